Context: an optimization exercise on an open-source flow, tuned for small area. The choices shown serve that exercise and are no tape-out recipe. At most, simulation tests tie the RTL to the original design; equivalence was not proved. Order is by start time. A run may have started before the one above it ended, and the first run may already hold edits. Some runs may be left out. An edit can pass the tests and still lose a function that they never use. For runs 1 and 3, only the layout was checked, not whether the RTL still works. The clock port is modelled as an ideal driver; clocking choices that lean on that would not hold on a real chip.

==> flow/design.v <==
module spi_slave_gpio_regmap (
  input  logic       clk,
  input  logic       rst_n,
  input  logic       cs,        
  input  logic       sclk,
  input  logic       mosi,
  output logic       miso,
  input  logic [7:0] gpio_in,
  output logic [7:0] gpio_out
);
  localparam byte ADDR_ID        = 8'h00;
  localparam byte ADDR_GPIO_IN   = 8'h01;
  localparam byte ADDR_GPIO_OUT  = 8'h02;
  localparam byte ID_VALUE       = 8'hA5;
  logic [7:0] regfile [0:255];
  assign gpio_out = regfile[ADDR_GPIO_OUT];
  logic sclk_d1, sclk_d2;
  logic cs_d1,   cs_d2;
  logic mosi_d1, mosi_d2;
  always_ff @(posedge clk or negedge rst_n) begin
    if (!rst_n) begin
      sclk_d1 <= 0; sclk_d2 <= 0;
      cs_d1   <= 1; cs_d2   <= 1;
      mosi_d1 <= 0; mosi_d2 <= 0;
    end else begin
      sclk_d1 <= sclk;
      sclk_d2 <= sclk_d1;
      cs_d1   <= cs;
      cs_d2   <= cs_d1;
      mosi_d1 <= mosi;
      mosi_d2 <= mosi_d1;
    end
  end
  wire sclk_rise =  sclk_d1 & ~sclk_d2;
  wire sclk_fall = ~sclk_d1 &  sclk_d2;
  wire cs_active = ~cs_d2;
  logic [2:0] bit_cnt;
  logic [1:0] byte_cnt;
  logic [7:0] shift_in;
  logic [7:0] shift_out;
  logic       rw;
  logic [7:0] addr;
  function automatic logic [7:0] read_reg(input logic [7:0] a);
    case (a)
      ADDR_ID       : read_reg = ID_VALUE;
      ADDR_GPIO_IN  : read_reg = gpio_in;
      default       : read_reg = regfile[a];
    endcase
  endfunction
  always_ff @(posedge clk or negedge rst_n) begin
    if (!rst_n) begin
      bit_cnt   <= 0;
      byte_cnt  <= 0;
      shift_in  <= 0;
      shift_out <= 0;
      rw        <= 0;
      addr      <= 0;
      miso      <= 0;
      for (int i = 0; i < 256; i++) begin
        regfile[i] <= 8'h00;
      end
    end
    else begin
      if (!cs_active) begin
        bit_cnt  <= 0;
        byte_cnt <= 0;
      end
      if (cs_active && sclk_rise) begin
        shift_in <= {shift_in[6:0], mosi_d2};
        if (bit_cnt == 3'd7) begin
          logic [7:0] full_byte;
          full_byte = {shift_in[6:0], mosi_d2};
          case (byte_cnt)
            2'd0: begin
              rw <= full_byte[0];
            end
            2'd1: begin
              addr <= full_byte;
              if (!rw)
                shift_out <= read_reg(full_byte);
            end
            2'd2: begin
              if (rw) begin
                if (addr != ADDR_ID && addr != ADDR_GPIO_IN)
                  regfile[addr] <= full_byte;
              end
            end
          endcase
          byte_cnt <= byte_cnt + 1;
          bit_cnt  <= 0;
        end
        else begin
          bit_cnt <= bit_cnt + 1;
        end
      end
      if (cs_active && sclk_fall) begin
        miso      <= shift_out[7];
        shift_out <= {shift_out[6:0], 1'b0};
      end
    end
  end
endmodule
==> flow/run.sh <==
#!/bin/bash
# synth_recipe.tcl (not shown) runs the flow's synth.tcl, then flattens the netlist and writes it again
# the make line also repeats each setting of config.mk as NAME=value (left out here)
make -C /OpenROAD-flow-scripts/flow DESIGN_CONFIG=/design/flow/config.mk WORK_HOME=/design/flow/orfs CLKGATE_MAP_FILE= SYNTH_SCRIPT=/design/flow/synth_recipe.tcl finish
==> flow/config.mk <==
export PLATFORM = sky130hd
export DESIGN_NAME = spi_slave_gpio_regmap
export DESIGN_NICKNAME = spi_slave_gpio_regmap
export VERILOG_FILES = /design/flow/design.v
export SDC_FILE = /design/flow/constraint.sdc
export NUM_CORES = 4
export LEC_CHECK = 0
export CAP_MARGIN = 40
export CORE_MARGIN = 2
export CORE_UTILIZATION = 45
export PLACE_DENSITY = 0.6
export SLEW_MARGIN = 40
==> flow/constraint.sdc <==
create_clock -name core_clock -period 10.0 [get_ports {clk}]
set_input_delay 2.0000 -clock core_clock [delete_from_list [all_inputs] [get_ports {clk}]]
set_output_delay 2.0000 -clock core_clock [all_outputs]
set_load 0.01 [all_outputs]
==> qor.txt, run 1 <==
CTS tree - built
Busiest layer in global routing - met2
Top cells by count, synth - dfrtp_1, mux2_2, a22oi_1
TritonCTS buffer count - 225
Cell Chain, Critical Path - buf_4, buf_12, and4b_4, buf_4, buf_4, a22oi_1, o22ai_1, nor4_1, nand4_1, nor4_1, o22ai_1
Antenna violations before repair - 98
Synth area leaders - dfrtp_1, mux2_2, a22oi_1
Worst clock skew - 0.03458 ns
Detailed Routing Iterations Pass 1 - 10
Seq cells post-synth - 2068
Crit end category - register
Top FF cell, synth - dfrtp_1
Most flops, register - regfile
Core area - 202300 um^2
Met3 Use GR - 29.31%
Register area share after synthesis - 56.46%
Status - timing/DRC/antenna clean
Post_cts resized - 0
Clock latency (worst-skew pair) - 0.91 ns
Sink Count - 2068
Crit path max-delay cell type - nor4_1
Clock buffer depth - 3
Initial DRC count - 14457
Vias in the first global route - 71030
Post-Syn Instances - 6828
Post-synthesis async set-or-reset flop share - 100.0%
Initial Util - 45.30%
Total GRT Usage - 54.58%
Clock slew at reported path FFs - 0.06 ns
Ys Warns - 2
Slew of the pin with the lowest slew margin - 1.096 ns
# setup viols final - 0
Share of cells above drive strength 1 - 45.02%
RD Place Congestion - 1.120
Number of setup buffers added after CTS - 0
H-tree depth - 4
Worst hold-check path type - reg2reg
CP peak stage delay - 0.89 ns
Global routing usage on met1 - 64.90%
Die height - 455.3 um
Row cnt - 165
Final hold vios - 0
Most used cell, CP - buf_4
Num ports - 22
Most frequent cell after synthesis - dfrtp_1
Via count - 76765
# nets final - 7015
GR Util met2 - 71.85%
Post-Route WL - 571.3 mm
Mapped Area - 91660 um^2
Syn-to-layout area delta - 16.84%
Top Registers - regfile (2032), addr (8), shift_out (8)
Number of port buffers - 21
Worst setup SP type - register
Worst path arrival time - 7.10 ns
Hold-fix buffers, CTS - 0
Setup TNS - 0 ns
Tcrit/Tclk final - 63.38%
Cell variety after synth - 62
Synth top area share - 56.40%
Max Fclk - 157.8 MHz
Pin count of the biggest net entering global routing - 142
Die Wd - 455.3 um
Clk Tree Root Cell - clkbuf_16
Filler cells - 17255
Gr ovfl total - 0
Syn Area/Cell - 13.42 um^2
Post-route antenna net violation count - 0
Number of flip-flops under the largest register name - 2032
Slew Viols, Final - 0
WL/cell - 57.65 um
DIE AREA - 207300 um^2
Minimum clock period - 6.338 ns
Via/cell ratio - 7.746
RSZ-0062 raised after global routing - false
First-pass GRT wire length - 734.1 mm
Critical-path maximum fanout - 107
Max-cap violation count - 0
Syn Nets - 6846
Cell accounting for the most synthesized area - dfrtp_1
Max_slew headroom - 26.96%
Post-DP HPWL - 393.8 mm
Post-synth EDFFs - 0
Kind of critical path - reg2reg
DRC viols - 0
Req. time, crit path - 10.76 ns
worst max-delay path, delay by kind of cell (launching register included):
kind | cells | cell delay [ns]
simple gates | 4 | 3.11
flops | 1 | 0.66
compound gates | 3 | 0.74
buf+inv | 4 | 1.31
final cells by class:
| cell class | count | area [um^2] | area share (%) |
|---|---|---|---|
| Clock inverter | 59 | 725.7 | 0.6776 |
| Sequential cell | 2068 | 51780 | 48.35 |
| Antenna cell | 56 | 140.1 | 0.1308 |
| Inverter | 3 | 11.26 | 0.01051 |
| Timing Repair Buffer | 492 | 5004 | 4.672 |
| Clock buffer | 353 | 6734 | 6.288 |
| Tap cell | 2672 | 3343 | 3.122 |
| Multi-Input combinational cell | 4207 | 39360 | 36.75 |
layout by cell type, fill, tap and decap left out, drive strengths merged, types with 23 or more instances in the layout:
master,n
a21oi,42
a221oi,76
a222oi,87
a22o,96
a22oi,520
a32oi,145
buf,459
clkbuf,366
clkinv,40
dfrtp,2066
diode,56
mux2,2048
nand2,146
nand3,79
nand4,78
nor2,358
nor3,36
nor4,70
o21ai,23
o22ai,204
layer usage:
metal  routed length [um]  vias to the layer above
met5                  804                        -
met4                61650                       59
met3                86200                     2413
met2               220200                     7459
met1               202400                    40372
li1                     -                    26462
worst paths after layout:
kind                                         to  slack, ns   startpoint  cells after the start
min in group asynchronous       regfile[181][2]       1.05        rst_n                      1
worst max register to register     shift_out[1]       3.66  shift_in[0]                     11
worst max-delay path               shift_out[1]       3.66  shift_in[0]                     11
worst min-delay path                      cs_d2       0.36        cs_d1                      0
worst min register to register            cs_d2       0.36        cs_d1                      0
max in group asynchronous       regfile[144][5]       6.55        rst_n                      5
per-stage QoR:
step,hold slack [ns],utilization [%],std cells,setup slack (ns),instance area [um^2]
2_1_floorplan,0.3312,-,6828,7.141,91660
3_3_place_gp,0.3474,47.96,9342,2.986,97040
3_5_place_dp,0.3534,48.86,9413,4.025,98850
4_1_cts,0.3605,52.55,9825,4.003,106300
5_1_grt,0.3654,52.87,9857,4.146,107000
6_report,0.3588,52.94,9910,3.662,107100
kinds of logic after synthesis:
| group | after synthesis | share of synthesized area (%) |
|---|---|---|
| AOI/OAI and AO/OA | 1250 | 10.51 |
| xor gates and xnor gates | 1 | 0.009557 |
| adders and majority gates | 5 | 0.06825 |
| buffers and inverters | 553 | 2.415 |
| DFF | 2068 | 56.46 |
| muxes | 2050 | 25.18 |
| and+or+nand+nor | 901 | 5.354 |
Power of run 1 is not shown: the default activity estimate is doubtful for this run.
==> inputs of run 2 (changes only) <==
==> flow/design.v (replaced) <==
module spi_slave_gpio_regmap (
  input  logic       clk,
  input  logic       rst_n,
  input  logic       cs,        
  input  logic       sclk,
  input  logic       mosi,
  output logic       miso,
  input  logic [7:0] gpio_in,
  output logic [7:0] gpio_out
);
  localparam logic [7:0] ID_VALUE = 8'hA5;
  logic sclk_d1, sclk_d2;
  logic cs_d1,   cs_d2;
  logic mosi_d1, mosi_d2;
  always_ff @(posedge clk or negedge rst_n) begin
    if (!rst_n) begin
      sclk_d1 <= 0; sclk_d2 <= 0;
      cs_d1   <= 1; cs_d2   <= 1;
      mosi_d1 <= 0; mosi_d2 <= 0;
    end else begin
      sclk_d1 <= sclk;
      sclk_d2 <= sclk_d1;
      cs_d1   <= cs;
      cs_d2   <= cs_d1;
      mosi_d1 <= mosi;
      mosi_d2 <= mosi_d1;
    end
  end
  wire sclk_rise =  sclk_d1 & ~sclk_d2;
  wire sclk_fall = ~sclk_d1 &  sclk_d2;
  wire cs_active = ~cs_d2;
  logic [2:0] bit_cnt;
  logic [1:0] byte_cnt;
  logic [7:0] shift_in;
  logic       rw;
  logic [7:0] addr;
  logic [7:0] gpio_reg;
  logic [7:0] wbuf;
  logic       wpend;
  logic [4:0] phase;
  logic       sweep;
  logic [7:0] rbuf;       
  logic [7:0] rpend;      
  logic [3:0] nout;       
  wire rise_act  = cs_active & sclk_rise;
  wire fall_act  = cs_active & sclk_fall;
  wire byte_done = rise_act & (bit_cnt == 3'd7);
  wire [7:0] full_byte = {shift_in[6:0], mosi_d2};
  wire ld_addr = byte_done & (byte_cnt == 2'd1);
  wire rd_load = ld_addr & ~rw;
  wire wr_evt  = byte_done & (byte_cnt == 2'd2) & rw;
  wire [7:0] addr_nx = ld_addr ? full_byte : addr;
  wire [7:0] wbuf_nx = wr_evt  ? full_byte : wbuf;
  wire       wact  = wr_evt | wpend;
  wire       wslot = (addr[4:0] == phase);
  logic [255:0] ring [0:7];
  logic [7:0]   ins;
  genvar gr;
  generate
    for (gr = 0; gr < 8; gr++) begin : g_ring
      assign ins[gr] = sweep | (wact & wslot & (addr[7:5] == gr));
      always_ff @(posedge clk)
        ring[gr] <= {ins[gr] ? wbuf_nx : ring[gr][7:0], ring[gr][255:8]};
    end
  endgenerate
  wire [4:0] rpos = addr_nx[4:0] - phase;    
  wire [2:0] rsel = addr_nx[7:5];
  function automatic logic is_tap(input int j, input int p);
    case (j)
      7: is_tap = (p % 2) == 0;
      6: is_tap = (p % 4) == 0;
      5: is_tap = (p == 0) || (p == 6) || (p == 12) || (p == 18) || (p == 24) || (p == 28);
      4: is_tap = (p % 8) == 0;
      3: is_tap = (p % 8) == 0;
      2: is_tap = (p == 0) || (p == 11) || (p == 22);
      1: is_tap = (p == 0) || (p == 11) || (p == 22);
      default: is_tap = (p % 16) == 0;
    endcase
  endfunction
  logic [7:0] aligned;
  logic [7:0] tapv;
  always_comb begin
    for (int j = 0; j < 8; j++) begin
      aligned[j] = 1'b0;
      tapv[j]    = 1'b0;
      for (int p = 0; p < 32; p++) begin
        if (is_tap(j, p) && rpos == p) begin
          aligned[j] = 1'b1;
          for (int r = 0; r < 8; r++)
            if (rsel == r) tapv[j] = ring[r][8*p + j];
        end
      end
    end
  end
  wire       special = (addr_nx[7:1] == 7'd0);
  wire [7:0] spec_val = addr_nx[0] ? gpio_in : ID_VALUE;
  wire [7:0] cap = aligned & (rd_load ? {8{~special}} : rpend);
  logic [7:0] rbuf_nx;
  always_comb
    for (int j = 0; j < 8; j++)
      rbuf_nx[j] = cap[j] ? tapv[j] : (rd_load ? spec_val[j] : rbuf[j]);
  always_ff @(posedge clk or negedge rst_n) begin
    if (!rst_n) begin
      bit_cnt  <= 0;
      byte_cnt <= 0;
      shift_in <= 0;
      rw       <= 0;
      addr     <= 0;
      gpio_reg <= 0;
      wbuf     <= 0;
      wpend    <= 0;
      phase    <= 0;
      sweep    <= 1;
      rbuf     <= 0;
      rpend    <= 0;
      nout     <= 4'd8;
      miso     <= 0;
    end else begin
      phase <= phase + 5'd1;
      if (phase == 5'd31) sweep <= 1'b0;
      addr  <= addr_nx;
      wbuf  <= wbuf_nx;
      wpend <= wact & ~wslot;
      rbuf  <= rbuf_nx;
      rpend <= (rd_load ? {8{~special}} : rpend) & ~aligned;
      if (!cs_active) begin
        bit_cnt  <= 0;
        byte_cnt <= 0;
      end
      if (rise_act) begin
        shift_in <= full_byte;
        if (bit_cnt == 3'd7) begin
          if (byte_cnt == 2'd0) rw <= full_byte[0];
          byte_cnt <= byte_cnt + 1;
          bit_cnt  <= 0;
        end else begin
          bit_cnt <= bit_cnt + 1;
        end
      end
      if (wr_evt && addr == 8'h02)
        gpio_reg <= full_byte;
      if (rd_load)
        nout <= 4'd0;
      if (fall_act) begin
        if (nout[3]) begin
          miso <= 1'b0;
        end else begin
          miso <= rbuf_nx[~nout[2:0]];
          nout <= nout + 4'd1;
        end
      end
    end
  end
  assign gpio_out = gpio_reg;
endmodule
==> qor.txt, run 2 <==
Status - timing/DRC/antenna clean
Most flops, register - ring
DIE AREA - 112900 um^2
WHS Path Cells - 0
Seq cells post-synth - 2119
Detailed Routing Iterations Pass 1 - 6
Die Wd - 336.0 um
Setup TNS - 0 ns
First-pass GRT wire length - 153.5 mm
Req. time, crit path - 10.73 ns
Synth top area share - 82.64%
Gr ovfl total - 0
Clock buffer depth - 3
Clk Tree Root Cell - clkbuf_16
Kind of critical path - reg2reg
RD Place Congestion - 0.9148
WHS Endpoint - ring[3][241]
Clock latency (worst-skew pair) - 0.79 ns
R2r setup slk - 3.46 ns
Worst setup SP type - register
Xor/xnor share of the synthesized area - 0.2118%
Post_cts resized - 0
Post-DP HPWL - 70.14 mm
TritonCTS buffer count - 186
# setup viols final - 0
Tcrit/Tclk final - 65.39%
Final hold vios - 0
Initial DRC count - 1917
Hold Slack - 0.2981 ns
RSZ-0062 raised after global routing - false
Multiplexer share of the synthesized area - 2.355%
Slew Viols, Final - 0
Crit path max-delay cell type - a211oi_1
Hold-fix buffers, CTS - 0
Worst R2R Path Depth - 22
Worst path arrival time - 7.27 ns
Post-route antenna net violation count - 0
Synth area leaders - dfxtp_1, dfrtp_1, mux2_2
Via/cell ratio - 4.779
Minimum clock period - 6.539 ns
Cell Chain, Critical Path - ha_1, ha_1, nand2_2, nor2_2, nand2_1, nand2_1, inv_1, ha_1, inv_1, fa_1, nand2b_1, nor2_1, o21ai_1, a2111oi_0, o221ai_1, o211ai_1, o2111ai_1, a211oi_1, o311a_1, nor4b_2, a2111oi_0, or4_1
Post-Synth Adder-Cell Area - 0.3430%
Core Util, Final - 53.16%
CP peak stage delay - 0.68 ns
Worst clock skew - 0.03975 ns
Post-synthesis async set-or-reset flop share - 3.351%
Max_slew headroom - 45.64%
Die height - 336.0 um
Crit end category - register
Number of setup buffers added after CTS - 0
Clock slew at reported path FFs - 0.06 ns
Worst hold-check path type - reg2reg
Most frequent cell after synthesis - dfxtp_1
Register area share after synthesis - 86.23%
WL/cell - 21.40 um
Ys Warns - 2
CTS tree - built
Number of flip-flops under the largest register name - 2048
Syn-to-layout area delta - 16.96%
Cell accounting for the most synthesized area - dfxtp_1
Sink Count - 2119
Largest family of logic cells by synthesized area - compound AO/OA/AOI/OAI gates
Post-Syn Instances - 3179
Initial Util - 45.45%
R2R Path Start - bit_cnt[0]
Post-synth EDFFs - 0
Top cells by count, synth - dfxtp_1, nand2_1, a21oi_1
Cell variety after synth - 93
# nets final - 3369
Most used cell, CP - ha_1
Slew of the pin with the lowest slew margin - 0.8084 ns
Mapped Area - 49610 um^2
Syn Nets - 3205
Cell Area, Placed - 51690 um^2
Num ports - 22
Synth Area in Compound Gates - 6.224%
Max-cap violation count - 0
Most frequent cells in the layout - dfxtp_1, clkbuf_16, nand2_1
Max Fclk - 152.9 MHz
Total GRT Usage - 18.93%
Buf/Inv on CP - 2
Post-Route WL - 106.3 mm
Final std cell area, no fill - 58030 um^2
Syn Area/Cell - 15.61 um^2
Row cnt - 121
Reg2reg end - miso
Hold_sp - ring[3][249]
Core area - 109200 um^2
Critical-path maximum fanout - 18
Top FF cell, synth - dfxtp_1
Antenna violations before repair - 11
Share of cells above drive strength 1 - 13.76%
Most common library cell in the layout ignoring fill and taps - dfxtp_1
Via count - 23738
Vias in the first global route - 23054
H-tree depth - 4
DRC viols - 0
Number of port buffers - 21
CP delay by family, top - compound AO/OA/AOI/OAI gates
Post-Synth Simple-Gate Area - 3.609%
Pin count of the biggest net entering global routing - 65
## run 2: worst reg2reg max path, delay by kind of cell (launching register included)
kind                       cells  cell delay [ns]
adders and majority gates      4             1.15
buffers and inverters          2             0.22
and+or+nand+nor                8             2.10
DFF                            1             0.37
AOI/OAI and AO/OA              8             2.65
## run 2: kinds of logic (layout without fill, tap and decap cells)
family                     Yosys count  after routing
AOI/OAI and AO/OA                  450            450
xor gates and xnor gates            12             12
adders and majority gates           13             13
buffers and inverters              116            426
DFF                               2119           2119
muxes                              106            106
other                                0              2
and+or+nand+nor                    363            363
## run 2: worst max path at each step
stage	start	endpoint	slack (ns)	depth (start not counted)
2_1_floorplan	bit_cnt[0]	miso	4.62	25
3_3_place_gp	bit_cnt[0]	miso	3.47	22
3_5_place_dp	bit_cnt[0]	miso	3.50	22
4_1_cts	bit_cnt[0]	miso	3.53	22
5_1_grt	bit_cnt[0]	miso	3.02	22
6_report	bit_cnt[0]	miso	3.46	22
## run 2: per-layer routing
metal  vias up  part of all wire, %  routed length, um  track usage, %
met3       248                  6.2               6600           3.979
met1     11603                   46              48810           26.08
met2       828                   43              46170           28.48
met4         2                  4.4               4691           9.226
li1      11057                    -                  -               -
met5         -                0.017                 18               0
## run 2: cell type report
type,instances,area (um^2)
Timing Repair Buffer,64,543.0
Inverter,28,107.6
Antenna cell,2,5.005
Fill cell,8849,51130
Clock buffer,271,5458
Clock inverter,63,874.6
Multi-Input combinational cell,944,6412
Sequential cell,2119,42780
Tap cell,1476,1847
## run 2: metrics by stage
| stage | instances | worst slack [ns] |
|---|---|---|
| final | 4967 | 3.461 |
| after global routing | 4965 | 3.015 |
| after CTS | 4965 | 3.532 |
| after detailed placement | 4631 | 3.504 |
| after global placement | 4628 | 3.468 |
| after floorplan | 3179 | 4.615 |
Power of run 2 is not shown: the default activity estimate is doubtful for this run.
==> inputs of run 3 (changes only) <==
--- a/flow/design.v
+++ b/flow/design.v
@@ -14,17 +14,17 @@
   logic mosi_d1, mosi_d2;
   always_ff @(posedge clk or negedge rst_n) begin
     if (!rst_n) begin
-      sclk_d1 <= 0; sclk_d2 <= 0;
-      cs_d1   <= 1; cs_d2   <= 1;
-      mosi_d1 <= 0; mosi_d2 <= 0;
+      cs_d1 <= 1; cs_d2 <= 1;
     end else begin
-      sclk_d1 <= sclk;
-      sclk_d2 <= sclk_d1;
-      cs_d1   <= cs;
-      cs_d2   <= cs_d1;
-      mosi_d1 <= mosi;
-      mosi_d2 <= mosi_d1;
+      cs_d1 <= cs;
+      cs_d2 <= cs_d1;
     end
+  end
+  always_ff @(posedge clk) begin
+    sclk_d1 <= sclk;
+    sclk_d2 <= sclk_d1;
+    mosi_d1 <= mosi;
+    mosi_d2 <= mosi_d1;
   end
   wire sclk_rise =  sclk_d1 & ~sclk_d2;
   wire sclk_fall = ~sclk_d1 &  sclk_d2;
@@ -40,7 +40,6 @@
   logic [4:0] phase;
   logic       sweep;
   logic [7:0] rbuf;       
-  logic [7:0] rpend;      
   logic [3:0] nout;       
   wire rise_act  = cs_active & sclk_rise;
   wire fall_act  = cs_active & sclk_fall;
@@ -94,49 +93,25 @@
   end
   wire       special = (addr_nx[7:1] == 7'd0);
   wire [7:0] spec_val = addr_nx[0] ? gpio_in : ID_VALUE;
-  wire [7:0] cap = aligned & (rd_load ? {8{~special}} : rpend);
+  wire [7:0] cap = aligned & {8{~special}};
   logic [7:0] rbuf_nx;
   always_comb
     for (int j = 0; j < 8; j++)
       rbuf_nx[j] = cap[j] ? tapv[j] : (rd_load ? spec_val[j] : rbuf[j]);
   always_ff @(posedge clk or negedge rst_n) begin
     if (!rst_n) begin
-      bit_cnt  <= 0;
-      byte_cnt <= 0;
-      shift_in <= 0;
-      rw       <= 0;
-      addr     <= 0;
       gpio_reg <= 0;
       wbuf     <= 0;
       wpend    <= 0;
       phase    <= 0;
       sweep    <= 1;
-      rbuf     <= 0;
-      rpend    <= 0;
       nout     <= 4'd8;
       miso     <= 0;
     end else begin
       phase <= phase + 5'd1;
       if (phase == 5'd31) sweep <= 1'b0;
-      addr  <= addr_nx;
       wbuf  <= wbuf_nx;
       wpend <= wact & ~wslot;
-      rbuf  <= rbuf_nx;
-      rpend <= (rd_load ? {8{~special}} : rpend) & ~aligned;
-      if (!cs_active) begin
-        bit_cnt  <= 0;
-        byte_cnt <= 0;
-      end
-      if (rise_act) begin
-        shift_in <= full_byte;
-        if (bit_cnt == 3'd7) begin
-          if (byte_cnt == 2'd0) rw <= full_byte[0];
-          byte_cnt <= byte_cnt + 1;
-          bit_cnt  <= 0;
-        end else begin
-          bit_cnt <= bit_cnt + 1;
-        end
-      end
       if (wr_evt && addr == 8'h02)
         gpio_reg <= full_byte;
       if (rd_load)
@@ -151,5 +126,23 @@
       end
     end
   end
+  always_ff @(posedge clk) begin
+    addr <= addr_nx;
+    rbuf <= rbuf_nx;
+    if (!cs_active) begin
+      bit_cnt  <= 0;
+      byte_cnt <= 0;
+    end
+    if (rise_act) begin
+      shift_in <= full_byte;
+      if (bit_cnt == 3'd7) begin
+        if (byte_cnt == 2'd0) rw <= full_byte[0];
+        byte_cnt <= byte_cnt + 1;
+        bit_cnt  <= 0;
+      end else begin
+        bit_cnt <= bit_cnt + 1;
+      end
+    end
+  end
   assign gpio_out = gpio_reg;
 endmodule
--- a/flow/config.mk
+++ b/flow/config.mk
@@ -8,5 +8,6 @@
 export CAP_MARGIN = 40
 export CORE_MARGIN = 2
 export CORE_UTILIZATION = 45
+export CTS_BUF_LIST = sky130_fd_sc_hd__clkbuf_2 sky130_fd_sc_hd__clkbuf_4
 export PLACE_DENSITY = 0.6
 export SLEW_MARGIN = 40
==> qor.txt, run 3 <==
Crit path max-delay cell type - nor3_2
H-tree depth - 5
DIE AREA - 111600 um^2
Cell Area, Placed - 51030 um^2
Antenna violations before repair - 4
CP delay by family, top - simple AND/OR/NAND/NOR gates
First-pass GRT wire length - 154.0 mm
Post_cts resized - 0
Slew Viols, Final - 0
Post-synthesis async set-or-reset flop share - 1.421%
R2r setup slk - 4.11 ns
R2R Path Start - bit_cnt[0]
Worst Setup SP - bit_cnt[0]
Clock latency (worst-skew pair) - 1.20 ns
Crit end category - register
WL/cell - 19.60 um
Req. time, crit path - 11.02 ns
Clk Tree Root Cell - clkbuf_4
Top FF cell, synth - dfxtp_1
RSZ-0062 raised after global routing - false
CP peak stage delay - 0.60 ns
Post-DP HPWL - 67.78 mm
Vias in the first global route - 24811
Status - timing/DRC/antenna clean
Pre-CTS WS - 4.179 ns
Top cells by count, synth - dfxtp_1, nand2_1, a21oi_1
Share of cells above drive strength 1 - 24.02%
Number of setup buffers added after CTS - 0
Gr ovfl total - 0
Most common library cell in the layout ignoring fill and taps - dfxtp_1
Die Wd - 334.1 um
Worst hold-check path type - reg2reg
Number of port buffers - 21
Post-route antenna net violation count - 0
Max_slew headroom - 42.80%
Via count - 24615
Via/cell ratio - 4.581
TritonCTS buffer count - 483
Most used cell, CP - ha_1
Worst setup SP type - register
Seq cells post-synth - 2111
Filler cells - 9091
Cell accounting for the most synthesized area - dfxtp_1
Post-route setup slack - 4.110 ns
Setup TNS - 0 ns
# nets final - 3615
DRC viols - 0
Total GRT Usage - 19.09%
Max Fclk - 169.8 MHz
Syn Area/Cell - 15.69 um^2
Cell variety after synth - 87
Cell Chain, Critical Path - ha_1, ha_1, nor4bb_4, buf_4, nand2_4, nand2_1, nand2_1, inv_1, ha_1, inv_1, fa_1, a211oi_1, nor3_1, o211a_1, or2_1, nor3_2, o31ai_2, nor2_1, a32oi_1, a32o_1, a311oi_1, o31ai_1
Synth top area share - 84.52%
Clock buffer depth - 4
Detailed Routing Iterations Pass 1 - 5
Hold_sp - ring[6][186]
Final hold vios - 0
Max-cap violation count - 0
Pin count of the biggest net entering global routing - 58
Sink Count - 2111
Kind of critical path - reg2reg
Most flops, register - ring
Mapped Area - 49030 um^2
Final std cell area, no fill - 57200 um^2
# setup viols final - 0
Number of flip-flops under the largest register name - 2048
Ys Warns - 2
Most frequent cell after synthesis - dfxtp_1
RD Place Congestion - 0.8881
Buf/Inv on CP - 3
Post-synth EDFFs - 11
Num ports - 22
Hold-fix buffers, CTS - 0
Worst path arrival time - 6.91 ns
Row cnt - 121
Syn-to-layout area delta - 16.66%
Core area - 108400 um^2
Post-Route WL - 105.3 mm
Die height - 334.1 um
Slew of the pin with the lowest slew margin - 0.8580 ns
Initial Util - 45.23%
Critical-path maximum fanout - 25
Register area share after synthesis - 86.74%
Minimum clock period - 5.890 ns
Synth area leaders - dfxtp_1, mux2_2, dfrtp_1
Worst clock skew - 0.1165 ns
Post-Syn Instances - 3124
Most frequent cells in the layout - dfxtp_1, clkbuf_4, nand2_1
CTS tree - built
Clock slew at reported path FFs - 0.08 ns
Tcrit/Tclk final - 58.90%
Syn Nets - 3150
Initial DRC count - 1698
-- run 3: changes by cell type in the layout (fill, tap and decap cells not counted), moves of 12 or more --
| cell | change |
|---|---|
| clkbuf_1 | -40 |
| clkinv_1 | +78 |
| o21ai_0 | -15 |
| clkbuf_16 | -189 |
| clkbuf_8 | -42 |
| dfrtp_1 | -41 |
| clkinv_2 | -12 |
| dfxtp_1 | +22 |
| clkbuf_4 | +743 |
-- run 3: worst register-to-register path: cells and delay by family, from the launching register on --
family	cells	cell delay [ns]
AO/OA/AOI/OAI	7	1.71
adder cells (fa/ha/maj)	4	1.03
buffers and inverters	3	0.62
flip-flops	1	0.35
AND/OR/NAND/NOR	8	2.03
-- run 3: worst paths after layout --
kind                                 to  cells after the start
max                                miso                     22
min                        ring[6][178]                      0
max reg2reg                        miso                     22
min reg2reg                ring[6][178]                      0
max in group asynchronous       wbuf[7]                      1
min in group asynchronous       nout[0]                      1
-- run 3: cell type report --
cell class / instances / area (um^2) / area share [%]
clock buffers: 743 / 5578 / 9.752
well taps: 1414 / 1769 / 3.093
multi-input cells: 904 / 6088 / 10.64
repair buffers: 64 / 558.0 / 0.9757
inverters: 25 / 93.84 / 0.1641
flip-flops and latches: 2111 / 42530 / 74.35
diodes: 4 / 10.01 / 0.01750
clock inverters: 108 / 573.1 / 1.002
-- run 3: kinds of logic after synthesis --
group	Yosys count	synth area share, %
flip-flops	2111	86.74
AO/OA/AOI/OAI	391	5.408
AND/OR/NAND/NOR	379	3.828
buffers and inverters	109	1.005
multiplexers	109	2.463
adder cells (fa/ha/maj)	13	0.3471
XOR/XNOR	12	0.2144
-- run 3: layer usage --
layer  global-route usage [%]  wire (um)
met2                    28.54      46720
met5                        0          0
met1                    25.95      49920
met4                    8.204       2740
met3                    5.398       5923
-- run 3: metrics by stage --
stage | instances | utilization [%] | hold slack [ns]
detailed placement | 4518 | 47.08 | 0.3121
floorplan | 3124 | - | 0.3096
global route | 5371 | 52.76 | 0.1888
CTS | 5369 | 52.75 | 0.2081
global placement | 4516 | 47.01 | 0.3095
finish | 5373 | 52.76 | 0.2269
Power of run 3 is not shown: the default activity estimate is doubtful for this run.
==> inputs of run 4 (changes only) <==
--- a/flow/design.v
+++ b/flow/design.v
@@ -83,10 +83,9 @@
       aligned[j] = 1'b0;
       tapv[j]    = 1'b0;
       for (int p = 0; p < 32; p++) begin
-        if (is_tap(j, p) && rpos == p) begin
-          aligned[j] = 1'b1;
-          for (int r = 0; r < 8; r++)
-            if (rsel == r) tapv[j] = ring[r][8*p + j];
+        if (is_tap(j, p)) begin
+          aligned[j] = aligned[j] | (rpos == p);
+          tapv[j] = tapv[j] | ((rpos == p) & ring[rsel][8*p + j]);
         end
       end
     end
==> flow/config.mk (replaced) <==
export PLATFORM = sky130hd
export DESIGN_NAME = spi_slave_gpio_regmap
export DESIGN_NICKNAME = spi_slave_gpio_regmap
export VERILOG_FILES = /design/flow/design.v
export SDC_FILE = /design/flow/constraint.sdc
export NUM_CORES = 4
export LEC_CHECK = 0
export CAP_MARGIN = 20
export CORE_MARGIN = 2
export CORE_UTILIZATION = 65
export CTS_BUF_LIST = sky130_fd_sc_hd__clkbuf_8
export CTS_CLUSTER_DIAMETER = 40
export CTS_CLUSTER_SIZE = 16
export PLACE_DENSITY = 0.75
export SLEW_MARGIN = 20
==> qor.txt, run 4 <==
Number of port buffers - 21
Die Wd - 278.0 um
Die height - 278.0 um
DIE AREA - 77270 um^2
Total GRT Usage - 28.10%
Number of flip-flops under the largest register name - 2048
Max Fclk - 159.4 MHz
Most common library cell in the layout ignoring fill and taps - dfxtp_1
Setup TNS - 0 ns
Post_cts resized - 0
Syn-to-layout area delta - 9.117%
Most frequent cells in the layout - dfxtp_1, clkbuf_8, mux2_2
Sink Count - 2111
Worst setup SP type - register
Post-synth EDFFs - 11
Slew Viols, Final - 0
Cell accounting for the most synthesized area - dfxtp_1
Max-cap violation count - 0
Slew of the pin with the lowest slew margin - 1.152 ns
Hold-fix buffers, CTS - 0
Mapped Area - 48790 um^2
Synth area leaders - dfxtp_1, mux2_2, dfrtp_1
Clock latency (worst-skew pair) - 0.84 ns
Seq cells post-synth - 2111
Filler cells - 4480
First-pass GRT wire length - 155.2 mm
Syn Area/Cell - 16.19 um^2
RSZ-0062 raised after global routing - false
Worst path arrival time - 6.97 ns
Crit end category - register
Critical-path maximum fanout - 36
RD Place Congestion - 0.9367
Post-synthesis async set-or-reset flop share - 1.421%
Top cells by count, synth - dfxtp_1, mux2_2, o21ai_0
CTS tree - built
Row cnt - 100
Pin count of the biggest net entering global routing - 40
Gr ovfl total - 0
Status - failed layout checks
Initial Util - 65.65%
Post-route antenna net violation count - 1
TritonCTS buffer count - 164
Ys Warns - 2
Initial DRC count - 1946
# setup viols final - 0
Detailed Routing Iterations Pass 1 - 6
Top FF cell, synth - dfxtp_1
Syn Nets - 3040
Register area share after synthesis - 87.16%
Post-Syn Instances - 3014
Via count - 22545
Worst clock skew - 0.03929 ns
Final hold vios - 0
Kind of critical path - reg2reg
DRC viols - 0
# nets final - 3183
Via/cell ratio - 5.368
Post-DP HPWL - 70.69 mm
Clock buffer depth - 3
Number of setup buffers added after CTS - 0
Post-Route WL - 107.9 mm
Clk Tree Root Cell - clkbuf_8
Synth top area share - 84.94%
Antenna violations before repair - 8
Share of cells above drive strength 1 - 12.16%
Vias in the first global route - 23051
Core area - 74320 um^2
Clock slew at reported path FFs - 0.09 ns
Most frequent cell after synthesis - dfxtp_1
Minimum clock period - 6.274 ns
Tcrit/Tclk final - 62.74%
Num ports - 22
Req. time, crit path - 10.70 ns
Max_slew headroom - 22.72%
Worst hold-check path type - reg2reg
Cell variety after synth - 100
WL/cell - 25.69 um
Most flops, register - ring
H-tree depth - 4
Layout check faults - antenna violations
[run 4: cell types whose count changed after synthesis, moves of 12 or more]
cell and change:
nand2_1 -69, buf_2 -12, a221oi_1 -13, a22o_1 +14, a21oi_1 -28, nor2_1 -16
o22ai_1 -17, o21a_1 +16
[run 4: final cells by class]
cell class                      count  area (um^2)  area share (%)
Clock buffer                      176         2422           4.550
Antenna cell                        7        17.52         0.03290
Timing Repair Buffer               51        430.4          0.8085
Tap cell                          969         1212           2.277
Multi-Input combinational cell    801         5884           11.05
Inverter                           28        105.1          0.1974
Sequential cell                  2111        42530           79.88
Clock inverter                     57        639.4           1.201
[run 4: cell families (layout without fill, tap and decap cells)]
group	Yosys count	count (layout)	synth area share [%]
other cells	0	7	0
simple gates	283	283	3.165
fa+ha+maj	13	13	0.3488
compound gates	384	384	5.714
mux	109	109	2.488
buf+inv	102	312	0.9078
flops	2111	2111	87.16
xor+xnor	12	12	0.2154
[run 4: metrics by stage]
stage          cells  utilization, %  cell area [um^2]  setup WS, ns  hold WS (ns)
2_1_floorplan   3014               -             48790         5.228        0.3096
3_3_place_gp    3960           67.47             50140         3.908        0.3096
3_5_place_dp    3960           67.49             50160         3.828        0.3121
4_1_cts         4193           71.61             53220         3.833        0.2865
5_1_grt         4194           71.61             53220         3.353        0.3153
6_report        4200           71.63             53240         3.726        0.3066
[run 4: worst paths after layout]
kind                          endpoint  cells after the start        start  slack, ns
max                               miso                     20  byte_cnt[1]       3.73
min                        ring[0][25]                      0  ring[0][33]       0.31
max reg2reg                       miso                     20  byte_cnt[1]       3.73
min reg2reg                ring[0][25]                      0  ring[0][33]       0.31
max in group asynchronous  gpio_reg[4]                      1        rst_n       8.17
min in group asynchronous  gpio_reg[3]                      1        rst_n       1.28
[run 4: critical path: stages, from the launching register on]
cell	delay [ns]
dfxtp_1	0.33
inv_1	0.11
ha_1	0.15
buf_4	0.39
inv_1	0.47
nor2_4	0.57
nand2_1	0.11
nand2_1	0.11
inv_1	0.06
ha_1	0.18
inv_1	0.07
fa_1	0.49
nor2b_1	0.70
o21ai_0	0.37
nor3_4	0.53
nor2_1	0.10
a21bo_2	0.27
or4_1	0.57
a32oi_1	0.20
o31ai_1	0.08
a211o_1	0.27
[run 4: metal layers]
layer | vias up | global-route usage, % | part of all wire, %
met5 | - | 0 | 0.012
met1 | 11256 | 40.58 | 47
met4 | 2 | 9.716 | 3.0
met2 | 735 | 43.05 | 45
li1 | 10365 | - | -
met3 | 187 | 5.280 | 5.6
Power of run 4 is not shown: the default activity estimate is doubtful for this run.
==> inputs of run 5 (changes only) <==
--- a/flow/config.mk
+++ b/flow/config.mk
@@ -8,8 +8,8 @@
 export CAP_MARGIN = 20
 export CORE_MARGIN = 2
 export CORE_UTILIZATION = 65
-export CTS_BUF_LIST = sky130_fd_sc_hd__clkbuf_8
-export CTS_CLUSTER_DIAMETER = 40
-export CTS_CLUSTER_SIZE = 16
+export CTS_BUF_LIST = sky130_fd_sc_hd__clkbuf_16
+export CTS_CLUSTER_DIAMETER = 50
+export CTS_CLUSTER_SIZE = 32
 export PLACE_DENSITY = 0.75
 export SLEW_MARGIN = 20
==> qor.txt, run 5 <==
Max_slew headroom - 22.17%
Setup TNS - 0 ns
RSZ-0062 raised after global routing - false
# setup viols final - 0
Synth top area share - 84.94%
Gr ovfl total - 0
Crit end category - register
Detailed Routing Iterations Pass 1 - 5
Critical-path maximum fanout - 36
Post_cts resized - 0
Most frequent cells in the layout - dfxtp_1, clkbuf_16, mux2_2
Post-Syn Instances - 3014
Via/cell ratio - 5.427
GR Util met2 - 46.72%
Clk Tree Root Cell - clkbuf_16
Initial Util - 65.65%
Top cells by count, synth - dfxtp_1, mux2_2, o21ai_0
Met3 Use GR - 4.886%
Worst hold-check path type - reg2reg
Footprint of the multi-input gates - 5884 um^2
DIE AREA - 77270 um^2
Hold-fix buffers, CTS - 0
# nets final - 3137
Filler cells - 4202
Reg area - 42530 um^2
Clock latency (worst-skew pair) - 0.72 ns
Global routing usage on met1 - 41.53%
Register area share after synthesis - 87.16%
Syn Area/Cell - 16.19 um^2
Cell accounting for the most synthesized area - dfxtp_1
Post-DP HPWL - 70.69 mm
Synth area leaders - dfxtp_1, mux2_2, dfrtp_1
TritonCTS buffer count - 118
Kind of critical path - reg2reg
Status - timing/DRC/antenna clean
CTS tree - built
Clock buffer depth - 3
Initial DRC count - 2073
Worst path arrival time - 6.86 ns
Minimum clock period - 6.257 ns
Max Fclk - 159.8 MHz
Req. time, crit path - 10.61 ns
Post-Route WL - 113.4 mm
Top FF cell, synth - dfxtp_1
Slew Viols, Final - 0
Max-cap violation count - 0
Syn-to-layout area delta - 11.61%
Seq cells post-synth - 2111
Final hold vios - 0
Core area - 74320 um^2
Cell variety after synth - 100
Syn Nets - 3040
Die Wd - 278.0 um
First-pass GRT wire length - 162.6 mm
WL/cell - 27.10 um
Antenna violations before repair - 4
Most flops, register - ring
Vias in the first global route - 23402
Number of setup buffers added after CTS - 0
Num ports - 22
Sink Count - 2111
Tcrit/Tclk final - 62.57%
Slew of the pin with the lowest slew margin - 1.160 ns
Ys Warns - 2
Post-synth EDFFs - 11
Post-route antenna net violation count - 0
Total GRT Usage - 29.38%
Share of cells above drive strength 1 - 11.95%
Most common library cell in the layout ignoring fill and taps - dfxtp_1
Row cnt - 100
DRC viols - 0
RD Place Congestion - 0.9367
Post-synthesis async set-or-reset flop share - 1.421%
H-tree depth - 3
Via count - 22714
Pin count of the biggest net entering global routing - 40
Most frequent cell after synthesis - dfxtp_1
Mapped Area - 48790 um^2
Core Util, Final - 73.27%
Clock slew at reported path FFs - 0.10 ns
Busiest layer in global routing - met2
Worst clock skew - 0.06937 ns
Number of flip-flops under the largest register name - 2048
Worst setup SP type - register
Die height - 278.0 um
Number of port buffers - 21
-- run 5: cell types whose count changed in the layout (fill, tap and decap cells not counted), sizes merged --
cell      delta
bufinv       +4
clkinv      +29
clkbuf      -57
inv         +11
diode        -5
clkinvlp     +3
-- run 5: worst max-delay path, stage by stage, from the launching register on --
cell	delay (ns)
dfxtp_1	0.33
inv_1	0.12
ha_1	0.15
buf_4	0.39
inv_1	0.48
nor2_4	0.56
nand2_1	0.11
nand2_1	0.11
inv_1	0.06
ha_1	0.18
inv_1	0.07
fa_1	0.49
nor2b_1	0.71
o21ai_0	0.37
nor3_4	0.54
nor2_1	0.10
a21bo_2	0.27
or4_1	0.57
a32oi_1	0.21
o31ai_1	0.09
a211o_1	0.27
-- run 5: per-layer routing --
layer  vias to the layer above  part of all wire (%)
li1                      10309                     -
met1                     11376                    45
met2                       812                    46
met3                       215                   6.0
met4                         2                   3.3
met5                         -                 0.011
-- run 5: logic make-up after synthesis --
| kind of cell | synth area share, % |
|---|---|
| flip-flops | 87.16 |
| XOR/XNOR | 0.2154 |
| multiplexers | 2.488 |
| AND/OR/NAND/NOR | 3.165 |
| buffers and inverters | 0.9078 |
| adder cells (fa/ha/maj) | 0.3488 |
| AO/OA/AOI/OAI | 5.714 |
-- run 5: final cells by class --
| type | count | share of cell area [%] |
|---|---|---|
| Sequential cell | 2111 | 78.09 |
| Clock buffer | 119 | 5.469 |
| Antenna cell | 2 | 0.009191 |
| Tap cell | 969 | 2.226 |
| Inverter | 28 | 0.1930 |
| Multi-Input combinational cell | 801 | 10.81 |
| Clock inverter | 104 | 2.413 |
| Timing Repair Buffer | 51 | 0.7904 |
-- run 5: per-stage QoR --
stage	area (um^2)	std cells	hold WS (ns)	setup WS (ns)
after floorplan	48790	3014	0.3096	5.228
after global placement	50140	3960	0.3096	3.908
after detailed placement	50160	3960	0.3121	3.828
after CTS	54450	4183	0.2851	3.862
after global routing	54450	4183	0.2823	3.393
final	54450	4185	0.2873	3.743
-- run 5: final timing paths --
kind / from / end / slack, ns / cells after the start
setup / recovery: byte_cnt[1] / miso / 3.74 / 20
hold / removal: ring[3][85] / ring[3][77] / 0.29 / 0
setup reg to reg: byte_cnt[1] / miso / 3.74 / 20
hold reg to reg: ring[3][85] / ring[3][77] / 0.29 / 0
max in group asynchronous: rst_n / gpio_reg[4] / 8.01 / 1
min in group asynchronous: rst_n / nout[1] / 1.40 / 1
Power of run 5 is not shown: the default activity estimate is doubtful for this run.
==> inputs of run 6 (changes only) <==
==> flow/flow/run.sh (new file) <==
#!/bin/bash
# Standard layout, with clock tree synthesis told not to add dummy loads.
set -euo pipefail
export CTS_ARGS="-sink_clustering_enable -repair_clock_nets -buf_list sky130_fd_sc_hd__clkbuf_16 -sink_clustering_size 32 -sink_clustering_max_diameter 50 -dont_use_dummy_load"
bash standard.sh > standard_flow.log 2>&1
==> flow/standard.sh (new file) <==
#!/bin/bash
# synth_recipe.tcl (not shown) runs the flow's synth.tcl, then flattens the netlist and writes it again
# the make line also repeats each setting of config.mk as NAME=value (left out here)
make -C /OpenROAD-flow-scripts/flow DESIGN_CONFIG=/design/flow/config.mk WORK_HOME=/design/flow/orfs CLKGATE_MAP_FILE= SYNTH_SCRIPT=/design/flow/synth_recipe.tcl "${@:-finish}"
--- a/flow/config.mk
+++ b/flow/config.mk
@@ -8,8 +8,5 @@
 export CAP_MARGIN = 20
 export CORE_MARGIN = 2
 export CORE_UTILIZATION = 65
-export CTS_BUF_LIST = sky130_fd_sc_hd__clkbuf_16
-export CTS_CLUSTER_DIAMETER = 50
-export CTS_CLUSTER_SIZE = 32
 export PLACE_DENSITY = 0.75
 export SLEW_MARGIN = 20
removed: flow/run.sh
==> qor.txt, run 6 <==
Kind of critical path - reg2reg
Worst path arrival time - 6.86 ns
# setup viols final - 0
R2R Path Start - byte_cnt[1]
Most used cell, CP - inv_1
Cell variety after synth - 100
CP peak stage delay - 0.71 ns
Seq cells post-synth - 2111
Worst hold-check path type - reg2reg
WHS Path Cells - 0
RSZ-0062 raised after global routing - false
Synth area leaders - dfxtp_1, mux2_2, dfrtp_1
Die Wd - 278.0 um
Syn Area/Cell - 16.19 um^2
Total GRT Usage - 28.72%
Via/cell ratio - 5.503
Max-cap violation count - 0
Crit end category - register
Syn-to-layout area delta - 8.868%
Clock latency (worst-skew pair) - 0.70 ns
Number of setup buffers added after CTS - 0
WHS Endpoint - ring[3][77]
Cell Chain, Critical Path - inv_1, ha_1, buf_4, inv_1, nor2_4, nand2_1, nand2_1, inv_1, ha_1, inv_1, fa_1, nor2b_1, o21ai_0, nor3_4, nor2_1, a21bo_2, or4_1, a32oi_1, o31ai_1, a211o_1
Cell accounting for the most synthesized area - dfxtp_1
DIE AREA - 77270 um^2
Critical-path maximum fanout - 36
CP delay by family, top - simple AND/OR/NAND/NOR gates
Syn Nets - 3040
Via count - 22453
Worst clock skew - 0.1302 ns
Post_cts resized - 0
Initial Util - 65.65%
Worst setup SP type - register
Sink Count - 2111
Num ports - 22
Most frequent cell after synthesis - dfxtp_1
H-tree depth - 3
Initial DRC count - 2030
RD Place Congestion - 0.9367
Met3 Use GR - 4.592%
Clock slew at reported path FFs - 0.08 ns
Slew of the pin with the lowest slew margin - 1.103 ns
Reg2reg end - miso
Req. time, crit path - 10.55 ns
Hold Slack - 0.2408 ns
Tcrit/Tclk final - 63.07%
Gr ovfl total - 0
Share of cells above drive strength 1 - 9.360%
Hold_sp - ring[3][85]
Placed cells - 3960
Number of port buffers - 21
Die height - 278.0 um
Most common library cell in the layout ignoring fill and taps - dfxtp_1
CTS tree - built
Core area - 74320 um^2
TritonCTS buffer count - 118
Number of flip-flops under the largest register name - 2048
First-pass GRT wire length - 159.2 mm
Worst R2R Path Depth - 20
Crit path max-delay cell type - nor2b_1
Mapped Area - 48790 um^2
Synth top area share - 84.94%
Post-DP HPWL - 70.69 mm
Most frequent cells in the layout - dfxtp_1, clkbuf_16, mux2_2
Max Fclk - 158.5 MHz
Ys Warns - 2
GR Util met2 - 45.90%
Buf/Inv on CP - 5
Post-synthesis async set-or-reset flop share - 1.421%
Minimum clock period - 6.307 ns
Post-synth EDFFs - 11
Antenna violations before repair - 6
WL/cell - 27.11 um
Max_slew headroom - 26.05%
Register area share after synthesis - 87.16%
Clock buffer depth - 3
Busiest layer in global routing - met2
Global routing usage on met1 - 40.72%
Clk Tree Root Cell - clkbuf_16
Status - timing/DRC/antenna clean
# nets final - 3137
Top cells by count, synth - dfxtp_1, mux2_2, o21ai_0
Setup TNS - 0 ns
R2r setup slk - 3.69 ns
Pin count of the biggest net entering global routing - 40
Post-Syn Instances - 3014
Most flops, register - ring
Hold-fix buffers, CTS - 0
Top FF cell, synth - dfxtp_1
Final hold vios - 0
Final cell count without fillers - 4080
DRC viols - 0
Post-route antenna net violation count - 0
Vias in the first global route - 23192
Row cnt - 100
Post-Route WL - 110.6 mm
Slew Viols, Final - 0
Detailed Routing Iterations Pass 1 - 6
run 6: how the worst max path moves through the flow:
stage / startpoint / end / slack, ns / cells past startpoint
floorplan: bit_cnt[0] / miso / 5.23 / 21
global placement: byte_cnt[1] / miso / 3.91 / 20
detailed placement: byte_cnt[1] / miso / 3.83 / 20
CTS: byte_cnt[1] / miso / 3.84 / 20
global route: byte_cnt[1] / miso / 3.37 / 20
finish: byte_cnt[1] / miso / 3.69 / 20
run 6: stage by stage:
stage	setup slack, ns	area [um^2]	utilization (%)
after global placement	3.908	50140	67.47
after global routing	3.369	53110	71.46
after floorplan	5.228	48790	-
final	3.693	53120	71.47
after detailed placement	3.828	50160	67.49
after CTS	3.841	53110	71.46
run 6: cell families after synthesis:
group           count (synthesis)  synth area share, %
flops                        2111                87.16
compound gates                384                5.714
simple gates                  283                3.165
mux                           109                2.488
buf+inv                       102               0.9078
fa+ha+maj                      13               0.3488
xor+xnor                       12               0.2154
run 6: layer usage:
| layer | routed length, um | share of wire, % |
|---|---|---|
| met5 | 30 | 0.027 |
| met4 | 3279 | 3.0 |
| met3 | 6291 | 5.7 |
| met2 | 51190 | 46 |
| met1 | 49820 | 45 |
run 6: worst reg2reg max path: cells and delay by family (launching register included):
family | cells | cell delay (ns)
AND/OR/NAND/NOR | 7 | 2.71
AO/OA/AOI/OAI | 5 | 1.27
buffers and inverters | 5 | 1.13
adder cells (fa/ha/maj) | 3 | 0.83
flip-flops | 1 | 0.33
run 6: cell type report:
cell class | instances | area, um^2
Antenna cell | 2 | 5.005
Sequential cell | 2111 | 42530
Timing Repair Buffer | 51 | 430.4
Multi-Input combinational cell | 801 | 5884
Tap cell | 969 | 1212
Inverter | 28 | 105.1
Fill cell | 4412 | 21210
Clock buffer | 118 | 2953
Power of run 6 is not shown: the default activity estimate is doubtful for this run.
==> inputs of run 7 (changes only) <==
==> flow/flow/run.sh (replaced) <==
#!/bin/bash
# Standard layout, with clock tree synthesis told not to add dummy loads.
set -euo pipefail
export CTS_ARGS="-sink_clustering_enable -repair_clock_nets -buf_list sky130_fd_sc_hd__clkbuf_8 -sink_clustering_size 16 -sink_clustering_max_diameter 40 -dont_use_dummy_load"
bash standard.sh > standard_flow.log 2>&1
==> qor.txt, run 7 <==
Via/cell ratio - 5.427
Top cells by count, synth - dfxtp_1, mux2_2, o21ai_0
Initial DRC count - 1908
First-pass GRT wire length - 154.2 mm
Gr ovfl total - 0
Most flops, register - ring
Filler cells - 4550
RSZ-0062 raised after global routing - false
Tcrit/Tclk final - 63.18%
Slew of the pin with the lowest slew margin - 1.110 ns
Cell variety after synth - 100
Ys Warns - 2
Syn Nets - 3040
Core area - 74320 um^2
Die height - 278.0 um
Worst path arrival time - 6.95 ns
Top FF cell, synth - dfxtp_1
DIE AREA - 77270 um^2
Most common library cell in the layout ignoring fill and taps - dfxtp_1
Post-DP HPWL - 70.69 mm
Kind of critical path - reg2reg
TritonCTS buffer count - 164
Synth area leaders - dfxtp_1, mux2_2, dfrtp_1
Number of port buffers - 21
Footprint of the multi-input gates - 5884 um^2
Syn Area/Cell - 16.19 um^2
Critical-path maximum fanout - 36
Worst setup SP type - register
Number of setup buffers added after CTS - 0
Most frequent cells in the layout - dfxtp_1, clkbuf_8, mux2_2
Setup TNS - 0 ns
WL/cell - 26.03 um
Req. time, crit path - 10.63 ns
Sink Count - 2111
Total GRT Usage - 27.92%
Reg area - 42530 um^2
CTS tree - built
Mapped Area - 48790 um^2
Status - timing/DRC/antenna clean
Post-synth EDFFs - 11
Via count - 22399
Post-route setup slack - 3.682 ns
Worst hold-check path type - reg2reg
Clock latency (worst-skew pair) - 0.84 ns
# setup viols final - 0
Initial Util - 65.65%
Vias in the first global route - 22831
Synth top area share - 84.94%
Max-cap violation count - 0
Most frequent cell after synthesis - dfxtp_1
# nets final - 3183
Post-Route WL - 107.4 mm
Die Wd - 278.0 um
Max_slew headroom - 25.56%
Post-route antenna net violation count - 0
Post_cts resized - 0
Post-Syn Instances - 3014
Slew Viols, Final - 0
Hold-fix buffers, CTS - 0
DRC viols - 0
Minimum clock period - 6.318 ns
H-tree depth - 4
Clk Tree Root Cell - clkbuf_8
Crit end category - register
Pre-CTS WS - 3.828 ns
Detailed Routing Iterations Pass 1 - 8
Register area share after synthesis - 87.16%
Antenna violations before repair - 7
RD Place Congestion - 0.9367
Row cnt - 100
Clock buffer depth - 3
Post-synthesis async set-or-reset flop share - 1.421%
Pin count of the biggest net entering global routing - 40
Max Fclk - 158.3 MHz
Num ports - 22
Cell accounting for the most synthesized area - dfxtp_1
Final hold vios - 0
Seq cells post-synth - 2111
Number of flip-flops under the largest register name - 2048
Syn-to-layout area delta - 7.447%
Share of cells above drive strength 1 - 10.68%
Worst clock skew - 0.1214 ns
Clock slew at reported path FFs - 0.09 ns
## run 7: layout make-up
class	count	share of cell area, %
Sequential cell	2111	81.12
Multi-Input combinational cell	801	11.22
Clock buffer	164	4.306
Tap cell	969	2.313
Timing Repair Buffer	51	0.8210
Inverter	28	0.2005
Antenna cell	3	0.01432
## run 7: worst paths after layout
kind / depth (start not counted) / slack, ns / startpoint / end
max: 20 / 3.68 / byte_cnt[1] / miso
min: 0 / 0.24 / ring[0][33] / ring[0][25]
max reg2reg: 20 / 3.68 / byte_cnt[1] / miso
min reg2reg: 0 / 0.24 / ring[0][33] / ring[0][25]
max in group asynchronous: 1 / 8.08 / rst_n / wbuf[2]
min in group asynchronous: 1 / 1.33 / rst_n / wbuf[6]
## run 7: logic make-up after synthesis
family | after synthesis | synth area share, %
flops | 2111 | 87.16
compound gates | 384 | 5.714
simple gates | 283 | 3.165
mux | 109 | 2.488
buf+inv | 102 | 0.9078
fa+ha+maj | 13 | 0.3488
xor+xnor | 12 | 0.2154
## run 7: layer usage
layer | wire length, um | share of wire, % | GRT usage (%) | up-vias
met2 | 47720 | 44 | 42.65 | 798
met4 | 3239 | 3.0 | 9.328 | 2
li1 | - | - | - | 10282
met1 | 49240 | 46 | 40.20 | 11118
met5 | 16 | 0.015 | 0 | -
met3 | 7197 | 6.7 | 5.776 | 199
## run 7: worst max-delay path, cell delays in order, from the launching register on
cell	delay, ns
dfxtp_1	0.32
inv_1	0.12
ha_1	0.16
buf_4	0.40
inv_1	0.48
nor2_4	0.57
nand2_1	0.11
nand2_1	0.11
inv_1	0.06
ha_1	0.18
inv_1	0.07
fa_1	0.49
nor2b_1	0.71
o21ai_0	0.37
nor3_4	0.55
nor2_1	0.10
a21bo_2	0.27
or4_1	0.57
a32oi_1	0.20
o31ai_1	0.08
a211o_1	0.27
## run 7: through the flow
| step | utilization (%) | instance area (um^2) | hold slack [ns] | instances |
|---|---|---|---|---|
| after floorplan | - | 48790 | 0.3096 | 3014 |
| after global placement | 67.47 | 50140 | 0.3096 | 3960 |
| after detailed placement | 67.49 | 50160 | 0.3121 | 3960 |
| after CTS | 70.53 | 52420 | 0.2392 | 4124 |
| after global routing | 70.53 | 52420 | 0.2517 | 4125 |
| final | 70.54 | 52420 | 0.2397 | 4127 |
Power of run 7 is not shown: the default activity estimate is doubtful for this run.
==> inputs of run 8 (changes only) <==
--- a/flow/design.v
+++ b/flow/design.v
@@ -71,25 +71,581 @@
       5: is_tap = (p == 0) || (p == 6) || (p == 12) || (p == 18) || (p == 24) || (p == 28);
       4: is_tap = (p % 8) == 0;
       3: is_tap = (p % 8) == 0;
-      2: is_tap = (p == 0) || (p == 11) || (p == 22);
-      1: is_tap = (p == 0) || (p == 11) || (p == 22);
+      2: is_tap = (p == 0) || (p == 10) || (p == 20);
+      1: is_tap = (p == 0) || (p == 10) || (p == 20);
       default: is_tap = (p % 16) == 0;
     endcase
   endfunction
-  logic [7:0] aligned;
-  logic [7:0] tapv;
+  logic [7:0]  r_oh, r_oh_n;
+  logic [15:0] p_oh;
+  logic [7:0]  aligned;
+  logic [7:0]  tapv;
   always_comb begin
+    for (int r = 0; r < 8; r++) begin
+      r_oh[r]   = (rsel == r);
+      r_oh_n[r] = ~r_oh[r];
+    end
+    for (int k = 0; k < 16; k++) p_oh[k] = (rpos == 2*k);
     for (int j = 0; j < 8; j++) begin
       aligned[j] = 1'b0;
-      tapv[j]    = 1'b0;
-      for (int p = 0; p < 32; p++) begin
-        if (is_tap(j, p)) begin
-          aligned[j] = aligned[j] | (rpos == p);
-          tapv[j] = tapv[j] | ((rpos == p) & ring[rsel][8*p + j]);
-        end
-      end
+      for (int k = 0; k < 16; k++)
+        if (is_tap(j, 2*k)) aligned[j] = aligned[j] | p_oh[k];
     end
   end
+  wire tl1;
+  sgr_aoi32 utl1 (.a({p_oh[0], p_oh[1], p_oh[2]}), .b({ring[0][7], ring[0][23], ring[0][39]}), .y(tl1));
+  wire tl2;
+  sgr_aoi32 utl2 (.a({p_oh[3], p_oh[4], p_oh[5]}), .b({ring[0][55], ring[0][71], ring[0][87]}), .y(tl2));
+  wire tl3;
+  sgr_aoi32 utl3 (.a({p_oh[6], p_oh[7], p_oh[8]}), .b({ring[0][103], ring[0][119], ring[0][135]}), .y(tl3));
+  wire tl4;
+  sgr_aoi32 utl4 (.a({p_oh[9], p_oh[10], p_oh[11]}), .b({ring[0][151], ring[0][167], ring[0][183]}), .y(tl4));
+  wire tl5;
+  sgr_aoi32 utl5 (.a({p_oh[12], p_oh[13], p_oh[14]}), .b({ring[0][199], ring[0][215], ring[0][231]}), .y(tl5));
+  wire tl6;
+  sgr_nand2 utl6 (.a({p_oh[15], ring[0][247]}), .y(tl6));
+  wire tg7;
+  sgr_nand3 utg7 (.a({tl1, tl2, tl3}), .y(tg7));
+  wire tg8;
+  sgr_nand3 utg8 (.a({tl4, tl5, tl6}), .y(tg8));
+  wire tl9;
+  sgr_aoi32 utl9 (.a({p_oh[0], p_oh[1], p_oh[2]}), .b({ring[1][7], ring[1][23], ring[1][39]}), .y(tl9));
+  wire tl10;
+  sgr_aoi32 utl10 (.a({p_oh[3], p_oh[4], p_oh[5]}), .b({ring[1][55], ring[1][71], ring[1][87]}), .y(tl10));
+  wire tl11;
+  sgr_aoi32 utl11 (.a({p_oh[6], p_oh[7], p_oh[8]}), .b({ring[1][103], ring[1][119], ring[1][135]}), .y(tl11));
+  wire tl12;
+  sgr_aoi32 utl12 (.a({p_oh[9], p_oh[10], p_oh[11]}), .b({ring[1][151], ring[1][167], ring[1][183]}), .y(tl12));
+  wire tl13;
+  sgr_aoi32 utl13 (.a({p_oh[12], p_oh[13], p_oh[14]}), .b({ring[1][199], ring[1][215], ring[1][231]}), .y(tl13));
+  wire tl14;
+  sgr_nand2 utl14 (.a({p_oh[15], ring[1][247]}), .y(tl14));
+  wire tg15;
+  sgr_nand3 utg15 (.a({tl9, tl10, tl11}), .y(tg15));
+  wire tg16;
+  sgr_nand3 utg16 (.a({tl12, tl13, tl14}), .y(tg16));
+  wire tl17;
+  sgr_aoi32 utl17 (.a({p_oh[0], p_oh[1], p_oh[2]}), .b({ring[2][7], ring[2][23], ring[2][39]}), .y(tl17));
+  wire tl18;
+  sgr_aoi32 utl18 (.a({p_oh[3], p_oh[4], p_oh[5]}), .b({ring[2][55], ring[2][71], ring[2][87]}), .y(tl18));
+  wire tl19;
+  sgr_aoi32 utl19 (.a({p_oh[6], p_oh[7], p_oh[8]}), .b({ring[2][103], ring[2][119], ring[2][135]}), .y(tl19));
+  wire tl20;
+  sgr_aoi32 utl20 (.a({p_oh[9], p_oh[10], p_oh[11]}), .b({ring[2][151], ring[2][167], ring[2][183]}), .y(tl20));
+  wire tl21;
+  sgr_aoi32 utl21 (.a({p_oh[12], p_oh[13], p_oh[14]}), .b({ring[2][199], ring[2][215], ring[2][231]}), .y(tl21));
+  wire tl22;
+  sgr_nand2 utl22 (.a({p_oh[15], ring[2][247]}), .y(tl22));
+  wire tg23;
+  sgr_nand3 utg23 (.a({tl17, tl18, tl19}), .y(tg23));
+  wire tg24;
+  sgr_nand3 utg24 (.a({tl20, tl21, tl22}), .y(tg24));
+  wire tl25;
+  sgr_aoi32 utl25 (.a({p_oh[0], p_oh[1], p_oh[2]}), .b({ring[3][7], ring[3][23], ring[3][39]}), .y(tl25));
+  wire tl26;
+  sgr_aoi32 utl26 (.a({p_oh[3], p_oh[4], p_oh[5]}), .b({ring[3][55], ring[3][71], ring[3][87]}), .y(tl26));
+  wire tl27;
+  sgr_aoi32 utl27 (.a({p_oh[6], p_oh[7], p_oh[8]}), .b({ring[3][103], ring[3][119], ring[3][135]}), .y(tl27));
+  wire tl28;
+  sgr_aoi32 utl28 (.a({p_oh[9], p_oh[10], p_oh[11]}), .b({ring[3][151], ring[3][167], ring[3][183]}), .y(tl28));
+  wire tl29;
+  sgr_aoi32 utl29 (.a({p_oh[12], p_oh[13], p_oh[14]}), .b({ring[3][199], ring[3][215], ring[3][231]}), .y(tl29));
+  wire tl30;
+  sgr_nand2 utl30 (.a({p_oh[15], ring[3][247]}), .y(tl30));
+  wire tg31;
+  sgr_nand3 utg31 (.a({tl25, tl26, tl27}), .y(tg31));
+  wire tg32;
+  sgr_nand3 utg32 (.a({tl28, tl29, tl30}), .y(tg32));
+  wire tl33;
+  sgr_aoi32 utl33 (.a({p_oh[0], p_oh[1], p_oh[2]}), .b({ring[4][7], ring[4][23], ring[4][39]}), .y(tl33));
+  wire tl34;
+  sgr_aoi32 utl34 (.a({p_oh[3], p_oh[4], p_oh[5]}), .b({ring[4][55], ring[4][71], ring[4][87]}), .y(tl34));
+  wire tl35;
+  sgr_aoi32 utl35 (.a({p_oh[6], p_oh[7], p_oh[8]}), .b({ring[4][103], ring[4][119], ring[4][135]}), .y(tl35));
+  wire tl36;
+  sgr_aoi32 utl36 (.a({p_oh[9], p_oh[10], p_oh[11]}), .b({ring[4][151], ring[4][167], ring[4][183]}), .y(tl36));
+  wire tl37;
+  sgr_aoi32 utl37 (.a({p_oh[12], p_oh[13], p_oh[14]}), .b({ring[4][199], ring[4][215], ring[4][231]}), .y(tl37));
+  wire tl38;
+  sgr_nand2 utl38 (.a({p_oh[15], ring[4][247]}), .y(tl38));
+  wire tg39;
+  sgr_nand3 utg39 (.a({tl33, tl34, tl35}), .y(tg39));
+  wire tg40;
+  sgr_nand3 utg40 (.a({tl36, tl37, tl38}), .y(tg40));
+  wire tl41;
+  sgr_aoi32 utl41 (.a({p_oh[0], p_oh[1], p_oh[2]}), .b({ring[5][7], ring[5][23], ring[5][39]}), .y(tl41));
+  wire tl42;
+  sgr_aoi32 utl42 (.a({p_oh[3], p_oh[4], p_oh[5]}), .b({ring[5][55], ring[5][71], ring[5][87]}), .y(tl42));
+  wire tl43;
+  sgr_aoi32 utl43 (.a({p_oh[6], p_oh[7], p_oh[8]}), .b({ring[5][103], ring[5][119], ring[5][135]}), .y(tl43));
+  wire tl44;
+  sgr_aoi32 utl44 (.a({p_oh[9], p_oh[10], p_oh[11]}), .b({ring[5][151], ring[5][167], ring[5][183]}), .y(tl44));
+  wire tl45;
+  sgr_aoi32 utl45 (.a({p_oh[12], p_oh[13], p_oh[14]}), .b({ring[5][199], ring[5][215], ring[5][231]}), .y(tl45));
+  wire tl46;
+  sgr_nand2 utl46 (.a({p_oh[15], ring[5][247]}), .y(tl46));
+  wire tg47;
+  sgr_nand3 utg47 (.a({tl41, tl42, tl43}), .y(tg47));
+  wire tg48;
+  sgr_nand3 utg48 (.a({tl44, tl45, tl46}), .y(tg48));
+  wire tl49;
+  sgr_aoi32 utl49 (.a({p_oh[0], p_oh[1], p_oh[2]}), .b({ring[6][7], ring[6][23], ring[6][39]}), .y(tl49));
+  wire tl50;
+  sgr_aoi32 utl50 (.a({p_oh[3], p_oh[4], p_oh[5]}), .b({ring[6][55], ring[6][71], ring[6][87]}), .y(tl50));
+  wire tl51;
+  sgr_aoi32 utl51 (.a({p_oh[6], p_oh[7], p_oh[8]}), .b({ring[6][103], ring[6][119], ring[6][135]}), .y(tl51));
+  wire tl52;
+  sgr_aoi32 utl52 (.a({p_oh[9], p_oh[10], p_oh[11]}), .b({ring[6][151], ring[6][167], ring[6][183]}), .y(tl52));
+  wire tl53;
+  sgr_aoi32 utl53 (.a({p_oh[12], p_oh[13], p_oh[14]}), .b({ring[6][199], ring[6][215], ring[6][231]}), .y(tl53));
+  wire tl54;
+  sgr_nand2 utl54 (.a({p_oh[15], ring[6][247]}), .y(tl54));
+  wire tg55;
+  sgr_nand3 utg55 (.a({tl49, tl50, tl51}), .y(tg55));
+  wire tg56;
+  sgr_nand3 utg56 (.a({tl52, tl53, tl54}), .y(tg56));
+  wire tl57;
+  sgr_aoi32 utl57 (.a({p_oh[0], p_oh[1], p_oh[2]}), .b({ring[7][7], ring[7][23], ring[7][39]}), .y(tl57));
+  wire tl58;
+  sgr_aoi32 utl58 (.a({p_oh[3], p_oh[4], p_oh[5]}), .b({ring[7][55], ring[7][71], ring[7][87]}), .y(tl58));
+  wire tl59;
+  sgr_aoi32 utl59 (.a({p_oh[6], p_oh[7], p_oh[8]}), .b({ring[7][103], ring[7][119], ring[7][135]}), .y(tl59));
+  wire tl60;
+  sgr_aoi32 utl60 (.a({p_oh[9], p_oh[10], p_oh[11]}), .b({ring[7][151], ring[7][167], ring[7][183]}), .y(tl60));
+  wire tl61;
+  sgr_aoi32 utl61 (.a({p_oh[12], p_oh[13], p_oh[14]}), .b({ring[7][199], ring[7][215], ring[7][231]}), .y(tl61));
+  wire tl62;
+  sgr_nand2 utl62 (.a({p_oh[15], ring[7][247]}), .y(tl62));
+  wire tg63;
+  sgr_nand3 utg63 (.a({tl57, tl58, tl59}), .y(tg63));
+  wire tg64;
+  sgr_nand3 utg64 (.a({tl60, tl61, tl62}), .y(tg64));
+  wire tl65;
+  sgr_aoi32 utl65 (.a({r_oh[0], r_oh[0], r_oh[1]}), .b({tg7, tg8, tg15}), .y(tl65));
+  wire tl66;
+  sgr_aoi32 utl66 (.a({r_oh[1], r_oh[2], r_oh[2]}), .b({tg16, tg23, tg24}), .y(tl66));
+  wire tl67;
+  sgr_aoi32 utl67 (.a({r_oh[3], r_oh[3], r_oh[4]}), .b({tg31, tg32, tg39}), .y(tl67));
+  wire tl68;
+  sgr_aoi32 utl68 (.a({r_oh[4], r_oh[5], r_oh[5]}), .b({tg40, tg47, tg48}), .y(tl68));
+  wire tl69;
+  sgr_aoi32 utl69 (.a({r_oh[6], r_oh[6], r_oh[7]}), .b({tg55, tg56, tg63}), .y(tl69));
+  wire tl70;
+  sgr_nand2 utl70 (.a({r_oh[7], tg64}), .y(tl70));
+  wire tg71;
+  sgr_nand3 utg71 (.a({tl65, tl66, tl67}), .y(tg71));
+  wire tg72;
+  sgr_nand3 utg72 (.a({tl68, tl69, tl70}), .y(tg72));
+  wire tg73;
+  sgr_nor2 utg73 (.a({tg71, tg72}), .y(tg73));
+  wire tg74;
+  sgr_inv utg74 (.a(tg73), .y(tg74));
+  assign tapv[7] = tg74;
+  wire tl75;
+  sgr_aoi32 utl75 (.a({p_oh[0], p_oh[2], p_oh[4]}), .b({ring[0][6], ring[0][38], ring[0][70]}), .y(tl75));
+  wire tl76;
+  sgr_aoi32 utl76 (.a({p_oh[6], p_oh[8], p_oh[10]}), .b({ring[0][102], ring[0][134], ring[0][166]}), .y(tl76));
+  wire tl77;
+  sgr_nand2 utl77 (.a({p_oh[12], ring[0][198]}), .y(tl77));
+  wire tl78;
+  sgr_nand2 utl78 (.a({p_oh[14], ring[0][230]}), .y(tl78));
+  wire tg79;
+  sgr_nand4 utg79 (.a({tl75, tl76, tl77, tl78}), .y(tg79));
+  wire tl80;
+  sgr_aoi32 utl80 (.a({p_oh[0], p_oh[2], p_oh[4]}), .b({ring[1][6], ring[1][38], ring[1][70]}), .y(tl80));
+  wire tl81;
+  sgr_aoi32 utl81 (.a({p_oh[6], p_oh[8], p_oh[10]}), .b({ring[1][102], ring[1][134], ring[1][166]}), .y(tl81));
+  wire tl82;
+  sgr_nand2 utl82 (.a({p_oh[12], ring[1][198]}), .y(tl82));
+  wire tl83;
+  sgr_nand2 utl83 (.a({p_oh[14], ring[1][230]}), .y(tl83));
+  wire tg84;
+  sgr_nand4 utg84 (.a({tl80, tl81, tl82, tl83}), .y(tg84));
+  wire tl85;
+  sgr_aoi32 utl85 (.a({p_oh[0], p_oh[2], p_oh[4]}), .b({ring[2][6], ring[2][38], ring[2][70]}), .y(tl85));
+  wire tl86;
+  sgr_aoi32 utl86 (.a({p_oh[6], p_oh[8], p_oh[10]}), .b({ring[2][102], ring[2][134], ring[2][166]}), .y(tl86));
+  wire tl87;
+  sgr_nand2 utl87 (.a({p_oh[12], ring[2][198]}), .y(tl87));
+  wire tl88;
+  sgr_nand2 utl88 (.a({p_oh[14], ring[2][230]}), .y(tl88));
+  wire tg89;
+  sgr_nand4 utg89 (.a({tl85, tl86, tl87, tl88}), .y(tg89));
+  wire tl90;
+  sgr_aoi32 utl90 (.a({p_oh[0], p_oh[2], p_oh[4]}), .b({ring[3][6], ring[3][38], ring[3][70]}), .y(tl90));
+  wire tl91;
+  sgr_aoi32 utl91 (.a({p_oh[6], p_oh[8], p_oh[10]}), .b({ring[3][102], ring[3][134], ring[3][166]}), .y(tl91));
+  wire tl92;
+  sgr_nand2 utl92 (.a({p_oh[12], ring[3][198]}), .y(tl92));
+  wire tl93;
+  sgr_nand2 utl93 (.a({p_oh[14], ring[3][230]}), .y(tl93));
+  wire tg94;
+  sgr_nand4 utg94 (.a({tl90, tl91, tl92, tl93}), .y(tg94));
+  wire tl95;
+  sgr_aoi32 utl95 (.a({p_oh[0], p_oh[2], p_oh[4]}), .b({ring[4][6], ring[4][38], ring[4][70]}), .y(tl95));
+  wire tl96;
+  sgr_aoi32 utl96 (.a({p_oh[6], p_oh[8], p_oh[10]}), .b({ring[4][102], ring[4][134], ring[4][166]}), .y(tl96));
+  wire tl97;
+  sgr_nand2 utl97 (.a({p_oh[12], ring[4][198]}), .y(tl97));
+  wire tl98;
+  sgr_nand2 utl98 (.a({p_oh[14], ring[4][230]}), .y(tl98));
+  wire tg99;
+  sgr_nand4 utg99 (.a({tl95, tl96, tl97, tl98}), .y(tg99));
+  wire tl100;
+  sgr_aoi32 utl100 (.a({p_oh[0], p_oh[2], p_oh[4]}), .b({ring[5][6], ring[5][38], ring[5][70]}), .y(tl100));
+  wire tl101;
+  sgr_aoi32 utl101 (.a({p_oh[6], p_oh[8], p_oh[10]}), .b({ring[5][102], ring[5][134], ring[5][166]}), .y(tl101));
+  wire tl102;
+  sgr_nand2 utl102 (.a({p_oh[12], ring[5][198]}), .y(tl102));
+  wire tl103;
+  sgr_nand2 utl103 (.a({p_oh[14], ring[5][230]}), .y(tl103));
+  wire tg104;
+  sgr_nand4 utg104 (.a({tl100, tl101, tl102, tl103}), .y(tg104));
+  wire tl105;
+  sgr_aoi32 utl105 (.a({p_oh[0], p_oh[2], p_oh[4]}), .b({ring[6][6], ring[6][38], ring[6][70]}), .y(tl105));
+  wire tl106;
+  sgr_aoi32 utl106 (.a({p_oh[6], p_oh[8], p_oh[10]}), .b({ring[6][102], ring[6][134], ring[6][166]}), .y(tl106));
+  wire tl107;
+  sgr_nand2 utl107 (.a({p_oh[12], ring[6][198]}), .y(tl107));
+  wire tl108;
+  sgr_nand2 utl108 (.a({p_oh[14], ring[6][230]}), .y(tl108));
+  wire tg109;
+  sgr_nand4 utg109 (.a({tl105, tl106, tl107, tl108}), .y(tg109));
+  wire tl110;
+  sgr_aoi32 utl110 (.a({p_oh[0], p_oh[2], p_oh[4]}), .b({ring[7][6], ring[7][38], ring[7][70]}), .y(tl110));
+  wire tl111;
+  sgr_aoi32 utl111 (.a({p_oh[6], p_oh[8], p_oh[10]}), .b({ring[7][102], ring[7][134], ring[7][166]}), .y(tl111));
+  wire tl112;
+  sgr_nand2 utl112 (.a({p_oh[12], ring[7][198]}), .y(tl112));
+  wire tl113;
+  sgr_nand2 utl113 (.a({p_oh[14], ring[7][230]}), .y(tl113));
+  wire tg114;
+  sgr_nand4 utg114 (.a({tl110, tl111, tl112, tl113}), .y(tg114));
+  wire tl115;
+  sgr_aoi32 utl115 (.a({r_oh[0], r_oh[1], r_oh[2]}), .b({tg79, tg84, tg89}), .y(tl115));
+  wire tl116;
+  sgr_aoi32 utl116 (.a({r_oh[3], r_oh[4], r_oh[5]}), .b({tg94, tg99, tg104}), .y(tl116));
+  wire tl117;
+  sgr_nand2 utl117 (.a({r_oh[6], tg109}), .y(tl117));
+  wire tl118;
+  sgr_nand2 utl118 (.a({r_oh[7], tg114}), .y(tl118));
+  wire tg119;
+  sgr_nand4 utg119 (.a({tl115, tl116, tl117, tl118}), .y(tg119));
+  assign tapv[6] = tg119;
+  wire tl120;
+  sgr_aoi32 utl120 (.a({p_oh[0], p_oh[3], p_oh[6]}), .b({ring[0][5], ring[0][53], ring[0][101]}), .y(tl120));
+  wire tl121;
+  sgr_aoi32 utl121 (.a({p_oh[9], p_oh[12], p_oh[14]}), .b({ring[0][149], ring[0][197], ring[0][229]}), .y(tl121));
+  wire tg122;
+  sgr_nand2 utg122 (.a({tl120, tl121}), .y(tg122));
+  wire tl123;
+  sgr_aoi32 utl123 (.a({p_oh[0], p_oh[3], p_oh[6]}), .b({ring[1][5], ring[1][53], ring[1][101]}), .y(tl123));
+  wire tl124;
+  sgr_aoi32 utl124 (.a({p_oh[9], p_oh[12], p_oh[14]}), .b({ring[1][149], ring[1][197], ring[1][229]}), .y(tl124));
+  wire tg125;
+  sgr_nand2 utg125 (.a({tl123, tl124}), .y(tg125));
+  wire tl126;
+  sgr_aoi32 utl126 (.a({p_oh[0], p_oh[3], p_oh[6]}), .b({ring[2][5], ring[2][53], ring[2][101]}), .y(tl126));
+  wire tl127;
+  sgr_aoi32 utl127 (.a({p_oh[9], p_oh[12], p_oh[14]}), .b({ring[2][149], ring[2][197], ring[2][229]}), .y(tl127));
+  wire tg128;
+  sgr_nand2 utg128 (.a({tl126, tl127}), .y(tg128));
+  wire tl129;
+  sgr_aoi32 utl129 (.a({p_oh[0], p_oh[3], p_oh[6]}), .b({ring[3][5], ring[3][53], ring[3][101]}), .y(tl129));
+  wire tl130;
+  sgr_aoi32 utl130 (.a({p_oh[9], p_oh[12], p_oh[14]}), .b({ring[3][149], ring[3][197], ring[3][229]}), .y(tl130));
+  wire tg131;
+  sgr_nand2 utg131 (.a({tl129, tl130}), .y(tg131));
+  wire tl132;
+  sgr_aoi32 utl132 (.a({p_oh[0], p_oh[3], p_oh[6]}), .b({ring[4][5], ring[4][53], ring[4][101]}), .y(tl132));
+  wire tl133;
+  sgr_aoi32 utl133 (.a({p_oh[9], p_oh[12], p_oh[14]}), .b({ring[4][149], ring[4][197], ring[4][229]}), .y(tl133));
+  wire tg134;
+  sgr_nand2 utg134 (.a({tl132, tl133}), .y(tg134));
+  wire tl135;
+  sgr_aoi32 utl135 (.a({p_oh[0], p_oh[3], p_oh[6]}), .b({ring[5][5], ring[5][53], ring[5][101]}), .y(tl135));
+  wire tl136;
+  sgr_aoi32 utl136 (.a({p_oh[9], p_oh[12], p_oh[14]}), .b({ring[5][149], ring[5][197], ring[5][229]}), .y(tl136));
+  wire tg137;
+  sgr_nand2 utg137 (.a({tl135, tl136}), .y(tg137));
+  wire tl138;
+  sgr_aoi32 utl138 (.a({p_oh[0], p_oh[3], p_oh[6]}), .b({ring[6][5], ring[6][53], ring[6][101]}), .y(tl138));
+  wire tl139;
+  sgr_aoi32 utl139 (.a({p_oh[9], p_oh[12], p_oh[14]}), .b({ring[6][149], ring[6][197], ring[6][229]}), .y(tl139));
+  wire tg140;
+  sgr_nand2 utg140 (.a({tl138, tl139}), .y(tg140));
+  wire tl141;
+  sgr_aoi32 utl141 (.a({p_oh[0], p_oh[3], p_oh[6]}), .b({ring[7][5], ring[7][53], ring[7][101]}), .y(tl141));
+  wire tl142;
+  sgr_aoi32 utl142 (.a({p_oh[9], p_oh[12], p_oh[14]}), .b({ring[7][149], ring[7][197], ring[7][229]}), .y(tl142));
+  wire tg143;
+  sgr_nand2 utg143 (.a({tl141, tl142}), .y(tg143));
+  wire tl144;
+  sgr_aoi32 utl144 (.a({r_oh[0], r_oh[1], r_oh[2]}), .b({tg122, tg125, tg128}), .y(tl144));
+  wire tl145;
+  sgr_aoi32 utl145 (.a({r_oh[3], r_oh[4], r_oh[5]}), .b({tg131, tg134, tg137}), .y(tl145));
+  wire tl146;
+  sgr_nand2 utl146 (.a({r_oh[6], tg140}), .y(tl146));
+  wire tl147;
+  sgr_nand2 utl147 (.a({r_oh[7], tg143}), .y(tl147));
+  wire tg148;
+  sgr_nand4 utg148 (.a({tl144, tl145, tl146, tl147}), .y(tg148));
+  assign tapv[5] = tg148;
+  wire tl149;
+  sgr_aoi32 utl149 (.a({p_oh[0], p_oh[4], p_oh[8]}), .b({ring[0][4], ring[0][68], ring[0][132]}), .y(tl149));
+  wire tl150;
+  sgr_nand2 utl150 (.a({p_oh[12], ring[0][196]}), .y(tl150));
+  wire tg151;
+  sgr_nand2 utg151 (.a({tl149, tl150}), .y(tg151));
+  wire tl152;
+  sgr_aoi32 utl152 (.a({p_oh[0], p_oh[4], p_oh[8]}), .b({ring[1][4], ring[1][68], ring[1][132]}), .y(tl152));
+  wire tl153;
+  sgr_nand2 utl153 (.a({p_oh[12], ring[1][196]}), .y(tl153));
+  wire tg154;
+  sgr_nand2 utg154 (.a({tl152, tl153}), .y(tg154));
+  wire tl155;
+  sgr_aoi32 utl155 (.a({p_oh[0], p_oh[4], p_oh[8]}), .b({ring[2][4], ring[2][68], ring[2][132]}), .y(tl155));
+  wire tl156;
+  sgr_nand2 utl156 (.a({p_oh[12], ring[2][196]}), .y(tl156));
+  wire tg157;
+  sgr_nand2 utg157 (.a({tl155, tl156}), .y(tg157));
+  wire tl158;
+  sgr_aoi32 utl158 (.a({p_oh[0], p_oh[4], p_oh[8]}), .b({ring[3][4], ring[3][68], ring[3][132]}), .y(tl158));
+  wire tl159;
+  sgr_nand2 utl159 (.a({p_oh[12], ring[3][196]}), .y(tl159));
+  wire tg160;
+  sgr_nand2 utg160 (.a({tl158, tl159}), .y(tg160));
+  wire tl161;
+  sgr_aoi32 utl161 (.a({p_oh[0], p_oh[4], p_oh[8]}), .b({ring[4][4], ring[4][68], ring[4][132]}), .y(tl161));
+  wire tl162;
+  sgr_nand2 utl162 (.a({p_oh[12], ring[4][196]}), .y(tl162));
+  wire tg163;
+  sgr_nand2 utg163 (.a({tl161, tl162}), .y(tg163));
+  wire tl164;
+  sgr_aoi32 utl164 (.a({p_oh[0], p_oh[4], p_oh[8]}), .b({ring[5][4], ring[5][68], ring[5][132]}), .y(tl164));
+  wire tl165;
+  sgr_nand2 utl165 (.a({p_oh[12], ring[5][196]}), .y(tl165));
+  wire tg166;
+  sgr_nand2 utg166 (.a({tl164, tl165}), .y(tg166));
+  wire tl167;
+  sgr_aoi32 utl167 (.a({p_oh[0], p_oh[4], p_oh[8]}), .b({ring[6][4], ring[6][68], ring[6][132]}), .y(tl167));
+  wire tl168;
+  sgr_nand2 utl168 (.a({p_oh[12], ring[6][196]}), .y(tl168));
+  wire tg169;
+  sgr_nand2 utg169 (.a({tl167, tl168}), .y(tg169));
+  wire tl170;
+  sgr_aoi32 utl170 (.a({p_oh[0], p_oh[4], p_oh[8]}), .b({ring[7][4], ring[7][68], ring[7][132]}), .y(tl170));
+  wire tl171;
+  sgr_nand2 utl171 (.a({p_oh[12], ring[7][196]}), .y(tl171));
+  wire tg172;
+  sgr_nand2 utg172 (.a({tl170, tl171}), .y(tg172));
+  wire tl173;
+  sgr_aoi32 utl173 (.a({r_oh[0], r_oh[1], r_oh[2]}), .b({tg151, tg154, tg157}), .y(tl173));
+  wire tl174;
+  sgr_aoi32 utl174 (.a({r_oh[3], r_oh[4], r_oh[5]}), .b({tg160, tg163, tg166}), .y(tl174));
+  wire tl175;
+  sgr_nand2 utl175 (.a({r_oh[6], tg169}), .y(tl175));
+  wire tl176;
+  sgr_nand2 utl176 (.a({r_oh[7], tg172}), .y(tl176));
+  wire tg177;
+  sgr_nand4 utg177 (.a({tl173, tl174, tl175, tl176}), .y(tg177));
+  assign tapv[4] = tg177;
+  wire tl178;
+  sgr_aoi32 utl178 (.a({p_oh[0], p_oh[4], p_oh[8]}), .b({ring[0][3], ring[0][67], ring[0][131]}), .y(tl178));
+  wire tl179;
+  sgr_nand2 utl179 (.a({p_oh[12], ring[0][195]}), .y(tl179));
+  wire tg180;
+  sgr_nand2 utg180 (.a({tl178, tl179}), .y(tg180));
+  wire tl181;
+  sgr_aoi32 utl181 (.a({p_oh[0], p_oh[4], p_oh[8]}), .b({ring[1][3], ring[1][67], ring[1][131]}), .y(tl181));
+  wire tl182;
+  sgr_nand2 utl182 (.a({p_oh[12], ring[1][195]}), .y(tl182));
+  wire tg183;
+  sgr_nand2 utg183 (.a({tl181, tl182}), .y(tg183));
+  wire tl184;
+  sgr_aoi32 utl184 (.a({p_oh[0], p_oh[4], p_oh[8]}), .b({ring[2][3], ring[2][67], ring[2][131]}), .y(tl184));
+  wire tl185;
+  sgr_nand2 utl185 (.a({p_oh[12], ring[2][195]}), .y(tl185));
+  wire tg186;
+  sgr_nand2 utg186 (.a({tl184, tl185}), .y(tg186));
+  wire tl187;
+  sgr_aoi32 utl187 (.a({p_oh[0], p_oh[4], p_oh[8]}), .b({ring[3][3], ring[3][67], ring[3][131]}), .y(tl187));
+  wire tl188;
+  sgr_nand2 utl188 (.a({p_oh[12], ring[3][195]}), .y(tl188));
+  wire tg189;
+  sgr_nand2 utg189 (.a({tl187, tl188}), .y(tg189));
+  wire tl190;
+  sgr_aoi32 utl190 (.a({p_oh[0], p_oh[4], p_oh[8]}), .b({ring[4][3], ring[4][67], ring[4][131]}), .y(tl190));
+  wire tl191;
+  sgr_nand2 utl191 (.a({p_oh[12], ring[4][195]}), .y(tl191));
+  wire tg192;
+  sgr_nand2 utg192 (.a({tl190, tl191}), .y(tg192));
+  wire tl193;
+  sgr_aoi32 utl193 (.a({p_oh[0], p_oh[4], p_oh[8]}), .b({ring[5][3], ring[5][67], ring[5][131]}), .y(tl193));
+  wire tl194;
+  sgr_nand2 utl194 (.a({p_oh[12], ring[5][195]}), .y(tl194));
+  wire tg195;
+  sgr_nand2 utg195 (.a({tl193, tl194}), .y(tg195));
+  wire tl196;
+  sgr_aoi32 utl196 (.a({p_oh[0], p_oh[4], p_oh[8]}), .b({ring[6][3], ring[6][67], ring[6][131]}), .y(tl196));
+  wire tl197;
+  sgr_nand2 utl197 (.a({p_oh[12], ring[6][195]}), .y(tl197));
+  wire tg198;
+  sgr_nand2 utg198 (.a({tl196, tl197}), .y(tg198));
+  wire tl199;
+  sgr_aoi32 utl199 (.a({p_oh[0], p_oh[4], p_oh[8]}), .b({ring[7][3], ring[7][67], ring[7][131]}), .y(tl199));
+  wire tl200;
+  sgr_nand2 utl200 (.a({p_oh[12], ring[7][195]}), .y(tl200));
+  wire tg201;
+  sgr_nand2 utg201 (.a({tl199, tl200}), .y(tg201));
+  wire tl202;
+  sgr_aoi32 utl202 (.a({r_oh[0], r_oh[1], r_oh[2]}), .b({tg180, tg183, tg186}), .y(tl202));
+  wire tl203;
+  sgr_aoi32 utl203 (.a({r_oh[3], r_oh[4], r_oh[5]}), .b({tg189, tg192, tg195}), .y(tl203));
+  wire tl204;
+  sgr_nand2 utl204 (.a({r_oh[6], tg198}), .y(tl204));
+  wire tl205;
+  sgr_nand2 utl205 (.a({r_oh[7], tg201}), .y(tl205));
+  wire tg206;
+  sgr_nand4 utg206 (.a({tl202, tl203, tl204, tl205}), .y(tg206));
+  assign tapv[3] = tg206;
+  wire tl207;
+  sgr_aoi32 utl207 (.a({p_oh[0], p_oh[5], p_oh[10]}), .b({ring[0][2], ring[0][82], ring[0][162]}), .y(tl207));
+  wire tg208;
+  sgr_nor2 utg208 (.a({r_oh_n[0], tl207}), .y(tg208));
+  wire tl209;
+  sgr_aoi32 utl209 (.a({p_oh[0], p_oh[5], p_oh[10]}), .b({ring[1][2], ring[1][82], ring[1][162]}), .y(tl209));
+  wire tg210;
+  sgr_nor2 utg210 (.a({r_oh_n[1], tl209}), .y(tg210));
+  wire tl211;
+  sgr_aoi32 utl211 (.a({p_oh[0], p_oh[5], p_oh[10]}), .b({ring[2][2], ring[2][82], ring[2][162]}), .y(tl211));
+  wire tg212;
+  sgr_nor2 utg212 (.a({r_oh_n[2], tl211}), .y(tg212));
+  wire tl213;
+  sgr_aoi32 utl213 (.a({p_oh[0], p_oh[5], p_oh[10]}), .b({ring[3][2], ring[3][82], ring[3][162]}), .y(tl213));
+  wire tg214;
+  sgr_nor2 utg214 (.a({r_oh_n[3], tl213}), .y(tg214));
+  wire tl215;
+  sgr_aoi32 utl215 (.a({p_oh[0], p_oh[5], p_oh[10]}), .b({ring[4][2], ring[4][82], ring[4][162]}), .y(tl215));
+  wire tg216;
+  sgr_nor2 utg216 (.a({r_oh_n[4], tl215}), .y(tg216));
+  wire tl217;
+  sgr_aoi32 utl217 (.a({p_oh[0], p_oh[5], p_oh[10]}), .b({ring[5][2], ring[5][82], ring[5][162]}), .y(tl217));
+  wire tg218;
+  sgr_nor2 utg218 (.a({r_oh_n[5], tl217}), .y(tg218));
+  wire tl219;
+  sgr_aoi32 utl219 (.a({p_oh[0], p_oh[5], p_oh[10]}), .b({ring[6][2], ring[6][82], ring[6][162]}), .y(tl219));
+  wire tg220;
+  sgr_nor2 utg220 (.a({r_oh_n[6], tl219}), .y(tg220));
+  wire tl221;
+  sgr_aoi32 utl221 (.a({p_oh[0], p_oh[5], p_oh[10]}), .b({ring[7][2], ring[7][82], ring[7][162]}), .y(tl221));
+  wire tg222;
+  sgr_nor2 utg222 (.a({r_oh_n[7], tl221}), .y(tg222));
+  wire tg223;
+  sgr_nor4 utg223 (.a({tg208, tg210, tg212, tg214}), .y(tg223));
+  wire tg224;
+  sgr_nor4 utg224 (.a({tg216, tg218, tg220, tg222}), .y(tg224));
+  wire tg225;
+  sgr_nand2 utg225 (.a({tg223, tg224}), .y(tg225));
+  assign tapv[2] = tg225;
+  wire tl226;
+  sgr_aoi32 utl226 (.a({p_oh[0], p_oh[5], p_oh[10]}), .b({ring[0][1], ring[0][81], ring[0][161]}), .y(tl226));
+  wire tg227;
+  sgr_nor2 utg227 (.a({r_oh_n[0], tl226}), .y(tg227));
+  wire tl228;
+  sgr_aoi32 utl228 (.a({p_oh[0], p_oh[5], p_oh[10]}), .b({ring[1][1], ring[1][81], ring[1][161]}), .y(tl228));
+  wire tg229;
+  sgr_nor2 utg229 (.a({r_oh_n[1], tl228}), .y(tg229));
+  wire tl230;
+  sgr_aoi32 utl230 (.a({p_oh[0], p_oh[5], p_oh[10]}), .b({ring[2][1], ring[2][81], ring[2][161]}), .y(tl230));
+  wire tg231;
+  sgr_nor2 utg231 (.a({r_oh_n[2], tl230}), .y(tg231));
+  wire tl232;
+  sgr_aoi32 utl232 (.a({p_oh[0], p_oh[5], p_oh[10]}), .b({ring[3][1], ring[3][81], ring[3][161]}), .y(tl232));
+  wire tg233;
+  sgr_nor2 utg233 (.a({r_oh_n[3], tl232}), .y(tg233));
+  wire tl234;
+  sgr_aoi32 utl234 (.a({p_oh[0], p_oh[5], p_oh[10]}), .b({ring[4][1], ring[4][81], ring[4][161]}), .y(tl234));
+  wire tg235;
+  sgr_nor2 utg235 (.a({r_oh_n[4], tl234}), .y(tg235));
+  wire tl236;
+  sgr_aoi32 utl236 (.a({p_oh[0], p_oh[5], p_oh[10]}), .b({ring[5][1], ring[5][81], ring[5][161]}), .y(tl236));
+  wire tg237;
+  sgr_nor2 utg237 (.a({r_oh_n[5], tl236}), .y(tg237));
+  wire tl238;
+  sgr_aoi32 utl238 (.a({p_oh[0], p_oh[5], p_oh[10]}), .b({ring[6][1], ring[6][81], ring[6][161]}), .y(tl238));
+  wire tg239;
+  sgr_nor2 utg239 (.a({r_oh_n[6], tl238}), .y(tg239));
+  wire tl240;
+  sgr_aoi32 utl240 (.a({p_oh[0], p_oh[5], p_oh[10]}), .b({ring[7][1], ring[7][81], ring[7][161]}), .y(tl240));
+  wire tg241;
+  sgr_nor2 utg241 (.a({r_oh_n[7], tl240}), .y(tg241));
+  wire tg242;
+  sgr_nor4 utg242 (.a({tg227, tg229, tg231, tg233}), .y(tg242));
+  wire tg243;
+  sgr_nor4 utg243 (.a({tg235, tg237, tg239, tg241}), .y(tg243));
+  wire tg244;
+  sgr_nand2 utg244 (.a({tg242, tg243}), .y(tg244));
+  assign tapv[1] = tg244;
+  wire tl245;
+  sgr_nand2 utl245 (.a({p_oh[0], ring[0][0]}), .y(tl245));
+  wire tl246;
+  sgr_nand2 utl246 (.a({p_oh[8], ring[0][128]}), .y(tl246));
+  wire tg247;
+  sgr_nand2 utg247 (.a({tl245, tl246}), .y(tg247));
+  wire tl248;
+  sgr_nand2 utl248 (.a({p_oh[0], ring[1][0]}), .y(tl248));
+  wire tl249;
+  sgr_nand2 utl249 (.a({p_oh[8], ring[1][128]}), .y(tl249));
+  wire tg250;
+  sgr_nand2 utg250 (.a({tl248, tl249}), .y(tg250));
+  wire tl251;
+  sgr_nand2 utl251 (.a({p_oh[0], ring[2][0]}), .y(tl251));
+  wire tl252;
+  sgr_nand2 utl252 (.a({p_oh[8], ring[2][128]}), .y(tl252));
+  wire tg253;
+  sgr_nand2 utg253 (.a({tl251, tl252}), .y(tg253));
+  wire tl254;
+  sgr_nand2 utl254 (.a({p_oh[0], ring[3][0]}), .y(tl254));
+  wire tl255;
+  sgr_nand2 utl255 (.a({p_oh[8], ring[3][128]}), .y(tl255));
+  wire tg256;
+  sgr_nand2 utg256 (.a({tl254, tl255}), .y(tg256));
+  wire tl257;
+  sgr_nand2 utl257 (.a({p_oh[0], ring[4][0]}), .y(tl257));
+  wire tl258;
+  sgr_nand2 utl258 (.a({p_oh[8], ring[4][128]}), .y(tl258));
+  wire tg259;
+  sgr_nand2 utg259 (.a({tl257, tl258}), .y(tg259));
+  wire tl260;
+  sgr_nand2 utl260 (.a({p_oh[0], ring[5][0]}), .y(tl260));
+  wire tl261;
+  sgr_nand2 utl261 (.a({p_oh[8], ring[5][128]}), .y(tl261));
+  wire tg262;
+  sgr_nand2 utg262 (.a({tl260, tl261}), .y(tg262));
+  wire tl263;
+  sgr_nand2 utl263 (.a({p_oh[0], ring[6][0]}), .y(tl263));
+  wire tl264;
+  sgr_nand2 utl264 (.a({p_oh[8], ring[6][128]}), .y(tl264));
+  wire tg265;
+  sgr_nand2 utg265 (.a({tl263, tl264}), .y(tg265));
+  wire tl266;
+  sgr_nand2 utl266 (.a({p_oh[0], ring[7][0]}), .y(tl266));
+  wire tl267;
+  sgr_nand2 utl267 (.a({p_oh[8], ring[7][128]}), .y(tl267));
+  wire tg268;
+  sgr_nand2 utg268 (.a({tl266, tl267}), .y(tg268));
+  wire tl269;
+  sgr_aoi32 utl269 (.a({r_oh[0], r_oh[1], r_oh[2]}), .b({tg247, tg250, tg253}), .y(tl269));
+  wire tl270;
+  sgr_aoi32 utl270 (.a({r_oh[3], r_oh[4], r_oh[5]}), .b({tg256, tg259, tg262}), .y(tl270));
+  wire tl271;
+  sgr_nand2 utl271 (.a({r_oh[6], tg265}), .y(tl271));
+  wire tl272;
+  sgr_nand2 utl272 (.a({r_oh[7], tg268}), .y(tl272));
+  wire tg273;
+  sgr_nand4 utg273 (.a({tl269, tl270, tl271, tl272}), .y(tg273));
+  assign tapv[0] = tg273;
   wire       special = (addr_nx[7:1] == 7'd0);
   wire [7:0] spec_val = addr_nx[0] ? gpio_in : ID_VALUE;
   wire [7:0] cap = aligned & {8{~special}};
@@ -145,3 +701,30 @@
   end
   assign gpio_out = gpio_reg;
 endmodule
+module sgr_inv (input logic a, output logic y);
+  assign y = ~a;
+endmodule
+module sgr_nand2 (input logic [1:0] a, output logic y);
+  assign y = ~&a;
+endmodule
+module sgr_nand3 (input logic [2:0] a, output logic y);
+  assign y = ~&a;
+endmodule
+module sgr_nand4 (input logic [3:0] a, output logic y);
+  assign y = ~&a;
+endmodule
+module sgr_nor2 (input logic [1:0] a, output logic y);
+  assign y = ~|a;
+endmodule
+module sgr_nor3 (input logic [2:0] a, output logic y);
+  assign y = ~|a;
+endmodule
+module sgr_nor4 (input logic [3:0] a, output logic y);
+  assign y = ~|a;
+endmodule
+module sgr_aoi22 (input logic [1:0] a, input logic [1:0] b, output logic y);
+  assign y = ~|(a & b);
+endmodule
+module sgr_aoi32 (input logic [2:0] a, input logic [2:0] b, output logic y);
+  assign y = ~|(a & b);
+endmodule
--- a/flow/config.mk
+++ b/flow/config.mk
@@ -10,3 +10,4 @@
 export CORE_UTILIZATION = 65
 export PLACE_DENSITY = 0.75
 export SLEW_MARGIN = 20
+export SYNTH_HIERARCHICAL = 1
==> qor.txt, run 8 <==
RD Place Congestion - 0.8497
Buf/Inv on CP - 2
Final hold vios - 0
Syn Nets - 2734
CTS tree - built
Detailed Routing Iterations Pass 1 - 6
CP peak stage delay - 0.53 ns
Max_slew headroom - 23.91%
Most flops, register - ring
Max Fclk - 147.1 MHz
Via count - 19437
Reg area - 42530 um^2
Worst hold-check path type - reg2reg
# nets final - 2927
Seq cells post-synth - 2111
Row cnt - 98
Syn Area/Cell - 17.30 um^2
Register area share after synthesis - 90.78%
Req. time, crit path - 10.63 ns
Core area - 71360 um^2
Vias in the first global route - 20077
Syn-to-layout area delta - 8.154%
Filler cells - 4345
Hold Slack - 0.2663 ns
Worst path arrival time - 7.42 ns
Crit end category - register
Synth top area share - 88.46%
Hold-fix buffers, CTS - 0
Post-route antenna net violation count - 0
Top FF cell, synth - dfxtp_1
Worst setup SP type - register
Top cells by count, synth - dfxtp_1, nand2_1, a222oi_1
Critical-path maximum fanout - 25
Post_cts resized - 0
Post-Syn Instances - 2708
# setup viols final - 0
Clock latency (worst-skew pair) - 0.84 ns
Pin count of the biggest net entering global routing - 41
DIE AREA - 74230 um^2
Most used cell, CP - ha_1
Clock buffer depth - 3
First-pass GRT wire length - 113.7 mm
Slew of the pin with the lowest slew margin - 1.141 ns
Synth area leaders - dfxtp_1, a222oi_1, mux2_1
Number of flip-flops under the largest register name - 2048
Die height - 272.5 um
Cell Chain, Critical Path - ha_1, ha_1, nand4bb_2, nor2_2, mux2i_1, ha_1, fa_1, nand2b_1, a21oi_2, xor2_2, xnor2_1, nand2_1, nor2_4, buf_16, buf_4, a222oi_1, nand2_1, a222oi_1, nand4_1, mux2_2, o211a_1, a32oi_1, o211ai_1
Initial DRC count - 1669
Most common library cell in the layout ignoring fill and taps - dfxtp_1
Post-synthesis async set-or-reset flop share - 1.421%
Gr ovfl total - 0
Total GRT Usage - 20.40%
Post-DP HPWL - 45.51 mm
WL/cell - 19.25 um
Clk Tree Root Cell - clkbuf_8
Post-Route WL - 74.12 mm
H-tree depth - 4
Footprint of the multi-input gates - 4213 um^2
Number of port buffers - 21
Kind of critical path - reg2reg
Minimum clock period - 6.797 ns
Antenna violations before repair - 4
Core Util, Final - 71.00%
Via/cell ratio - 5.049
Most frequent cell after synthesis - dfxtp_1
Initial Util - 65.64%
Mapped Area - 46850 um^2
Max-cap violation count - 0
Num ports - 22
Clock slew at reported path FFs - 0.09 ns
Post-route setup slack - 3.203 ns
RSZ-0062 raised after global routing - false
Post-synth EDFFs - 11
Pre-CTS WS - 3.398 ns
Number of setup buffers added after CTS - 0
Status - timing/DRC/antenna clean
Most frequent cells in the layout - dfxtp_1, clkbuf_8, nand2_1
Setup TNS - 0 ns
Worst clock skew - 0.09058 ns
TritonCTS buffer count - 165
Cell variety after synth - 59
Ys Warns - 8
Crit path max-delay cell type - nor2_2
Cell accounting for the most synthesized area - dfxtp_1
Slew Viols, Final - 0
Sink Count - 2111
Share of cells above drive strength 1 - 8.520%
Die Wd - 272.5 um
CP delay by family, top - simple AND/OR/NAND/NOR gates
Tcrit/Tclk final - 67.97%
DRC viols - 0
==> run 8: cell types whose count changed after synthesis, moves of 15 or more <==
cell      delta
a222oi_1   +111
o21ai_0     -64
nand2_1     +62
mux2_2      -59
mux2_1      +58
a21oi_1     -56
clkbuf_1    -33
a22oi_1     -25
buf_2       -20
o21a_1      -19
a211oi_1    -18
a22o_1      -18
nand2b_1    -16
mux2i_1     -15
==> run 8: layer usage <==
metal	vias up	track usage, %	share of wire (%)
met2	617	30.68	44
li1	9291	-	-
met4	4	9.919	3.9
met1	9325	28.35	46
met5	-	0	0.036
met3	200	4.514	5.9
==> run 8: layout make-up <==
| cell class | count | share of cell area [%] |
|---|---|---|
| sequential | 2111 | 83.93 |
| multi-input combinational | 553 | 8.315 |
| clock buffer | 165 | 4.482 |
| tap | 950 | 2.346 |
| timing repair buffer | 36 | 0.6668 |
| inverter | 34 | 0.2519 |
| antenna | 1 | 0.004939 |
==> run 8: modules after synthesis, one instance, submodules excluded <==
module / flip-flops and latches / cells inside
spi_slave_gpio_regmap: 2111 / 2435
sgr_nor4: 0 / 1
sgr_aoi32: 0 / 1
sgr_nand4: 0 / 1
sgr_nand3: 0 / 1
sgr_inv: 0 / 1
sgr_nand2: 0 / 1
sgr_nor2: 0 / 1
==> run 8: path summary, 6_finish.rpt <==
check | startpoint | endpoint | slack (ns) | depth (start not counted)
min | ring[6][165] | ring[6][157] | 0.27 | 0
max | bit_cnt[0] | miso | 3.20 | 23
min in group asynchronous | rst_n | wbuf[2] | 1.26 | 1
max reg2reg | bit_cnt[0] | miso | 3.20 | 23
min reg2reg | ring[6][165] | ring[6][157] | 0.27 | 0
max in group asynchronous | rst_n | wbuf[3] | 8.18 | 1
==> run 8: cell families after synthesis <==
logic type               count (synthesis)  share of synthesized area [%]
buffers and inverters                   44                         0.3579
multiplexers                            93                          2.246
flip-flops                            2111                          90.78
adder cells (fa/ha/maj)                 13                         0.3632
XOR/XNOR                                17                         0.3633
AO/OA/AOI/OAI                          161                          3.218
AND/OR/NAND/NOR                        269                          2.674
==> run 8: per-stage QoR <==
step | cell area, um^2 | instances
3_3_place_gp | 48370 | 3683
2_1_floorplan | 46850 | 2708
6_report | 50670 | 3850
3_5_place_dp | 48370 | 3683
4_1_cts | 50640 | 3848
5_1_grt | 50670 | 3850
Power of run 8 is not shown: the default activity estimate is doubtful for this run.
==> inputs of run 9 (changes only) <==
==> flow/flow/run.sh (replaced) <==
#!/bin/bash
# Standard layout, with clock tree synthesis told not to add dummy loads and
# the port buffers made with the smallest buffer.
set -euo pipefail
export CTS_ARGS="-sink_clustering_enable -repair_clock_nets -buf_list sky130_fd_sc_hd__clkbuf_8 -sink_clustering_size 16 -sink_clustering_max_diameter 40 -dont_use_dummy_load"
export BUFFER_PORTS_ARGS="-buffer_cell sky130_fd_sc_hd__buf_1"
bash standard.sh > standard_flow.log 2>&1
==> flow/config.mk (replaced) <==
export PLATFORM = sky130hd
export DESIGN_NAME = spi_slave_gpio_regmap
export DESIGN_NICKNAME = spi_slave_gpio_regmap
export VERILOG_FILES = /design/flow/design.v
export SDC_FILE = /design/flow/constraint.sdc
export NUM_CORES = 4
export LEC_CHECK = 0
export CAP_MARGIN = 0
export CORE_MARGIN = 2
export CORE_UTILIZATION = 75
export PLACE_DENSITY = 0.85
export SLEW_MARGIN = 0
export SYNTH_HIERARCHICAL = 1
==> qor.txt, run 9 <==
Status - timing/DRC/antenna clean
R2r setup slk - 1.98 ns
Syn Nets - 2734
First-pass GRT wire length - 144.7 mm
Worst Setup SP - bit_cnt[0]
Cell Chain, Critical Path - ha_1, ha_1, nand4bb_2, nor2_2, mux2i_1, ha_1, fa_1, nand2b_1, a21oi_2, xor2_2, xnor2_1, nand2_1, nor2_4, buf_4, a222oi_1, nand3_1, a222oi_1, nand3_1, nor2_1, inv_1, mux2_2, or3_1, a32oi_1, o211ai_1
Initial DRC count - 2631
Hold-fix buffers, CTS - 0
Clock latency (worst-skew pair) - 0.83 ns
R2R Path Start - bit_cnt[0]
Sink Count - 2111
Crit path max-delay cell type - nor2_2
Via/cell ratio - 5.833
Syn-to-layout area delta - 7.401%
Die height - 253.9 um
Post-synth EDFFs - 11
Post-synthesis async set-or-reset flop share - 1.421%
Worst clock skew - 0.09484 ns
Post-route antenna net violation count - 0
Detailed Routing Iterations Pass 1 - 7
Post-Syn Instances - 2708
Final cell count without fillers - 3735
Tcrit/Tclk final - 80.16%
Initial Util - 75.91%
Cell variety after synth - 59
Post_cts resized - 0
# nets final - 2923
Crit end category - register
Top cells by count, synth - dfxtp_1, nand2_1, a222oi_1
Worst setup endpoint - miso
TritonCTS buffer count - 158
RSZ-0062 raised after global routing - false
Worst hold-check path type - reg2reg
Number of port buffers - 21
Synth area leaders - dfxtp_1, a222oi_1, mux2_1
Reg area - 42530 um^2
CP peak stage delay - 0.64 ns
Clock slew at reported path FFs - 0.11 ns
Slew Viols, Final - 0
RD Place Congestion - 0.8688
Top FF cell, synth - dfxtp_1
Gr ovfl total - 0
Post-DP HPWL - 54.87 mm
Pin count of the biggest net entering global routing - 58
# setup viols final - 0
Post-Route WL - 103.1 mm
Max_slew headroom - 5.391%
Final hold vios - 0
Clock buffer depth - 3
CTS tree - built
Cell accounting for the most synthesized area - dfxtp_1
Filler cells - 2483
Register area share after synthesis - 90.78%
Slew of the pin with the lowest slew margin - 1.413 ns
Share of cells above drive strength 1 - 8.394%
Core area - 61710 um^2
Req. time, crit path - 10.69 ns
Num ports - 22
Most frequent cells in the layout - dfxtp_1, clkbuf_8, nand2_1
H-tree depth - 4
Most used cell, CP - ha_1
Antenna violations before repair - 8
Setup TNS - 0 ns
Worst path arrival time - 8.71 ns
Mapped Area - 46850 um^2
Worst R2R Path Depth - 24
Max-cap violation count - 0
Most frequent cell after synthesis - dfxtp_1
Via count - 21787
Die Wd - 253.9 um
Number of flip-flops under the largest register name - 2048
Ys Warns - 8
Most common library cell in the layout ignoring fill and taps - dfxtp_1
Syn Area/Cell - 17.30 um^2
Synth top area share - 88.46%
Minimum clock period - 8.016 ns
DRC viols - 0
Vias in the first global route - 22949
Max Fclk - 124.7 MHz
Number of setup buffers added after CTS - 0
Clk Tree Root Cell - clkbuf_8
Total GRT Usage - 31.41%
Kind of critical path - reg2reg
Row cnt - 91
Footprint of the multi-input gates - 4215 um^2
Worst setup SP type - register
DIE AREA - 64480 um^2
Most flops, register - ring
WL/cell - 27.60 um
Seq cells post-synth - 2111
Placed cells - 3574
Reg2reg end - miso
Critical-path maximum fanout - 57
-- run 9: cell count changes in the layout (fill, tap and decap cells not counted) --
cell / delta
a31oi_1: -1
buf_16: -1
clkdlybuf4s50_1: -20
a21oi_1: +1
buf_2: -1
buf_4: +4
diode_2: +2
buf_1: +20
a21oi_2: -1
a31oi_2: +1
clkbuf_8: -7
clkbuf_2: +1
-- run 9: worst min path at each step --
stage,startpoint,end,cells after the start
floorplan,mosi_d1,mosi_d2,0
detailed placement,ring[1][204],ring[1][196],0
finish,ring[4][149],ring[4][141],0
global route,ring[4][149],ring[4][141],0
global placement,ring[1][97],ring[1][89],0
CTS,ring[4][149],ring[4][141],0
-- run 9: cell families (layout without fill, tap and decap cells) --
| kind of cell | after synthesis | after routing | synth area share, % |
|---|---|---|---|
| flip-flops | 2111 | 2111 | 90.78 |
| XOR/XNOR | 17 | 17 | 0.3633 |
| adder cells (fa/ha/maj) | 13 | 13 | 0.3632 |
| other | 0 | 3 | 0 |
| AND/OR/NAND/NOR | 269 | 269 | 2.674 |
| AO/OA/AOI/OAI | 161 | 161 | 3.218 |
| buffers and inverters | 44 | 231 | 0.3579 |
| multiplexers | 93 | 93 | 2.246 |
-- run 9: cell type report --
class                   instances  area share (%)
flip-flops and latches       2111           84.52
multi-input cells             553           8.378
clock buffers                 158           4.322
well taps                     837           2.081
repair buffers                 39          0.4277
inverters                      34          0.2537
diodes                          3         0.01492
-- run 9: critical path, delay by kind of cell (launching register included) --
family | cells | cell delay (ns)
AO/OA/AOI/OAI | 5 | 1.66
XOR/XNOR | 2 | 0.54
adder cells (fa/ha/maj) | 4 | 1.40
flip-flops | 1 | 0.45
multiplexers | 2 | 0.68
AND/OR/NAND/NOR | 9 | 2.57
buffers and inverters | 2 | 0.58
-- run 9: Yosys stat by module, one instance, submodules excluded, a selection --
module	cells inside	times used	area, um^2	flip-flops and latches
sgr_nand4	1	13	6.256	0
sgr_nor4	1	4	12.51	0
sgr_nor2	1	17	3.754	0
sgr_inv	1	1	3.754	0
sgr_nand3	1	18	5.005	0
spi_slave_gpio_regmap	2435	1	44990	2111
-- run 9: stage by stage --
| stage | hold WS, ns | utilization, % | worst slack (ns) | area, um^2 |
|---|---|---|---|---|
| final | 0.2693 | 81.53 | 1.984 | 50310 |
| after global routing | 0.2779 | 81.52 | 1.843 | 50310 |
| after CTS | 0.2761 | 81.51 | 2.418 | 50300 |
| after detailed placement | 0.3121 | 77.98 | 3.003 | 48120 |
| after global placement | 0.3096 | 77.98 | 3.820 | 48120 |
| after floorplan | 0.3096 | - | 3.771 | 46850 |
-- run 9: layer usage --
layer  track usage [%]  routed length [um]  up-vias
met4             20.35                7411        8
met2             49.80               48600     1416
li1                  -                   -     9262
met5                 0                  52        -
met1             38.23               37720    10576
met3             8.542                9311      525
Power of run 9 is not shown: the default activity estimate is doubtful for this run.
==> inputs of run 10 (changes only) <==
--- a/flow/design.v
+++ b/flow/design.v
@@ -57,9 +57,13 @@
   genvar gr;
   generate
     for (gr = 0; gr < 8; gr++) begin : g_ring
+      logic [7:0] slot_in;
       assign ins[gr] = sweep | (wact & wslot & (addr[7:5] == gr));
+      for (genvar j = 0; j < 8; j++) begin : g_bit
+        sgr_ao22 u_in (.a({ins[gr], ~ins[gr]}), .b({wbuf_nx[j], ring[gr][j]}), .y(slot_in[j]));
+      end
       always_ff @(posedge clk)
-        ring[gr] <= {ins[gr] ? wbuf_nx : ring[gr][7:0], ring[gr][255:8]};
+        ring[gr] <= {slot_in, ring[gr][255:8]};
     end
   endgenerate
   wire [4:0] rpos = addr_nx[4:0] - phase;    
@@ -728,3 +732,6 @@
 module sgr_aoi32 (input logic [2:0] a, input logic [2:0] b, output logic y);
   assign y = ~|(a & b);
 endmodule
+module sgr_ao22 (input logic [1:0] a, input logic [1:0] b, output logic y);
+  assign y = |(a & b);
+endmodule
==> flow/flow/run.sh (replaced) <==
#!/bin/bash
# Standard layout, with clock tree synthesis told not to add dummy loads and
# the port buffers made with the smallest buffer.
set -euo pipefail
export CTS_ARGS="-sink_clustering_enable -repair_clock_nets -buf_list sky130_fd_sc_hd__clkbuf_4 -sink_clustering_buffer sky130_fd_sc_hd__clkbuf_16 -sink_clustering_size 36 -sink_clustering_max_diameter 70 -dont_use_dummy_load"
export BUFFER_PORTS_ARGS="-buffer_cell sky130_fd_sc_hd__buf_1"
bash standard.sh > standard_flow.log 2>&1
==> flow/config.mk (replaced) <==
export PLATFORM = sky130hd
export DESIGN_NAME = spi_slave_gpio_regmap
export DESIGN_NICKNAME = spi_slave_gpio_regmap
export VERILOG_FILES = /design/flow/design.v
export SDC_FILE = /design/flow/constraint.sdc
export NUM_CORES = 4
export LEC_CHECK = 0
export CAP_MARGIN = 20
export CORE_MARGIN = 2
export CORE_UTILIZATION = 65
export PLACE_DENSITY = 0.75
export SLEW_MARGIN = 20
export SYNTH_HIERARCHICAL = 1
==> qor.txt, run 10 <==
Max_slew headroom - 24.52%
Minimum clock period - 6.585 ns
Number of setup buffers added after CTS - 0
Cell variety after synth - 59
Setup TNS - 0 ns
Hold-fix buffers, CTS - 0
RD Place Congestion - 0.8970
Initial DRC count - 2218
Mapped Area - 46670 um^2
Most used cell, CP - ha_1
Number of port buffers - 21
Post-route antenna net violation count - 0
Max-cap violation count - 0
# setup viols final - 0
Number of flip-flops under the largest register name - 2048
Register area share after synthesis - 91.13%
Num ports - 22
CTS tree - built
Post-synth EDFFs - 11
RSZ-0062 raised after global routing - false
Post-DP HPWL - 48.37 mm
Gr ovfl total - 0
Worst path arrival time - 7.46 ns
Via/cell ratio - 5.156
Req. time, crit path - 10.87 ns
Total GRT Usage - 21.62%
Synth top area share - 88.80%
Most frequent cell after synthesis - dfxtp_1
Detailed Routing Iterations Pass 1 - 10
Core area - 71240 um^2
Worst clock skew - 0.1271 ns
Clk Tree Root Cell - clkbuf_4
Synth area leaders - dfxtp_1, a222oi_1, dfrtp_1
H-tree depth - 3
Pin count of the biggest net entering global routing - 49
DIE AREA - 73950 um^2
Kind of critical path - reg2reg
Most flops, register - ring
WL/cell - 21.19 um
Post-Route WL - 79.59 mm
Status - timing/DRC/antenna clean
Post-Syn Instances - 2709
First-pass GRT wire length - 119.6 mm
Slew Viols, Final - 0
Worst setup SP type - register
Ys Warns - 8
Syn Nets - 2735
Most common library cell in the layout ignoring fill and taps - dfxtp_1
Antenna violations before repair - 3
Clock latency (worst-skew pair) - 1.04 ns
# nets final - 2831
Syn-to-layout area delta - 6.293%
CP peak stage delay - 0.65 ns
Tcrit/Tclk final - 65.85%
Post-synthesis async set-or-reset flop share - 1.421%
Initial Util - 65.51%
Most frequent cells in the layout - dfxtp_1, nand2_1, a222oi_1
Final hold vios - 0
Die Wd - 271.9 um
Row cnt - 98
DRC viols - 0
Clock buffer depth - 3
Cell Chain, Critical Path - ha_1, ha_1, nand3b_1, nor2_4, mux2_2, inv_1, ha_1, fa_1, nand2b_1, a21oi_1, xor2_1, xnor2_1, nand2_1, nor2_4, buf_4, a222oi_1, nand2_1, a222oi_1, nand4_1, mux2_2, o211a_1, a21boi_1, o211ai_1
Post_cts resized - 0
Crit path max-delay cell type - a222oi_1
Seq cells post-synth - 2111
Vias in the first global route - 19580
Sink Count - 2111
Clock slew at reported path FFs - 0.12 ns
Top FF cell, synth - dfxtp_1
TritonCTS buffer count - 69
Worst hold-check path type - reg2reg
Die height - 271.9 um
Crit end category - register
Share of cells above drive strength 1 - 4.816%
Via count - 19366
Slew of the pin with the lowest slew margin - 1.131 ns
Max Fclk - 151.9 MHz
Cell accounting for the most synthesized area - dfxtp_1
Syn Area/Cell - 17.23 um^2
Top cells by count, synth - dfxtp_1, nand2_1, a222oi_1
Critical-path maximum fanout - 48
==> run 10: changes by cell type after synthesis, sizes merged, moves of 3 or more <==
cell,change
a22o,+64
mux2,-62
a21o,+4
nand3,+4
nor2,+4
o21ai,-4
mux2i,-3
nand2,-3
o211ai,-3
or2,-3
==> run 10: cell families (layout without fill, tap and decap cells) <==
logic type,count (synthesis),in the layout,synth area share [%]
adder cells (fa/ha/maj),13,13,0.3646
other,0,3,0
buffers and inverters,45,139,0.3888
AO/OA/AOI/OAI,222,222,4.416
multiplexers,28,28,0.6756
XOR/XNOR,16,16,0.3298
flip-flops,2111,2111,91.13
AND/OR/NAND/NOR,274,274,2.700
==> run 10: through the flow <==
stage | cells | setup WS (ns) | instance area (um^2) | hold WS, ns | util [%]
after floorplan | 2709 | 3.544 | 46670 | 0.3096 | -
after global placement | 3684 | 3.874 | 48030 | 0.3096 | 67.42
after detailed placement | 3684 | 3.661 | 48030 | 0.3121 | 67.42
after CTS | 3753 | 3.555 | 49600 | 0.2351 | 69.62
after global routing | 3756 | 3.012 | 49600 | 0.2457 | 69.63
final | 3756 | 3.415 | 49600 | 0.2376 | 69.63
==> run 10: cell type report <==
type | instances | area, um^2
antenna | 3 | 7.507
inverter | 36 | 135.1
tap | 950 | 1189
timing repair buffer | 34 | 177.7
sequential | 2111 | 42530
clock buffer | 69 | 1569
multi-input combinational | 553 | 4000
fill | 4495 | 21640
==> run 10: final timing paths <==
check                             from           to  slack (ns)  cells past startpoint
setup / recovery            bit_cnt[0]         miso        3.41                     23
setup reg to reg            bit_cnt[0]         miso        3.41                     23
hold / removal             ring[4][99]  ring[4][91]        0.24                      0
min in group asynchronous        rst_n     phase[1]        1.05                      1
hold reg to reg            ring[4][99]  ring[4][91]        0.24                      0
max in group asynchronous        rst_n  gpio_reg[7]        8.34                      1
==> run 10: worst max-delay path, delay by kind of cell, from the launching register on <==
family / cells / cell delay [ns]
buf+inv: 2 / 0.45
flops: 1 / 0.38
fa+ha+maj: 4 / 1.07
compound gates: 6 / 1.69
mux: 2 / 0.65
simple gates: 7 / 1.65
xor+xnor: 2 / 0.51
==> run 10: per-module statistics from Yosys, one instance, submodules excluded <==
module | cell area [um^2] | cells inside
sgr_ao22 | 8.758 | 1
sgr_nor2 | 3.754 | 1
sgr_aoi32 | 10.01 | 1
sgr_inv | 3.754 | 1
sgr_nand4 | 6.256 | 1
spi_slave_gpio_regmap | 44250 | 2372
sgr_nand2 | 3.754 | 1
sgr_nor4 | 12.51 | 1
sgr_nand3 | 5.005 | 1
==> run 10: layer usage <==
layer | track usage [%] | routed length (um)
met5 | 0 | 0
met4 | 6.246 | 2234
met3 | 3.835 | 5018
met2 | 32.99 | 34940
met1 | 32.12 | 37390
Power of run 10 is not shown: the default activity estimate is doubtful for this run.
==> inputs of run 11 (changes only) <==
==> flow/flow/run.sh (replaced) <==
#!/bin/bash
# Standard layout, with clock tree synthesis told not to add dummy loads and
# the port buffers made with the smallest buffer.
set -euo pipefail
export CTS_ARGS="-sink_clustering_enable -repair_clock_nets -buf_list sky130_fd_sc_hd__clkbuf_8 -sink_clustering_size 18 -sink_clustering_max_diameter 60 -dont_use_dummy_load"
export BUFFER_PORTS_ARGS="-buffer_cell sky130_fd_sc_hd__buf_1"
bash standard.sh > standard_flow.log 2>&1
==> qor.txt, run 11 <==
Hold-fix buffers, CTS - 0
Slew Viols, Final - 0
Syn Area/Cell - 17.23 um^2
# setup viols final - 0
Setup TNS - 0 ns
Post-synth EDFFs - 11
First-pass GRT wire length - 118.8 mm
RSZ-0062 raised after global routing - false
Number of setup buffers added after CTS - 0
Max_slew headroom - 28.45%
Max Fclk - 155.9 MHz
Post-Syn Instances - 2709
Die Wd - 271.9 um
Status - timing/DRC/antenna clean
Total GRT Usage - 21.59%
Critical-path maximum fanout - 48
Post-synthesis async set-or-reset flop share - 1.421%
Req. time, crit path - 10.72 ns
Clk Tree Root Cell - clkbuf_8
Post-Route WL - 78.68 mm
Worst setup SP type - register
Cell accounting for the most synthesized area - dfxtp_1
Clock slew at reported path FFs - 0.11 ns
Share of cells above drive strength 1 - 7.006%
Post-route antenna net violation count - 0
DIE AREA - 73950 um^2
Gr ovfl total - 0
Num ports - 22
H-tree depth - 4
Initial DRC count - 2120
Sink Count - 2111
Pin count of the biggest net entering global routing - 49
# nets final - 2897
Hold_sp - ring[3][34]
Ys Warns - 8
Most common library cell in the layout ignoring fill and taps - dfxtp_1
Synth top area share - 88.80%
Synth area leaders - dfxtp_1, a222oi_1, dfrtp_1
Number of port buffers - 21
DRC viols - 0
Most frequent cells in the layout - dfxtp_1, clkbuf_8, nand2_1
Clock buffer depth - 3
Final std cell area, no fill - 49890 um^2
Most flops, register - ring
Max-cap violation count - 0
Worst path arrival time - 7.13 ns
Top cells by count, synth - dfxtp_1, nand2_1, a222oi_1
Cell Area, Placed - 48030 um^2
Clock latency (worst-skew pair) - 0.81 ns
Row cnt - 98
Hold Slack - 0.2866 ns
Detailed Routing Iterations Pass 1 - 9
CTS tree - built
Top FF cell, synth - dfxtp_1
Slew of the pin with the lowest slew margin - 1.072 ns
Tcrit/Tclk final - 64.14%
Die height - 271.9 um
Post_cts resized - 0
Cell variety after synth - 59
Register area share after synthesis - 91.13%
Crit end category - register
Final hold vios - 0
Number of flip-flops under the largest register name - 2048
Worst Setup SP - bit_cnt[0]
Minimum clock period - 6.414 ns
Seq cells post-synth - 2111
Via/cell ratio - 5.145
Mapped Area - 46670 um^2
Antenna violations before repair - 2
RD Place Congestion - 0.8970
Syn Nets - 2735
Most frequent cell after synthesis - dfxtp_1
Syn-to-layout area delta - 6.906%
R2R Path Start - bit_cnt[0]
WL/cell - 20.59 um
Worst hold-check path type - reg2reg
Via count - 19659
Core area - 71240 um^2
Vias in the first global route - 19997
Worst clock skew - 0.07139 ns
TritonCTS buffer count - 135
Initial Util - 65.51%
Post-DP HPWL - 48.37 mm
Kind of critical path - reg2reg
run 11: cell counts after synthesis:
Identical to the previous run, type by type.
run 11: path summary, 6_finish.rpt:
| path | endpoint | slack [ns] | depth (start not counted) |
|---|---|---|---|
| max in group asynchronous | wbuf[6] | 8.11 | 1 |
| max | miso | 3.59 | 23 |
| max reg2reg | miso | 3.59 | 23 |
| min in group asynchronous | miso | 1.29 | 1 |
| min | ring[3][26] | 0.29 | 0 |
| min reg2reg | ring[3][26] | 0.29 | 0 |
run 11: per-module statistics from Yosys, one instance, submodules excluded, a selection:
module / flops+latches / area [um^2] / cells
sgr_aoi32: 0 / 10.01 / 1
spi_slave_gpio_regmap: 2111 / 44250 / 2372
sgr_nand2: 0 / 3.754 / 1
sgr_nor4: 0 / 12.51 / 1
sgr_nor2: 0 / 3.754 / 1
sgr_ao22: 0 / 8.758 / 1
sgr_nand4: 0 / 6.256 / 1
run 11: metrics by stage:
stage          setup WS (ns)  std cells  util, %
2_1_floorplan          3.544       2709        -
3_3_place_gp           3.874       3684    67.42
3_5_place_dp           3.661       3684    67.42
4_1_cts                3.647       3819    70.02
5_1_grt                3.108       3820    70.03
6_report               3.586       3821    70.03
run 11: cell type report:
cell class	instances	area, um^2
inverter	36	135.1
tap	950	1189
multi-input combinational	553	4000
fill	4439	21350
clock buffer	135	1858
timing repair buffer	34	177.7
antenna	2	5.005
sequential	2111	42530
run 11: kinds of logic (layout without fill, tap and decap cells):
kind of cell / count (synthesis) / after routing / share of synthesized area (%)
other cells: 0 / 2 / 0
buf+inv: 45 / 205 / 0.3888
mux: 28 / 28 / 0.6756
simple gates: 274 / 274 / 2.700
xor+xnor: 16 / 16 / 0.3298
fa+ha+maj: 13 / 13 / 0.3646
compound gates: 222 / 222 / 4.416
flops: 2111 / 2111 / 91.13
run 11: worst max-delay path, cell delays in order, from the launching register on:
cell      delay (ns)
edfxtp_1        0.37
ha_1            0.16
ha_1            0.23
nand3b_1        0.23
nor2_4          0.41
mux2_2          0.28
inv_1           0.06
ha_1            0.20
fa_1            0.44
nand2b_1        0.17
a21oi_1         0.15
xor2_1          0.33
xnor2_1         0.25
nand2_1         0.23
nor2_4          0.47
buf_4           0.67
a222oi_1        0.19
nand2_1         0.10
a222oi_1        0.15
nand4_1         0.34
mux2_2          0.23
nor2_1          0.04
or4b_1          0.48
o211ai_1        0.12
run 11: layer usage:
metal  share of wire (%)  global-route usage (%)
met2                  43                   31.73
met5                   0                       0
met4                 3.4                   8.589
met1                  47                   31.00
met3                 7.2                   5.528
Power of run 11 is not shown: the default activity estimate is doubtful for this run.
==> inputs of run 12 (changes only) <==
==> flow/flow/run.sh (replaced) <==
#!/bin/bash
# Standard layout, with clock tree synthesis told not to add dummy loads and
# the port buffers made with the smallest buffer.
set -euo pipefail
export CTS_ARGS="-sink_clustering_enable -repair_clock_nets -buf_list sky130_fd_sc_hd__clkbuf_8 -sink_clustering_buffer sky130_fd_sc_hd__clkbuf_16 -sink_clustering_size 30 -sink_clustering_max_diameter 60 -dont_use_dummy_load"
export BUFFER_PORTS_ARGS="-buffer_cell sky130_fd_sc_hd__buf_1"
bash standard.sh > standard_flow.log 2>&1
==> qor.txt, run 12 <==
CP delay by family, top - compound AO/OA/AOI/OAI gates
Number of flip-flops under the largest register name - 2048
Initial DRC count - 2261
Post-synthesis async set-or-reset flop share - 1.421%
Worst path arrival time - 7.19 ns
Sink Count - 2111
Register area share after synthesis - 91.13%
WL/cell - 21.30 um
Top cells by count, synth - dfxtp_1, nand2_1, a222oi_1
Num ports - 22
RSZ-0062 raised after global routing - false
Worst setup SP type - register
# setup viols final - 0
Filler cells - 4390
First-pass GRT wire length - 120.7 mm
Worst Setup SP - bit_cnt[0]
Clock slew at reported path FFs - 0.11 ns
Most common library cell in the layout ignoring fill and taps - dfxtp_1
Mapped Area - 46670 um^2
Number of setup buffers added after CTS - 0
Seq cells post-synth - 2111
Hold_sp - ring[3][99]
Final hold vios - 0
Crit path depth - 23
Tcrit/Tclk final - 65.65%
Max_slew headroom - 28.06%
Syn Nets - 2735
Clock buffer depth - 3
Via count - 19550
Slew of the pin with the lowest slew margin - 1.078 ns
Die Wd - 271.9 um
DIE AREA - 73950 um^2
Worst hold-check path type - reg2reg
Top FF cell, synth - dfxtp_1
Most frequent cells in the layout - dfxtp_1, nand2_1, a222oi_1
Synth area leaders - dfxtp_1, a222oi_1, dfrtp_1
Minimum clock period - 6.565 ns
Setup TNS - 0 ns
Post_cts resized - 0
Initial Util - 65.51%
Row cnt - 98
Number of port buffers - 21
Status - timing/DRC/antenna clean
R2r setup slk - 3.43 ns
Cell variety after synth - 59
Critical-path maximum fanout - 48
Buf/Inv on CP - 2
Crit end category - register
Pin count of the biggest net entering global routing - 49
Worst clock skew - 0.09252 ns
Share of cells above drive strength 1 - 5.390%
Slew Viols, Final - 0
Kind of critical path - reg2reg
Worst setup endpoint - miso
Post-Syn Instances - 2709
Via/cell ratio - 5.183
RD Place Congestion - 0.8970
H-tree depth - 3
CTS tree - built
Syn-to-layout area delta - 7.319%
Max-cap violation count - 0
Max Fclk - 152.3 MHz
Hold-fix buffers, CTS - 0
Post-synth EDFFs - 11
Gr ovfl total - 0
Die height - 271.9 um
Detailed Routing Iterations Pass 1 - 9
Most flops, register - ring
Reg2reg end - miso
Syn Area/Cell - 17.23 um^2
R2R Path Start - bit_cnt[0]
Hold Slack - 0.2612 ns
# nets final - 2848
Worst R2R Path Depth - 23
Cell Chain, Critical Path - ha_1, ha_1, nand3b_1, nor2_4, mux2_2, inv_1, ha_1, fa_1, nand2b_1, a21oi_1, xor2_1, xnor2_1, nand2_1, nor2_4, buf_4, a222oi_1, nand2_1, a222oi_1, nand4_1, mux2_2, o211a_1, a21boi_1, o211ai_1
Antenna violations before repair - 2
Total GRT Usage - 21.83%
Ys Warns - 8
DRC viols - 0
Synth top area share - 88.80%
TritonCTS buffer count - 86
Most used cell, CP - ha_1
Post-route antenna net violation count - 0
CP peak stage delay - 0.63 ns
Most frequent cell after synthesis - dfxtp_1
Clock latency (worst-skew pair) - 0.80 ns
Req. time, crit path - 10.62 ns
Cell accounting for the most synthesized area - dfxtp_1
Crit path max-delay cell type - a222oi_1
Clk Tree Root Cell - clkbuf_8
Core area - 71240 um^2
Post-Route WL - 80.36 mm
Post-DP HPWL - 48.37 mm
Vias in the first global route - 19751
## run 12: per-module statistics from Yosys (local to each module, per instance)
module                 cells inside  flops+latches
sgr_aoi32                         1              0
sgr_nor4                          1              0
sgr_nand2                         1              0
sgr_nor2                          1              0
spi_slave_gpio_regmap          2372           2111
sgr_inv                           1              0
sgr_ao22                          1              0
sgr_nand4                         1              0
sgr_nand3                         1              0
## run 12: routing by layer
metal  up-vias  GRT usage, %  wire (um)
li1       9214             -          -
met1      9562         32.37      37810
met2       648         33.36      35510
met3       126         3.570       5089
met4         0         6.810       1951
met5         -             0          0
## run 12: logic make-up (layout without fill, tap and decap cells)
| kind of cell | Yosys count | in the layout | synth area share, % |
|---|---|---|---|
| DFF | 2111 | 2111 | 91.13 |
| and+or+nand+nor | 274 | 274 | 2.700 |
| AOI/OAI and AO/OA | 222 | 222 | 4.416 |
| buffers and inverters | 45 | 156 | 0.3888 |
| muxes | 28 | 28 | 0.6756 |
| xor gates and xnor gates | 16 | 16 | 0.3298 |
| adders and majority gates | 13 | 13 | 0.3646 |
| other | 0 | 2 | 0 |
## run 12: worst min path at each step
stage | endpoint | slack (ns) | cells past startpoint
floorplan | mosi_d2 | 0.31 | 0
global placement | ring[4][135] | 0.31 | 0
detailed placement | ring[0][82] | 0.31 | 0
CTS | ring[4][241] | 0.25 | 0
global route | ring[4][241] | 0.26 | 0
finish | ring[3][91] | 0.26 | 0
## run 12: cell type report
class	count	area (um^2)	share of cell area, %
Timing Repair Buffer	34	177.7	0.3548
Inverter	36	135.1	0.2698
Sequential cell	2111	42530	84.91
Multi-Input combinational cell	553	4000	7.987
Tap cell	950	1189	2.373
Antenna cell	2	5.005	0.009993
Clock buffer	86	2051	4.095
## run 12: metrics by stage
stage	instance area [um^2]	setup WS (ns)	utilization [%]	std cells
after floorplan	46670	3.544	-	2709
after global placement	48030	3.874	67.42	3684
after detailed placement	48030	3.661	67.42	3684
after CTS	50080	3.559	70.29	3770
after global routing	50080	3.006	70.30	3772
final	50080	3.435	70.30	3772
Power of run 12 is not shown: the default activity estimate is doubtful for this run.
==> inputs of run 13 (changes only) <==
==> flow/flow/run.sh (replaced) <==
#!/bin/bash
# Standard layout, with clock tree synthesis told not to add dummy loads and
# the port buffers made with the smallest buffer.
set -euo pipefail
export CTS_ARGS="-sink_clustering_enable -repair_clock_nets -buf_list sky130_fd_sc_hd__clkbuf_8 -sink_clustering_size 20 -sink_clustering_max_diameter 60 -dont_use_dummy_load"
export BUFFER_PORTS_ARGS="-buffer_cell sky130_fd_sc_hd__buf_1"
bash standard.sh > standard_flow.log 2>&1
==> qor.txt, run 13 <==
Vias in the first global route - 19787
CTS tree - built
Kind of critical path - reg2reg
TritonCTS buffer count - 117
Cell accounting for the most synthesized area - dfxtp_1
Mapped Area - 46670 um^2
R2r setup slk - 3.51 ns
Max-cap violation count - 0
Share of cells above drive strength 1 - 6.419%
Multiplexer share of the synthesized area - 0.6756%
Num ports - 22
First-pass GRT wire length - 118.6 mm
Xor/xnor share of the synthesized area - 0.3298%
Max_slew headroom - 28.37%
Minimum clock period - 6.487 ns
Syn Nets - 2735
Clk Tree Root Cell - clkbuf_8
Row cnt - 98
Post-Synth Adder-Cell Area - 0.3646%
Syn-to-layout area delta - 6.376%
Antenna violations before repair - 2
RD Place Congestion - 0.8970
Post-synthesis async set-or-reset flop share - 1.421%
Largest family of logic cells by synthesized area - compound AO/OA/AOI/OAI gates
Crit end category - register
Core area - 71240 um^2
Hold-fix buffers, CTS - 0
Final hold vios - 0
Initial Util - 65.51%
Post-Synth Simple-Gate Area - 2.700%
Synth Area in Compound Gates - 4.416%
Worst hold-check path type - reg2reg
Synth top area share - 88.80%
Sink Count - 2111
Worst setup SP type - register
Clock buffer depth - 3
Post-route antenna net violation count - 0
WL/cell - 20.77 um
Number of setup buffers added after CTS - 0
Post-DP HPWL - 48.37 mm
Clock latency (worst-skew pair) - 0.75 ns
Slew of the pin with the lowest slew margin - 1.073 ns
Most flops, register - ring
Via/cell ratio - 5.143
Most common library cell in the layout ignoring fill and taps - dfxtp_1
Seq cells post-synth - 2111
DRC viols - 0
Max Fclk - 154.2 MHz
Most frequent cells in the layout - dfxtp_1, nand2_1, a222oi_1
Top FF cell, synth - dfxtp_1
RSZ-0062 raised after global routing - false
Post-synth EDFFs - 11
Setup TNS - 0 ns
Die Wd - 271.9 um
Register area share after synthesis - 91.13%
Initial DRC count - 2005
Slew Viols, Final - 0
# setup viols final - 0
Ys Warns - 8
Syn Area/Cell - 17.23 um^2
Cell variety after synth - 59
Req. time, crit path - 10.67 ns
Via count - 19560
DIE AREA - 73950 um^2
Number of port buffers - 21
Tcrit/Tclk final - 64.87%
Pin count of the biggest net entering global routing - 49
Die height - 271.9 um
Total GRT Usage - 21.44%
Worst path arrival time - 7.16 ns
Status - timing/DRC/antenna clean
Gr ovfl total - 0
Number of flip-flops under the largest register name - 2048
Post-Syn Instances - 2709
Worst clock skew - 0.09179 ns
Post_cts resized - 0
Post-Route WL - 78.97 mm
Clock slew at reported path FFs - 0.11 ns
Detailed Routing Iterations Pass 1 - 7
Filler cells - 4478
Top cells by count, synth - dfxtp_1, nand2_1, a222oi_1
Most frequent cell after synthesis - dfxtp_1
H-tree depth - 3
Critical-path maximum fanout - 48
Synth area leaders - dfxtp_1, a222oi_1, dfrtp_1
# nets final - 2879
run 13: per-stage QoR:
step | setup slack (ns) | util (%) | hold WS (ns) | std cells | cell area, um^2
5_1_grt | 3.039 | 69.68 | 0.2624 | 3803 | 49640
3_5_place_dp | 3.661 | 67.42 | 0.3121 | 3684 | 48030
2_1_floorplan | 3.544 | - | 0.3096 | 2709 | 46670
6_report | 3.513 | 69.68 | 0.2645 | 3803 | 49640
3_3_place_gp | 3.874 | 67.42 | 0.3096 | 3684 | 48030
4_1_cts | 3.601 | 69.68 | 0.2684 | 3801 | 49640
run 13: worst paths after layout:
| kind | start | endpoint | cells past startpoint |
|---|---|---|---|
| min | ring[0][157] | ring[0][149] | 0 |
| max reg2reg | bit_cnt[0] | miso | 23 |
| max in group asynchronous | rst_n | wbuf[2] | 1 |
| min in group asynchronous | rst_n | gpio_reg[3] | 1 |
| max | bit_cnt[0] | miso | 23 |
| min reg2reg | ring[0][157] | ring[0][149] | 0 |
run 13: final cells by class:
type | instances | area (um^2) | area share [%]
clock buffer | 117 | 1610 | 3.244
antenna | 2 | 5.005 | 0.01008
tap | 950 | 1189 | 2.394
timing repair buffer | 34 | 177.7 | 0.3579
inverter | 36 | 135.1 | 0.2722
sequential | 2111 | 42530 | 85.66
multi-input combinational | 553 | 4000 | 8.058
run 13: logic make-up (layout without fill, tap and decap cells):
family / Yosys count / in the layout
compound gates: 222 / 222
xor+xnor: 16 / 16
flops: 2111 / 2111
buf+inv: 45 / 187
mux: 28 / 28
simple gates: 274 / 274
other cells: 0 / 2
fa+ha+maj: 13 / 13
run 13: modules after synthesis, one instance, submodules excluded, excerpt:
module,cells,area [um^2]
sgr_nand4,1,6.256
sgr_aoi32,1,10.01
sgr_nor2,1,3.754
sgr_nor4,1,12.51
spi_slave_gpio_regmap,2372,44250
sgr_nand3,1,5.005
sgr_ao22,1,8.758
sgr_inv,1,3.754
run 13: critical path: stages, from the launching register on:
cell	delay, ns
edfxtp_1	0.39
ha_1	0.18
ha_1	0.25
nand3b_1	0.23
nor2_4	0.41
mux2_2	0.28
inv_1	0.06
ha_1	0.20
fa_1	0.43
nand2b_1	0.17
a21oi_1	0.15
xor2_1	0.33
xnor2_1	0.25
nand2_1	0.23
nor2_4	0.47
buf_4	0.67
a222oi_1	0.19
nand2_1	0.10
a222oi_1	0.16
nand4_1	0.34
mux2_2	0.23
nor2_1	0.04
or4b_1	0.48
o211ai_1	0.11
run 13: routing by layer:
layer | track usage [%] | vias to the layer above | share of wire, % | routed length, um
met3 | 4.099 | 145 | 7.1 | 5594
met5 | 0 | - | 0 | 0
li1 | - | 9238 | - | -
met2 | 32.38 | 669 | 44 | 34450
met1 | 31.24 | 9508 | 46 | 36630
met4 | 7.880 | 0 | 2.9 | 2296
Power of run 13 is not shown: the default activity estimate is doubtful for this run.
==> inputs of run 14 (changes only) <==
--- a/flow/config.mk
+++ b/flow/config.mk
@@ -7,7 +7,7 @@
 export LEC_CHECK = 0
 export CAP_MARGIN = 20
 export CORE_MARGIN = 2
-export CORE_UTILIZATION = 65
-export PLACE_DENSITY = 0.75
+export CORE_UTILIZATION = 75
+export PLACE_DENSITY = 0.85
 export SLEW_MARGIN = 20
 export SYNTH_HIERARCHICAL = 1
==> qor.txt, run 14 <==
Status - timing/DRC/antenna clean
Synth area leaders - dfxtp_1, a222oi_1, dfrtp_1
Post-route antenna net violation count - 0
DRC viols - 0
# setup viols final - 0
Syn-to-layout area delta - 6.000%
Hold-fix buffers, CTS - 0
Minimum clock period - 6.942 ns
Die Wd - 253.4 um
Number of setup buffers added after CTS - 0
Most frequent cells in the layout - dfxtp_1, nand2_1, a222oi_1
Final std cell area, no fill - 49470 um^2
Pin count of the biggest net entering global routing - 58
Number of flip-flops under the largest register name - 2048
Slew of the pin with the lowest slew margin - 1.155 ns
Max_slew headroom - 22.89%
Post-Route WL - 90.91 mm
Clock buffer depth - 3
Antenna violations before repair - 2
Detailed Routing Iterations Pass 1 - 8
Post-synth EDFFs - 11
Post-DP HPWL - 56.27 mm
Synth top area share - 88.80%
Hold Slack - 0.2891 ns
TritonCTS buffer count - 116
Ys Warns - 8
DIE AREA - 64230 um^2
Worst clock skew - 0.1030 ns
RSZ-0062 raised after global routing - false
Initial DRC count - 2553
Syn Nets - 2735
Syn Area/Cell - 17.23 um^2
Cell variety after synth - 59
Max Fclk - 144.1 MHz
Die height - 253.4 um
WL/cell - 24.66 um
Register area share after synthesis - 91.13%
Filler cells - 2668
Vias in the first global route - 21547
RD Place Congestion - 0.9223
Final hold vios - 0
Core area - 61600 um^2
Req. time, crit path - 10.65 ns
Clk Tree Root Cell - clkbuf_8
Max-cap violation count - 0
Share of cells above drive strength 1 - 6.285%
Post-synthesis async set-or-reset flop share - 1.421%
CTS tree - built
Post_cts resized - 0
Worst path arrival time - 7.60 ns
Post-route setup slack - 3.058 ns
Top cells by count, synth - dfxtp_1, nand2_1, a222oi_1
Seq cells post-synth - 2111
Clock latency (worst-skew pair) - 0.78 ns
Number of port buffers - 21
Gr ovfl total - 0
Worst setup SP type - register
Total GRT Usage - 28.73%
Most common library cell in the layout ignoring fill and taps - dfxtp_1
Setup TNS - 0 ns
Critical-path maximum fanout - 57
# nets final - 2876
Via count - 20892
Cell accounting for the most synthesized area - dfxtp_1
Mapped Area - 46670 um^2
Crit end category - register
First-pass GRT wire length - 134.2 mm
Clock slew at reported path FFs - 0.12 ns
Via/cell ratio - 5.668
Most frequent cell after synthesis - dfxtp_1
Cell Area, Placed - 47870 um^2
Most flops, register - ring
Num ports - 22
Initial Util - 75.76%
Kind of critical path - reg2reg
Post-Syn Instances - 2709
Slew Viols, Final - 0
Sink Count - 2111
Tcrit/Tclk final - 69.42%
Worst hold-check path type - reg2reg
Top FF cell, synth - dfxtp_1
Pre-CTS WS - 3.367 ns
H-tree depth - 3
Row cnt - 91
## run 14: cell counts after synthesis
No cell type changed its count.
## run 14: critical path, stage by stage (launching register included)
cell and delay, ns:
edfxtp_1 0.41, ha_1 0.19, ha_1 0.29, nand3b_1 0.32, nor2_4 0.46, mux2_2 0.27, inv_1 0.07, ha_1 0.20
fa_1 0.43, nand2b_1 0.18, a21oi_1 0.26, xor2_1 0.35, xnor2_1 0.19, nand2_1 0.23, nor2_4 0.10, buf_4 0.39
a222oi_1 0.52, nand2_1 0.12, a222oi_1 0.60, nand4_1 0.27, mux2_2 0.35, o211a_1 0.26, a21boi_1 0.18, o211ai_1 0.14
## run 14: layout make-up
| cell class | instances | area [um^2] | area share, % |
|---|---|---|---|
| inverters | 36 | 135.1 | 0.2732 |
| flip-flops and latches | 2111 | 42530 | 85.97 |
| multi-input cells | 553 | 3998 | 8.081 |
| repair buffers | 32 | 162.7 | 0.3288 |
| clock buffers | 116 | 1597 | 3.227 |
| diodes | 1 | 2.502 | 0.005059 |
| well taps | 837 | 1047 | 2.117 |
## run 14: worst paths after layout
kind,slack (ns),startpoint,cells past startpoint,end
max,3.06,bit_cnt[0],23,miso
min,0.29,ring[5][8],0,ring[5][0]
max reg2reg,3.06,bit_cnt[0],23,miso
min reg2reg,0.29,ring[5][8],0,ring[5][0]
max in group asynchronous,8.07,rst_n,1,wbuf[0]
min in group asynchronous,1.33,rst_n,1,miso
## run 14: per-stage QoR
stage,util [%],cells
2_1_floorplan,-,2709
3_3_place_gp,77.71,3569
3_5_place_dp,77.71,3569
4_1_cts,80.30,3685
5_1_grt,80.31,3686
6_report,80.31,3686
## run 14: logic make-up (layout without fill, tap and decap cells)
family                     count (synthesis)  in the layout  synth area share [%]
AOI/OAI and AO/OA                        222            222                 4.416
xor gates and xnor gates                  16             16                0.3298
adders and majority gates                 13             13                0.3646
buffers and inverters                     45            184                0.3888
DFF                                     2111           2111                 91.13
muxes                                     28             28                0.6756
other                                      0              1                     0
and+or+nand+nor                          274            274                 2.700
## run 14: Yosys stat by module, one instance, submodules excluded, excerpt
module / cells inside / cell area, um^2 / flops+latches / times used
sgr_aoi32: 1 / 10.01 / 0 / 119
sgr_ao22: 1 / 8.758 / 0 / 64
sgr_inv: 1 / 3.754 / 0 / 1
sgr_nand2: 1 / 3.754 / 0 / 101
sgr_nand3: 1 / 5.005 / 0 / 18
sgr_nand4: 1 / 6.256 / 0 / 13
spi_slave_gpio_regmap: 2372 / 44250 / 2111 / 1
sgr_nor4: 1 / 12.51 / 0 / 4
## run 14: layer usage
metal	vias to the layer above	share of wire [%]	global-route usage, %
met3	357	8.2	5.345
met1	10106	40	38.21
met2	1191	46	45.45
met5	-	0	0
met4	0	5.8	15.33
li1	9238	-	-
Power of run 14 is not shown: the default activity estimate is doubtful for this run.
==> inputs of run 15 (changes only) <==
--- a/flow/config.mk
+++ b/flow/config.mk
@@ -7,7 +7,8 @@
 export LEC_CHECK = 0
 export CAP_MARGIN = 20
 export CORE_MARGIN = 2
-export CORE_UTILIZATION = 75
-export PLACE_DENSITY = 0.85
+export CORE_UTILIZATION = 65
+export GPL_TIMING_DRIVEN = 0
+export PLACE_DENSITY = 0.75
 export SLEW_MARGIN = 20
 export SYNTH_HIERARCHICAL = 1
==> qor.txt, run 15 <==
Worst Setup SP - bit_cnt[0]
Worst hold-check path type - reg2reg
Xor/xnor share of the synthesized area - 0.3298%
DRC viols - 0
Hold_sp - ring[2][27]
Number of flip-flops under the largest register name - 2048
Num ports - 22
Largest family of logic cells by synthesized area - compound AO/OA/AOI/OAI gates
Syn Nets - 2735
Most used cell, CP - ha_1
Most frequent cell after synthesis - dfxtp_1
Global routing usage on met1 - 31.16%
Initial DRC count - 1792
Via/cell ratio - 5.171
Syn-to-layout area delta - 7.022%
Max Fclk - 140.3 MHz
Detailed Routing Iterations Pass 1 - 6
Register area share after synthesis - 91.13%
Core area - 71240 um^2
Post-Route WL - 77.76 mm
Clk Tree Root Cell - clkbuf_8
Placed cells - 3694
CTS tree - built
Status - timing/DRC/antenna clean
Met3 Use GR - 3.500%
CP peak stage delay - 1.04 ns
Number of port buffers - 21
Synth area leaders - dfxtp_1, a222oi_1, dfrtp_1
Most frequent cells in the layout - dfxtp_1, nand2_1, a222oi_1
Post-Synth Adder-Cell Area - 0.3646%
Seq cells post-synth - 2111
Busiest layer in global routing - met2
Multiplexer share of the synthesized area - 0.6756%
Critical-path maximum fanout - 21
Hold-fix buffers, CTS - 0
Max_slew headroom - 14.30%
Synth Area in Compound Gates - 4.416%
Clock latency (worst-skew pair) - 0.76 ns
Minimum clock period - 7.125 ns
Row cnt - 98
Die height - 271.9 um
CP delay by family, top - compound AO/OA/AOI/OAI gates
Most flops, register - ring
TritonCTS buffer count - 116
Sink Count - 2111
Top FF cell, synth - dfxtp_1
Post-DP HPWL - 47.66 mm
Core Util, Final - 70.11%
Post-route setup slack - 2.875 ns
DIE AREA - 73950 um^2
Ys Warns - 8
Slew Viols, Final - 0
Cell variety after synth - 59
Tcrit/Tclk final - 71.25%
# nets final - 2888
Cell accounting for the most synthesized area - dfxtp_1
Crit end category - register
Post-synthesis async set-or-reset flop share - 1.421%
RD Place Congestion - 0.8135
Post-route antenna net violation count - 0
Worst clock skew - 0.08381 ns
Top cells by count, synth - dfxtp_1, nand2_1, a222oi_1
Synth top area share - 88.80%
H-tree depth - 3
Clock buffer depth - 3
Final cell count without fillers - 3811
Antenna violations before repair - 1
Slew of the pin with the lowest slew margin - 1.281 ns
Mapped Area - 46670 um^2
Pin count of the biggest net entering global routing - 31
Via count - 19706
Final hold vios - 0
Post_cts resized - 0
Pre-CTS WS - 2.879 ns
Max-cap violation count - 0
Kind of critical path - reg2reg
Syn Area/Cell - 17.23 um^2
Share of cells above drive strength 1 - 6.538%
Gr ovfl total - 0
Number of setup buffers added after CTS - 0
Clock slew at reported path FFs - 0.11 ns
Buf/Inv on CP - 4
Worst path arrival time - 7.71 ns
# setup viols final - 0
Post-Syn Instances - 2709
First-pass GRT wire length - 117.9 mm
RSZ-0062 raised after global routing - false
Die Wd - 271.9 um
GR Util met2 - 32.05%
Post-synth EDFFs - 11
Req. time, crit path - 10.58 ns
Initial Util - 65.51%
Most common library cell in the layout ignoring fill and taps - dfxtp_1
Total GRT Usage - 21.15%
Crit path max-delay cell type - a222oi_1
R2R Path Start - bit_cnt[0]
Vias in the first global route - 20034
Post-Synth Simple-Gate Area - 2.700%
Worst setup SP type - register
WL/cell - 20.41 um
[run 15: changes by cell type in the layout (fill, tap and decap cells not counted), sizes merged]
cell	before	now
buf	31	38
clkbuf	117	122
[run 15: path summary, 6_finish.rpt]
kind                       slack (ns)  cells past startpoint          end
max                              2.87                     25         miso
min in group asynchronous        1.28                      1      wbuf[0]
max in group asynchronous        8.23                      1      wbuf[3]
min                              0.25                      0  ring[2][19]
min reg2reg                      0.25                      0  ring[2][19]
max reg2reg                      2.87                     25         miso
[run 15: final cells by class]
cell class	instances	area (um^2)
Fill cell	4412	21300
Inverter	36	135.1
Antenna cell	1	2.502
Clock buffer	116	1597
Multi-Input combinational cell	553	4038
Sequential cell	2111	42530
Timing Repair Buffer	35	411.6
Buffer	9	46.29
Tap cell	950	1189
[run 15: cell families after synthesis]
kind of cell / count (synthesis)
buffers and inverters: 45
DFF: 2111
xor gates and xnor gates: 16
and+or+nand+nor: 274
AOI/OAI and AO/OA: 222
muxes: 28
adders and majority gates: 13
[run 15: stage by stage]
| stage | hold WS [ns] | cell area, um^2 | setup TNS, ns |
|---|---|---|---|
| after CTS | 0.2517 | 49940 | 0 |
| after global placement | 0.3096 | 47930 | -3.645 |
| after floorplan | 0.3096 | 46670 | 0 |
| final | 0.2506 | 49940 | 0 |
| after global routing | 0.2566 | 49940 | 0 |
| after detailed placement | 0.3121 | 48350 | 0 |
[run 15: Yosys stat by module (local to each module, per instance)]
module | flops+latches | cells | cell area [um^2] | times used
sgr_ao22 | 0 | 1 | 8.758 | 64
sgr_aoi32 | 0 | 1 | 10.01 | 119
sgr_inv | 0 | 1 | 3.754 | 1
sgr_nand2 | 0 | 1 | 3.754 | 101
sgr_nand3 | 0 | 1 | 5.005 | 18
sgr_nand4 | 0 | 1 | 6.256 | 13
sgr_nor2 | 0 | 1 | 3.754 | 17
sgr_nor4 | 0 | 1 | 12.51 | 4
spi_slave_gpio_regmap | 2111 | 2372 | 44250 | 1
[run 15: layer usage]
| layer | vias to the layer above | wire length (um) |
|---|---|---|
| met5 | - | 0 |
| met4 | 0 | 2277 |
| met3 | 151 | 4709 |
| met2 | 600 | 34170 |
| met1 | 9706 | 36610 |
| li1 | 9249 | - |
Power of run 15 is not shown: the default activity estimate is doubtful for this run.
==> inputs of run 16 (changes only) <==
==> flow/flow/run.sh (replaced) <==
#!/bin/bash
# Standard layout, with clock tree synthesis told not to add dummy loads and
# the port buffers made with the smallest buffer.
set -euo pipefail
export CTS_ARGS="-sink_clustering_enable -repair_clock_nets -buf_list sky130_fd_sc_hd__clkbuf_8 -sink_clustering_buffer sky130_fd_sc_hd__clkbuf_4 -sink_clustering_size 11 -sink_clustering_max_diameter 45 -dont_use_dummy_load"
export BUFFER_PORTS_ARGS="-buffer_cell sky130_fd_sc_hd__buf_1"
bash standard.sh > standard_flow.log 2>&1
--- a/flow/config.mk
+++ b/flow/config.mk
@@ -8,7 +8,6 @@
 export CAP_MARGIN = 20
 export CORE_MARGIN = 2
 export CORE_UTILIZATION = 65
-export GPL_TIMING_DRIVEN = 0
 export PLACE_DENSITY = 0.75
 export SLEW_MARGIN = 20
 export SYNTH_HIERARCHICAL = 1
==> qor.txt, run 16 <==
Setup TNS - 0 ns
DIE AREA - 73950 um^2
Cell accounting for the most synthesized area - dfxtp_1
First-pass GRT wire length - 120.1 mm
# nets final - 2973
Antenna violations before repair - 2
Synth area leaders - dfxtp_1, a222oi_1, dfrtp_1
Share of cells above drive strength 1 - 9.406%
Final hold vios - 0
RD Place Congestion - 0.8970
Most frequent cell after synthesis - dfxtp_1
Gr ovfl total - 0
Top cells by count, synth - dfxtp_1, nand2_1, a222oi_1
Xor/xnor share of the synthesized area - 0.3298%
Crit end category - register
Post-route antenna net violation count - 0
Initial Util - 65.51%
Most common library cell in the layout ignoring fill and taps - dfxtp_1
DRC viols - 0
CTS tree - built
Status - timing/DRC/antenna clean
Final cell count without fillers - 3897
Max Fclk - 155.9 MHz
Worst hold-check path type - reg2reg
Clk Tree Root Cell - clkbuf_8
Ys Warns - 8
Syn-to-layout area delta - 6.547%
RSZ-0062 raised after global routing - false
Crit path max-delay cell type - a222oi_1
Worst setup SP type - register
Row cnt - 98
Synth top area share - 88.80%
Detailed Routing Iterations Pass 1 - 9
Most flops, register - ring
Hold-fix buffers, CTS - 0
Worst clock skew - 0.09871 ns
# setup viols final - 0
WL/cell - 20.22 um
Minimum clock period - 6.416 ns
Syn Nets - 2735
Sink Count - 2111
TritonCTS buffer count - 211
Busiest layer in global routing - met2
Cell variety after synth - 59
Post-Route WL - 78.81 mm
Post-Syn Instances - 2709
Mapped Area - 46670 um^2
Top FF cell, synth - dfxtp_1
Critical-path maximum fanout - 48
Synth Area in Compound Gates - 4.416%
Vias in the first global route - 20608
Most used cell, CP - ha_1
Syn Area/Cell - 17.23 um^2
Clock latency (worst-skew pair) - 0.82 ns
Total GRT Usage - 21.76%
Die Wd - 271.9 um
H-tree depth - 4
Req. time, crit path - 10.67 ns
CP peak stage delay - 0.59 ns
R2r setup slk - 3.58 ns
Clock slew at reported path FFs - 0.10 ns
Number of port buffers - 21
Via/cell ratio - 5.174
Die height - 271.9 um
Worst path arrival time - 7.09 ns
Register area share after synthesis - 91.13%
Global routing usage on met1 - 31.34%
Seq cells post-synth - 2111
Post_cts resized - 0
Post-Synth Simple-Gate Area - 2.700%
Filler cells - 4520
Clock buffer depth - 3
Pin count of the biggest net entering global routing - 49
Initial DRC count - 1879
Post-synthesis async set-or-reset flop share - 1.421%
Core area - 71240 um^2
Tcrit/Tclk final - 64.16%
Slew of the pin with the lowest slew margin - 1.089 ns
Number of setup buffers added after CTS - 0
Post-Synth Adder-Cell Area - 0.3646%
Largest family of logic cells by synthesized area - compound AO/OA/AOI/OAI gates
Most frequent cells in the layout - dfxtp_1, clkbuf_4, nand2_1
Met3 Use GR - 5.404%
GR Util met2 - 31.88%
Num ports - 22
Kind of critical path - reg2reg
Placed cells - 3684
Slew Viols, Final - 0
Number of flip-flops under the largest register name - 2048
Cell Chain, Critical Path - ha_1, ha_1, nand3b_1, nor2_4, mux2_2, inv_1, ha_1, fa_1, nand2b_1, a21oi_1, xor2_1, xnor2_1, nand2_1, nor2_4, buf_4, a222oi_1, nand2_1, a222oi_1, nand4_1, mux2_2, o211a_1, a21boi_1, o211ai_1
Max_slew headroom - 27.35%
Post-DP HPWL - 48.37 mm
Max-cap violation count - 0
Post-synth EDFFs - 11
Via count - 20165
Multiplexer share of the synthesized area - 0.6756%
run 16: changes by cell type in the layout (fill, tap and decap cells not counted), moves of 7 or more:
cell	previous run	this run
nor2_4	11	4
buf_16	8	0
buf_4	1	13
clkbuf_8	116	17
clkbuf_4	0	194
run 16: cell families after synthesis:
group | count (synthesis)
AO/OA/AOI/OAI | 222
adder cells (fa/ha/maj) | 13
AND/OR/NAND/NOR | 274
flip-flops | 2111
XOR/XNOR | 16
multiplexers | 28
buffers and inverters | 45
run 16: worst paths after layout:
kind | end | cells after the start | from
setup / recovery | miso | 23 | bit_cnt[0]
hold / removal | ring[2][163] | 0 | ring[2][171]
setup reg to reg | miso | 23 | bit_cnt[0]
hold reg to reg | ring[2][163] | 0 | ring[2][171]
max in group asynchronous | wbuf[6] | 1 | rst_n
min in group asynchronous | gpio_reg[5] | 1 | rst_n
run 16: through the flow:
stage / setup slack, ns / hold WS [ns] / utilization, % / area, um^2
after global routing: 3.092 / 0.2774 / 69.79 / 49720
final: 3.584 / 0.2695 / 69.80 / 49720
after CTS: 3.632 / 0.2645 / 69.79 / 49720
after global placement: 3.874 / 0.3096 / 67.42 / 48030
after floorplan: 3.544 / 0.3096 / - / 46670
after detailed placement: 3.661 / 0.3121 / 67.42 / 48030
run 16: critical path: cells and delay by family, from the launching register on:
kind / cells / cell delay (ns)
flip-flops: 1 / 0.37
buffers and inverters: 2 / 0.46
AO/OA/AOI/OAI: 6 / 1.64
AND/OR/NAND/NOR: 7 / 1.60
XOR/XNOR: 2 / 0.52
multiplexers: 2 / 0.64
adder cells (fa/ha/maj): 4 / 1.03
run 16: modules after synthesis, one instance, submodules excluded:
module	flops+latches	area, um^2	cells
sgr_aoi32	0	10.01	1
sgr_nor2	0	3.754	1
spi_slave_gpio_regmap	2111	44250	2372
sgr_nand4	0	6.256	1
sgr_nand2	0	3.754	1
sgr_ao22	0	8.758	1
sgr_nand3	0	5.005	1
sgr_nor4	0	12.51	1
sgr_inv	0	3.754	1
run 16: per-layer routing:
layer / vias up / wire length [um] / share of wire (%)
li1: 9498 / - / -
met1: 9745 / 36780 / 47
met2: 756 / 33870 / 43
met3: 166 / 5726 / 7.3
met4: 0 / 2434 / 3.1
met5: - / 0 / 0
run 16: cell type report:
class	instances	area, um^2	share of cell area, %
Clock buffer	211	1690	3.400
Multi-Input combinational cell	553	4000	8.045
Tap cell	950	1189	2.391
Antenna cell	2	5.005	0.01007
Inverter	36	135.1	0.2718
Timing Repair Buffer	34	177.7	0.3573
Sequential cell	2111	42530	85.53
Power of run 16 is not shown: the default activity estimate is doubtful for this run.
==> inputs of run 17 (changes only) <==
==> flow/flow/run.sh (replaced) <==
#!/bin/bash
# Standard layout, with clock tree synthesis told not to add dummy loads and
# the port buffers made with the smallest buffer.
set -euo pipefail
export CTS_ARGS="-sink_clustering_enable -repair_clock_nets -buf_list sky130_fd_sc_hd__clkbuf_4 -sink_clustering_size 10 -sink_clustering_max_diameter 40 -dont_use_dummy_load"
export BUFFER_PORTS_ARGS="-buffer_cell sky130_fd_sc_hd__buf_1"
bash standard.sh > standard_flow.log 2>&1
==> qor.txt, run 17 <==
Minimum clock period - 6.434 ns
Syn Nets - 2735
Clk Tree Root Cell - clkbuf_4
Hold Slack - 0.2388 ns
Worst hold-check path type - reg2reg
Ys Warns - 8
Crit end category - register
Initial DRC count - 1922
Clock slew at reported path FFs - 0.10 ns
Most frequent cells in the layout - dfxtp_1, clkbuf_4, nand2_1
Reg2reg end - miso
Final std cell area, no fill - 49790 um^2
Via/cell ratio - 5.164
Number of flip-flops under the largest register name - 2048
Global routing usage on met1 - 31.04%
Worst path arrival time - 7.35 ns
Slew Viols, Final - 0
WHS Endpoint - ring[3][107]
Post-route antenna net violation count - 0
Worst R2R Path Depth - 23
Most common library cell in the layout ignoring fill and taps - dfxtp_1
Crit path max-delay cell type - a222oi_1
Top cells by count, synth - dfxtp_1, nand2_1, a222oi_1
Row cnt - 98
Setup TNS - 0 ns
Tcrit/Tclk final - 64.34%
Cell accounting for the most synthesized area - dfxtp_1
H-tree depth - 4
Met3 Use GR - 5.466%
Busiest layer in global routing - met2
Slew of the pin with the lowest slew margin - 1.074 ns
Kind of critical path - reg2reg
TritonCTS buffer count - 233
Seq cells post-synth - 2111
DIE AREA - 73950 um^2
Clock latency (worst-skew pair) - 1.08 ns
First-pass GRT wire length - 120.0 mm
Post_cts resized - 0
RSZ-0062 raised after global routing - false
Initial Util - 65.51%
Status - timing/DRC/antenna clean
Max Fclk - 155.4 MHz
Worst setup SP type - register
Syn Area/Cell - 17.23 um^2
GR Util met2 - 32.01%
RD Place Congestion - 0.8970
CP peak stage delay - 0.63 ns
Most frequent cell after synthesis - dfxtp_1
Post-DP HPWL - 48.37 mm
R2r setup slk - 3.57 ns
Share of cells above drive strength 1 - 10.08%
Pin count of the biggest net entering global routing - 49
Post-Route WL - 78.39 mm
Core area - 71240 um^2
Post-synth EDFFs - 11
# setup viols final - 0
Number of port buffers - 21
Top FF cell, synth - dfxtp_1
Mapped Area - 46670 um^2
Detailed Routing Iterations Pass 1 - 6
Clock buffer depth - 3
Synth area leaders - dfxtp_1, a222oi_1, dfrtp_1
Synth top area share - 88.80%
WHS Path Cells - 0
R2R Path Start - bit_cnt[0]
Hold_sp - ring[3][115]
Sink Count - 2111
Via count - 20258
Critical-path maximum fanout - 48
Register area share after synthesis - 91.13%
Gr ovfl total - 0
# nets final - 2995
Cell Area, Placed - 48030 um^2
Die Wd - 271.9 um
Hold-fix buffers, CTS - 0
Cell variety after synth - 59
Vias in the first global route - 20764
Max_slew headroom - 28.30%
Die height - 271.9 um
Most used cell, CP - ha_1
Final hold vios - 0
Req. time, crit path - 10.92 ns
Most flops, register - ring
Post-synthesis async set-or-reset flop share - 1.421%
Antenna violations before repair - 3
WL/cell - 19.98 um
Worst clock skew - 0.1149 ns
Syn-to-layout area delta - 6.695%
Num ports - 22
Total GRT Usage - 21.73%
DRC viols - 0
Number of setup buffers added after CTS - 0
Max-cap violation count - 0
Post-Syn Instances - 2709
CTS tree - built
Cell Chain, Critical Path - ha_1, ha_1, nand3b_1, nor2_4, mux2_2, inv_1, ha_1, fa_1, nand2b_1, a21oi_1, xor2_1, xnor2_1, nand2_1, nor2_4, buf_4, a222oi_1, nand2_1, a222oi_1, nand4_1, mux2_2, o211a_1, a21boi_1, o211ai_1
[run 17: cell types whose count changed in the layout (fill, tap and decap cells not counted), sizes merged]
cell / delta
clkbuf: +22
diode: +4
[run 17: per-stage QoR]
stage                     setup slack, ns  util (%)  std cells
after global routing                3.103     69.89       3923
after CTS                           3.648     69.87       3917
after global placement              3.874     67.42       3684
final                               3.566     69.89       3923
after floorplan                     3.544         -       2709
after detailed placement            3.661     67.42       3684
[run 17: worst max-delay path: cells and delay by family, from the launching register on]
family          cells  cell delay, ns
compound gates      6            1.67
xor+xnor            2            0.51
fa+ha+maj           4            1.03
buf+inv             2            0.46
flops               1            0.37
mux                 2            0.64
simple gates        7            1.60
[run 17: area by class of cell]
| class | instances | area (um^2) |
|---|---|---|
| sequential | 2111 | 42530 |
| fill | 4518 | 21450 |
| multi-input combinational | 553 | 4000 |
| clock buffer | 233 | 1749 |
| tap | 950 | 1189 |
| timing repair buffer | 34 | 177.7 |
| inverter | 36 | 135.1 |
| antenna | 6 | 15.01 |
[run 17: kinds of logic after synthesis]
logic type	share of synthesized area (%)
adder cells (fa/ha/maj)	0.3646
multiplexers	0.6756
flip-flops	91.13
AND/OR/NAND/NOR	2.700
XOR/XNOR	0.3298
buffers and inverters	0.3888
AO/OA/AOI/OAI	4.416
[run 17: how the worst max path moves through the flow]
stage / startpoint / end / slack [ns]
2_1_floorplan: bit_cnt[0] / miso / 3.54
3_3_place_gp: bit_cnt[0] / miso / 3.87
4_1_cts: bit_cnt[0] / miso / 3.65
6_report: bit_cnt[0] / miso / 3.57
3_5_place_dp: bit_cnt[0] / miso / 3.66
5_1_grt: bit_cnt[0] / miso / 3.10
[run 17: metal layers]
metal	wire (um)	part of all wire, %
met5	0	0
met4	2189	2.8
met3	5953	7.6
met2	34310	44
met1	35940	46
[run 17: per-module statistics from Yosys, one instance, submodules excluded]
module	area, um^2	cells inside	times used	flip-flops and latches
sgr_nand3	5.005	1	18	0
sgr_nand4	6.256	1	13	0
sgr_aoi32	10.01	1	119	0
sgr_nand2	3.754	1	101	0
sgr_nor4	12.51	1	4	0
sgr_inv	3.754	1	1	0
sgr_nor2	3.754	1	17	0
spi_slave_gpio_regmap	44250	2372	1	2111
sgr_ao22	8.758	1	64	0
Power of run 17 is not shown: the default activity estimate is doubtful for this run.
==> inputs of run 18 (changes only) <==
--- a/flow/design.v
+++ b/flow/design.v
@@ -35,11 +35,11 @@
   logic       rw;
   logic [7:0] addr;
   logic [7:0] gpio_reg;
-  logic [7:0] wbuf;
   logic       wpend;
   logic [4:0] phase;
   logic       sweep;
-  logic [7:0] rbuf;       
+  logic [7:0] dbuf;
+  logic [7:0] dbuf_nx;
   logic [3:0] nout;       
   wire rise_act  = cs_active & sclk_rise;
   wire fall_act  = cs_active & sclk_fall;
@@ -49,7 +49,6 @@
   wire rd_load = ld_addr & ~rw;
   wire wr_evt  = byte_done & (byte_cnt == 2'd2) & rw;
   wire [7:0] addr_nx = ld_addr ? full_byte : addr;
-  wire [7:0] wbuf_nx = wr_evt  ? full_byte : wbuf;
   wire       wact  = wr_evt | wpend;
   wire       wslot = (addr[4:0] == phase);
   logic [255:0] ring [0:7];
@@ -60,7 +59,7 @@
       logic [7:0] slot_in;
       assign ins[gr] = sweep | (wact & wslot & (addr[7:5] == gr));
       for (genvar j = 0; j < 8; j++) begin : g_bit
-        sgr_ao22 u_in (.a({ins[gr], ~ins[gr]}), .b({wbuf_nx[j], ring[gr][j]}), .y(slot_in[j]));
+        sgr_ao22 u_in (.a({ins[gr], ~ins[gr]}), .b({dbuf_nx[j], ring[gr][j]}), .y(slot_in[j]));
       end
       always_ff @(posedge clk)
         ring[gr] <= {slot_in, ring[gr][255:8]};
@@ -652,15 +651,16 @@
   assign tapv[0] = tg273;
   wire       special = (addr_nx[7:1] == 7'd0);
   wire [7:0] spec_val = addr_nx[0] ? gpio_in : ID_VALUE;
-  wire [7:0] cap = aligned & {8{~special}};
-  logic [7:0] rbuf_nx;
+  wire       reading = rd_load | ~nout[3];
+  wire [7:0] cap = aligned & {8{~special & reading}};
   always_comb
     for (int j = 0; j < 8; j++)
-      rbuf_nx[j] = cap[j] ? tapv[j] : (rd_load ? spec_val[j] : rbuf[j]);
+      dbuf_nx[j] = wr_evt ? full_byte[j] :
+                   cap[j] ? tapv[j] : (rd_load ? spec_val[j] : dbuf[j]);
   always_ff @(posedge clk or negedge rst_n) begin
     if (!rst_n) begin
       gpio_reg <= 0;
-      wbuf     <= 0;
+      dbuf     <= 0;
       wpend    <= 0;
       phase    <= 0;
       sweep    <= 1;
@@ -669,7 +669,7 @@
     end else begin
       phase <= phase + 5'd1;
       if (phase == 5'd31) sweep <= 1'b0;
-      wbuf  <= wbuf_nx;
+      dbuf  <= dbuf_nx;
       wpend <= wact & ~wslot;
       if (wr_evt && addr == 8'h02)
         gpio_reg <= full_byte;
@@ -679,7 +679,7 @@
         if (nout[3]) begin
           miso <= 1'b0;
         end else begin
-          miso <= rbuf_nx[~nout[2:0]];
+          miso <= dbuf_nx[~nout[2:0]];
           nout <= nout + 4'd1;
         end
       end
@@ -687,7 +687,6 @@
   end
   always_ff @(posedge clk) begin
     addr <= addr_nx;
-    rbuf <= rbuf_nx;
     if (!cs_active) begin
       bit_cnt  <= 0;
       byte_cnt <= 0;
==> flow/flow/run.sh (replaced) <==
#!/bin/bash
# Standard layout, with clock tree synthesis told not to add dummy loads and
# the port buffers made with the smallest buffer.
set -euo pipefail
export CTS_ARGS="-sink_clustering_enable -repair_clock_nets -buf_list sky130_fd_sc_hd__clkbuf_8 -sink_clustering_size 20 -sink_clustering_max_diameter 60 -dont_use_dummy_load"
export BUFFER_PORTS_ARGS="-buffer_cell sky130_fd_sc_hd__buf_1"
bash standard.sh > standard_flow.log 2>&1
==> qor.txt, run 18 <==
RD Place Congestion - 0.8481
Ys Warns - 8
Num ports - 22
Initial Util - 65.40%
Most flops, register - ring
Synth area leaders - dfxtp_1, a222oi_1, dfrtp_1
Worst Setup SP - bit_cnt[0]
WHS Path Cells - 0
CTS tree - built
TritonCTS buffer count - 116
Detailed Routing Iterations Pass 1 - 7
Pre-CTS WS - 3.006 ns
Total GRT Usage - 21.19%
Most frequent cell after synthesis - dfxtp_1
Number of port buffers - 21
Mapped Area - 46590 um^2
Post_cts resized - 0
Register area share after synthesis - 90.93%
Syn Nets - 2745
Max Fclk - 140.6 MHz
Cell Chain, Critical Path - ha_1, ha_1, nand3b_2, nor2_2, mux2i_1, ha_1, fa_1, nand2b_1, a21oi_1, xor2_1, xnor2_1, nand2_1, nor2_2, buf_4, a222oi_1, nand3_1, a222oi_1, nand3_1, nor2_1, inv_1, nand2_1, o211ai_1, a22o_1
# setup viols final - 0
Vias in the first global route - 20048
WHS Endpoint - ring[2][144]
Minimum clock period - 7.110 ns
Share of cells above drive strength 1 - 6.115%
First-pass GRT wire length - 117.7 mm
Initial DRC count - 1759
Pin count of the biggest net entering global routing - 33
Cell accounting for the most synthesized area - dfxtp_1
Req. time, crit path - 10.67 ns
Syn Area/Cell - 17.14 um^2
Max_slew headroom - 21.50%
Cell variety after synth - 58
Gr ovfl total - 0
WL/cell - 20.35 um
Via count - 19638
Clock latency (worst-skew pair) - 0.74 ns
H-tree depth - 3
Tcrit/Tclk final - 71.10%
Post-route antenna net violation count - 0
Number of setup buffers added after CTS - 0
Footprint of the multi-input gates - 4118 um^2
Most frequent cells in the layout - dfxtp_1, nand2_1, a222oi_1
Hold-fix buffers, CTS - 0
Most common library cell in the layout ignoring fill and taps - dfxtp_1
Status - timing/DRC/antenna clean
Final hold vios - 0
Critical-path maximum fanout - 17
Core Util, Final - 69.61%
Kind of critical path - reg2reg
Slew of the pin with the lowest slew margin - 1.173 ns
Synth top area share - 88.60%
Crit path max-delay cell type - o211ai_1
Reg2reg end - ring[2][255]
Worst path arrival time - 7.78 ns
Post-Route WL - 77.63 mm
Worst hold-check path type - reg2reg
R2R Path Start - bit_cnt[0]
Setup TNS - 0 ns
Reg area - 42370 um^2
Core area - 71240 um^2
Hold Slack - 0.2450 ns
Hold_sp - ring[2][152]
Filler cells - 4445
Die Wd - 271.7 um
R2r setup slk - 2.89 ns
Post-synth EDFFs - 11
Most used cell, CP - ha_1
Syn-to-layout area delta - 6.432%
Crit end category - register
Sink Count - 2103
Clk Tree Root Cell - clkbuf_8
Worst clock skew - 0.09909 ns
Top cells by count, synth - dfxtp_1, nand2_1, a222oi_1
CP peak stage delay - 0.84 ns
Clock buffer depth - 3
Antenna violations before repair - 5
Worst R2R Path Depth - 23
Max-cap violation count - 0
Post-DP HPWL - 48.07 mm
DRC viols - 0
Die height - 271.7 um
Row cnt - 98
Post-synthesis async set-or-reset flop share - 1.427%
Via/cell ratio - 5.149
DIE AREA - 73840 um^2
Seq cells post-synth - 2103
# nets final - 2890
Post-route setup slack - 2.890 ns
Clock slew at reported path FFs - 0.11 ns
Worst setup SP type - register
Number of flip-flops under the largest register name - 2048
Top FF cell, synth - dfxtp_1
RSZ-0062 raised after global routing - false
Post-Syn Instances - 2719
Slew Viols, Final - 0
## run 18: how the worst max path moves through the flow
| stage | endpoint | slack, ns | cells after the start |
|---|---|---|---|
| after floorplan | miso | 2.94 | 23 |
| after detailed placement | miso | 3.01 | 24 |
| after global routing | ring[1][255] | 2.33 | 23 |
| after global placement | ring[4][250] | 2.61 | 20 |
| final | ring[2][255] | 2.89 | 23 |
| after CTS | miso | 2.91 | 24 |
## run 18: per-stage QoR
step / std cells / cell area, um^2
floorplan: 2719 / 46590
global placement: 3695 / 47970
detailed placement: 3696 / 47990
CTS: 3812 / 49590
global route: 3814 / 49590
finish: 3814 / 49590
## run 18: Yosys stat by module (local to each module, per instance)
module / times used / cells inside
sgr_inv: 1 / 1
sgr_nand4: 13 / 1
sgr_nand3: 18 / 1
sgr_nor2: 17 / 1
spi_slave_gpio_regmap: 1 / 2382
sgr_nor4: 4 / 1
sgr_aoi32: 119 / 1
sgr_nand2: 101 / 1
sgr_ao22: 64 / 1
## run 18: cell type report
type	count	area share, %
Inverter	33	0.2498
Antenna cell	2	0.01009
Tap cell	950	2.397
Multi-Input combinational cell	574	8.303
Sequential cell	2103	85.43
Timing Repair Buffer	36	0.3886
Clock buffer	116	3.219
## run 18: logic make-up (layout without fill, tap and decap cells)
| kind of cell | count (synthesis) | count (layout) | share of synthesized area, % |
|---|---|---|---|
| xor gates and xnor gates | 17 | 17 | 0.3491 |
| buffers and inverters | 42 | 185 | 0.3384 |
| adders and majority gates | 13 | 13 | 0.3652 |
| and+or+nand+nor | 283 | 283 | 2.806 |
| AOI/OAI and AO/OA | 237 | 237 | 4.635 |
| DFF | 2103 | 2103 | 90.93 |
| other | 0 | 2 | 0 |
| muxes | 24 | 24 | 0.5800 |
## run 18: routing by layer
layer  vias to the layer above  wire length, um  track usage (%)
li1                       9282                -                -
met1                      9560            37260            31.34
met2                       622            32950            31.15
met3                       172             4567            3.804
met4                         2             2835            8.907
met5                         -               13                0
## run 18: critical path, delay by kind of cell (launching register included)
family	cells	cell delay [ns]
XOR/XNOR	2	0.58
AND/OR/NAND/NOR	9	2.64
AO/OA/AOI/OAI	5	1.49
adder cells (fa/ha/maj)	4	1.15
flip-flops	1	0.37
multiplexers	1	0.29
buffers and inverters	2	0.50
Power of run 18 is not shown: the default activity estimate is doubtful for this run.
==> inputs of run 19 (changes only) <==
==> flow/flow/run.sh (replaced) <==
#!/bin/bash
# Standard layout, with clock tree synthesis told not to add dummy loads and
# the port buffers made with the smallest buffer.
set -euo pipefail
export CTS_ARGS="-sink_clustering_enable -repair_clock_nets -buf_list sky130_fd_sc_hd__clkbuf_4 -sink_clustering_buffer sky130_fd_sc_hd__clkbuf_8 -sink_clustering_size 20 -sink_clustering_max_diameter 60 -dont_use_dummy_load"
export BUFFER_PORTS_ARGS="-buffer_cell sky130_fd_sc_hd__buf_1"
bash standard.sh > standard_flow.log 2>&1
==> qor.txt, run 19 <==
RD Place Congestion - 0.8481
Gr ovfl total - 0
Die height - 271.7 um
Num ports - 22
Detailed Routing Iterations Pass 1 - 9
Reg area - 42370 um^2
Vias in the first global route - 19985
Status - timing/DRC/antenna clean
Post-DP HPWL - 48.07 mm
Synth area leaders - dfxtp_1, a222oi_1, dfrtp_1
Worst setup SP type - register
RSZ-0062 raised after global routing - false
Filler cells - 4441
Register area share after synthesis - 90.93%
DRC viols - 0
Slew of the pin with the lowest slew margin - 1.196 ns
Setup TNS - 0 ns
Kind of critical path - reg2reg
Top FF cell, synth - dfxtp_1
Final cell count without fillers - 3814
Critical-path maximum fanout - 26
Syn Nets - 2745
Cell Area, Placed - 47990 um^2
Final std cell area, no fill - 49530 um^2
Ys Warns - 8
Crit path max-delay cell type - a222oi_1
Post-Route WL - 77.72 mm
First-pass GRT wire length - 117.9 mm
Most flops, register - ring
Footprint of the multi-input gates - 4118 um^2
Max-cap violation count - 0
Clock slew at reported path FFs - 0.11 ns
Post_cts resized - 0
Clock buffer depth - 3
Worst path arrival time - 7.94 ns
Clk Tree Root Cell - clkbuf_4
Final hold vios - 0
Worst hold-check path type - reg2reg
Sink Count - 2103
Multiplexer share of the synthesized area - 0.5800%
Pin count of the biggest net entering global routing - 33
Max Fclk - 140.4 MHz
Hold-fix buffers, CTS - 0
Via count - 19685
Syn-to-layout area delta - 6.311%
# nets final - 2890
WL/cell - 20.38 um
DIE AREA - 73840 um^2
Most frequent cell after synthesis - dfxtp_1
Max_slew headroom - 20.21%
Row cnt - 98
Via/cell ratio - 5.161
# setup viols final - 0
Slew Viols, Final - 0
Post-Synth Adder-Cell Area - 0.3652%
Largest family of logic cells by synthesized area - compound AO/OA/AOI/OAI gates
Post-synthesis async set-or-reset flop share - 1.427%
Most common library cell in the layout ignoring fill and taps - dfxtp_1
CTS tree - built
Crit end category - register
Post-synth EDFFs - 11
Core area - 71240 um^2
Buf/Inv on CP - 1
Tcrit/Tclk final - 71.24%
CP peak stage delay - 0.82 ns
Number of flip-flops under the largest register name - 2048
Req. time, crit path - 10.82 ns
Number of port buffers - 21
Total GRT Usage - 21.22%
Synth Area in Compound Gates - 4.635%
Initial DRC count - 1762
Most frequent cells in the layout - dfxtp_1, nand2_1, a222oi_1
Post-route antenna net violation count - 0
H-tree depth - 3
Seq cells post-synth - 2103
Number of setup buffers added after CTS - 0
Cell Chain, Critical Path - ha_1, ha_1, nand3b_2, nor2_2, mux2i_1, ha_1, fa_1, nand2b_1, a21oi_1, xor2_1, xor2_1, nand2_1, nor2_4, buf_4, a222oi_1, nand2_1, a222oi_1, nand4_1, nand2b_1, mux2i_1, o41ai_1, a31oi_1, o21ai_0, a221o_1
Minimum clock period - 7.124 ns
Most used cell, CP - ha_1
Share of cells above drive strength 1 - 6.115%
Die Wd - 271.7 um
Synth top area share - 88.60%
CP delay by family, top - simple AND/OR/NAND/NOR gates
Top cells by count, synth - dfxtp_1, nand2_1, a222oi_1
Initial Util - 65.40%
Worst clock skew - 0.1463 ns
Mapped Area - 46590 um^2
Post-Synth Simple-Gate Area - 2.806%
Cell variety after synth - 58
Antenna violations before repair - 5
Placed cells - 3696
Post-Syn Instances - 2719
Core Util, Final - 69.53%
Syn Area/Cell - 17.14 um^2
Clock latency (worst-skew pair) - 0.98 ns
Xor/xnor share of the synthesized area - 0.3491%
TritonCTS buffer count - 116
Cell accounting for the most synthesized area - dfxtp_1
## run 19: cell types whose count changed in the layout (fill, tap and decap cells not counted)
cell / change
clkbuf_4: +9
clkbuf_8: -9
## run 19: logic make-up (layout without fill, tap and decap cells)
family                   after synthesis  after routing
AO/OA/AOI/OAI                        237            237
multiplexers                          24             24
flip-flops                          2103           2103
AND/OR/NAND/NOR                      283            283
buffers and inverters                 42            185
XOR/XNOR                              17             17
other                                  0              2
adder cells (fa/ha/maj)               13             13
## run 19: metal layers
layer | global-route usage (%) | part of all wire [%]
met1 | 31.34 | 48
met3 | 3.927 | 6.3
met5 | 0 | 0.017
met4 | 8.329 | 3.3
met2 | 31.41 | 43
## run 19: worst reg2reg max path: stages (launching register included)
cell and delay (ns):
edfxtp_1 0.37, ha_1 0.15, ha_1 0.25, nand3b_2 0.24
nor2_2 0.72, mux2i_1 0.30, ha_1 0.30, fa_1 0.45
nand2b_1 0.17, a21oi_1 0.16, xor2_1 0.34, xor2_1 0.17
nand2_1 0.20, nor2_4 0.19, buf_4 0.31, a222oi_1 0.40
nand2_1 0.10, a222oi_1 0.82, nand4_1 0.29, nand2b_1 0.23
mux2i_1 0.21, o41ai_1 0.11, a31oi_1 0.15, o21ai_0 0.10
a221o_1 0.26
## run 19: worst paths after layout
kind,from,to,slack [ns],cells past startpoint
hold / removal,ring[2][152],ring[2][144],0.21,0
hold reg to reg,ring[2][152],ring[2][144],0.21,0
setup / recovery,bit_cnt[0],miso,2.88,24
min in group asynchronous,rst_n,gpio_reg[3],1.13,1
max in group asynchronous,rst_n,dbuf[2],8.31,1
setup reg to reg,bit_cnt[0],miso,2.88,24
## run 19: layout make-up
class / instances / share of cell area, %
Clock buffer: 116 / 3.109
Timing Repair Buffer: 36 / 0.3890
Antenna cell: 2 / 0.01010
Tap cell: 950 / 2.400
Multi-Input combinational cell: 574 / 8.313
Inverter: 33 / 0.2501
Sequential cell: 2103 / 85.53
## run 19: per-stage QoR
stage	setup WS (ns)	hold WS, ns
3_5_place_dp	3.006	0.3121
3_3_place_gp	2.611	0.3096
2_1_floorplan	2.938	0.3096
4_1_cts	2.907	0.2157
6_report	2.876	0.2082
5_1_grt	2.300	0.2194
## run 19: Yosys stat by module, one instance, submodules excluded
module | cells | times used
spi_slave_gpio_regmap | 2382 | 1
sgr_nand2 | 1 | 101
sgr_ao22 | 1 | 64
sgr_inv | 1 | 1
sgr_nor4 | 1 | 4
sgr_aoi32 | 1 | 119
sgr_nor2 | 1 | 17
sgr_nand4 | 1 | 13
sgr_nand3 | 1 | 18
Power of run 19 is not shown: the default activity estimate is doubtful for this run.
==> inputs of run 20 (changes only) <==
--- a/flow/design.v
+++ b/flow/design.v
@@ -50,14 +50,16 @@
   wire wr_evt  = byte_done & (byte_cnt == 2'd2) & rw;
   wire [7:0] addr_nx = ld_addr ? full_byte : addr;
   wire       wact  = wr_evt | wpend;
-  wire       wslot = (addr[4:0] == phase);
+  logic [7:0]  r_oh, r_oh_n;
+  logic [15:0] p_oh;
+  wire       wslot = p_oh[0];
   logic [255:0] ring [0:7];
   logic [7:0]   ins;
   genvar gr;
   generate
     for (gr = 0; gr < 8; gr++) begin : g_ring
       logic [7:0] slot_in;
-      assign ins[gr] = sweep | (wact & wslot & (addr[7:5] == gr));
+      assign ins[gr] = sweep | (wact & wslot & r_oh[gr]);
       for (genvar j = 0; j < 8; j++) begin : g_bit
         sgr_ao22 u_in (.a({ins[gr], ~ins[gr]}), .b({dbuf_nx[j], ring[gr][j]}), .y(slot_in[j]));
       end
@@ -79,8 +81,6 @@
       default: is_tap = (p % 16) == 0;
     endcase
   endfunction
-  logic [7:0]  r_oh, r_oh_n;
-  logic [15:0] p_oh;
   logic [7:0]  aligned;
   logic [7:0]  tapv;
   always_comb begin
==> qor.txt, run 20 <==
Post-Syn Instances - 2690
Initial Util - 65.90%
Syn Nets - 2716
TritonCTS buffer count - 118
Core area - 70390 um^2
Kind of critical path - reg2reg
Post-synth EDFFs - 11
Ys Warns - 8
Post_cts resized - 0
Mapped Area - 46390 um^2
Most frequent cell after synthesis - dfxtp_1
WL/cell - 20.69 um
Number of setup buffers added after CTS - 0
Global routing usage on met1 - 31.89%
Slew of the pin with the lowest slew margin - 1.134 ns
CP delay by family, top - simple AND/OR/NAND/NOR gates
Post-DP HPWL - 47.47 mm
Worst Setup SP - bit_cnt[0]
WHS Path Cells - 0
DRC viols - 0
# setup viols final - 0
Cell accounting for the most synthesized area - dfxtp_1
Antenna violations before repair - 4
Footprint of the multi-input gates - 3926 um^2
Vias in the first global route - 19798
Crit path depth - 25
Gr ovfl total - 0
Met3 Use GR - 3.600%
Clock slew at reported path FFs - 0.11 ns
Top cells by count, synth - dfxtp_1, nand2_1, a222oi_1
Buf/Inv on CP - 2
Minimum clock period - 7.231 ns
Synth top area share - 88.98%
Worst setup SP type - register
R2r setup slk - 2.77 ns
Via/cell ratio - 5.165
Cell variety after synth - 56
# nets final - 2871
Syn Area/Cell - 17.25 um^2
Max-cap violation count - 0
Worst hold-check path type - reg2reg
Most flops, register - ring
WHS Endpoint - ring[1][148]
Number of port buffers - 21
Initial DRC count - 1940
Setup TNS - 0 ns
Busiest layer in global routing - met1
Tcrit/Tclk final - 72.31%
Crit path max-delay cell type - a21oi_1
Hold_sp - ring[1][156]
Seq cells post-synth - 2103
Post-route antenna net violation count - 0
Total GRT Usage - 21.43%
H-tree depth - 3
Worst clock skew - 0.1811 ns
Final hold vios - 0
CP peak stage delay - 0.87 ns
Reg2reg end - miso
Register area share after synthesis - 91.32%
Synth area leaders - dfxtp_1, a222oi_1, dfrtp_1
Post-Route WL - 78.42 mm
Critical-path maximum fanout - 44
DIE AREA - 73520 um^2
Status - timing/DRC/antenna clean
R2R Path Start - bit_cnt[0]
GR Util met2 - 31.63%
Reg area - 42370 um^2
Max_slew headroom - 23.82%
Filler cells - 4415
Row cnt - 97
Number of flip-flops under the largest register name - 2048
Most frequent cells in the layout - dfxtp_1, nand2_1, a222oi_1
Die Wd - 271.2 um
Via count - 19576
RSZ-0062 raised after global routing - false
Post-synthesis async set-or-reset flop share - 1.427%
Top FF cell, synth - dfxtp_1
Pin count of the biggest net entering global routing - 45
Most common library cell in the layout ignoring fill and taps - dfxtp_1
Num ports - 22
Req. time, crit path - 10.91 ns
Worst R2R Path Depth - 25
Sink Count - 2103
Clk Tree Root Cell - clkbuf_4
RD Place Congestion - 0.9063
Hold-fix buffers, CTS - 0
Detailed Routing Iterations Pass 1 - 6
First-pass GRT wire length - 118.5 mm
Clock buffer depth - 3
Share of cells above drive strength 1 - 6.472%
Worst path arrival time - 8.14 ns
Clock latency (worst-skew pair) - 1.01 ns
Max Fclk - 138.3 MHz
Crit end category - register
Die height - 271.2 um
Syn-to-layout area delta - 6.519%
CTS tree - built
Slew Viols, Final - 0
## run 20: per-layer routing
layer,vias up,routed length (um)
met4,0,3234
li1,9217,-
met2,688,33240
met1,9486,37010
met3,185,4929
met5,-,0
## run 20: how the worst max path moves through the flow
stage,to,slack [ns]
after global routing,miso,2.22
after global placement,miso,3.16
final,miso,2.77
after floorplan,miso,2.98
after detailed placement,miso,2.94
after CTS,miso,2.91
## run 20: final cells by class
cell class | instances | share of cell area, %
timing repair buffer | 44 | 0.5115
multi-input combinational | 549 | 7.946
clock buffer | 118 | 3.173
antenna | 7 | 0.03545
sequential | 2103 | 85.73
tap | 940 | 2.380
inverter | 29 | 0.2203
## run 20: Yosys stat by module (local to each module, per instance)
module	copies in the design	flip-flops and latches
sgr_nand2	101	0
sgr_nand3	18	0
spi_slave_gpio_regmap	1	2103
sgr_inv	1	0
sgr_nor4	4	0
sgr_nand4	13	0
sgr_ao22	64	0
sgr_nor2	17	0
sgr_aoi32	119	0
## run 20: cell families after synthesis
family | Yosys count | synth area share (%)
flip-flops | 2103 | 91.32
AND/OR/NAND/NOR | 280 | 2.802
AO/OA/AOI/OAI | 223 | 4.383
buffers and inverters | 38 | 0.3290
multiplexers | 22 | 0.5421
adder cells (fa/ha/maj) | 13 | 0.3668
XOR/XNOR | 11 | 0.2535
## run 20: stage by stage
stage	setup slack, ns	std cells	util, %	area, um^2	hold slack, ns
2_1_floorplan	2.980	2690	-	46390	0.3096
6_report	2.769	3790	70.20	49410	0.1354
3_3_place_gp	3.158	3665	67.95	47830	0.3095
5_1_grt	2.220	3789	70.20	49410	0.1327
4_1_cts	2.909	3783	70.17	49400	0.1443
3_5_place_dp	2.943	3665	67.95	47830	0.3121
Power of run 20 is not shown: the default activity estimate is doubtful for this run.
==> inputs of run 21 (changes only) <==
--- a/flow/config.mk
+++ b/flow/config.mk
@@ -7,7 +7,7 @@
 export LEC_CHECK = 0
 export CAP_MARGIN = 20
 export CORE_MARGIN = 2
-export CORE_UTILIZATION = 65
-export PLACE_DENSITY = 0.75
+export CORE_UTILIZATION = 72
+export PLACE_DENSITY = 0.82
 export SLEW_MARGIN = 20
 export SYNTH_HIERARCHICAL = 1
==> qor.txt, run 21 <==
RSZ-0062 raised after global routing - false
Top FF cell, synth - dfxtp_1
Ys Warns - 8
# nets final - 2869
Detailed Routing Iterations Pass 1 - 9
Post_cts resized - 0
Final hold vios - 0
Syn Nets - 2716
Share of cells above drive strength 1 - 6.371%
Post-DP HPWL - 53.07 mm
Most frequent cells in the layout - dfxtp_1, nand2_1, a222oi_1
Register area share after synthesis - 91.32%
Worst setup SP type - register
Number of flip-flops under the largest register name - 2048
Worst clock skew - 0.1135 ns
Slew of the pin with the lowest slew margin - 1.149 ns
Critical-path maximum fanout - 16
Status - timing/DRC/antenna clean
WL/cell - 23.15 um
Clk Tree Root Cell - clkbuf_4
Clock slew at reported path FFs - 0.12 ns
Gr ovfl total - 0
Kind of critical path - reg2reg
CTS tree - built
H-tree depth - 3
Tcrit/Tclk final - 72.38%
First-pass GRT wire length - 127.5 mm
Post-Syn Instances - 2690
Most common library cell in the layout ignoring fill and taps - dfxtp_1
Most flops, register - ring
Vias in the first global route - 21194
Req. time, crit path - 10.92 ns
RD Place Congestion - 0.9370
Initial Util - 72.36%
Cell variety after synth - 56
Max_slew headroom - 23.10%
Total GRT Usage - 25.91%
Minimum clock period - 7.238 ns
Worst path arrival time - 8.16 ns
Crit end category - register
Synth area leaders - dfxtp_1, a222oi_1, dfrtp_1
GR Util met2 - 40.58%
Max-cap violation count - 0
Seq cells post-synth - 2103
Cell accounting for the most synthesized area - dfxtp_1
TritonCTS buffer count - 115
Setup TNS - 0 ns
Via count - 20392
Most frequent cell after synthesis - dfxtp_1
DIE AREA - 66480 um^2
Clock latency (worst-skew pair) - 1.02 ns
Post-Route WL - 85.60 mm
Top cells by count, synth - dfxtp_1, nand2_1, a222oi_1
Synth top area share - 88.98%
Max Fclk - 138.2 MHz
Die height - 257.8 um
Syn Area/Cell - 17.25 um^2
Pin count of the biggest net entering global routing - 35
Die Wd - 257.8 um
Met3 Use GR - 5.457%
Post-synth EDFFs - 11
DRC viols - 0
Mapped Area - 46390 um^2
Initial DRC count - 2252
Row cnt - 93
Slew Viols, Final - 0
Worst hold-check path type - reg2reg
Hold-fix buffers, CTS - 0
Post-synthesis async set-or-reset flop share - 1.427%
Syn-to-layout area delta - 6.182%
Core area - 64120 um^2
# setup viols final - 0
Global routing usage on met1 - 35.32%
Num ports - 22
Number of setup buffers added after CTS - 0
Clock buffer depth - 3
Sink Count - 2103
Number of port buffers - 21
Busiest layer in global routing - met2
Via/cell ratio - 5.514
Post-route antenna net violation count - 0
Antenna violations before repair - 5
## run 21: cell count changes in the layout (fill, tap and decap cells not counted)
cell,previous run,this run
buf_4,23,24
clkbuf_8,109,106
o21ai_2,1,0
diode_2,7,2
o21ai_1,2,3
## run 21: metrics by stage
| stage | utilization, % | setup slack [ns] | instances | hold WS (ns) | cell area [um^2] |
|---|---|---|---|---|---|
| 6_report | 76.83 | 2.762 | 3698 | 0.2414 | 49260 |
| 5_1_grt | 76.82 | 2.402 | 3697 | 0.2535 | 49260 |
| 4_1_cts | 76.81 | 2.847 | 3696 | 0.2325 | 49250 |
| 3_5_place_dp | 74.43 | 2.912 | 3581 | 0.3121 | 47720 |
| 3_3_place_gp | 74.43 | 3.439 | 3581 | 0.3096 | 47720 |
| 2_1_floorplan | - | 2.980 | 2690 | 0.3096 | 46390 |
## run 21: logic make-up after synthesis
logic type                 after synthesis  synth area share (%)
adders and majority gates               13                0.3668
muxes                                   22                0.5421
AOI/OAI and AO/OA                      223                 4.383
DFF                                   2103                 91.32
buffers and inverters                   38                0.3290
and+or+nand+nor                        280                 2.802
xor gates and xnor gates                11                0.2535
## run 21: per-layer routing
| metal | part of all wire (%) | wire, um | vias up |
|---|---|---|---|
| met4 | 4.5 | 3841 | 6 |
| met5 | 0.050 | 43 | - |
| met1 | 42 | 36060 | 9950 |
| li1 | - | - | 9205 |
| met2 | 45 | 38750 | 971 |
| met3 | 8.1 | 6904 | 260 |
## run 21: worst paths after layout
path,slack (ns),depth (start not counted),startpoint,end
min reg2reg,0.24,0,ring[5][228],ring[5][220]
max,2.76,24,bit_cnt[0],miso
max reg2reg,2.76,24,bit_cnt[0],miso
min,0.24,0,ring[5][228],ring[5][220]
max in group asynchronous,8.37,1,rst_n,dbuf[1]
min in group asynchronous,1.10,1,rst_n,wpend
## run 21: critical path, cell delays in order (launching register included)
cell and delay [ns]:
edfxtp_1 0.39, ha_1 0.16, ha_1 0.23, and4bb_1 0.51, and2_1 0.37, mux2i_1 0.21
ha_1 0.28, fa_1 0.44, nand2b_1 0.17, a21oi_1 0.15, xor2_1 0.32, xor2_2 0.18
nand2b_1 0.30, nor2_2 0.93, a222oi_1 0.35, nand3_1 0.18, a222oi_1 0.10, nand3_1 0.16
nor2_1 0.07, inv_1 0.07, a21oi_1 0.06, a21oi_1 0.86, nor2_1 0.10, a2111oi_0 0.41
nand4b_1 0.17
## run 21: final cells by class
type                            instances  area, um^2
Antenna cell                            2       5.005
Clock buffer                          115        1526
Fill cell                            3281       14860
Inverter                               29       108.9
Multi-Input combinational cell        549        3923
Sequential cell                      2103       42370
Tap cell                              855        1070
Timing Repair Buffer                   45       260.3
## run 21: per-module statistics from Yosys, one instance, submodules excluded
| module | flip-flops and latches | area (um^2) |
|---|---|---|
| sgr_nor2 | 0 | 3.754 |
| sgr_nand2 | 0 | 3.754 |
| sgr_aoi32 | 0 | 10.01 |
| sgr_inv | 0 | 3.754 |
| spi_slave_gpio_regmap | 2103 | 43970 |
| sgr_nor4 | 0 | 12.51 |
| sgr_nand4 | 0 | 6.256 |
| sgr_ao22 | 0 | 8.758 |
| sgr_nand3 | 0 | 5.005 |
Power of run 21 is not shown: the default activity estimate is doubtful for this run.
==> inputs of run 22 (changes only) <==
==> flow/config.mk (replaced) <==
export PLATFORM = sky130hd
export DESIGN_NAME = spi_slave_gpio_regmap
export DESIGN_NICKNAME = spi_slave_gpio_regmap
export VERILOG_FILES = /design/flow/design.v
export SDC_FILE = /design/flow/constraint.sdc
export NUM_CORES = 4
export LEC_CHECK = 0
export CAP_MARGIN = 0
export CORE_MARGIN = 2
export CORE_UTILIZATION = 65
export PLACE_DENSITY = 0.75
export SLEW_MARGIN = 0
export SYNTH_HIERARCHICAL = 1
==> qor.txt, run 22 <==
Top cells by count, synth - dfxtp_1, nand2_1, a222oi_1
Post-Syn Instances - 2690
Crit end category - register
Gr ovfl total - 0
CP peak stage delay - 0.87 ns
Post-synthesis async set-or-reset flop share - 1.427%
RSZ-0062 raised after global routing - false
Total GRT Usage - 21.43%
Via count - 19576
CTS tree - built
Hold-fix buffers, CTS - 0
Share of cells above drive strength 1 - 6.472%
Minimum clock period - 7.231 ns
TritonCTS buffer count - 118
Final cell count without fillers - 3790
Post-route antenna net violation count - 0
Top FF cell, synth - dfxtp_1
Number of setup buffers added after CTS - 0
Seq cells post-synth - 2103
Max Fclk - 138.3 MHz
Status - timing/DRC/antenna clean
Most flops, register - ring
Post-synth EDFFs - 11
Register area share after synthesis - 91.32%
Die height - 271.2 um
Clock latency (worst-skew pair) - 1.01 ns
Slew of the pin with the lowest slew margin - 1.134 ns
Row cnt - 97
Ys Warns - 8
Synth area leaders - dfxtp_1, a222oi_1, dfrtp_1
# nets final - 2871
Crit path max-delay cell type - a21oi_1
Syn Nets - 2716
DRC viols - 0
Initial DRC count - 1940
Cell accounting for the most synthesized area - dfxtp_1
Cell variety after synth - 56
Number of port buffers - 21
H-tree depth - 3
Detailed Routing Iterations Pass 1 - 6
Antenna violations before repair - 4
Pin count of the biggest net entering global routing - 45
Tcrit/Tclk final - 72.31%
Die Wd - 271.2 um
Number of flip-flops under the largest register name - 2048
Core area - 70390 um^2
Initial Util - 65.90%
Kind of critical path - reg2reg
# setup viols final - 0
Clock slew at reported path FFs - 0.11 ns
DIE AREA - 73520 um^2
Syn-to-layout area delta - 6.519%
Num ports - 22
Mapped Area - 46390 um^2
Worst path arrival time - 8.14 ns
Req. time, crit path - 10.91 ns
Most common library cell in the layout ignoring fill and taps - dfxtp_1
Worst setup SP type - register
Placed cells - 3665
Most frequent cells in the layout - dfxtp_1, nand2_1, a222oi_1
RD Place Congestion - 0.9063
Post_cts resized - 0
Core Util, Final - 70.20%
Via/cell ratio - 5.165
Final hold vios - 0
Critical-path maximum fanout - 44
Post-DP HPWL - 47.47 mm
Worst clock skew - 0.1811 ns
Max_slew headroom - 23.82%
Vias in the first global route - 19798
First-pass GRT wire length - 118.5 mm
Worst hold-check path type - reg2reg
Post-Route WL - 78.42 mm
Clk Tree Root Cell - clkbuf_4
Slew Viols, Final - 0
Most frequent cell after synthesis - dfxtp_1
Syn Area/Cell - 17.25 um^2
Clock buffer depth - 3
Synth top area share - 88.98%
Sink Count - 2103
WL/cell - 20.69 um
Max-cap violation count - 0
Setup TNS - 0 ns
run 22: worst paths after layout:
path	startpoint	end	cells after the start	slack (ns)
max in group asynchronous	rst_n	dbuf[3]	1	8.34
worst max register to register	bit_cnt[0]	miso	25	2.77
min in group asynchronous	rst_n	dbuf[0]	1	1.04
worst max-delay path	bit_cnt[0]	miso	25	2.77
worst min-delay path	ring[1][156]	ring[1][148]	0	0.14
worst min register to register	ring[1][156]	ring[1][148]	0	0.14
run 22: per-module statistics from Yosys, one instance, submodules excluded:
module,area (um^2),copies in the design
sgr_ao22,8.758,64
sgr_aoi32,10.01,119
sgr_inv,3.754,1
sgr_nand2,3.754,101
sgr_nand3,5.005,18
sgr_nand4,6.256,13
sgr_nor2,3.754,17
sgr_nor4,12.51,4
spi_slave_gpio_regmap,43970,1
run 22: layout make-up:
class	instances	area [um^2]
fill	4415	20980
timing repair buffer	44	252.7
clock buffer	118	1568
antenna	7	17.52
sequential	2103	42370
multi-input combinational	549	3926
tap	940	1176
inverter	29	108.9
run 22: kinds of logic (layout without fill, tap and decap cells):
group / count (synthesis) / in the layout / synth area share (%)
xor gates and xnor gates: 11 / 11 / 0.2535
and+or+nand+nor: 280 / 280 / 2.802
muxes: 22 / 22 / 0.5421
DFF: 2103 / 2103 / 91.32
buffers and inverters: 38 / 191 / 0.3290
AOI/OAI and AO/OA: 223 / 223 / 4.383
adders and majority gates: 13 / 13 / 0.3668
other: 0 / 7 / 0
run 22: critical path: cells and delay by family (launching register included):
family / cells / cell delay [ns]
DFF: 1 / 0.38
buffers and inverters: 2 / 0.73
xor gates and xnor gates: 2 / 0.48
AOI/OAI and AO/OA: 6 / 1.72
and+or+nand+nor: 10 / 2.51
adders and majority gates: 4 / 1.10
muxes: 1 / 0.21
run 22: stage by stage:
step	area [um^2]	hold slack [ns]	setup slack [ns]
2_1_floorplan	46390	0.3096	2.980
3_3_place_gp	47830	0.3095	3.158
3_5_place_dp	47830	0.3121	2.943
4_1_cts	49400	0.1443	2.909
5_1_grt	49410	0.1327	2.220
6_report	49410	0.1354	2.769
run 22: layer usage:
layer	global-route usage, %	vias to the layer above	routed length, um
met3	3.600	185	4929
met5	0	-	0
met1	31.89	9486	37010
li1	-	9217	-
met4	8.820	0	3234
met2	31.63	688	33240
Power of run 22 is not shown: the default activity estimate is doubtful for this run.

## re-timing with driven ports
In the flow no input, the clock included, has a driving cell. The finished layouts below were timed again as built, in two steps.
Step 1 sets driving cells, clkbuf_16 on the clock port and buf_2 on the other inputs (assumed; they add their load-dependent delay and slew).
Step 2 adds t to the input delays and takes it off the output delays; t is the mean of the earliest and latest rising clock arrival at the registers after step 1. Input paths then give back, and output paths get back, about the clock's delay inside the block.
a / b / c = no drivers / after step 1 / after step 2; a / b = the first two.
| run | shift t [ns] | slack for setup (ns) | latest minus earliest clock arrival (ns) | worst register clock-pin slew, ns |
|---|---|---|---|---|
| run 1 | 0.991 | 3.662 / 3.662 / 3.662 | 0.039 / 0.038 | 0.07 / 0.07 |
| run 2 | 0.844 | 3.461 / 3.461 / 3.461 | 0.045 / 0.046 | 0.07 / 0.07 |
| run 3 | 1.212 | 4.110 / 4.110 / 4.110 | 0.146 / 0.146 | 0.08 / 0.08 |
| run 4 | 0.889 | 3.726 / 3.726 / 3.726 | 0.044 / 0.045 | 0.11 / 0.11 |
| run 5 | 0.758 | 3.743 / 3.743 / 3.743 | 0.086 / 0.086 | 0.12 / 0.12 |
| run 6 | 0.708 | 3.693 / 3.693 / 3.693 | 0.140 / 0.140 | 0.11 / 0.11 |
| run 7 | 0.848 | 3.682 / 3.682 / 3.682 | 0.128 / 0.127 | 0.10 / 0.10 |
| run 8 | 0.848 | 3.203 / 3.203 / 3.203 | 0.110 / 0.110 | 0.10 / 0.10 |
| run 9 | 0.851 | 1.984 / 1.984 / 1.984 | 0.106 / 0.106 | 0.12 / 0.12 |
| run 10 | 1.029 | 3.415 / 3.415 / 3.415 | 0.150 / 0.150 | 0.13 / 0.13 |
| run 11 | 0.831 | 3.586 / 3.586 / 3.586 | 0.078 / 0.077 | 0.11 / 0.11 |
| run 12 | 0.799 | 3.435 / 3.435 / 3.435 | 0.126 / 0.127 | 0.11 / 0.11 |
| run 13 | 0.784 | 3.513 / 3.513 / 3.513 | 0.126 / 0.126 | 0.12 / 0.12 |
| run 14 | 0.789 | 3.058 / 3.058 / 3.058 | 0.111 / 0.111 | 0.12 / 0.12 |
| run 15 | 0.764 | 2.875 / 2.875 / 2.875 | 0.109 / 0.109 | 0.12 / 0.12 |
| run 16 | 0.840 | 3.584 / 3.584 / 3.584 | 0.101 / 0.100 | 0.12 / 0.12 |
| run 17 | 1.075 | 3.566 / 3.566 / 3.566 | 0.140 / 0.140 | 0.11 / 0.11 |
| run 18 | 0.771 | 2.890 / 2.890 / 2.890 | 0.133 / 0.134 | 0.12 / 0.12 |
| run 19 | 0.992 | 2.876 / 2.876 / 2.876 | 0.190 / 0.190 | 0.12 / 0.12 |
| run 20 | 0.997 | 2.769 / 2.769 / 2.769 | 0.218 / 0.218 | 0.12 / 0.12 |
| run 21 | 1.015 | 2.762 / 2.762 / 2.762 | 0.148 / 0.147 | 0.12 / 0.12 |
| run 22 | 0.997 | 2.769 / 2.769 / 2.769 | 0.218 / 0.218 | 0.12 / 0.12 |
